This design comes from an exercise in tuning for small area on the open sky130 flow, not from production work.
RTL that was checked went through simulation tests only; none was proved equivalent to the original.
Runs are listed by start time; runs that overlapped did not see each other's results, and the first one shown may already differ from the original design.
Some runs may be left out. An edit can pass the tests and still lose a function that they never use.
No functional check of the RTL was part of run 22.
Power figures rest on the tool's default switching activity, not on a simulated workload.

===== flow/run.sh =====
#!/bin/bash
# synth_recipe.tcl (not shown) runs the flow's synth.tcl, then flattens the netlist and writes it again
# the make line also repeats each setting of config.mk as NAME=value (left out here)
make -C /OpenROAD-flow-scripts/flow DESIGN_CONFIG=/design/flow/config.mk WORK_HOME=/design/flow/orfs CLKGATE_MAP_FILE= SYNTH_SCRIPT=/design/flow/synth_recipe.tcl finish

===== flow/constraint.sdc =====
create_clock -name core_clock -period 5.0 [get_ports {ap_clk}]
set_input_delay 1.0000 -clock core_clock [delete_from_list [all_inputs] [get_ports {ap_clk}]]
set_output_delay 1.0000 -clock core_clock [all_outputs]
set_load 0.01 [all_outputs]

===== flow/design.v =====
`timescale 1ns/1ps
module ctrl_s_axi
#(parameter
    C_S_AXI_ADDR_WIDTH = 6,
    C_S_AXI_DATA_WIDTH = 32
)(
    input  wire                          ACLK,
    input  wire                          ARESET,
    input  wire                          ACLK_EN,
    input  wire [C_S_AXI_ADDR_WIDTH-1:0] AWADDR,
    input  wire                          AWVALID,
    output wire                          AWREADY,
    input  wire [C_S_AXI_DATA_WIDTH-1:0] WDATA,
    input  wire [C_S_AXI_DATA_WIDTH/8-1:0] WSTRB,
    input  wire                          WVALID,
    output wire                          WREADY,
    output wire [1:0]                    BRESP,
    output wire                          BVALID,
    input  wire                          BREADY,
    input  wire [C_S_AXI_ADDR_WIDTH-1:0] ARADDR,
    input  wire                          ARVALID,
    output wire                          ARREADY,
    output wire [C_S_AXI_DATA_WIDTH-1:0] RDATA,
    output wire [1:0]                    RRESP,
    output wire                          RVALID,
    input  wire                          RREADY,
    output wire [0:0]                    en,
    output wire [2:0]                    sel,
    output wire [16:0]                   size
);
localparam
    ADDR_EN_DATA_0   = 6'h10,
    ADDR_EN_CTRL     = 6'h14,
    ADDR_SEL_DATA_0  = 6'h18,
    ADDR_SEL_CTRL    = 6'h1c,
    ADDR_SIZE_DATA_0 = 6'h20,
    ADDR_SIZE_CTRL   = 6'h24,
    WRIDLE           = 2'd0,
    WRDATA           = 2'd1,
    WRRESP           = 2'd2,
    WRRESET          = 2'd3,
    RDIDLE           = 2'd0,
    RDDATA           = 2'd1,
    RDRESET          = 2'd2,
    ADDR_BITS                = 6;
    reg  [1:0]                    wstate;
    reg  [1:0]                    wnext;
    reg  [ADDR_BITS-1:0]          waddr;
    wire [C_S_AXI_DATA_WIDTH-1:0] wmask;
    wire                          aw_hs;
    wire                          w_hs;
    reg  [1:0]                    rstate;
    reg  [1:0]                    rnext;
    reg  [C_S_AXI_DATA_WIDTH-1:0] rdata;
    wire                          ar_hs;
    wire [ADDR_BITS-1:0]          raddr;
    reg  [0:0]                    int_en;
    reg  [2:0]                    int_sel;
    reg  [16:0]                   int_size;
assign AWREADY = (wstate == WRIDLE);
assign WREADY  = (wstate == WRDATA);
assign BRESP   = 2'b00;   
assign BVALID  = (wstate == WRRESP);
assign wmask   = { {8{WSTRB[3]}}, {8{WSTRB[2]}}, {8{WSTRB[1]}}, {8{WSTRB[0]}} };
assign aw_hs   = AWVALID & AWREADY;
assign w_hs    = WVALID & WREADY;
always @(posedge ACLK) begin
    if (ARESET)
        wstate <= WRRESET;
    else if (ACLK_EN)
        wstate <= wnext;
end
always @(*) begin
    case (wstate)
        WRIDLE:
            if (AWVALID)
                wnext = WRDATA;
            else
                wnext = WRIDLE;
        WRDATA:
            if (WVALID)
                wnext = WRRESP;
            else
                wnext = WRDATA;
        WRRESP:
            if (BREADY)
                wnext = WRIDLE;
            else
                wnext = WRRESP;
        default:
            wnext = WRIDLE;
    endcase
end
always @(posedge ACLK) begin
    if (ACLK_EN) begin
        if (aw_hs)
            waddr <= AWADDR[ADDR_BITS-1:0];
    end
end
assign ARREADY = (rstate == RDIDLE);
assign RDATA   = rdata;
assign RRESP   = 2'b00;   
assign RVALID  = (rstate == RDDATA);
assign ar_hs   = ARVALID & ARREADY;
assign raddr   = ARADDR[ADDR_BITS-1:0];
always @(posedge ACLK) begin
    if (ARESET)
        rstate <= RDRESET;
    else if (ACLK_EN)
        rstate <= rnext;
end
always @(*) begin
    case (rstate)
        RDIDLE:
            if (ARVALID)
                rnext = RDDATA;
            else
                rnext = RDIDLE;
        RDDATA:
            if (RREADY & RVALID)
                rnext = RDIDLE;
            else
                rnext = RDDATA;
        default:
            rnext = RDIDLE;
    endcase
end
always @(posedge ACLK) begin
    if (ACLK_EN) begin
        if (ar_hs) begin
            rdata <= 'b0;
            case (raddr)
                ADDR_EN_DATA_0: begin
                    rdata <= int_en[0:0];
                end
                ADDR_SEL_DATA_0: begin
                    rdata <= int_sel[2:0];
                end
                ADDR_SIZE_DATA_0: begin
                    rdata <= int_size[16:0];
                end
            endcase
        end
    end
end
assign en   = int_en;
assign sel  = int_sel;
assign size = int_size;
always @(posedge ACLK) begin
    if (ARESET)
        int_en[0:0] <= 0;
    else if (ACLK_EN) begin
        if (w_hs && waddr == ADDR_EN_DATA_0)
            int_en[0:0] <= (WDATA[31:0] & wmask) | (int_en[0:0] & ~wmask);
    end
end
always @(posedge ACLK) begin
    if (ARESET)
        int_sel[2:0] <= 0;
    else if (ACLK_EN) begin
        if (w_hs && waddr == ADDR_SEL_DATA_0)
            int_sel[2:0] <= (WDATA[31:0] & wmask) | (int_sel[2:0] & ~wmask);
    end
end
always @(posedge ACLK) begin
    if (ARESET)
        int_size[16:0] <= 0;
    else if (ACLK_EN) begin
        if (w_hs && waddr == ADDR_SIZE_DATA_0)
            int_size[16:0] <= (WDATA[31:0] & wmask) | (int_size[16:0] & ~wmask);
    end
end
endmodule
`timescale 1 ns / 1 ps
module probe_core (clk,rst_n,en,sel,size,data_num,s0_axis_tdata,s0_axis_tvalid,s0_axis_tlast,s0_axis_tkeep,s0_axis_tstrb,s0_axis_tready,s1_axis_tdata,s1_axis_tvalid,s1_axis_tlast,s1_axis_tkeep,s1_axis_tstrb,s1_axis_tready,s2_axis_tdata,s2_axis_tvalid,s2_axis_tlast,s2_axis_tkeep,s2_axis_tstrb,s2_axis_tready,s3_axis_tdata,s3_axis_tvalid,s3_axis_tlast,s3_axis_tkeep,s3_axis_tstrb,s3_axis_tready,s4_axis_tdata,s4_axis_tvalid,s4_axis_tlast,s4_axis_tkeep,s4_axis_tstrb,s4_axis_tready,s5_axis_tdata,s5_axis_tvalid,s5_axis_tlast,s5_axis_tkeep,s5_axis_tstrb,s5_axis_tready,s6_axis_tdata,s6_axis_tvalid,s6_axis_tlast,s6_axis_tkeep,s6_axis_tstrb,s6_axis_tready,s7_axis_tdata,s7_axis_tvalid,s7_axis_tlast,s7_axis_tkeep,s7_axis_tstrb,s7_axis_tready,probe_axis_tdata,probe_axis_tvalid,probe_axis_tlast,probe_axis_tkeep,probe_axis_tstrb,probe_axis_tready,m0_axis_tdata,m0_axis_tvalid,m0_axis_tlast,m0_axis_tkeep,m0_axis_tstrb,m0_axis_tready,m1_axis_tdata,m1_axis_tvalid,m1_axis_tlast,m1_axis_tkeep,m1_axis_tstrb,m1_axis_tready,m2_axis_tdata,m2_axis_tvalid,m2_axis_tlast,m2_axis_tkeep,m2_axis_tstrb,m2_axis_tready,m3_axis_tdata,m3_axis_tvalid,m3_axis_tlast,m3_axis_tkeep,m3_axis_tstrb,m3_axis_tready,m4_axis_tdata,m4_axis_tvalid,m4_axis_tlast,m4_axis_tkeep,m4_axis_tstrb,m4_axis_tready,m5_axis_tdata,m5_axis_tvalid,m5_axis_tlast,m5_axis_tkeep,m5_axis_tstrb,m5_axis_tready,m6_axis_tdata,m6_axis_tvalid,m6_axis_tlast,m6_axis_tkeep,m6_axis_tstrb,m6_axis_tready,m7_axis_tdata,m7_axis_tvalid,m7_axis_tlast,m7_axis_tkeep,m7_axis_tstrb,m7_axis_tready);
parameter width=32;
parameter num=8;
parameter timeout=1000;
input clk;    
input rst_n;  
input en;                    
input [2:0] sel;             
input [16:0] size;           
output reg [16:0] data_num;  
input [width-1:0] s0_axis_tdata;    
input s0_axis_tvalid;
input s0_axis_tlast;
input [width/8-1:0] s0_axis_tkeep;
input [width/8-1:0] s0_axis_tstrb;
output reg s0_axis_tready;
input [width-1:0] s1_axis_tdata;    
input s1_axis_tvalid;
input s1_axis_tlast;
input [width/8-1:0] s1_axis_tkeep;
input [width/8-1:0] s1_axis_tstrb;
output reg s1_axis_tready;
input [width-1:0] s2_axis_tdata;    
input s2_axis_tvalid;
input s2_axis_tlast;
input [width/8-1:0] s2_axis_tkeep;
input [width/8-1:0] s2_axis_tstrb;
output reg s2_axis_tready;
input [width-1:0] s3_axis_tdata;    
input s3_axis_tvalid;
input s3_axis_tlast;
input [width/8-1:0] s3_axis_tkeep;
input [width/8-1:0] s3_axis_tstrb;
output reg s3_axis_tready;
input [width-1:0] s4_axis_tdata;    
input s4_axis_tvalid;
input s4_axis_tlast;
input [width/8-1:0] s4_axis_tkeep;
input [width/8-1:0] s4_axis_tstrb;
output reg s4_axis_tready;
input [width-1:0] s5_axis_tdata;    
input s5_axis_tvalid;
input s5_axis_tlast;
input [width/8-1:0] s5_axis_tkeep;
input [width/8-1:0] s5_axis_tstrb;
output reg s5_axis_tready;
input [width-1:0] s6_axis_tdata;    
input s6_axis_tvalid;
input s6_axis_tlast;
input [width/8-1:0] s6_axis_tkeep;
input [width/8-1:0] s6_axis_tstrb;
output reg s6_axis_tready;
input [width-1:0] s7_axis_tdata;    
input s7_axis_tvalid;
input s7_axis_tlast;
input [width/8-1:0] s7_axis_tkeep;
input [width/8-1:0] s7_axis_tstrb;
output reg s7_axis_tready;
output reg [width-1:0] probe_axis_tdata;   
output reg probe_axis_tvalid;
output reg probe_axis_tlast;
output reg [width/8-1:0] probe_axis_tkeep;
output reg [width/8-1:0] probe_axis_tstrb;
input probe_axis_tready;
output reg [width-1:0] m0_axis_tdata;      
output reg m0_axis_tvalid;
output reg m0_axis_tlast;
output reg [width/8-1:0] m0_axis_tkeep;
output reg [width/8-1:0] m0_axis_tstrb;
input m0_axis_tready;
output reg [width-1:0] m1_axis_tdata;      
output reg m1_axis_tvalid;
output reg m1_axis_tlast;
output reg [width/8-1:0] m1_axis_tkeep;
output reg [width/8-1:0] m1_axis_tstrb;
input m1_axis_tready;
output reg [width-1:0] m2_axis_tdata;      
output reg m2_axis_tvalid;
output reg m2_axis_tlast;
output reg [width/8-1:0] m2_axis_tkeep;
output reg [width/8-1:0] m2_axis_tstrb;
input m2_axis_tready;
output reg [width-1:0] m3_axis_tdata;      
output reg m3_axis_tvalid;
output reg m3_axis_tlast;
output reg [width/8-1:0] m3_axis_tkeep;
output reg [width/8-1:0] m3_axis_tstrb;
input m3_axis_tready;
output reg [width-1:0] m4_axis_tdata;      
output reg m4_axis_tvalid;
output reg m4_axis_tlast;
output reg [width/8-1:0] m4_axis_tkeep;
output reg [width/8-1:0] m4_axis_tstrb;
input m4_axis_tready;
output reg [width-1:0] m5_axis_tdata;      
output reg m5_axis_tvalid;
output reg m5_axis_tlast;
output reg [width/8-1:0] m5_axis_tkeep;
output reg [width/8-1:0] m5_axis_tstrb;
input m5_axis_tready;
output reg [width-1:0] m6_axis_tdata;      
output reg m6_axis_tvalid;
output reg m6_axis_tlast;
output reg [width/8-1:0] m6_axis_tkeep;
output reg [width/8-1:0] m6_axis_tstrb;
input m6_axis_tready;
output reg [width-1:0] m7_axis_tdata;      
output reg m7_axis_tvalid;
output reg m7_axis_tlast;
output reg [width/8-1:0] m7_axis_tkeep;
output reg [width/8-1:0] m7_axis_tstrb;
input m7_axis_tready;
always@(posedge clk or negedge rst_n)
begin
  if(!rst_n)
    begin
      s0_axis_tready<=0;
      m0_axis_tdata<=0;
      m0_axis_tvalid<=0;
      m0_axis_tlast<=0;
      m0_axis_tkeep<=0;
      m0_axis_tstrb<=0;
      s1_axis_tready<=0;
      m1_axis_tdata<=0;
      m1_axis_tvalid<=0;
      m1_axis_tlast<=0;
      m1_axis_tkeep<=0;
      m1_axis_tstrb<=0;
      s2_axis_tready<=0;
      m2_axis_tdata<=0;
      m2_axis_tvalid<=0;
      m2_axis_tlast<=0;
      m2_axis_tkeep<=0;
      m2_axis_tstrb<=0;
      s3_axis_tready<=0;
      m3_axis_tdata<=0;
      m3_axis_tvalid<=0;
      m3_axis_tlast<=0;
      m3_axis_tkeep<=0;
      m3_axis_tstrb<=0;
      s4_axis_tready<=0;
      m4_axis_tdata<=0;
      m4_axis_tvalid<=0;
      m4_axis_tlast<=0;
      m4_axis_tkeep<=0;
      m4_axis_tstrb<=0;
      s5_axis_tready<=0;
      m5_axis_tdata<=0;
      m5_axis_tvalid<=0;
      m5_axis_tlast<=0;
      m5_axis_tkeep<=0;
      m5_axis_tstrb<=0;
      s6_axis_tready<=0;
      m6_axis_tdata<=0;
      m6_axis_tvalid<=0;
      m6_axis_tlast<=0;
      m6_axis_tkeep<=0;
      m6_axis_tstrb<=0;
      s7_axis_tready<=0;
      m7_axis_tdata<=0;
      m7_axis_tvalid<=0;
      m7_axis_tlast<=0;
      m7_axis_tkeep<=0;
      m7_axis_tstrb<=0;
    end
  else
    begin
      s0_axis_tready<=m0_axis_tready;
      m0_axis_tdata<=s0_axis_tdata;
      m0_axis_tvalid<=s0_axis_tvalid;
      m0_axis_tlast<=s0_axis_tlast;
      m0_axis_tkeep<=s0_axis_tkeep;
      m0_axis_tstrb<=s0_axis_tstrb;
      s1_axis_tready<=m1_axis_tready;
      m1_axis_tdata<=s1_axis_tdata;
      m1_axis_tvalid<=s1_axis_tvalid;
      m1_axis_tlast<=s1_axis_tlast;
      m1_axis_tkeep<=s1_axis_tkeep;
      m1_axis_tstrb<=s1_axis_tstrb;
      s2_axis_tready<=m2_axis_tready;
      m2_axis_tdata<=s2_axis_tdata;
      m2_axis_tvalid<=s2_axis_tvalid;
      m2_axis_tlast<=s2_axis_tlast;
      m2_axis_tkeep<=s2_axis_tkeep;
      m2_axis_tstrb<=s2_axis_tstrb;
      s3_axis_tready<=m3_axis_tready;
      m3_axis_tdata<=s3_axis_tdata;
      m3_axis_tvalid<=s3_axis_tvalid;
      m3_axis_tlast<=s3_axis_tlast;
      m3_axis_tkeep<=s3_axis_tkeep;
      m3_axis_tstrb<=s3_axis_tstrb;
      s4_axis_tready<=m4_axis_tready;
      m4_axis_tdata<=s4_axis_tdata;
      m4_axis_tvalid<=s4_axis_tvalid;
      m4_axis_tlast<=s4_axis_tlast;
      m4_axis_tkeep<=s4_axis_tkeep;
      m4_axis_tstrb<=s4_axis_tstrb;
      s5_axis_tready<=m5_axis_tready;
      m5_axis_tdata<=s5_axis_tdata;
      m5_axis_tvalid<=s5_axis_tvalid;
      m5_axis_tlast<=s5_axis_tlast;
      m5_axis_tkeep<=s5_axis_tkeep;
      m5_axis_tstrb<=s5_axis_tstrb;
      s6_axis_tready<=m6_axis_tready;
      m6_axis_tdata<=s6_axis_tdata;
      m6_axis_tvalid<=s6_axis_tvalid;
      m6_axis_tlast<=s6_axis_tlast;
      m6_axis_tkeep<=s6_axis_tkeep;
      m6_axis_tstrb<=s6_axis_tstrb;
      s7_axis_tready<=m7_axis_tready;
      m7_axis_tdata<=s7_axis_tdata;
      m7_axis_tvalid<=s7_axis_tvalid;
      m7_axis_tlast<=s7_axis_tlast;
      m7_axis_tkeep<=s7_axis_tkeep;
      m7_axis_tstrb<=s7_axis_tstrb;
    end
end
reg en_reg;
always@(posedge clk or negedge rst_n)
begin
  if(!rst_n)
    en_reg<=0;
  else
    en_reg<=en;
end
reg [width-1:0] target_tdata;
reg target_tvalid;
reg target_tlast;
reg [width/8-1:0] target_tkeep;
reg [width/8-1:0] target_tstrb;
reg target_tready;
always@(*)
begin
  if(!rst_n)
    begin
      target_tdata=0;
      target_tvalid=0;
      target_tlast=0;
      target_tkeep=0;
      target_tstrb=0;
      target_tready=0;
    end
  else
    begin
      case(sel)
        3'd0 : begin
                 target_tdata=s0_axis_tdata;
                 target_tvalid=s0_axis_tvalid;
                 target_tlast=s0_axis_tlast;
                 target_tkeep=s0_axis_tkeep;
                 target_tstrb=s0_axis_tstrb;
                 target_tready=s0_axis_tready;
               end
        3'd1 : begin
                 target_tdata=s1_axis_tdata;
                 target_tvalid=s1_axis_tvalid;
                 target_tlast=s1_axis_tlast;
                 target_tkeep=s1_axis_tkeep;
                 target_tstrb=s1_axis_tstrb;
                 target_tready=s1_axis_tready;
               end
        3'd2 : begin
                 target_tdata=s2_axis_tdata;
                 target_tvalid=s2_axis_tvalid;
                 target_tlast=s2_axis_tlast;
                 target_tkeep=s2_axis_tkeep;
                 target_tstrb=s2_axis_tstrb;
                 target_tready=s2_axis_tready;
               end
        3'd3 : begin
                 target_tdata=s3_axis_tdata;
                 target_tvalid=s3_axis_tvalid;
                 target_tlast=s3_axis_tlast;
                 target_tkeep=s3_axis_tkeep;
                 target_tstrb=s3_axis_tstrb;
                 target_tready=s3_axis_tready;
               end
        3'd4 : begin
                 target_tdata=s4_axis_tdata;
                 target_tvalid=s4_axis_tvalid;
                 target_tlast=s4_axis_tlast;
                 target_tkeep=s4_axis_tkeep;
                 target_tstrb=s4_axis_tstrb;
                 target_tready=s4_axis_tready;
               end
        3'd5 : begin
                 target_tdata=s5_axis_tdata;
                 target_tvalid=s5_axis_tvalid;
                 target_tlast=s5_axis_tlast;
                 target_tkeep=s5_axis_tkeep;
                 target_tstrb=s5_axis_tstrb;
                 target_tready=s5_axis_tready;
               end
        3'd6 : begin
                 target_tdata=s6_axis_tdata;
                 target_tvalid=s6_axis_tvalid;
                 target_tlast=s6_axis_tlast;
                 target_tkeep=s6_axis_tkeep;
                 target_tstrb=s6_axis_tstrb;
                 target_tready=s6_axis_tready;
               end
        3'd7 : begin
                 target_tdata=s7_axis_tdata;
                 target_tvalid=s7_axis_tvalid;
                 target_tlast=s7_axis_tlast;
                 target_tkeep=s7_axis_tkeep;
                 target_tstrb=s7_axis_tstrb;
                 target_tready=s7_axis_tready;
               end
      endcase
    end
end
reg [15:0] wait_time;
reg [16:0] data_cnt;
reg [2:0] state;
localparam STATE_init=3'b001;      
localparam STATE_transfer=3'b010;  
localparam STATE_done=3'b100;      
always@(posedge clk or negedge rst_n)
begin
  if(!rst_n)
    begin
      state<=STATE_init;
      wait_time<=0;
      data_num<=0;
      data_cnt<=0;
      probe_axis_tdata<=0;
      probe_axis_tvalid<=0;
      probe_axis_tlast<=0;
      probe_axis_tkeep<=0;
      probe_axis_tstrb<=0;
    end
  else
    begin
      case(state)
        STATE_init : begin
                       if(!en_reg&&en)
                         begin
                           state<=STATE_transfer;
                           wait_time<=0;
                           data_num<=0;
                           data_cnt<=0;
                           probe_axis_tdata<=0;
                           probe_axis_tvalid<=0;
                           probe_axis_tlast<=0;
                           probe_axis_tkeep<=0;
                           probe_axis_tstrb<=0;
                         end
                       else
                         begin
                           state<=STATE_init;
                           wait_time<=0;
                           data_num<=data_num;
                           data_cnt<=0;
                           probe_axis_tdata<=0;
                           probe_axis_tvalid<=0;
                           probe_axis_tlast<=0;
                           probe_axis_tkeep<=0;
                           probe_axis_tstrb<=0;
                         end
                     end
        STATE_transfer : begin
                           if(probe_axis_tready&&target_tready)
                             begin
                               if(probe_axis_tvalid)  
                                 data_num<=data_num+1;
                               else
                                 data_num<=data_num;
                               if(target_tvalid)  
                                 begin
                                   wait_time<=0;
                                   data_cnt<=data_cnt+1;
                                   probe_axis_tdata<=target_tdata;
                                   probe_axis_tvalid<=target_tvalid;
                                   probe_axis_tkeep<=target_tkeep;
                                   probe_axis_tstrb<=target_tstrb;
                                   if(data_cnt==size-1)  
                                     begin
                                       state<=STATE_done;
                                       probe_axis_tlast<=1;
                                     end
                                   else
                                     begin
                                       state<=state;
                                       probe_axis_tlast<=0;
                                     end
                                 end
                               else  
                                 begin
                                   if(wait_time==timeout)
                                     begin
                                       state<=STATE_done;
                                       wait_time<=wait_time;
                                       data_cnt<=data_cnt;
                                       probe_axis_tdata<=0;
                                       probe_axis_tvalid<=1;
                                       probe_axis_tlast<=1;
                                       probe_axis_tkeep<=(1<<(width/8))-1;
                                       probe_axis_tstrb<=(1<<(width/8))-1;
                                     end
                                   else
                                     begin
                                       state<=state;
                                       wait_time<=wait_time+1;
                                       data_cnt<=data_cnt;
                                       probe_axis_tdata<=0;
                                       probe_axis_tvalid<=0;
                                       probe_axis_tlast<=0;
                                       probe_axis_tkeep<=0;
                                       probe_axis_tstrb<=0;
                                     end
                                 end
                             end
                           else
                             begin
                               state<=state;
                               wait_time<=wait_time;
                               data_num<=data_num;
                               data_cnt<=data_cnt;
                               probe_axis_tdata<=probe_axis_tdata;
                               probe_axis_tvalid<=probe_axis_tvalid;
                               probe_axis_tlast<=probe_axis_tlast;
                               probe_axis_tkeep<=probe_axis_tkeep;
                               probe_axis_tstrb<=probe_axis_tstrb;
                             end
                         end
        STATE_done : begin
                       if(probe_axis_tready)
                         begin
                           state<=STATE_init;
                           wait_time<=0;
                           data_cnt<=0;
                           probe_axis_tdata<=0;
                           probe_axis_tvalid<=0;
                           probe_axis_tlast<=0;
                           probe_axis_tkeep<=0;
                           probe_axis_tstrb<=0;
                           if(wait_time==0)  
                             data_num<=data_num+1;
                           else  
                             data_num<=data_num;
                         end
                       else
                         begin
                           state<=state;
                           wait_time<=wait_time;
                           data_num<=data_num;
                           data_cnt<=data_cnt;
                           probe_axis_tdata<=probe_axis_tdata;
                           probe_axis_tvalid<=probe_axis_tvalid;
                           probe_axis_tlast<=probe_axis_tlast;
                           probe_axis_tkeep<=probe_axis_tkeep;
                           probe_axis_tstrb<=probe_axis_tstrb;
                         end
                     end
        default : begin
                    state<=STATE_init;
                    wait_time<=0;
                    data_num<=0;
                    data_cnt<=0;
                    probe_axis_tdata<=0;
                    probe_axis_tvalid<=0;
                    probe_axis_tlast<=0;
                    probe_axis_tkeep<=0;
                    probe_axis_tstrb<=0;
                  end
      endcase
    end
end
endmodule
`timescale 1 ns / 1 ps
module dma_probe (ap_clk,ap_rst_n,s_axi_control_AWVALID,s_axi_control_AWREADY,s_axi_control_AWADDR,s_axi_control_WVALID,s_axi_control_WREADY,s_axi_control_WDATA,s_axi_control_WSTRB,s_axi_control_ARVALID,s_axi_control_ARREADY,s_axi_control_ARADDR,s_axi_control_RVALID,s_axi_control_RREADY,s_axi_control_RDATA,s_axi_control_RRESP,s_axi_control_BVALID,s_axi_control_BREADY,s_axi_control_BRESP,data_num,s0_axis_tdata,s0_axis_tvalid,s0_axis_tlast,s0_axis_tkeep,s0_axis_tready,s1_axis_tdata,s1_axis_tvalid,s1_axis_tlast,s1_axis_tkeep,s1_axis_tready,s2_axis_tdata,s2_axis_tvalid,s2_axis_tlast,s2_axis_tkeep,s2_axis_tready,s3_axis_tdata,s3_axis_tvalid,s3_axis_tlast,s3_axis_tkeep,s3_axis_tready,s4_axis_tdata,s4_axis_tvalid,s4_axis_tlast,s4_axis_tkeep,s4_axis_tready,s5_axis_tdata,s5_axis_tvalid,s5_axis_tlast,s5_axis_tkeep,s5_axis_tready,s6_axis_tdata,s6_axis_tvalid,s6_axis_tlast,s6_axis_tkeep,s6_axis_tready,s7_axis_tdata,s7_axis_tvalid,s7_axis_tlast,s7_axis_tkeep,s7_axis_tready,probe_axis_tdata,probe_axis_tvalid,probe_axis_tlast,probe_axis_tkeep,probe_axis_tready,m0_axis_tdata,m0_axis_tvalid,m0_axis_tlast,m0_axis_tkeep,m0_axis_tready,m1_axis_tdata,m1_axis_tvalid,m1_axis_tlast,m1_axis_tkeep,m1_axis_tready,m2_axis_tdata,m2_axis_tvalid,m2_axis_tlast,m2_axis_tkeep,m2_axis_tready,m3_axis_tdata,m3_axis_tvalid,m3_axis_tlast,m3_axis_tkeep,m3_axis_tready,m4_axis_tdata,m4_axis_tvalid,m4_axis_tlast,m4_axis_tkeep,m4_axis_tready,m5_axis_tdata,m5_axis_tvalid,m5_axis_tlast,m5_axis_tkeep,m5_axis_tready,m6_axis_tdata,m6_axis_tvalid,m6_axis_tlast,m6_axis_tkeep,m6_axis_tready,m7_axis_tdata,m7_axis_tvalid,m7_axis_tlast,m7_axis_tkeep,m7_axis_tready);
parameter width=32;
parameter num=8;
parameter timeout=1000;
localparam C_S_AXI_CONTROL_ADDR_WIDTH=6;
localparam C_S_AXI_CONTROL_DATA_WIDTH=32;
localparam C_S_AXI_CONTROL_WSTRB_WIDTH=(32/8);
input ap_clk;
input ap_rst_n;
input s_axi_control_AWVALID;
output s_axi_control_AWREADY;
input [C_S_AXI_CONTROL_ADDR_WIDTH-1:0] s_axi_control_AWADDR;
input s_axi_control_WVALID;
output s_axi_control_WREADY;
input [C_S_AXI_CONTROL_DATA_WIDTH-1:0] s_axi_control_WDATA;
input [C_S_AXI_CONTROL_WSTRB_WIDTH-1:0] s_axi_control_WSTRB;
input s_axi_control_ARVALID;
output s_axi_control_ARREADY;
input [C_S_AXI_CONTROL_ADDR_WIDTH-1:0] s_axi_control_ARADDR;
output s_axi_control_RVALID;
input s_axi_control_RREADY;
output [C_S_AXI_CONTROL_DATA_WIDTH-1:0] s_axi_control_RDATA;
output [1:0] s_axi_control_RRESP;
output s_axi_control_BVALID;
input s_axi_control_BREADY;
output [1:0] s_axi_control_BRESP;
output [16:0] data_num;             
input [width-1:0] s0_axis_tdata;    
input s0_axis_tvalid;
input s0_axis_tlast;
input [width/8-1:0] s0_axis_tkeep;
output s0_axis_tready;
input [width-1:0] s1_axis_tdata;    
input s1_axis_tvalid;
input s1_axis_tlast;
input [width/8-1:0] s1_axis_tkeep;
output s1_axis_tready;
input [width-1:0] s2_axis_tdata;    
input s2_axis_tvalid;
input s2_axis_tlast;
input [width/8-1:0] s2_axis_tkeep;
output s2_axis_tready;
input [width-1:0] s3_axis_tdata;    
input s3_axis_tvalid;
input s3_axis_tlast;
input [width/8-1:0] s3_axis_tkeep;
output s3_axis_tready;
input [width-1:0] s4_axis_tdata;    
input s4_axis_tvalid;
input s4_axis_tlast;
input [width/8-1:0] s4_axis_tkeep;
output s4_axis_tready;
input [width-1:0] s5_axis_tdata;    
input s5_axis_tvalid;
input s5_axis_tlast;
input [width/8-1:0] s5_axis_tkeep;
output s5_axis_tready;
input [width-1:0] s6_axis_tdata;    
input s6_axis_tvalid;
input s6_axis_tlast;
input [width/8-1:0] s6_axis_tkeep;
output s6_axis_tready;
input [width-1:0] s7_axis_tdata;    
input s7_axis_tvalid;
input s7_axis_tlast;
input [width/8-1:0] s7_axis_tkeep;
output s7_axis_tready;
output [width-1:0] probe_axis_tdata;   
output probe_axis_tvalid;
output probe_axis_tlast;
output [width/8-1:0] probe_axis_tkeep;
input probe_axis_tready;
output [width-1:0] m0_axis_tdata;      
output m0_axis_tvalid;
output m0_axis_tlast;
output [width/8-1:0] m0_axis_tkeep;
input m0_axis_tready;
output [width-1:0] m1_axis_tdata;      
output m1_axis_tvalid;
output m1_axis_tlast;
output [width/8-1:0] m1_axis_tkeep;
input m1_axis_tready;
output [width-1:0] m2_axis_tdata;      
output m2_axis_tvalid;
output m2_axis_tlast;
output [width/8-1:0] m2_axis_tkeep;
input m2_axis_tready;
output [width-1:0] m3_axis_tdata;      
output m3_axis_tvalid;
output m3_axis_tlast;
output [width/8-1:0] m3_axis_tkeep;
input m3_axis_tready;
output [width-1:0] m4_axis_tdata;      
output m4_axis_tvalid;
output m4_axis_tlast;
output [width/8-1:0] m4_axis_tkeep;
input m4_axis_tready;
output [width-1:0] m5_axis_tdata;      
output m5_axis_tvalid;
output m5_axis_tlast;
output [width/8-1:0] m5_axis_tkeep;
input m5_axis_tready;
output [width-1:0] m6_axis_tdata;      
output m6_axis_tvalid;
output m6_axis_tlast;
output [width/8-1:0] m6_axis_tkeep;
input m6_axis_tready;
output [width-1:0] m7_axis_tdata;      
output m7_axis_tvalid;
output m7_axis_tlast;
output [width/8-1:0] m7_axis_tkeep;
input m7_axis_tready;
wire en;
wire [2:0] sel;
wire [16:0] size;
ctrl_s_axi #(
    .C_S_AXI_ADDR_WIDTH(C_S_AXI_CONTROL_ADDR_WIDTH),
    .C_S_AXI_DATA_WIDTH(C_S_AXI_CONTROL_DATA_WIDTH))
U_ctrl_s_axi(
    .AWVALID(s_axi_control_AWVALID),
    .AWREADY(s_axi_control_AWREADY),
    .AWADDR(s_axi_control_AWADDR),
    .WVALID(s_axi_control_WVALID),
    .WREADY(s_axi_control_WREADY),
    .WDATA(s_axi_control_WDATA),
    .WSTRB(s_axi_control_WSTRB),
    .ARVALID(s_axi_control_ARVALID),
    .ARREADY(s_axi_control_ARREADY),
    .ARADDR(s_axi_control_ARADDR),
    .RVALID(s_axi_control_RVALID),
    .RREADY(s_axi_control_RREADY),
    .RDATA(s_axi_control_RDATA),
    .RRESP(s_axi_control_RRESP),
    .BVALID(s_axi_control_BVALID),
    .BREADY(s_axi_control_BREADY),
    .BRESP(s_axi_control_BRESP),
    .ACLK(ap_clk),
    .ARESET(!ap_rst_n),
    .ACLK_EN(1'b1),
    .en(en),
    .sel(sel),
    .size(size)
);
probe_core #(
    .width(width),
    .num(num),
    .timeout(timeout))
U_core(
    .clk(ap_clk),
    .rst_n(ap_rst_n),
    .en(en),
    .sel(sel),
    .size(size),
    .data_num(data_num),
    .s0_axis_tdata(s0_axis_tdata),
    .s0_axis_tvalid(s0_axis_tvalid),
    .s0_axis_tlast(s0_axis_tlast),
    .s0_axis_tkeep(s0_axis_tkeep),
    .s0_axis_tstrb(0),
    .s0_axis_tready(s0_axis_tready),
    .s1_axis_tdata(s1_axis_tdata),
    .s1_axis_tvalid(s1_axis_tvalid),
    .s1_axis_tlast(s1_axis_tlast),
    .s1_axis_tkeep(s1_axis_tkeep),
    .s1_axis_tstrb(0),
    .s1_axis_tready(s1_axis_tready),
    .s2_axis_tdata(s2_axis_tdata),
    .s2_axis_tvalid(s2_axis_tvalid),
    .s2_axis_tlast(s2_axis_tlast),
    .s2_axis_tkeep(s2_axis_tkeep),
    .s2_axis_tstrb(0),
    .s2_axis_tready(s2_axis_tready),
    .s3_axis_tdata(s3_axis_tdata),
    .s3_axis_tvalid(s3_axis_tvalid),
    .s3_axis_tlast(s3_axis_tlast),
    .s3_axis_tkeep(s3_axis_tkeep),
    .s3_axis_tstrb(0),
    .s3_axis_tready(s3_axis_tready),
    .s4_axis_tdata(s4_axis_tdata),
    .s4_axis_tvalid(s4_axis_tvalid),
    .s4_axis_tlast(s4_axis_tlast),
    .s4_axis_tkeep(s4_axis_tkeep),
    .s4_axis_tstrb(0),
    .s4_axis_tready(s4_axis_tready),
    .s5_axis_tdata(s5_axis_tdata),
    .s5_axis_tvalid(s5_axis_tvalid),
    .s5_axis_tlast(s5_axis_tlast),
    .s5_axis_tkeep(s5_axis_tkeep),
    .s5_axis_tstrb(0),
    .s5_axis_tready(s5_axis_tready),
    .s6_axis_tdata(s6_axis_tdata),
    .s6_axis_tvalid(s6_axis_tvalid),
    .s6_axis_tlast(s6_axis_tlast),
    .s6_axis_tkeep(s6_axis_tkeep),
    .s6_axis_tstrb(0),
    .s6_axis_tready(s6_axis_tready),
    .s7_axis_tdata(s7_axis_tdata),
    .s7_axis_tvalid(s7_axis_tvalid),
    .s7_axis_tlast(s7_axis_tlast),
    .s7_axis_tkeep(s7_axis_tkeep),
    .s7_axis_tstrb(0),
    .s7_axis_tready(s7_axis_tready),
    .probe_axis_tdata(probe_axis_tdata),
    .probe_axis_tvalid(probe_axis_tvalid),
    .probe_axis_tlast(probe_axis_tlast),
    .probe_axis_tkeep(probe_axis_tkeep),
    .probe_axis_tstrb(),
    .probe_axis_tready(probe_axis_tready),
    .m0_axis_tdata(m0_axis_tdata),
    .m0_axis_tvalid(m0_axis_tvalid),
    .m0_axis_tlast(m0_axis_tlast),
    .m0_axis_tkeep(m0_axis_tkeep),
    .m0_axis_tstrb(),
    .m0_axis_tready(m0_axis_tready),
    .m1_axis_tdata(m1_axis_tdata),
    .m1_axis_tvalid(m1_axis_tvalid),
    .m1_axis_tlast(m1_axis_tlast),
    .m1_axis_tkeep(m1_axis_tkeep),
    .m1_axis_tstrb(),
    .m1_axis_tready(m1_axis_tready),
    .m2_axis_tdata(m2_axis_tdata),
    .m2_axis_tvalid(m2_axis_tvalid),
    .m2_axis_tlast(m2_axis_tlast),
    .m2_axis_tkeep(m2_axis_tkeep),
    .m2_axis_tstrb(),
    .m2_axis_tready(m2_axis_tready),
    .m3_axis_tdata(m3_axis_tdata),
    .m3_axis_tvalid(m3_axis_tvalid),
    .m3_axis_tlast(m3_axis_tlast),
    .m3_axis_tkeep(m3_axis_tkeep),
    .m3_axis_tstrb(),
    .m3_axis_tready(m3_axis_tready),
    .m4_axis_tdata(m4_axis_tdata),
    .m4_axis_tvalid(m4_axis_tvalid),
    .m4_axis_tlast(m4_axis_tlast),
    .m4_axis_tkeep(m4_axis_tkeep),
    .m4_axis_tstrb(),
    .m4_axis_tready(m4_axis_tready),
    .m5_axis_tdata(m5_axis_tdata),
    .m5_axis_tvalid(m5_axis_tvalid),
    .m5_axis_tlast(m5_axis_tlast),
    .m5_axis_tkeep(m5_axis_tkeep),
    .m5_axis_tstrb(),
    .m5_axis_tready(m5_axis_tready),
    .m6_axis_tdata(m6_axis_tdata),
    .m6_axis_tvalid(m6_axis_tvalid),
    .m6_axis_tlast(m6_axis_tlast),
    .m6_axis_tkeep(m6_axis_tkeep),
    .m6_axis_tstrb(),
    .m6_axis_tready(m6_axis_tready),
    .m7_axis_tdata(m7_axis_tdata),
    .m7_axis_tvalid(m7_axis_tvalid),
    .m7_axis_tlast(m7_axis_tlast),
    .m7_axis_tkeep(m7_axis_tkeep),
    .m7_axis_tstrb(),
    .m7_axis_tready(m7_axis_tready)
);
endmodule

===== flow/config.mk =====
export PLATFORM = sky130hd
export DESIGN_NAME = dma_probe
export DESIGN_NICKNAME = dma_probe
export VERILOG_FILES = /design/flow/design.v
export SDC_FILE = /design/flow/constraint.sdc
export NUM_CORES = 4
export LEC_CHECK = 0
export CAP_MARGIN = 20
export CORE_AREA = 5 5 245 245
export DIE_AREA = 0 0 250 250
export SLEW_MARGIN = 20

==> flow_summary.ini, run 1 <==
[outcome]
run_status = timing/DRC/antenna clean

[global_routing]
antenna_found_initial = 40
grt_remaining_overflow = 0
grt_pass1_wl_um = 114000
grt_max_degree = 157
first_global_vias = 14800
grt_use_total_pct = 25.4

[cts]
htree_levels = 2
clock_latency_ns = 0.59
clock_sinks = 452
clkTransAtPathRegs_ns = 0.06
cts_tree = done
root_buffer = clkbuf_16
post_cts_buffers = 0
clk_path_buf_depth = 3
cts_inserted_buffers = 51
cts_hold_buf = 0
ctsResizeCount = 0

[placement]
dp_hpwl_um = 65700
port-buffer-count = 740
post-place-ws_ns = 0.723
routabilityCongestion = 0.996

[layout]
final_net_count = 2478
final_util_pct = 47.3
drive_above_1_share_pct = 7.93
syn_to_final_growth_pct = 58.4

[route]
drtAntennaViolNets = 0
wl_per_cell_um = 28.2
finalWirelength_um = 82600
drt_iter0_markers = 837
via_count = 14600
drc = 0
viasPerCell = 4.99
dr.pass1.iters = 5

[floorplanning]
initial_core_util_pct = 29.9
fp-row-count = 88
pin_count = 776
core_area_um2 = 57400
dieHeight_um = 250
chipWidth_um = 250
die_area_um2 = 62500

[sta]
skew_ns = 0.0176
timing.final.ws_setup_ns = 1.24
tightest_slew_ns = 1.02
final_max_slew_viol_count = 0
layout_worst_path_cycle_share_pct = 75.3
slew_headroom_pct = 32.2
rsz0062_at_grt = no
finalSetupTns_ns = 0
hold_violations = 0
finalSetupViolCount = 0
timing.hold.ws_ns = 0.339
max_clock_freq_ghz = 0.266
period_minus_slack_ns = 3.76

[pwr]
p_leak_nw = 10.9
pwr-share-clk_pct = 44.6
comb_power_share_pct = 10.6
p_sw_share_pct = 23.4
p_per_area_nw_per_um2 = 318
pwr-share-seq_pct = 44.8
total_power_mw = 8.64
p_int_mw = 6.61
ir_worst_vdd_mv = 0.295
switchingPower_mw = 2.02

[logic_synthesis]
synth_top_cell_by_area = dfrtp_1
synth_area_per_cell_um2 = 12.6
synth.area.top_cells = dfrtp_1 (59%), edfxtp_1 (4.0%), dfxtp_1 (2.9%)
synth_warnings = 10
synth.distinct_cells = 84
ys_seq_elements = 452
netlist_instances = 1361
ys_seq_area_share_pct = 66.0
synth-async-reset-ratio_pct = 89.4
synth-edff-count = 23
yosysTopAreaCellShare_pct = 58.9
syn_area_um2 = 17100
yosys_most_used_dff = dfrtp_1

[critical_path]
ff2ff_path_depth = 7
worstReg2RegEnd = U_core.data_cnt[16]$_DFFE_PN0P_
critPathKind = flop to flop
crit_required_ns = 5.51
r2r_setup_slack_ns = 1.24
critical_path.endpoint_type = flop
cp.arrival_ns = 4.27
cp_max_fo = 30
start_kind = flop

[job]
cap_violations = 0

[min_path]
hp-class = primary input to asynchronous set/reset pin
## cells in the mapped netlist, types with 5 or more instances
master and number:
mux2i_1 34, o41ai_1 21, xnor2_1 10, o31ai_1 14, a211oi_1 9, dfxtp_1 25, mux2_2 15, clkbuf_1 46
nor3_1 15, dfrtp_1 403, buf_2 15, a31oi_1 7, nand2_1 119, and3_1 11, or4_1 12, nand4_1 11
or3_1 25, o21ai_0 39, a21oi_1 93, a221oi_1 19, nand2b_1 6, xor2_1 11, a22o_1 6, nor3b_1 6
o21a_1 19, o21ai_1 28, nor4_1 5, nor2_1 66, buf_4 20, buf_1 6, mux4_2 20, inv_1 23
o22ai_1 17, a22oi_1 8, and2_1 18, edfxtp_1 23, nor2b_1 13, nand3_1 51, ha_1 5
## cells by family after synthesis
logic type / Yosys count / share of synthesized area, %
other: 1 / 0.0219
DFF: 452 / 66.0
adders and majority gates: 5 / 0.365
AOI/OAI and AO/OA: 322 / 12.5
muxes: 69 / 5.60
and+or+nand+nor: 379 / 11.3
xor gates and xnor gates: 21 / 1.07
buffers and inverters: 112 / 3.10
## cell type report
cell class / instances / area [um^2]
tap: 765 / 957
timing repair buffer: 762 / 7630
inverter: 23 / 86.3
multi-input combinational: 815 / 5380
sequential: 452 / 11300
antenna: 23 / 57.6
clock inverter: 25 / 277
clock buffer: 67 / 1440
fill: 5199 / 30200
## worst max path at each step
stage,from,to,slack (ns),cells past startpoint
2_1_floorplan,s4_axis_tvalid,U_core.data_cnt[13]$_DFFE_PN0P_,2.43,7
3_3_place_gp,s5_axis_tvalid,U_core.data_cnt[16]$_DFFE_PN0P_,0.80,7
4_1_cts,flop,U_core.data_cnt[16]$_DFFE_PN0P_,1.15,7
6_report,flop,U_core.data_cnt[16]$_DFFE_PN0P_,1.24,7
3_5_place_dp,s5_axis_tvalid,U_core.data_cnt[16]$_DFFE_PN0P_,0.72,7
5_1_grt,flop,U_core.data_cnt[16]$_DFFE_PN0P_,0.97,7
## placed cells by master, fill, tap and decap left out, types with 14 or more instances in the layout
cell type,count
a21oi_1,93
a221oi_1,19
and2_1,18
buf_4,17
clkbuf_16,52
clkdlybuf4s50_1,739
conb_1,19
dfrtp_1,403
dfxtp_1,22
diode_2,23
edfxtp_1,23
inv_1,20
mux2_2,15
mux2i_1,34
mux4_2,20
nand2_1,119
nand3_1,51
nor2_1,65
nor3_1,15
o21a_1,19
o21ai_0,39
o21ai_1,28
o22ai_1,17
o31ai_1,14
o41ai_1,21
or3_1,24
## critical path, cell delays in order (launching register included)
cell	delay, ns
dfxtp_4	0.67
or3_2	0.21
buf_4	0.42
o21ai_0	0.21
a31oi_2	0.79
o221ai_1	0.64
or4_1	0.58
a21oi_1	0.15
## power by group through the flow
stage | sequential, mW | combinational [mW] | clock (mW)
detailed placement | 3.94 | 0.921 | 0
finish | 3.87 | 0.914 | 3.86
global route | 3.88 | 0.962 | 4.11
floorplan | 4.00 | 0.0816 | 0
global placement | 3.93 | 0.916 | 0
CTS | 3.87 | 0.924 | 3.94
## per-layer routing
layer / part of all wire (%) / track usage, % / up-vias
met5: 0.092 / 0 / -
met4: 4.6 / 11.8 / 12
met3: 9.0 / 8.61 / 150
met2: 48 / 41.2 / 741
met1: 38 / 30.6 / 7310
li1: - / - / 6431
## per-stage QoR
stage | instances | instance area (um^2)
after floorplan | 1379 | 17200
after global routing | 2929 | 27100
final | 2932 | 27100
after global placement | 2817 | 25400
after CTS | 2909 | 27100
after detailed placement | 2817 | 25400
==> run 2: changes to the inputs <==
==> flow/design.v (replaced) <==
`timescale 1ns/1ps
module ctrl_s_axi (
    input  wire        ACLK,
    input  wire        ARESET,
    input  wire [5:0]  AWADDR,
    input  wire        AWVALID,
    output wire        AWREADY,
    input  wire [31:0] WDATA,
    input  wire [3:0]  WSTRB,
    input  wire        WVALID,
    output wire        WREADY,
    output wire [1:0]  BRESP,
    output wire        BVALID,
    input  wire        BREADY,
    input  wire [5:0]  ARADDR,
    input  wire        ARVALID,
    output wire        ARREADY,
    output wire [31:0] RDATA,
    output wire [1:0]  RRESP,
    output wire        RVALID,
    input  wire        RREADY,
    output wire        en,
    output wire [2:0]  sel,
    output wire [16:0] size
);
reg aw_rdy, w_rdy, b_vld;
reg [1:0] wsel;
assign AWREADY = aw_rdy;
assign WREADY  = w_rdy;
assign BVALID  = b_vld;
assign BRESP   = 2'b00;
always @(posedge ACLK) begin
    if (ARESET) begin
        aw_rdy <= 1'b0;
        w_rdy  <= 1'b0;
        b_vld  <= 1'b0;
    end else begin
        aw_rdy <= (aw_rdy & ~AWVALID) | (b_vld & BREADY) | (~aw_rdy & ~w_rdy & ~b_vld);
        w_rdy  <= (aw_rdy & AWVALID) | (w_rdy & ~WVALID);
        b_vld  <= (w_rdy & WVALID) | (b_vld & ~BREADY);
    end
end
wire aw_en   = (AWADDR == 6'h10);
wire aw_sel  = (AWADDR == 6'h18);
wire aw_size = (AWADDR == 6'h20);
always @(posedge ACLK) begin
    if (aw_rdy)
        wsel <= {aw_sel | aw_size, aw_en | aw_sel};
end
wire w_hs = w_rdy & WVALID;
reg        int_en;
reg [2:0]  int_sel;
reg [16:0] int_size;
assign en   = int_en;
assign sel  = int_sel;
assign size = int_size;
always @(posedge ACLK) begin
    if (ARESET)
        int_en <= 1'b0;
    else if (w_hs && wsel == 2'b01 && WSTRB[0])
        int_en <= WDATA[0];
end
always @(posedge ACLK) begin
    if (ARESET)
        int_sel <= 3'd0;
    else if (w_hs && wsel == 2'b11 && WSTRB[0])
        int_sel <= WDATA[2:0];
end
always @(posedge ACLK) begin
    if (ARESET)
        int_size <= 17'd0;
    else if (w_hs && wsel == 2'b10) begin
        if (WSTRB[0]) int_size[7:0]  <= WDATA[7:0];
        if (WSTRB[1]) int_size[15:8] <= WDATA[15:8];
        if (WSTRB[2]) int_size[16]   <= WDATA[16];
    end
end
reg ar_rdy, r_vld;
reg [16:0] rdata;
assign ARREADY = ar_rdy;
assign RVALID  = r_vld;
assign RRESP   = 2'b00;
assign RDATA   = {15'd0, rdata};
always @(posedge ACLK) begin
    if (ARESET) begin
        ar_rdy <= 1'b0;
        r_vld  <= 1'b0;
    end else begin
        ar_rdy <= (ar_rdy & ~ARVALID) | (r_vld & RREADY) | (~ar_rdy & ~r_vld);
        r_vld  <= (ar_rdy & ARVALID) | (r_vld & ~RREADY);
    end
end
wire ar_en   = (ARADDR == 6'h10);
wire ar_sel  = (ARADDR == 6'h18);
wire ar_size = (ARADDR == 6'h20);
always @(posedge ACLK) begin
    if (ar_rdy)
        rdata <= ({17{ar_en}}   & {16'd0, int_en})
               | ({17{ar_sel}}  & {14'd0, int_sel})
               | ({17{ar_size}} & int_size);
end
endmodule
`timescale 1 ns / 1 ps
module probe_core (
    input  wire         clk,
    input  wire         rst_n,
    input  wire         en,
    input  wire [2:0]   sel,
    input  wire [16:0]  size,
    output reg  [16:0]  data_num,
    input  wire [255:0] s_tdata,
    input  wire [7:0]   s_tvalid,
    input  wire [31:0]  s_tkeep,
    input  wire [7:0]   s_tready,       
    output reg  [31:0]  probe_axis_tdata,
    output reg          probe_axis_tvalid,
    output reg          probe_axis_tlast,
    output reg  [3:0]   probe_axis_tkeep,
    input  wire         probe_axis_tready
);
wire [7:0] sel_oh = 8'd1 << sel;
wire [7:0] vsel   = sel_oh & s_tvalid;    
wire t_ready = |(sel_oh & s_tready);
wire t_valid = |vsel;
reg [31:0] t_data;
reg [3:0]  t_nkeep;    
integer i;
always @(*) begin
    t_data  = 32'd0;
    t_nkeep = 4'd0;
    for (i = 0; i < 8; i = i + 1) begin
        t_data  = t_data  | ({32{vsel[i]}} & s_tdata[32*i +: 32]);
        t_nkeep = t_nkeep | ({4{vsel[i]}}  & ~s_tkeep[4*i +: 4]);
    end
end
reg en_q;
reg xfer, done;           
reg [9:0]  wait_time;     
reg [16:0] data_cnt;      
wire start = ~xfer & ~done & en & ~en_q;
wire step  = xfer & probe_axis_tready & t_ready;
wire tmo   = &{wait_time[9:5], wait_time[3]};
wire [17:0] cnt_inc = {1'b0, data_cnt} + 18'd1;
wire hit   = (cnt_inc == {1'b0, size});
wire fin   = step & (t_valid ? hit : tmo);
wire last_real = ~wait_time[3];
always @(posedge clk or negedge rst_n) begin
    if (!rst_n)
        en_q <= 1'b0;
    else
        en_q <= en;
end
always @(posedge clk or negedge rst_n) begin
    if (!rst_n) begin
        xfer <= 1'b0;
        done <= 1'b0;
        probe_axis_tvalid <= 1'b0;
        data_num <= 17'd0;
    end else begin
        if (start) begin
            xfer <= 1'b1;
            data_num <= 17'd0;
        end else if (step) begin
            if (fin) begin
                xfer <= 1'b0;
                done <= 1'b1;
            end
            probe_axis_tvalid <= t_valid | tmo;
            if (probe_axis_tvalid)
                data_num <= data_num + 17'd1;
        end else if (done & probe_axis_tready) begin
            done <= 1'b0;
            probe_axis_tvalid <= 1'b0;
            if (last_real)
                data_num <= data_num + 17'd1;
        end
    end
end
always @(posedge clk) begin
    if (start) begin
        wait_time <= 10'd0;
        data_cnt  <= 17'd0;
    end else if (step) begin
        if (t_valid) begin
            wait_time <= 10'd0;
            data_cnt  <= cnt_inc[16:0];
        end else begin
            wait_time <= wait_time + 10'd1;
        end
    end
end
always @(posedge clk) begin
    if (step) begin
        probe_axis_tdata <= t_data;
        probe_axis_tkeep <= ~t_nkeep;
        probe_axis_tlast <= ~t_valid | hit;
    end
end
endmodule
`timescale 1 ns / 1 ps
module dma_probe (ap_clk,ap_rst_n,s_axi_control_AWVALID,s_axi_control_AWREADY,s_axi_control_AWADDR,s_axi_control_WVALID,s_axi_control_WREADY,s_axi_control_WDATA,s_axi_control_WSTRB,s_axi_control_ARVALID,s_axi_control_ARREADY,s_axi_control_ARADDR,s_axi_control_RVALID,s_axi_control_RREADY,s_axi_control_RDATA,s_axi_control_RRESP,s_axi_control_BVALID,s_axi_control_BREADY,s_axi_control_BRESP,data_num,s0_axis_tdata,s0_axis_tvalid,s0_axis_tlast,s0_axis_tkeep,s0_axis_tready,s1_axis_tdata,s1_axis_tvalid,s1_axis_tlast,s1_axis_tkeep,s1_axis_tready,s2_axis_tdata,s2_axis_tvalid,s2_axis_tlast,s2_axis_tkeep,s2_axis_tready,s3_axis_tdata,s3_axis_tvalid,s3_axis_tlast,s3_axis_tkeep,s3_axis_tready,s4_axis_tdata,s4_axis_tvalid,s4_axis_tlast,s4_axis_tkeep,s4_axis_tready,s5_axis_tdata,s5_axis_tvalid,s5_axis_tlast,s5_axis_tkeep,s5_axis_tready,s6_axis_tdata,s6_axis_tvalid,s6_axis_tlast,s6_axis_tkeep,s6_axis_tready,s7_axis_tdata,s7_axis_tvalid,s7_axis_tlast,s7_axis_tkeep,s7_axis_tready,probe_axis_tdata,probe_axis_tvalid,probe_axis_tlast,probe_axis_tkeep,probe_axis_tready,m0_axis_tdata,m0_axis_tvalid,m0_axis_tlast,m0_axis_tkeep,m0_axis_tready,m1_axis_tdata,m1_axis_tvalid,m1_axis_tlast,m1_axis_tkeep,m1_axis_tready,m2_axis_tdata,m2_axis_tvalid,m2_axis_tlast,m2_axis_tkeep,m2_axis_tready,m3_axis_tdata,m3_axis_tvalid,m3_axis_tlast,m3_axis_tkeep,m3_axis_tready,m4_axis_tdata,m4_axis_tvalid,m4_axis_tlast,m4_axis_tkeep,m4_axis_tready,m5_axis_tdata,m5_axis_tvalid,m5_axis_tlast,m5_axis_tkeep,m5_axis_tready,m6_axis_tdata,m6_axis_tvalid,m6_axis_tlast,m6_axis_tkeep,m6_axis_tready,m7_axis_tdata,m7_axis_tvalid,m7_axis_tlast,m7_axis_tkeep,m7_axis_tready);
parameter width=32;
parameter num=8;
parameter timeout=1000;
localparam C_S_AXI_CONTROL_ADDR_WIDTH=6;
localparam C_S_AXI_CONTROL_DATA_WIDTH=32;
localparam C_S_AXI_CONTROL_WSTRB_WIDTH=(32/8);
input ap_clk;
input ap_rst_n;
input s_axi_control_AWVALID;
output s_axi_control_AWREADY;
input [C_S_AXI_CONTROL_ADDR_WIDTH-1:0] s_axi_control_AWADDR;
input s_axi_control_WVALID;
output s_axi_control_WREADY;
input [C_S_AXI_CONTROL_DATA_WIDTH-1:0] s_axi_control_WDATA;
input [C_S_AXI_CONTROL_WSTRB_WIDTH-1:0] s_axi_control_WSTRB;
input s_axi_control_ARVALID;
output s_axi_control_ARREADY;
input [C_S_AXI_CONTROL_ADDR_WIDTH-1:0] s_axi_control_ARADDR;
output s_axi_control_RVALID;
input s_axi_control_RREADY;
output [C_S_AXI_CONTROL_DATA_WIDTH-1:0] s_axi_control_RDATA;
output [1:0] s_axi_control_RRESP;
output s_axi_control_BVALID;
input s_axi_control_BREADY;
output [1:0] s_axi_control_BRESP;
output [16:0] data_num;             
input [width-1:0] s0_axis_tdata;    
input s0_axis_tvalid;
input s0_axis_tlast;
input [width/8-1:0] s0_axis_tkeep;
output s0_axis_tready;
input [width-1:0] s1_axis_tdata;    
input s1_axis_tvalid;
input s1_axis_tlast;
input [width/8-1:0] s1_axis_tkeep;
output s1_axis_tready;
input [width-1:0] s2_axis_tdata;    
input s2_axis_tvalid;
input s2_axis_tlast;
input [width/8-1:0] s2_axis_tkeep;
output s2_axis_tready;
input [width-1:0] s3_axis_tdata;    
input s3_axis_tvalid;
input s3_axis_tlast;
input [width/8-1:0] s3_axis_tkeep;
output s3_axis_tready;
input [width-1:0] s4_axis_tdata;    
input s4_axis_tvalid;
input s4_axis_tlast;
input [width/8-1:0] s4_axis_tkeep;
output s4_axis_tready;
input [width-1:0] s5_axis_tdata;    
input s5_axis_tvalid;
input s5_axis_tlast;
input [width/8-1:0] s5_axis_tkeep;
output s5_axis_tready;
input [width-1:0] s6_axis_tdata;    
input s6_axis_tvalid;
input s6_axis_tlast;
input [width/8-1:0] s6_axis_tkeep;
output s6_axis_tready;
input [width-1:0] s7_axis_tdata;    
input s7_axis_tvalid;
input s7_axis_tlast;
input [width/8-1:0] s7_axis_tkeep;
output s7_axis_tready;
output [width-1:0] probe_axis_tdata;   
output probe_axis_tvalid;
output probe_axis_tlast;
output [width/8-1:0] probe_axis_tkeep;
input probe_axis_tready;
output [width-1:0] m0_axis_tdata;      
output m0_axis_tvalid;
output m0_axis_tlast;
output [width/8-1:0] m0_axis_tkeep;
input m0_axis_tready;
output [width-1:0] m1_axis_tdata;      
output m1_axis_tvalid;
output m1_axis_tlast;
output [width/8-1:0] m1_axis_tkeep;
input m1_axis_tready;
output [width-1:0] m2_axis_tdata;      
output m2_axis_tvalid;
output m2_axis_tlast;
output [width/8-1:0] m2_axis_tkeep;
input m2_axis_tready;
output [width-1:0] m3_axis_tdata;      
output m3_axis_tvalid;
output m3_axis_tlast;
output [width/8-1:0] m3_axis_tkeep;
input m3_axis_tready;
output [width-1:0] m4_axis_tdata;      
output m4_axis_tvalid;
output m4_axis_tlast;
output [width/8-1:0] m4_axis_tkeep;
input m4_axis_tready;
output [width-1:0] m5_axis_tdata;      
output m5_axis_tvalid;
output m5_axis_tlast;
output [width/8-1:0] m5_axis_tkeep;
input m5_axis_tready;
output [width-1:0] m6_axis_tdata;      
output m6_axis_tvalid;
output m6_axis_tlast;
output [width/8-1:0] m6_axis_tkeep;
input m6_axis_tready;
output [width-1:0] m7_axis_tdata;      
output m7_axis_tvalid;
output m7_axis_tlast;
output [width/8-1:0] m7_axis_tkeep;
input m7_axis_tready;
wire [8*width-1:0] s_tdata  = {s7_axis_tdata,s6_axis_tdata,s5_axis_tdata,s4_axis_tdata,s3_axis_tdata,s2_axis_tdata,s1_axis_tdata,s0_axis_tdata};
wire [num-1:0]     s_tvalid = {s7_axis_tvalid,s6_axis_tvalid,s5_axis_tvalid,s4_axis_tvalid,s3_axis_tvalid,s2_axis_tvalid,s1_axis_tvalid,s0_axis_tvalid};
wire [num-1:0]     s_tlast  = {s7_axis_tlast,s6_axis_tlast,s5_axis_tlast,s4_axis_tlast,s3_axis_tlast,s2_axis_tlast,s1_axis_tlast,s0_axis_tlast};
wire [8*width/8-1:0] s_tkeep = {s7_axis_tkeep,s6_axis_tkeep,s5_axis_tkeep,s4_axis_tkeep,s3_axis_tkeep,s2_axis_tkeep,s1_axis_tkeep,s0_axis_tkeep};
wire [num-1:0]     m_tready = {m7_axis_tready,m6_axis_tready,m5_axis_tready,m4_axis_tready,m3_axis_tready,m2_axis_tready,m1_axis_tready,m0_axis_tready};
reg [num-1:0]      s_tready_r;
reg [num-1:0]      m_tvalid_r;
reg [8*width-1:0]  m_tdata_r;
reg [num-1:0]      m_tlast_r;
reg [8*width/8-1:0] m_tkeep_r;
always @(posedge ap_clk or negedge ap_rst_n)
  if (!ap_rst_n) begin
    s_tready_r <= 0;
    m_tvalid_r <= 0;
  end else begin
    s_tready_r <= m_tready;
    m_tvalid_r <= s_tvalid;
  end
always @(posedge ap_clk) begin
  m_tdata_r <= s_tdata;
  m_tlast_r <= s_tlast;
  m_tkeep_r <= s_tkeep;
end
assign {s7_axis_tready,s6_axis_tready,s5_axis_tready,s4_axis_tready,s3_axis_tready,s2_axis_tready,s1_axis_tready,s0_axis_tready} = s_tready_r;
assign {m7_axis_tvalid,m6_axis_tvalid,m5_axis_tvalid,m4_axis_tvalid,m3_axis_tvalid,m2_axis_tvalid,m1_axis_tvalid,m0_axis_tvalid} = m_tvalid_r;
assign {m7_axis_tdata,m6_axis_tdata,m5_axis_tdata,m4_axis_tdata,m3_axis_tdata,m2_axis_tdata,m1_axis_tdata,m0_axis_tdata} = m_tdata_r;
assign {m7_axis_tlast,m6_axis_tlast,m5_axis_tlast,m4_axis_tlast,m3_axis_tlast,m2_axis_tlast,m1_axis_tlast,m0_axis_tlast} = m_tlast_r;
assign {m7_axis_tkeep,m6_axis_tkeep,m5_axis_tkeep,m4_axis_tkeep,m3_axis_tkeep,m2_axis_tkeep,m1_axis_tkeep,m0_axis_tkeep} = m_tkeep_r;
wire en;
wire [2:0] sel;
wire [16:0] size;
ctrl_s_axi U_ctrl_s_axi (
  .ACLK(ap_clk),
  .ARESET(!ap_rst_n),
  .AWADDR(s_axi_control_AWADDR),
  .AWVALID(s_axi_control_AWVALID),
  .AWREADY(s_axi_control_AWREADY),
  .WDATA(s_axi_control_WDATA),
  .WSTRB(s_axi_control_WSTRB),
  .WVALID(s_axi_control_WVALID),
  .WREADY(s_axi_control_WREADY),
  .BRESP(s_axi_control_BRESP),
  .BVALID(s_axi_control_BVALID),
  .BREADY(s_axi_control_BREADY),
  .ARADDR(s_axi_control_ARADDR),
  .ARVALID(s_axi_control_ARVALID),
  .ARREADY(s_axi_control_ARREADY),
  .RDATA(s_axi_control_RDATA),
  .RRESP(s_axi_control_RRESP),
  .RVALID(s_axi_control_RVALID),
  .RREADY(s_axi_control_RREADY),
  .en(en),
  .sel(sel),
  .size(size)
);
probe_core U_core (
  .clk(ap_clk),
  .rst_n(ap_rst_n),
  .en(en),
  .sel(sel),
  .size(size),
  .data_num(data_num),
  .s_tdata(s_tdata),
  .s_tvalid(s_tvalid),
  .s_tkeep(s_tkeep),
  .s_tready(s_tready_r),
  .probe_axis_tdata(probe_axis_tdata),
  .probe_axis_tvalid(probe_axis_tvalid),
  .probe_axis_tlast(probe_axis_tlast),
  .probe_axis_tkeep(probe_axis_tkeep),
  .probe_axis_tready(probe_axis_tready)
);
endmodule
==> flow_summary.ini, run 2 <==
[cts]
clk_path_buf_depth = 3
cts_hold_buf = 0
cts_inserted_buffers = 49
ctsResizeCount = 0
clkTransAtPathRegs_ns = 0.06
clock_latency_ns = 0.59
clock_sinks = 442
post_cts_buffers = 0
root_buffer = clkbuf_16
cts_tree = done
htree_levels = 2

[layout]
drive_above_1_share_pct = 6.19
syn_to_final_growth_pct = 72.2
top_register = m_tdata_r
layout_commonest_cell = clkdlybuf4s50_1
final_net_count = 2236
top_regs = m_tdata_r: 256 flops, U_core.probe_axis_tdata: 32 flops, m_tkeep_r: 32 flops
mostFrequentLayoutCells = clkdlybuf4s50_1 (739), dfxtp_1 (349), a22oi_1 (128)
largest_reg_flops = 256
nFillCells = 5409

[critical_path]
cp_max_fo = 22
cpPeakStageDelay_ns = 0.97
cp_cell_sequence = mux4_2 -> a21oi_4 -> buf_4 -> o21ai_1 -> buf_4 -> nand2b_1 -> nor2_1
crit_required_ns = 5.45
cp.arrival_ns = 3.62
critical_path.endpoint_type = flop
slowest_stage = dfxtp_1
crit_top_cell = buf_4
worst_r2r_startpoint = U_ctrl_s_axi.int_sel[0]$_SDFFE_PN0P_
critPathKind = flop to flop
start_kind = flop
crit_path_start = U_ctrl_s_axi.int_sel[0]$_SDFFE_PN0P_

[floorplanning]
dieHeight_um = 250
pin_count = 776
die_area_um2 = 62500
chipWidth_um = 250
core_area_um2 = 57400
initial_core_util_pct = 24.1
fp-row-count = 88

[sta]
period_minus_slack_ns = 3.17
max_clock_freq_ghz = 0.316
slew_headroom_pct = 31.5
finalSetupTns_ns = 0
final_max_slew_viol_count = 0
hold_violations = 0
tightest_slew_ns = 1.03
layout_worst_path_cycle_share_pct = 63.4
finalSetupViolCount = 0
skew_ns = 0.0191
rsz0062_at_grt = no

[logic_synthesis]
synth_warnings = 3
syn_area_um2 = 13800
ys_seq_area_share_pct = 69.4
synth_most_common_cell = dfxtp_1
netlist_top_cells_count = dfxtp_1 (349), a22oi_1 (128), nor2_1 (59), edfxtp_1 (56), nand2_1 (54)
synth-edff-count = 56
synth.distinct_cells = 61
synth.area.top_cells = dfxtp_1 (51%), edfxtp_1 (12%), a22oi_1 (6.9%)
synth_top_cell_by_area = dfxtp_1
synth-async-reset-ratio_pct = 8.37
netlist_instances = 1114
ys_seq_elements = 442
yosys_most_used_dff = dfxtp_1
synth_area_per_cell_um2 = 12.4
yosysTopAreaCellShare_pct = 50.5

[placement]
port-buffer-count = 740
dp_hpwl_um = 60300
routabilityCongestion = 0.963

[pwr]
ir_worst_vdd_mv = 0.255
p_per_area_nw_per_um2 = 359
p_leak_nw = 8.87
total_power_mw = 8.55

[global_routing]
grt_pass1_wl_um = 100000
grt_remaining_overflow = 0
antenna_found_initial = 53
grt_max_degree = 39
grt_use_total_pct = 22.4
first_global_vias = 12600

[route]
dr.pass1.iters = 6
drtAntennaViolNets = 0
viasPerCell = 4.67
finalWirelength_um = 74400
wl_per_cell_um = 27.5
drt_iter0_markers = 877
via_count = 12600
drc = 0

[min_path]
hp-class = flop to flop
min_from = U_ctrl_s_axi.int_en$_SDFFE_PN0P_

[job]
cap_violations = 0

[outcome]
run_status = timing/DRC/antenna clean
-- run 2: area by class of cell --
type	instances	area (um^2)	area share, %
flip-flops and latches	442	9590	40.3
repair buffers	759	7540	31.7
multi-input cells	606	3970	16.7
clock buffers	74	1450	6.09
well taps	765	957	4.02
clock inverters	18	203	0.851
diodes	29	72.6	0.305
inverters	7	26.3	0.110
-- run 2: kinds of logic after synthesis --
kind of cell | Yosys count | share of synthesized area, %
compound gates | 219 | 11.2
xor+xnor | 50 | 3.17
fa+ha+maj | 3 | 0.271
buf+inv | 84 | 2.93
flops | 442 | 69.4
mux | 10 | 0.823
other cells | 1 | 0.0271
simple gates | 305 | 12.2
-- run 2: path summary, 6_finish.rpt --
kind                                               endpoint  slack (ns)  cells past startpoint
max reg2reg                U_core.wait_time[6]$_SDFFE_PP0P_        1.83                      7
min reg2reg                           U_core.en_q$_DFF_PN0_        0.42                      0
max in group asynchronous           m_tvalid_r[2]$_DFF_PN0_        3.65                      2
min in group asynchronous           s_tready_r[6]$_DFF_PN0_        0.52                      1
min                                   U_core.en_q$_DFF_PN0_        0.42                      0
max                        U_core.wait_time[6]$_SDFFE_PP0P_        1.83                      7
-- run 2: stage by stage --
step           setup WS (ns)  util (%)  instance area (um^2)  hold WS [ns]  instances
5_1_grt                 1.61      41.4                 23700         0.453       2673
6_report                1.83      41.5                 23800         0.421       2700
3_3_place_gp            1.47      38.5                 22100         0.420       2579
2_1_floorplan           2.34         -                 13900         0.350       1132
4_1_cts                 1.78      41.4                 23700         0.431       2671
3_5_place_dp            1.46      38.5                 22100         0.416       2579
-- run 2: per-layer routing --
metal / vias up / global-route usage, % / part of all wire (%)
li1: 5552 / - / -
met1: 6088 / 26.8 / 39
met2: 782 / 36.2 / 46
met3: 151 / 10.1 / 12
met4: 28 / 7.00 / 3.5
met5: - / 0 / 0.25
-- run 2: critical path: cells and delay by family, from the launching register on --
kind,cells,cell delay (ns)
AO/OA/AOI/OAI,2,0.50
buffers and inverters,2,0.64
flip-flops,1,0.97
multiplexers,1,0.50
AND/OR/NAND/NOR,2,0.40
-- run 2: power by group --
part           switching, mW  leakage (nW)  internal (mW)
clock                   1.52         0.816           2.17
sequential            0.0885          3.93           3.79
combinational          0.417          4.13          0.571
total                   2.02          8.87           6.53
==> run 3: changes to the inputs <==
==> flow/flow/run.sh (new file) <==
#!/bin/bash
# Standard ORFS layout (standard.sh, unchanged synthesis), except that the
# port buffers that global placement inserts on every input and output use the
# smallest buffer, sky130_fd_sc_hd__buf_1, instead of the resizer's default choice.
set -euo pipefail
export BUFFER_PORTS_ARGS="-buffer_cell sky130_fd_sc_hd__buf_1"
bash standard.sh synth > synth.log 2>&1
bash standard.sh finish > layout.log 2>&1
==> flow/standard.sh (new file) <==
#!/bin/bash
# synth_recipe.tcl (not shown) runs the flow's synth.tcl, then flattens the netlist and writes it again
# the make line also repeats each setting of config.mk as NAME=value (left out here)
make -C /OpenROAD-flow-scripts/flow DESIGN_CONFIG=/design/flow/config.mk WORK_HOME=/design/flow/orfs CLKGATE_MAP_FILE= SYNTH_SCRIPT=/design/flow/synth_recipe.tcl "${@:-finish}"
removed: flow/run.sh
==> flow_summary.ini, run 3 <==
[outcome]
run_status = timing/DRC/antenna clean

[floorplanning]
pin_count = 776
chipWidth_um = 250
initial_core_util_pct = 24.1
dieHeight_um = 250
fp-row-count = 88
core_area_um2 = 57400
die_area_um2 = 62500

[pwr]
p_int_mw = 6.30
ir_worst_vdd_mv = 0.254
p_leak_nw = 6.92
p_sw_share_pct = 24.3
switchingPower_mw = 2.02
p_per_area_nw_per_um2 = 432
pwr-share-seq_pct = 46.6
comb_power_share_pct = 7.3
pwr-share-clk_pct = 46.1

[placement]
port-buffer-count = 740
dp_hpwl_um = 58900
routabilityCongestion = 1.02

[sta]
finalSetupTns_ns = 0
skew_ns = 0.0146
hold_violations = 0
final_max_slew_viol_count = 0
finalSetupViolCount = 0
layout_worst_path_cycle_share_pct = 68.3
period_minus_slack_ns = 3.42
max_clock_freq_ghz = 0.293
slew_headroom_pct = 30.1
tightest_slew_ns = 1.05
timing.hold.ws_ns = 0.409
rsz0062_at_grt = no

[logic_synthesis]
synth.distinct_cells = 61
synth_most_common_cell = dfxtp_1
ys_seq_elements = 442
syn_area_um2 = 13800
ys_seq_area_share_pct = 69.4
synth-async-reset-ratio_pct = 8.37
synth_warnings = 3
yosysTopAreaCellShare_pct = 50.5
synth_top_cell_by_area = dfxtp_1
synth.area.top_cells = dfxtp_1 (51%), edfxtp_1 (12%), a22oi_1 (6.9%)
netlist_top_cells_count = dfxtp_1 (349), a22oi_1 (128), nor2_1 (59), edfxtp_1 (56), nand2_1 (54)
synth-edff-count = 56
yosys_most_used_dff = dfxtp_1
netlist_instances = 1114
synth_area_per_cell_um2 = 12.4

[global_routing]
first_global_vias = 12700
grt_use_total_pct = 21.6
antenna_found_initial = 56
grt_pass1_wl_um = 97500
grt_remaining_overflow = 0
grt_max_degree = 42

[cts]
post_cts_buffers = 0
clock_latency_ns = 0.58
cts_tree = done
clk_path_buf_depth = 3
htree_levels = 2
ctsResizeCount = 0
clkTransAtPathRegs_ns = 0.06
clock_sinks = 442
root_buffer = clkbuf_16
cts_hold_buf = 0
cts_inserted_buffers = 48

[critical_path]
cp_max_fo = 20
crit_required_ns = 5.45
cpPeakStageDelay_ns = 1.01
cp_top_family = simple AND/OR/NAND/NOR gates
cp_cell_sequence = or4bb_1 -> nand4_1 -> nor2_1 -> nor2b_1 -> nand4_1 -> xor2_1 -> nor2_1
cp.arrival_ns = 3.87
critical_path.endpoint_type = flop
critPathKind = flop to flop
start_kind = flop
crit_buf_inv = 0
slowest_stage = dfxtp_1

[layout]
largest_reg_flops = 256
syn_to_final_growth_pct = 39.4
top_register = m_tdata_r
top_regs = m_tdata_r: 256 flops, U_core.probe_axis_tdata: 32 flops, m_tkeep_r: 32 flops
nFillCells = 5869
mostFrequentLayoutCells = buf_1 (739), dfxtp_1 (349), a22oi_1 (128)
layout_commonest_cell = buf_1
drive_above_1_share_pct = 6.46
final_net_count = 2237

[route]
dr.pass1.iters = 5
viasPerCell = 4.75
drc = 0
via_count = 12800
drt_iter0_markers = 1114
finalWirelength_um = 72300
wl_per_cell_um = 26.8
drtAntennaViolNets = 0

[job]
cap_violations = 0

[min_path]
hp-class = flop to flop
[run 3: metal layers]
metal	GRT usage, %	vias up	share of wire [%]
met3	10.7	179	13
li1	-	5545	-
met2	33.6	891	45
met1	26.0	6157	38
met5	0	-	0.37
met4	7.66	40	3.6
[run 3: cell type report]
cell class,instances,area (um^2),area share (%)
sequential,442,9590,49.8
clock buffer,67,1460,7.57
tap,765,957,4.96
clock inverter,22,277,1.43
timing repair buffer,761,2940,15.2
antenna,26,65.1,0.337
inverter,7,26.3,0.136
multi-input combinational,606,3970,20.6
[run 3: cell families after synthesis]
logic type	synth area share, %
other	0.0271
XOR/XNOR	3.17
adder cells (fa/ha/maj)	0.271
AO/OA/AOI/OAI	11.2
flip-flops	69.4
multiplexers	0.823
buffers and inverters	2.93
AND/OR/NAND/NOR	12.2
[run 3: power groups by stage]
stage / Clock [mW] / Combinational (mW) / Sequential [mW]
after global routing: 4.04 / 0.651 / 3.89
after CTS: 3.89 / 0.608 / 3.88
after floorplan: 0 / 0.146 / 4.02
after global placement: 0 / 0.600 / 3.95
after detailed placement: 0 / 0.605 / 3.95
final: 3.84 / 0.609 / 3.88
[run 3: path summary, 6_finish.rpt]
path	start	endpoint	slack [ns]	cells after the start
max reg2reg	U_ctrl_s_axi.int_sel[0]$_SDFFE_PN0P_	U_core.data_cnt[9]$_SDFFE_PP0P_	1.58	7
max in group asynchronous	ap_rst_n	m_tvalid_r[2]$_DFF_PN0_	3.65	2
min in group asynchronous	ap_rst_n	U_core.data_num[16]$_DFFE_PN0P_	0.46	1
min reg2reg	U_ctrl_s_axi.int_en$_SDFFE_PN0P_	U_core.en_q$_DFF_PN0_	0.41	0
max	U_ctrl_s_axi.int_sel[0]$_SDFFE_PN0P_	U_core.data_cnt[9]$_SDFFE_PP0P_	1.58	7
min	U_ctrl_s_axi.int_en$_SDFFE_PN0P_	U_core.en_q$_DFF_PN0_	0.41	0
[run 3: worst reg2reg max path, delay by kind of cell, from the launching register on]
family           cells  cell delay [ns]
flip-flops           1             1.01
AND/OR/NAND/NOR      6             2.11
XOR/XNOR             1             0.18
[run 3: per-stage QoR]
stage	power, mW	area (um^2)	worst slack [ns]	std cells	util [%]
2_1_floorplan	4.16	13900	2.34	1132	-
3_3_place_gp	4.55	17500	1.60	2581	30.5
3_5_place_dp	4.56	17500	1.58	2581	30.5
4_1_cts	8.38	19200	1.72	2670	33.5
5_1_grt	8.59	19200	1.49	2676	33.5
6_report	8.32	19300	1.58	2696	33.6
==> run 4: changes to the inputs <==
--- a/flow/design.v
+++ b/flow/design.v
@@ -137,11 +137,11 @@
 reg xfer, done;           
-reg [9:0]  wait_time;     
-reg [16:0] data_cnt;      
+reg [9:0]  wait_lfsr;
+wire [9:0] wait_next = {wait_lfsr[8:0], ~(wait_lfsr[9] ^ wait_lfsr[6])};
+wire [16:0] last_num = size - 17'd1 - {16'd0, probe_axis_tvalid};
 wire start = ~xfer & ~done & en & ~en_q;
 wire step  = xfer & probe_axis_tready & t_ready;
-wire tmo   = &{wait_time[9:5], wait_time[3]};
-wire [17:0] cnt_inc = {1'b0, data_cnt} + 18'd1;
-wire hit   = (cnt_inc == {1'b0, size});
+wire tmo   = (wait_lfsr == 10'h164);
+wire hit   = (|size) & (data_num == last_num);
 wire fin   = step & (t_valid ? hit : tmo);
-wire last_real = ~wait_time[3];
+wire last_real = ~wait_lfsr[6];
 always @(posedge clk or negedge rst_n) begin
@@ -179,13 +179,6 @@
 always @(posedge clk) begin
-    if (start) begin
-        wait_time <= 10'd0;
-        data_cnt  <= 17'd0;
-    end else if (step) begin
-        if (t_valid) begin
-            wait_time <= 10'd0;
-            data_cnt  <= cnt_inc[16:0];
-        end else begin
-            wait_time <= wait_time + 10'd1;
-        end
-    end
+    if (start | (step & t_valid))
+        wait_lfsr <= 10'd0;
+    else if (step)
+        wait_lfsr <= wait_next;
 end
==> flow_summary.ini, run 4 <==
[route]
dr.pass1.iters = 7
drt_iter0_markers = 915
viasPerCell = 4.71
via_count = 12200
drc = 0
wl_per_cell_um = 29.4
drtAntennaViolNets = 0
finalWirelength_um = 76200

[critical_path]
critPathKind = flop to flop
worstReg2RegEnd = U_core.xfer$_DFFE_PN0P_
critical_path.endpoint_type = flop
cpPeakStageDelay_ns = 0.92
worst_r2r_startpoint = U_ctrl_s_axi.int_sel[0]$_SDFFE_PN0P_
cp_top_family = compound AO/OA/AOI/OAI gates
cp_cell_sequence = nor3b_2 -> a21oi_1 -> a21oi_4 -> buf_4 -> a21boi_0 -> o21ai_1 -> a21o_1
slowest_stage = dfxtp_1
crit_buf_inv = 1
cp_max_fo = 48
ff2ff_path_depth = 7
start_kind = flop
crit_required_ns = 5.46
cp.arrival_ns = 3.57
r2r_setup_slack_ns = 1.88

[cts]
ctsResizeCount = 0
cts_tree = done
post_cts_buffers = 0
cts_hold_buf = 0
clock_sinks = 425
root_buffer = clkbuf_16
clk_path_buf_depth = 3
clkTransAtPathRegs_ns = 0.06
cts_inserted_buffers = 47
clock_latency_ns = 0.58
htree_levels = 2

[placement]
dp_cells = 2479
routabilityCongestion = 0.987
post-place-ws_ns = 1.71
port-buffer-count = 740
dp_hpwl_um = 63200

[layout]
multi_input_area_um2 = 3590
syn_to_final_growth_pct = 40.1
layout_commonest_cell = buf_1
final_util_pct = 32.1
final_cell_count_no_fill = 2589
top_regs = m_tdata_r: 256 flops, U_core.probe_axis_tdata: 32 flops, m_tkeep_r: 32 flops
top_register = m_tdata_r
mostFrequentLayoutCells = buf_1 (739), dfxtp_1 (332), a22oi_1 (82)
largest_reg_flops = 256
nFillCells = 6028
final_net_count = 2134
drive_above_1_share_pct = 6.44
regArea_um2 = 9250

[floorplanning]
chipWidth_um = 250
dieHeight_um = 250
core_area_um2 = 57400
fp-row-count = 88
initial_core_util_pct = 22.9
pin_count = 776
die_area_um2 = 62500

[sta]
rsz0062_at_grt = no
max_clock_freq_ghz = 0.321
tightest_slew_ns = 0.965
final_max_slew_viol_count = 0
timing.final.ws_setup_ns = 1.88
layout_worst_path_cycle_share_pct = 62.3
timing.hold.ws_ns = 0.457
finalSetupViolCount = 0
slew_headroom_pct = 35.5
finalSetupTns_ns = 0
period_minus_slack_ns = 3.12
skew_ns = 0.0263
hold_violations = 0

[min_path]
min_from = U_ctrl_s_axi.int_en$_SDFFE_PN0P_
hp-class = flop to flop
min_to = U_core.en_q$_DFF_PN0_
hold-path-cell-count = 0

[logic_synthesis]
yosysTopAreaCellShare_pct = 50.6
synth_warnings = 3
netlist_top_cells_count = dfxtp_1 (332), a22oi_1 (82), nand3_1 (57), edfxtp_1 (56), clkbuf_1 (50)
synth.area.top_cells = dfxtp_1 (51%), edfxtp_1 (13%), dfrtp_1 (7.1%)
synth_most_common_cell = dfxtp_1
ys_seq_area_share_pct = 70.5
synth-edff-count = 56
netlist_instances = 1017
synth.distinct_cells = 57
ys_seq_elements = 425
synth-async-reset-ratio_pct = 8.71
syn_area_um2 = 13100
synth_area_per_cell_um2 = 12.9
synth_top_cell_by_area = dfxtp_1
yosys_most_used_dff = dfxtp_1

[job]
cap_violations = 0

[global_routing]
grt_remaining_overflow = 0
grt_max_degree = 64
antenna_found_initial = 71
first_global_vias = 12000
grt_use_total_pct = 22.9
grt_pass1_wl_um = 101000

[pwr]
p_leak_nw = 6.61
p_per_area_nw_per_um2 = 428
ir_worst_vdd_mv = 0.230

[outcome]
run_status = timing/DRC/antenna clean
==> run 4: cell families (layout without fill, tap and decap cells) <==
group	count (synthesis)	count (layout)	share of synthesized area (%)
AOI/OAI and AO/OA	222	222	12.8
xor gates and xnor gates	25	25	1.67
adders and majority gates	3	3	0.286
buffers and inverters	87	853	3.11
DFF	425	425	70.5
muxes	24	24	1.87
other	1	42	0.0286
and+or+nand+nor	230	230	9.78
==> run 4: final cells by class <==
class / instances / area share (%)
Antenna cell: 23 / 0.313
Multi-Input combinational cell: 523 / 19.5
Tap cell: 765 / 5.20
Timing Repair Buffer: 756 / 15.8
Clock buffer: 65 / 7.56
Inverter: 10 / 0.204
Clock inverter: 22 / 1.16
Sequential cell: 425 / 50.3
==> run 4: worst register-to-register path, cell delays in order, from the launching register on <==
cell      delay (ns)
dfxtp_1         0.92
nor3b_2         0.30
a21oi_1         0.10
a21oi_4         0.28
buf_4           0.68
a21boi_0        0.37
o21ai_1         0.13
a21o_1          0.21
==> run 4: per-stage QoR <==
step	instance area, um^2	total power [mW]
floorplan	13200	3.98
global placement	16700	4.36
detailed placement	16700	4.37
CTS	18300	7.93
global route	18400	8.12
finish	18400	7.87
==> run 4: power by group <==
| group | total [mW] | leakage, nW | internal [mW] | switching [mW] |
|---|---|---|---|---|
| registers | 3.73 | 3.79 | 3.64 | 0.0856 |
| logic | 0.566 | 2.04 | 0.178 | 0.388 |
| clock network | 3.57 | 0.786 | 2.11 | 1.46 |
==> run 4: per-layer routing <==
metal	up-vias	part of all wire, %	global-route usage, %
met3	163	14	11.0
met5	-	0.36	0
met2	777	45	35.7
li1	5251	-	-
met4	44	3.0	6.47
met1	5969	38	28.4
==> run 4: how the worst max path moves through the flow <==
stage          slack [ns]  depth (start not counted)                                  from                                to
2_1_floorplan        2.43                          4               s_axi_control_ARADDR[1]   U_ctrl_s_axi.rdata[8]$_DFFE_PP_
3_3_place_gp         1.76                          7                        s0_axis_tvalid  U_core.wait_lfsr[1]$_SDFFE_PP0P_
3_5_place_dp         1.71                          7                        s0_axis_tvalid  U_core.wait_lfsr[4]$_SDFFE_PP0P_
4_1_cts              1.77                          7  U_ctrl_s_axi.int_sel[0]$_SDFFE_PN0P_           U_core.xfer$_DFFE_PN0P_
5_1_grt              1.54                         11  U_core.probe_axis_tvalid$_DFFE_PN0P_           U_core.xfer$_DFFE_PN0P_
6_report             1.88                          7  U_ctrl_s_axi.int_sel[0]$_SDFFE_PN0P_           U_core.xfer$_DFFE_PN0P_
==> run 5: changes to the inputs <==
==> flow/flow/run.sh (replaced) <==
#!/bin/bash
set -euo pipefail
export BUFFER_PORTS_ARGS="-buffer_cell sky130_fd_sc_hd__buf_1"
export CTS_ARGS="-sink_clustering_enable -repair_clock_nets -dont_use_dummy_load -sink_clustering_size 20 -sink_clustering_max_diameter 60 -buf_list sky130_fd_sc_hd__clkbuf_8"
bash standard.sh synth > synth.log 2>&1
bash standard.sh finish > layout.log 2>&1
==> flow_summary.ini, run 5 <==
[cts]
clk_path_buf_depth = 3
clock_latency_ns = 0.64
root_buffer = clkbuf_8
clock_sinks = 425
post_cts_buffers = 0
cts_tree = done
clkTransAtPathRegs_ns = 0.10
cts_inserted_buffers = 37
htree_levels = 2
ctsResizeCount = 0
cts_hold_buf = 0

[layout]
final_net_count = 2124
drive_above_1_share_pct = 4.28
syn_to_final_growth_pct = 31.7
final_area_um2 = 17300
largest_reg_flops = 256
layout_commonest_cell = buf_1
top_register = m_tdata_r
mostFrequentLayoutCells = buf_1 (739), dfxtp_1 (332), a22oi_1 (82)
top_regs = m_tdata_r: 256 flops, U_core.probe_axis_tdata: 32 flops, m_tkeep_r: 32 flops

[outcome]
run_status = timing/DRC/antenna clean

[global_routing]
grt_remaining_overflow = 0
antenna_found_initial = 69
grt_pass1_wl_um = 99900
grt_use_total_pct = 22.8
grt_max_degree = 64
first_global_vias = 11800

[sta]
finalSetupViolCount = 0
tightest_slew_ns = 0.922
finalSetupTns_ns = 0
rsz0062_at_grt = no
final_max_slew_viol_count = 0
hold_violations = 0
max_clock_freq_ghz = 0.320
slew_headroom_pct = 38.2
layout_worst_path_cycle_share_pct = 62.4
period_minus_slack_ns = 3.12
timing.final.ws_setup_ns = 1.88
skew_ns = 0.0888

[logic_synthesis]
yosysTopAreaCellShare_pct = 50.6
yosys_most_used_dff = dfxtp_1
synth_warnings = 3
synth_top_cell_by_area = dfxtp_1
synth-edff-count = 56
netlist_top_cells_count = dfxtp_1 (332), a22oi_1 (82), nand3_1 (57), edfxtp_1 (56), clkbuf_1 (50)
syn_area_um2 = 13100
synth-async-reset-ratio_pct = 8.71
synth_area_per_cell_um2 = 12.9
ys_seq_area_share_pct = 70.5
ys_seq_elements = 425
synth.area.top_cells = dfxtp_1 (51%), edfxtp_1 (13%), dfrtp_1 (7.1%)
synth_most_common_cell = dfxtp_1
netlist_instances = 1017
synth.distinct_cells = 57

[floorplanning]
core_area_um2 = 57400
die_area_um2 = 62500
initial_core_util_pct = 22.9
fp-row-count = 88
pin_count = 776
chipWidth_um = 250
dieHeight_um = 250

[route]
drtAntennaViolNets = 0
via_count = 12100
finalWirelength_um = 75600
drc = 0
wl_per_cell_um = 29.8
viasPerCell = 4.76
drt_iter0_markers = 869
dr.pass1.iters = 5

[pwr]
ir_worst_vdd_mv = 0.216
p_per_area_nw_per_um2 = 351
p_leak_nw = 6.09

[critical_path]
cp.arrival_ns = 3.61
critPathKind = flop to flop
cp_max_fo = 48
critical_path.endpoint_type = flop
start_kind = flop
crit_required_ns = 5.49

[placement]
routabilityCongestion = 0.987
post-place-ws_ns = 1.71
dp_hpwl_um = 63200
port-buffer-count = 740
place_area_um2 = 16700

[min_path]
hp-class = flop to flop

[job]
cap_violations = 0
==> run 5: path summary, 6_finish.rpt <==
| check | slack [ns] | depth (start not counted) | from | to |
|---|---|---|---|---|
| max in group asynchronous | 3.92 | 2 | ap_rst_n | m_tvalid_r[0]$_DFF_PN0_ |
| worst max register to register | 1.88 | 7 | U_ctrl_s_axi.int_sel[0]$_SDFFE_PN0P_ | U_core.xfer$_DFFE_PN0P_ |
| worst min-delay path | 0.44 | 0 | U_ctrl_s_axi.int_en$_SDFFE_PN0P_ | U_core.en_q$_DFF_PN0_ |
| worst max-delay path | 1.88 | 7 | U_ctrl_s_axi.int_sel[0]$_SDFFE_PN0P_ | U_core.xfer$_DFFE_PN0P_ |
| worst min register to register | 0.44 | 0 | U_ctrl_s_axi.int_en$_SDFFE_PN0P_ | U_core.en_q$_DFF_PN0_ |
| min in group asynchronous | 0.53 | 2 | ap_rst_n | U_core.data_num[10]$_DFFE_PN0P_ |
==> run 5: cell families (layout without fill, tap and decap cells) <==
| group | count (synthesis) | after routing | share of synthesized area [%] |
|---|---|---|---|
| other cells | 1 | 41 | 0.0286 |
| flops | 425 | 425 | 70.5 |
| fa+ha+maj | 3 | 3 | 0.286 |
| xor+xnor | 25 | 25 | 1.67 |
| buf+inv | 87 | 803 | 3.11 |
| simple gates | 230 | 230 | 9.78 |
| mux | 24 | 24 | 1.87 |
| compound gates | 222 | 222 | 12.8 |
==> run 5: per-layer routing <==
layer / share of wire [%] / routed length [um] / GRT usage, % / vias up
li1: - / - / - / 5172
met3: 13 / 9830 / 10.3 / 160
met2: 45 / 34000 / 35.9 / 786
met5: 0.32 / 241 / 0 / -
met1: 39 / 29400 / 28.5 / 5918
met4: 2.8 / 2150 / 6.03 / 38
==> run 5: power breakdown <==
group / internal, mW / switching, mW / total (mW)
clock network: 0.663 / 1.12 / 1.78
registers: 3.64 / 0.0838 / 3.72
logic: 0.178 / 0.388 / 0.566
total: 4.48 / 1.59 / 6.07
==> run 5: cell type report <==
class / count / area (um^2)
clock buffers: 37 / 509
inverters: 10 / 37.5
diodes: 22 / 55.1
multi-input cells: 523 / 3590
fillers: 6116 / 40100
repair buffers: 756 / 2900
well taps: 765 / 957
flip-flops and latches: 425 / 9250
==> run 5: through the flow <==
step	util, %	total power [mW]	hold WS, ns	std cells
2_1_floorplan	-	3.98	0.358	1035
3_3_place_gp	29.2	4.36	0.459	2479
3_5_place_dp	29.2	4.37	0.459	2479
4_1_cts	30.1	6.12	0.398	2516
5_1_grt	30.1	6.29	0.430	2524
6_report	30.2	6.07	0.443	2538
==> run 5: worst max-delay path, stage by stage, from the launching register on <==
cell and delay, ns:
dfxtp_1 0.93, a22o_1 0.28, a21oi_1 0.12, a21oi_4 0.28, buf_4 0.69, a21boi_0 0.36, o21ai_1 0.13, a21o_1 0.21
==> run 6: changes to the inputs <==
==> flow/flow/run.sh (replaced) <==
#!/bin/bash
set -euo pipefail
export BUFFER_PORTS_ARGS="-buffer_cell sky130_fd_sc_hd__buf_1"
export CTS_ARGS="-sink_clustering_enable -repair_clock_nets -dont_use_dummy_load -sink_clustering_size 28 -sink_clustering_max_diameter 80 -buf_list sky130_fd_sc_hd__clkbuf_16"
bash standard.sh synth > synth.log 2>&1
bash standard.sh finish > layout.log 2>&1
==> flow_summary.ini, run 6 <==
[cts]
clk_path_buf_depth = 3
clock_latency_ns = 0.60
clkTransAtPathRegs_ns = 0.11
root_buffer = clkbuf_16
post_cts_buffers = 0
cts_tree = done
htree_levels = 1
cts_inserted_buffers = 26
clock_sinks = 425
ctsResizeCount = 0
cts_hold_buf = 0

[route]
via_count = 12000
wl_met2_um = 34200
wl_per_cell_um = 30.0
dr.pass1.iters = 5
wl_met1_um = 29200
drtAntennaViolNets = 0
finalWirelength_um = 75800
routed.top_layer = met5
drc = 0
viasPerCell = 4.75
drt_iter0_markers = 804
routed-wl-met3_um = 9980

[job]
cap_violations = 0

[logic_synthesis]
synth_area_per_cell_um2 = 12.9
synth_top_cell_by_area = dfxtp_1
synth_warnings = 3
synth_most_common_cell = dfxtp_1
ys_seq_area_share_pct = 70.5
netlist_top_cells_count = dfxtp_1 (332), a22oi_1 (82), nand3_1 (57), edfxtp_1 (56), clkbuf_1 (50)
syn_area_um2 = 13100
yosys_most_used_dff = dfxtp_1
yosysTopAreaCellShare_pct = 50.6
synth-async-reset-ratio_pct = 8.71
synth.distinct_cells = 57
netlist_instances = 1017
synth-edff-count = 56
synth.area.top_cells = dfxtp_1 (51%), edfxtp_1 (13%), dfrtp_1 (7.1%)
ys_seq_elements = 425

[global_routing]
grt_max_degree = 64
grt_remaining_overflow = 0
grt_pass1_wl_um = 99700
grt_use_total_pct = 22.6
first_global_vias = 11800
antenna_found_initial = 70

[layout]
mostFrequentLayoutCells = buf_1 (739), dfxtp_1 (332), a22oi_1 (82)
final_cell_count_no_fill = 2525
final_util_pct = 30.4
top_register = m_tdata_r
nFillCells = 6094
syn_to_final_growth_pct = 32.8
top_regs = m_tdata_r: 256 flops, U_core.probe_axis_tdata: 32 flops, m_tkeep_r: 32 flops
largest_reg_flops = 256
drive_above_1_share_pct = 3.68
layout_commonest_cell = buf_1
final_net_count = 2113

[sta]
finalSetupViolCount = 0
rsz0062_at_grt = no
finalSetupTns_ns = 0
max_clock_freq_ghz = 0.315
skew_ns = 0.0732
slew_headroom_pct = 37.6
tightest_slew_ns = 0.935
period_minus_slack_ns = 3.17
final_max_slew_viol_count = 0
layout_worst_path_cycle_share_pct = 63.4
hold_violations = 0

[pwr]
p_per_area_nw_per_um2 = 364
ir_worst_vdd_mv = 0.271
p_leak_nw = 6.15

[floorplanning]
initial_core_util_pct = 22.9
chipWidth_um = 250
pin_count = 776
die_area_um2 = 62500
fp-row-count = 88
dieHeight_um = 250
core_area_um2 = 57400

[placement]
port-buffer-count = 740
routabilityCongestion = 0.987
dp_hpwl_um = 63200
dp_cells = 2479

[min_path]
hp-class = primary input to flop

[critical_path]
critical_path.endpoint_type = flop
cp.arrival_ns = 3.62
cp_max_fo = 48
crit_required_ns = 5.45
critPathKind = flop to flop
start_kind = flop

[outcome]
run_status = timing/DRC/antenna clean
==> run 6: cell count changes in the layout (fill, tap and decap cells not counted) <==
cell       before  now
diode_2        22   20
clkbuf_16       0   26
clkbuf_8       37    0
==> run 6: worst paths after layout <==
check,from,to,slack [ns],cells past startpoint
setup reg to reg,U_ctrl_s_axi.int_sel[0]$_SDFFE_PN0P_,U_core.xfer$_DFFE_PN0P_,1.83,7
max in group asynchronous,ap_rst_n,s_tready_r[0]$_DFF_PN0_,3.88,2
hold / removal,m7_axis_tready,s_tready_r[7]$_DFF_PN0_,0.48,1
hold reg to reg,U_ctrl_s_axi.int_en$_SDFFE_PN0P_,U_core.en_q$_DFF_PN0_,0.51,0
min in group asynchronous,ap_rst_n,s_tready_r[7]$_DFF_PN0_,0.53,2
setup / recovery,U_ctrl_s_axi.int_sel[0]$_SDFFE_PN0P_,U_core.xfer$_DFFE_PN0P_,1.83,7
==> run 6: area by class of cell <==
| cell class | count | area, um^2 | area share [%] |
|---|---|---|---|
| antenna | 20 | 50.0 | 0.287 |
| sequential | 425 | 9250 | 53.1 |
| inverter | 10 | 37.5 | 0.215 |
| timing repair buffer | 756 | 2900 | 16.6 |
| clock buffer | 26 | 651 | 3.73 |
| tap | 765 | 957 | 5.49 |
| multi-input combinational | 523 | 3590 | 20.6 |
==> run 6: metrics by stage <==
stage / area (um^2) / setup slack [ns] / hold WS, ns / power (mW)
after floorplan: 13200 / 2.43 / 0.358 / 3.98
final: 17400 / 1.83 / 0.483 / 6.35
after global placement: 16700 / 1.76 / 0.459 / 4.36
after CTS: 17400 / 1.72 / 0.436 / 6.41
after global routing: 17400 / 1.54 / 0.446 / 6.57
after detailed placement: 16700 / 1.71 / 0.459 / 4.37
==> run 6: worst max-delay path, stage by stage (launching register included) <==
cell,delay (ns)
dfxtp_1,0.95
a22o_1,0.28
a21oi_1,0.12
a21oi_4,0.28
buf_4,0.68
a21boi_0,0.35
o21ai_1,0.13
a21o_1,0.21
==> run 6: kinds of logic after synthesis <==
family | Yosys count | synth area share [%]
multiplexers | 24 | 1.87
XOR/XNOR | 25 | 1.67
AND/OR/NAND/NOR | 230 | 9.78
other | 1 | 0.0286
AO/OA/AOI/OAI | 222 | 12.8
flip-flops | 425 | 70.5
adder cells (fa/ha/maj) | 3 | 0.286
buffers and inverters | 87 | 3.11
==> run 6: metal layers <==
layer | up-vias | global-route usage (%)
li1 | 5161 | -
met1 | 5882 | 28.3
met2 | 747 | 35.8
met3 | 155 | 10.3
met4 | 44 | 5.85
met5 | - | 0
==> run 6: where the power goes <==
| part | internal (mW) | switching, mW |
|---|---|---|
| Sequential | 3.64 | 0.0847 |
| Combinational | 0.178 | 0.388 |
| Clock | 0.918 | 1.14 |
| Total | 4.74 | 1.62 |
==> run 7: changes to the inputs <==
==> flow/flow/run.sh (replaced) <==
#!/bin/bash
set -euo pipefail
export BUFFER_PORTS_ARGS="-buffer_cell sky130_fd_sc_hd__buf_1"
export CTS_ARGS="-sink_clustering_enable -repair_clock_nets -dont_use_dummy_load -sink_clustering_size 16 -sink_clustering_max_diameter 50 -buf_list sky130_fd_sc_hd__clkbuf_8"
bash standard.sh synth > synth.log 2>&1
bash standard.sh finish > layout.log 2>&1
==> flow_summary.ini, run 7 <==
[outcome]
run_status = timing/DRC/antenna clean

[placement]
dp_hpwl_um = 63200
port-buffer-count = 740
dp_cells = 2479
routabilityCongestion = 0.987

[floorplanning]
fp-row-count = 88
initial_core_util_pct = 22.9
core_area_um2 = 57400
die_area_um2 = 62500
dieHeight_um = 250
pin_count = 776
chipWidth_um = 250

[cts]
post_cts_buffers = 0
root_buffer = clkbuf_8
ctsResizeCount = 0
clk_path_buf_depth = 3
clock_latency_ns = 0.64
cts_inserted_buffers = 46
htree_levels = 2
clkTransAtPathRegs_ns = 0.07
cts_hold_buf = 0
cts_tree = done
clock_sinks = 425

[critical_path]
start_kind = flop
cpPeakStageDelay_ns = 0.93
critical_path.endpoint_type = flop
critPathKind = flop to flop
crit_path_start = U_ctrl_s_axi.int_sel[0]$_SDFFE_PN0P_
cp_max_fo = 48
cp.arrival_ns = 3.63
worst_r2r_startpoint = U_ctrl_s_axi.int_sel[0]$_SDFFE_PN0P_
slowest_stage = dfxtp_1
crit_required_ns = 5.51
r2r_setup_slack_ns = 1.88
cp_cell_sequence = a22o_1 -> a21oi_1 -> a21oi_4 -> buf_4 -> a21boi_0 -> o21ai_1 -> a21o_1

[logic_synthesis]
ys_seq_elements = 425
synth-async-reset-ratio_pct = 8.71
synth_top_cell_by_area = dfxtp_1
yosysTopAreaCellShare_pct = 50.6
yosys_most_used_dff = dfxtp_1
synth_most_common_cell = dfxtp_1
netlist_top_cells_count = dfxtp_1 (332), a22oi_1 (82), nand3_1 (57), edfxtp_1 (56), clkbuf_1 (50)
synth.distinct_cells = 57
syn_area_um2 = 13100
synth-edff-count = 56
synth.area.top_cells = dfxtp_1 (51%), edfxtp_1 (13%), dfrtp_1 (7.1%)
synth_area_per_cell_um2 = 12.9
synth_warnings = 3
netlist_instances = 1017
ys_seq_area_share_pct = 70.5

[pwr]
p_leak_nw = 6.16
p_per_area_nw_per_um2 = 359
ir_worst_vdd_mv = 0.189

[sta]
final_max_slew_viol_count = 0
period_minus_slack_ns = 3.12
finalSetupTns_ns = 0
max_clock_freq_ghz = 0.320
hold_violations = 0
finalSetupViolCount = 0
rsz0062_at_grt = no
layout_worst_path_cycle_share_pct = 62.5
skew_ns = 0.0836
tightest_slew_ns = 0.923
slew_headroom_pct = 38.2

[global_routing]
grt_util_met3_pct = 10.8
grt_max_degree = 64
grt_use_total_pct = 22.8
grt_use_met1_pct = 28.2
grt.busiest_layer = met2
antenna_found_initial = 69
grt_use_met2_pct = 35.8
grt_remaining_overflow = 0
first_global_vias = 11900
grt_pass1_wl_um = 100000

[route]
finalWirelength_um = 75600
dr.pass1.iters = 5
drtAntennaViolNets = 0
viasPerCell = 4.75
drt_iter0_markers = 803
drc = 0
wl_per_cell_um = 29.7
via_count = 12100

[job]
cap_violations = 0

[layout]
largest_reg_flops = 256
layout_commonest_cell = buf_1
final_cell_count_no_fill = 2546
final_net_count = 2133
mostFrequentLayoutCells = buf_1 (739), dfxtp_1 (332), a22oi_1 (82)
top_register = m_tdata_r
top_regs = m_tdata_r: 256 flops, U_core.probe_axis_tdata: 32 flops, m_tkeep_r: 32 flops
syn_to_final_growth_pct = 32.7
drive_above_1_share_pct = 4.77

[min_path]
min_from = U_ctrl_s_axi.int_en$_SDFFE_PN0P_
hp-class = flop to flop
## run 7: cell types whose count changed in the layout (fill, tap and decap cells not counted)
| cell | change |
|---|---|
| clkbuf_8 | +46 |
| diode_2 | +1 |
| clkbuf_16 | -26 |
## run 7: layout make-up
type | instances | area [um^2]
Clock buffer | 46 | 633
Antenna cell | 21 | 52.6
Tap cell | 765 | 957
Timing Repair Buffer | 756 | 2900
Inverter | 10 | 37.5
Fill cell | 6107 | 39900
Sequential cell | 425 | 9250
Multi-Input combinational cell | 523 | 3590
## run 7: worst max-delay path: cells and delay by family, from the launching register on
family	cells	cell delay, ns
buffers and inverters	1	0.70
DFF	1	0.93
AOI/OAI and AO/OA	6	1.41
## run 7: path summary, 6_finish.rpt
kind,to,cells past startpoint
setup / recovery,U_core.xfer$_DFFE_PN0P_,7
hold / removal,U_core.en_q$_DFF_PN0_,0
setup reg to reg,U_core.xfer$_DFFE_PN0P_,7
hold reg to reg,U_core.en_q$_DFF_PN0_,0
max in group asynchronous,s_tready_r[4]$_DFF_PN0_,2
min in group asynchronous,m_tvalid_r[4]$_DFF_PN0_,2
## run 7: logic make-up (layout without fill, tap and decap cells)
| group | count (synthesis) | count (layout) | share of synthesized area, % |
|---|---|---|---|
| simple gates | 230 | 230 | 9.78 |
| fa+ha+maj | 3 | 3 | 0.286 |
| buf+inv | 87 | 812 | 3.11 |
| flops | 425 | 425 | 70.5 |
| mux | 24 | 24 | 1.87 |
| compound gates | 222 | 222 | 12.8 |
| xor+xnor | 25 | 25 | 1.67 |
| other cells | 1 | 40 | 0.0286 |
## run 7: stage by stage
step           worst slack, ns  cell area, um^2  util, %  hold slack [ns]  total power, mW
6_report                  1.88            17400     30.4            0.419             6.25
5_1_grt                   1.52            17400     30.3            0.410             6.49
4_1_cts                   1.81            17400     30.3            0.394             6.32
3_5_place_dp              1.71            16700     29.2            0.459             4.37
3_3_place_gp              1.76            16700     29.2            0.459             4.36
2_1_floorplan             2.43            13200        -            0.358             3.98
## run 7: layer usage
layer | routed length (um) | share of wire (%)
met5 | 272 | 0.36
met4 | 2360 | 3.1
met3 | 10100 | 13
met2 | 33800 | 45
met1 | 29100 | 38
## run 7: power by group
| part | total, mW | internal [mW] | switching [mW] | leakage [nW] |
|---|---|---|---|---|
| registers | 3.72 | 3.64 | 0.0842 | 3.79 |
| logic | 0.567 | 0.178 | 0.389 | 2.04 |
| clock network | 1.96 | 0.814 | 1.15 | 0.331 |
==> run 8: changes to the inputs <==
--- a/flow/config.mk
+++ b/flow/config.mk
@@ -8,4 +8,4 @@
 export CAP_MARGIN = 20
-export CORE_AREA = 5 5 245 245
-export DIE_AREA = 0 0 250 250
+export CORE_AREA = 5 5 175 175
+export DIE_AREA = 0 0 180 180
 export SLEW_MARGIN = 20
==> flow_summary.ini, run 8 <==
[outcome]
run_status = stopped before the end
haltStage = I/O pin placement (3_2_place_iop)
error_line = [ERROR PPL-0024] Number of IO pins (776) exceeds maximum number of available positions (644). Increase the die perimeter from 720.00um to 1055.36um.

[floorplanning]
initial_core_util_pct = 45.9
dieHeight_um = 180
fp-row-count = 62
chipWidth_um = 180

[logic_synthesis]
synth_warnings = 3
yosys_most_used_dff = dfxtp_1
ys_seq_area_share_pct = 70.5
synth-simple-area-share_pct = 9.78
yosysTopAreaCellShare_pct = 50.6
synth-edff-count = 56
synth_area_per_cell_um2 = 12.9
synth_most_common_cell = dfxtp_1
synthMuxAreaShare_pct = 1.87
syn_area_um2 = 13100
synth_compound_area_share_pct = 12.8
synth.area.top_cells = dfxtp_1 (51%), edfxtp_1 (13%), dfrtp_1 (7.1%)
ys_seq_elements = 425
synth.distinct_cells = 57
synth_top_family_by_area = compound AO/OA/AOI/OAI gates
netlist_top_cells_count = dfxtp_1 (332), a22oi_1 (82), nand3_1 (57), edfxtp_1 (56), clkbuf_1 (50)
synthXorXnorAreaFrac_pct = 1.67
synth_fa_ha_area_share_pct = 0.286
netlist_instances = 1017
synth_top_cell_by_area = dfxtp_1
synth-async-reset-ratio_pct = 8.71
run 8: logic make-up after synthesis:
family | after synthesis
AO/OA/AOI/OAI | 222
multiplexers | 24
AND/OR/NAND/NOR | 230
buffers and inverters | 87
XOR/XNOR | 25
adder cells (fa/ha/maj) | 3
other | 1
flip-flops | 425
==> run 9: changes to the inputs <==
--- a/flow/config.mk
+++ b/flow/config.mk
@@ -8,4 +8,4 @@
 export CAP_MARGIN = 20
-export CORE_AREA = 5 5 175 175
-export DIE_AREA = 0 0 180 180
+export CORE_AREA = 5 5 155 155
+export DIE_AREA = 0 0 160 160
 export SLEW_MARGIN = 20
==> flow_summary.ini, run 9 <==
[logic_synthesis]
ys_seq_elements = 425
syn_area_um2 = 13100
synth_top_cell_by_area = dfxtp_1
synth_area_per_cell_um2 = 12.9
synth_warnings = 3
synth-async-reset-ratio_pct = 8.71
ys_seq_area_share_pct = 70.5
yosysTopAreaCellShare_pct = 50.6
synth_most_common_cell = dfxtp_1
synth-edff-count = 56
synth.distinct_cells = 57
netlist_instances = 1017
yosys_most_used_dff = dfxtp_1
synth.area.top_cells = dfxtp_1 (51%), edfxtp_1 (13%), dfrtp_1 (7.1%)
netlist_top_cells_count = dfxtp_1 (332), a22oi_1 (82), nand3_1 (57), edfxtp_1 (56), clkbuf_1 (50)

[floorplanning]
fp-row-count = 54
chipWidth_um = 160
dieHeight_um = 160
initial_core_util_pct = 59.8

[outcome]
run_status = stopped before the end
haltStage = I/O pin placement (3_2_place_iop)
error_line = [ERROR PPL-0024] Number of IO pins (776) exceeds maximum number of available positions (572). Increase the die perimeter from 640.00um to 1055.36um.
[run 9: logic make-up after synthesis]
kind of cell | Yosys count | share of synthesized area, %
and+or+nand+nor | 230 | 9.78
buffers and inverters | 87 | 3.11
xor gates and xnor gates | 25 | 1.67
AOI/OAI and AO/OA | 222 | 12.8
other | 1 | 0.0286
muxes | 24 | 1.87
DFF | 425 | 70.5
adders and majority gates | 3 | 0.286
==> run 10: changes to the inputs <==
--- a/flow/config.mk
+++ b/flow/config.mk
@@ -8,4 +8,4 @@
 export CAP_MARGIN = 20
-export CORE_AREA = 5 5 155 155
-export DIE_AREA = 0 0 160 160
+export CORE_AREA = 5 5 220 220
+export DIE_AREA = 0 0 225 225
 export SLEW_MARGIN = 20
==> flow_summary.ini, run 10 <==
[critical_path]
critical_path.endpoint_type = flop
cp_cell_sequence = a22o_1 -> a21oi_1 -> a21oi_4 -> buf_4 -> inv_1 -> o21ai_1 -> nor2_1
cpPeakStageDelay_ns = 0.87
crit_required_ns = 5.45
slowest_stage = dfxtp_1
cp.arrival_ns = 3.68
start_kind = flop
cp_max_fo = 51
ff2ff_path_depth = 7
critPathKind = flop to flop

[route]
viasPerCell = 5.04
wl_per_cell_um = 31.0
finalWirelength_um = 74000
dr.pass1.iters = 5
drtAntennaViolNets = 0
drc = 0
drt_iter0_markers = 907
via_count = 12100

[outcome]
run_status = timing/DRC/antenna clean

[sta]
final_max_slew_viol_count = 0
rsz0062_at_grt = no
skew_ns = 0.0596
finalSetupTns_ns = 0
layout_worst_path_cycle_share_pct = 64.7
timing.hold.ws_ns = 0.184
finalSetupViolCount = 0
max_clock_freq_ghz = 0.309
slew_headroom_pct = 29.2
hold_violations = 0
tightest_slew_ns = 1.06
period_minus_slack_ns = 3.23

[floorplanning]
dieHeight_um = 225
fp-row-count = 78
core_area_um2 = 45600
initial_core_util_pct = 28.8
chipWidth_um = 225
die_area_um2 = 50600
pin_count = 776

[placement]
routabilityCongestion = 0.936
port-buffer-count = 740
dp_hpwl_um = 61200

[cts]
clock_latency_ns = 0.64
post_cts_buffers = 0
clk_path_buf_depth = 3
clkTransAtPathRegs_ns = 0.09
cts_tree = done
cts_inserted_buffers = 45
ctsResizeCount = 0
htree_levels = 2
clock_sinks = 425
cts_hold_buf = 0
root_buffer = clkbuf_8

[pwr]
total_power_mw = 6.22
p_leak_nw = 6.14
ir_worst_vdd_mv = 0.185
p_per_area_nw_per_um2 = 361

[global_routing]
grt_use_total_pct = 27.3
grt_max_degree = 61
grt_remaining_overflow = 0
first_global_vias = 11600
grt_pass1_wl_um = 95800
antenna_found_initial = 81

[logic_synthesis]
synth_area_per_cell_um2 = 12.9
synthMuxAreaShare_pct = 1.87
yosysTopAreaCellShare_pct = 50.6
synth_most_common_cell = dfxtp_1
synth.area.top_cells = dfxtp_1 (51%), edfxtp_1 (13%), dfrtp_1 (7.1%)
synth_fa_ha_area_share_pct = 0.286
netlist_instances = 1017
syn_area_um2 = 13100
synth_compound_area_share_pct = 12.8
synth_warnings = 3
synth-async-reset-ratio_pct = 8.71
synth.distinct_cells = 57
ys_seq_area_share_pct = 70.5
synth-simple-area-share_pct = 9.78
netlist_top_cells_count = dfxtp_1 (332), a22oi_1 (82), nand3_1 (57), edfxtp_1 (56), clkbuf_1 (50)
synthXorXnorAreaFrac_pct = 1.67
synth_top_family_by_area = compound AO/OA/AOI/OAI gates
synth-edff-count = 56
synth_top_cell_by_area = dfxtp_1
yosys_most_used_dff = dfxtp_1
ys_seq_elements = 425

[layout]
drive_above_1_share_pct = 4.66
multi_input_area_um2 = 3580
syn_to_final_growth_pct = 31.1
top_register = m_tdata_r
final_net_count = 2131
layout_commonest_cell = buf_1
largest_reg_flops = 256
mostFrequentLayoutCells = buf_1 (739), dfxtp_1 (332), a22oi_1 (82)
top_regs = m_tdata_r: 256 flops, U_core.probe_axis_tdata: 32 flops, m_tkeep_r: 32 flops
nFillCells = 4638
regArea_um2 = 9250
final_util_pct = 37.8

[job]
cap_violations = 0

[min_path]
hp-class = primary input to asynchronous set/reset pin
==> run 10: cell counts after synthesis <==
Identical to the previous run, type by type.
==> run 10: worst max-delay path, delay by kind of cell, from the launching register on <==
family          cells  cell delay (ns)
compound gates      4             1.22
buf+inv             2             0.85
simple gates        1             0.10
flops               1             0.87
==> run 10: power by group <==
part	leakage, nW	internal, mW	switching [mW]
sequential	3.79	3.64	0.0894
clock	0.324	0.797	1.13
combinational	2.02	0.178	0.383
==> run 10: worst paths after layout <==
| check | start | end | slack (ns) |
|---|---|---|---|
| max | U_ctrl_s_axi.int_sel[0]$_SDFFE_PN0P_ | U_core.wait_lfsr[2]$_SDFFE_PP0P_ | 1.77 |
| min | ap_rst_n | s_tready_r[5]$_DFF_PN0_ | 0.18 |
| max reg2reg | U_ctrl_s_axi.int_sel[0]$_SDFFE_PN0P_ | U_core.wait_lfsr[2]$_SDFFE_PP0P_ | 1.77 |
| min reg2reg | U_ctrl_s_axi.int_en$_SDFFE_PN0P_ | U_core.en_q$_DFF_PN0_ | 0.38 |
| max in group asynchronous | ap_rst_n | m_tvalid_r[7]$_DFF_PN0_ | 3.91 |
| min in group core_clock | U_ctrl_s_axi.int_en$_SDFFE_PN0P_ | U_core.en_q$_DFF_PN0_ | 0.38 |
==> run 10: cell families after synthesis <==
kind of cell,count (synthesis)
buffers and inverters,87
AO/OA/AOI/OAI,222
flip-flops,425
multiplexers,24
XOR/XNOR,25
other,1
AND/OR/NAND/NOR,230
adder cells (fa/ha/maj),3
==> run 10: through the flow <==
stage	cells	worst slack [ns]	instance area (um^2)
global route	2375	1.43	17200
finish	2392	1.77	17200
floorplan	1035	2.43	13200
CTS	2358	1.65	17100
global placement	2313	1.77	16500
detailed placement	2313	1.70	16500
==> run 10: layout make-up <==
| class | count | share of cell area [%] |
|---|---|---|
| repair buffers | 755 | 16.8 |
| flip-flops and latches | 425 | 53.7 |
| inverters | 10 | 0.218 |
| well taps | 600 | 4.36 |
| clock buffers | 45 | 3.60 |
| diodes | 34 | 0.494 |
| multi-input cells | 523 | 20.8 |
==> run 10: routing by layer <==
layer	share of wire (%)	global-route usage, %	up-vias
met4	3.8	11.2	56
li1	-	-	5208
met3	15	18.1	167
met2	45	41.6	769
met5	0.50	0	-
met1	35	30.2	5864
==> run 11: changes to the inputs <==
--- a/flow/flow/run.sh
+++ b/flow/flow/run.sh
@@ -1,2 +1,7 @@
 #!/bin/bash
+# The standard layout (standard.sh, standard synthesis unchanged) with two changes:
+#  - global placement buffers every input and output port with the smallest buffer,
+#    sky130_fd_sc_hd__buf_1, rather than the resizer's default pick;
+#  - clock tree synthesis uses clkbuf_8 leaf clusters of at most 16 sinks within 50 um
+#    and no dummy loads. The tree is still balanced for the registers it drives.
 set -euo pipefail
--- a/flow/config.mk
+++ b/flow/config.mk
@@ -8,4 +8,4 @@
 export CAP_MARGIN = 20
-export CORE_AREA = 5 5 220 220
-export DIE_AREA = 0 0 225 225
+export CORE_AREA = 5 5 245 245
+export DIE_AREA = 0 0 250 250
 export SLEW_MARGIN = 20
==> flow_summary.ini, run 11 <==
[route]
finalWirelength_um = 75600
drt_iter0_markers = 803
via_count = 12100
drtAntennaViolNets = 0
viasPerCell = 4.75
dr.pass1.iters = 5
wl_per_cell_um = 29.7
drc = 0

[logic_synthesis]
synth_most_common_cell = dfxtp_1
yosysTopAreaCellShare_pct = 50.6
synth.distinct_cells = 57
synth.area.top_cells = dfxtp_1 (51%), edfxtp_1 (13%), dfrtp_1 (7.1%)
netlist_top_cells_count = dfxtp_1 (332), a22oi_1 (82), nand3_1 (57), edfxtp_1 (56), clkbuf_1 (50)
yosys_most_used_dff = dfxtp_1
synth_warnings = 3
synth_area_per_cell_um2 = 12.9
ys_seq_area_share_pct = 70.5
netlist_instances = 1017
synth-async-reset-ratio_pct = 8.71
synth_top_cell_by_area = dfxtp_1
synth-edff-count = 56
ys_seq_elements = 425
syn_area_um2 = 13100

[sta]
timing.hold.ws_ns = 0.419
period_minus_slack_ns = 3.12
rsz0062_at_grt = no
final_max_slew_viol_count = 0
skew_ns = 0.0836
layout_worst_path_cycle_share_pct = 62.5
tightest_slew_ns = 0.923
slew_headroom_pct = 38.2
finalSetupViolCount = 0
finalSetupTns_ns = 0
hold_violations = 0
timing.final.ws_setup_ns = 1.88
max_clock_freq_ghz = 0.320

[pwr]
total_power_mw = 6.25
p_leak_nw = 6.16
p_per_area_nw_per_um2 = 359
ir_worst_vdd_mv = 0.189

[cts]
ctsResizeCount = 0
cts_hold_buf = 0
post_cts_buffers = 0
cts_tree = done
clkTransAtPathRegs_ns = 0.07
htree_levels = 2
cts_inserted_buffers = 46
clk_path_buf_depth = 3
clock_sinks = 425
clock_latency_ns = 0.64
root_buffer = clkbuf_8

[critical_path]
start_kind = flop
cp.arrival_ns = 3.63
critical_path.endpoint_type = flop
cp_cell_sequence = a22o_1 -> a21oi_1 -> a21oi_4 -> buf_4 -> a21boi_0 -> o21ai_1 -> a21o_1
slowest_stage = dfxtp_1
cp_max_fo = 48
critPathKind = flop to flop
crit_required_ns = 5.51
cpPeakStageDelay_ns = 0.93

[layout]
syn_to_final_growth_pct = 32.7
final_area_um2 = 17400
mostFrequentLayoutCells = buf_1 (739), dfxtp_1 (332), a22oi_1 (82)
nFillCells = 6107
multi_input_area_um2 = 3590
top_regs = m_tdata_r: 256 flops, U_core.probe_axis_tdata: 32 flops, m_tkeep_r: 32 flops
top_register = m_tdata_r
final_cell_count_no_fill = 2546
regArea_um2 = 9250
final_util_pct = 30.4
largest_reg_flops = 256
layout_commonest_cell = buf_1
final_net_count = 2133
drive_above_1_share_pct = 4.77

[outcome]
run_status = timing/DRC/antenna clean

[placement]
place_area_um2 = 16700
dp_hpwl_um = 63200
port-buffer-count = 740
post-place-ws_ns = 1.71
routabilityCongestion = 0.987
dp_cells = 2479

[job]
cap_violations = 0

[global_routing]
grt_use_total_pct = 22.8
antenna_found_initial = 69
grt_max_degree = 64
first_global_vias = 11900
grt_remaining_overflow = 0
grt_pass1_wl_um = 100000

[floorplanning]
core_area_um2 = 57400
pin_count = 776
initial_core_util_pct = 22.9
dieHeight_um = 250
chipWidth_um = 250
die_area_um2 = 62500
fp-row-count = 88

[min_path]
hp-class = flop to flop
run 11: changes by cell type in the layout (fill, tap and decap cells not counted):
| cell | change |
|---|---|
| clkbuf_8 | +1 |
| buf_4 | +1 |
| diode_2 | -13 |
| nor4b_2 | -1 |
| nor4b_4 | +1 |
run 11: worst paths after layout:
path / depth (start not counted) / slack [ns] / start / to
worst min-delay path: 0 / 0.42 / U_ctrl_s_axi.int_en$_SDFFE_PN0P_ / U_core.en_q$_DFF_PN0_
max in group asynchronous: 2 / 3.92 / ap_rst_n / s_tready_r[4]$_DFF_PN0_
worst max register to register: 7 / 1.88 / U_ctrl_s_axi.int_sel[0]$_SDFFE_PN0P_ / U_core.xfer$_DFFE_PN0P_
worst min register to register: 0 / 0.42 / U_ctrl_s_axi.int_en$_SDFFE_PN0P_ / U_core.en_q$_DFF_PN0_
min in group asynchronous: 2 / 0.53 / ap_rst_n / m_tvalid_r[4]$_DFF_PN0_
worst max-delay path: 7 / 1.88 / U_ctrl_s_axi.int_sel[0]$_SDFFE_PN0P_ / U_core.xfer$_DFFE_PN0P_
run 11: area by class of cell:
cell class / instances / share of cell area [%]
antenna: 21 / 0.302
clock buffer: 46 / 3.63
inverter: 10 / 0.215
multi-input combinational: 523 / 20.6
sequential: 425 / 53.1
tap: 765 / 5.49
timing repair buffer: 756 / 16.6
run 11: cell families after synthesis:
kind of cell | after synthesis | share of synthesized area, %
compound gates | 222 | 12.8
xor+xnor | 25 | 1.67
fa+ha+maj | 3 | 0.286
buf+inv | 87 | 3.11
flops | 425 | 70.5
mux | 24 | 1.87
other cells | 1 | 0.0286
simple gates | 230 | 9.78
run 11: worst max-delay path, delay by kind of cell (launching register included):
kind            cells  cell delay (ns)
buf+inv             1             0.70
compound gates      6             1.41
flops               1             0.93
run 11: layer usage:
metal	part of all wire [%]	global-route usage (%)
met1	38	28.2
met2	45	35.8
met3	13	10.8
met4	3.1	6.22
met5	0.36	0
run 11: power breakdown:
part           leakage [nW]  switching [mW]  internal [mW]
sequential             3.79          0.0842           3.64
combinational          2.04           0.389          0.178
clock                 0.331            1.15          0.814
==> run 12: changes to the inputs <==
--- a/flow/config.mk
+++ b/flow/config.mk
@@ -7,5 +7,5 @@
 export LEC_CHECK = 0
-export CAP_MARGIN = 20
+export CAP_MARGIN = 0
 export CORE_AREA = 5 5 245 245
 export DIE_AREA = 0 0 250 250
-export SLEW_MARGIN = 20
+export SLEW_MARGIN = 0
==> flow_summary.ini, run 12 <==
[outcome]
run_status = timing/DRC/antenna clean

[layout]
drive_above_1_share_pct = 4.77
final_util_pct = 30.4
top_register = m_tdata_r
syn_to_final_growth_pct = 32.7
layout_commonest_cell = buf_1
final_cell_count_no_fill = 2546
mostFrequentLayoutCells = buf_1 (739), dfxtp_1 (332), a22oi_1 (82)
largest_reg_flops = 256
top_regs = m_tdata_r: 256 flops, U_core.probe_axis_tdata: 32 flops, m_tkeep_r: 32 flops
final_net_count = 2133

[critical_path]
start_kind = flop
cp.arrival_ns = 3.63
cp_max_fo = 48
crit_required_ns = 5.51
critPathKind = flop to flop
critical_path.endpoint_type = flop

[pwr]
ir_worst_vdd_mv = 0.189
pwr-share-seq_pct = 59.5
p_per_area_nw_per_um2 = 359
switchingPower_mw = 1.62
p_int_mw = 4.63
comb_power_share_pct = 9.1
total_power_mw = 6.25
p_leak_nw = 6.16
p_sw_share_pct = 25.9
pwr-share-clk_pct = 31.4

[placement]
dp_cells = 2479
routabilityCongestion = 0.987
port-buffer-count = 740
dp_hpwl_um = 63200

[logic_synthesis]
ys_seq_elements = 425
yosys_most_used_dff = dfxtp_1
synth.area.top_cells = dfxtp_1 (51%), edfxtp_1 (13%), dfrtp_1 (7.1%)
ys_seq_area_share_pct = 70.5
synth-edff-count = 56
synth_top_cell_by_area = dfxtp_1
synth_most_common_cell = dfxtp_1
synth.distinct_cells = 57
synth_area_per_cell_um2 = 12.9
synth-async-reset-ratio_pct = 8.71
netlist_top_cells_count = dfxtp_1 (332), a22oi_1 (82), nand3_1 (57), edfxtp_1 (56), clkbuf_1 (50)
yosysTopAreaCellShare_pct = 50.6
synth_warnings = 3
netlist_instances = 1017
syn_area_um2 = 13100

[global_routing]
first_global_vias = 11900
grt_use_total_pct = 22.8
grt_remaining_overflow = 0
grt_max_degree = 64
antenna_found_initial = 69
grt_pass1_wl_um = 100000

[cts]
clk_path_buf_depth = 3
htree_levels = 2
clock_latency_ns = 0.64
post_cts_buffers = 0
ctsResizeCount = 0
cts_inserted_buffers = 46
clock_sinks = 425
root_buffer = clkbuf_8
cts_tree = done
clkTransAtPathRegs_ns = 0.07
cts_hold_buf = 0

[route]
finalWirelength_um = 75600
drtAntennaViolNets = 0
drc = 0
wl_per_cell_um = 29.7
via_count = 12100
viasPerCell = 4.75
dr.pass1.iters = 5
drt_iter0_markers = 803

[floorplanning]
chipWidth_um = 250
core_area_um2 = 57400
die_area_um2 = 62500
initial_core_util_pct = 22.9
fp-row-count = 88
dieHeight_um = 250
pin_count = 776

[sta]
period_minus_slack_ns = 3.12
max_clock_freq_ghz = 0.320
finalSetupViolCount = 0
finalSetupTns_ns = 0
tightest_slew_ns = 0.923
layout_worst_path_cycle_share_pct = 62.5
slew_headroom_pct = 38.2
rsz0062_at_grt = no
skew_ns = 0.0836
hold_violations = 0
final_max_slew_viol_count = 0

[job]
cap_violations = 0

[min_path]
hp-class = flop to flop
==> run 12: metrics by stage <==
stage	setup WS (ns)	cell area, um^2	hold WS (ns)
after floorplan	2.43	13200	0.358
after global placement	1.76	16700	0.459
after detailed placement	1.71	16700	0.459
after CTS	1.81	17400	0.394
after global routing	1.52	17400	0.410
final	1.88	17400	0.419
==> run 12: worst max-delay path, stage by stage (launching register included) <==
cell and delay, ns:
dfxtp_1 0.93, a22o_1 0.28, a21oi_1 0.12, a21oi_4 0.28
buf_4 0.70, a21boi_0 0.38, o21ai_1 0.14, a21o_1 0.21
==> run 12: worst paths after layout <==
path	start	cells after the start	slack (ns)	to
min	U_ctrl_s_axi.int_en$_SDFFE_PN0P_	0	0.42	U_core.en_q$_DFF_PN0_
max in group asynchronous	ap_rst_n	2	3.92	s_tready_r[4]$_DFF_PN0_
max	U_ctrl_s_axi.int_sel[0]$_SDFFE_PN0P_	7	1.88	U_core.xfer$_DFFE_PN0P_
max reg2reg	U_ctrl_s_axi.int_sel[0]$_SDFFE_PN0P_	7	1.88	U_core.xfer$_DFFE_PN0P_
min in group asynchronous	ap_rst_n	2	0.53	m_tvalid_r[4]$_DFF_PN0_
min reg2reg	U_ctrl_s_axi.int_en$_SDFFE_PN0P_	0	0.42	U_core.en_q$_DFF_PN0_
==> run 12: logic make-up after synthesis <==
| logic type | after synthesis | share of synthesized area [%] |
|---|---|---|
| flip-flops | 425 | 70.5 |
| AND/OR/NAND/NOR | 230 | 9.78 |
| AO/OA/AOI/OAI | 222 | 12.8 |
| buffers and inverters | 87 | 3.11 |
| XOR/XNOR | 25 | 1.67 |
| multiplexers | 24 | 1.87 |
| adder cells (fa/ha/maj) | 3 | 0.286 |
| other | 1 | 0.0286 |
==> run 12: layout make-up <==
| type | count | area, um^2 |
|---|---|---|
| Tap cell | 765 | 957 |
| Timing Repair Buffer | 756 | 2900 |
| Antenna cell | 21 | 52.6 |
| Fill cell | 6107 | 39900 |
| Inverter | 10 | 37.5 |
| Clock buffer | 46 | 633 |
| Multi-Input combinational cell | 523 | 3590 |
| Sequential cell | 425 | 9250 |
==> run 12: power by group through the flow <==
stage / combinational (mW) / sequential (mW) / clock (mW)
floorplan: 0.111 / 3.86 / 0
global placement: 0.560 / 3.80 / 0
detailed placement: 0.570 / 3.80 / 0
CTS: 0.572 / 3.72 / 2.02
global route: 0.607 / 3.74 / 2.15
finish: 0.567 / 3.72 / 1.96
==> run 12: per-layer routing <==
metal	track usage (%)	part of all wire, %	vias up
met1	28.2	38	5895
met2	35.8	45	798
met3	10.8	13	166
met5	0	0.36	-
met4	6.22	3.1	42
li1	-	-	5195
==> run 13: changes to the inputs <==
--- a/flow/flow/run.sh
+++ b/flow/flow/run.sh
@@ -8,3 +8,3 @@
 export BUFFER_PORTS_ARGS="-buffer_cell sky130_fd_sc_hd__buf_1"
-export CTS_ARGS="-sink_clustering_enable -repair_clock_nets -dont_use_dummy_load -sink_clustering_size 16 -sink_clustering_max_diameter 50 -buf_list sky130_fd_sc_hd__clkbuf_8"
+export CTS_ARGS="-sink_clustering_enable -repair_clock_nets -dont_use_dummy_load -sink_clustering_size 10 -sink_clustering_max_diameter 40 -buf_list {sky130_fd_sc_hd__clkbuf_4 sky130_fd_sc_hd__clkbuf_8}"
 bash standard.sh synth > synth.log 2>&1
--- a/flow/config.mk
+++ b/flow/config.mk
@@ -7,5 +7,5 @@
 export LEC_CHECK = 0
-export CAP_MARGIN = 0
+export CAP_MARGIN = 20
 export CORE_AREA = 5 5 245 245
 export DIE_AREA = 0 0 250 250
-export SLEW_MARGIN = 0
+export SLEW_MARGIN = 20
==> flow_summary.ini, run 13 <==
[outcome]
run_status = timing/DRC/antenna clean

[layout]
largest_reg_flops = 256
final_area_um2 = 17700
nFillCells = 6092
final_net_count = 2157
syn_to_final_growth_pct = 35.2
top_regs = m_tdata_r: 256 flops, U_core.probe_axis_tdata: 32 flops, m_tkeep_r: 32 flops
drive_above_1_share_pct = 6.05
layout_commonest_cell = buf_1
top_register = m_tdata_r
mostFrequentLayoutCells = buf_1 (739), dfxtp_1 (332), a22oi_1 (82)

[sta]
hold_violations = 0
layout_worst_path_cycle_share_pct = 64.0
final_max_slew_viol_count = 0
slew_headroom_pct = 36.8
skew_ns = 0.0758
max_clock_freq_ghz = 0.312
finalSetupTns_ns = 0
rsz0062_at_grt = no
tightest_slew_ns = 0.943
period_minus_slack_ns = 3.20
finalSetupViolCount = 0

[global_routing]
grt_use_total_pct = 23.0
grt_max_degree = 64
grt_remaining_overflow = 0
grt_pass1_wl_um = 101000
antenna_found_initial = 71
first_global_vias = 12100

[floorplanning]
dieHeight_um = 250
pin_count = 776
core_area_um2 = 57400
chipWidth_um = 250
fp-row-count = 88
initial_core_util_pct = 22.9
die_area_um2 = 62500

[logic_synthesis]
syn_area_um2 = 13100
synth_warnings = 3
synth_top_cell_by_area = dfxtp_1
yosys_most_used_dff = dfxtp_1
ys_seq_elements = 425
synth-async-reset-ratio_pct = 8.71
ys_seq_area_share_pct = 70.5
yosysTopAreaCellShare_pct = 50.6
synth_most_common_cell = dfxtp_1
netlist_top_cells_count = dfxtp_1 (332), a22oi_1 (82), nand3_1 (57), edfxtp_1 (56), clkbuf_1 (50)
netlist_instances = 1017
synth.distinct_cells = 57
synth-edff-count = 56
synth.area.top_cells = dfxtp_1 (51%), edfxtp_1 (13%), dfrtp_1 (7.1%)
synth_area_per_cell_um2 = 12.9

[critical_path]
cp.arrival_ns = 3.68
worstReg2RegEnd = U_core.xfer$_DFFE_PN0P_
crit_path_start = U_core.probe_axis_tvalid$_DFFE_PN0P_
critical_path.endpoint_type = flop
crit_required_ns = 5.48
cp_max_fo = 8
r2r_setup_slack_ns = 1.80
ff2ff_path_depth = 11
critPathKind = flop to flop
endpoint = U_core.xfer$_DFFE_PN0P_
worst_r2r_startpoint = U_core.probe_axis_tvalid$_DFFE_PN0P_
start_kind = flop

[pwr]
p_leak_nw = 6.33
p_per_area_nw_per_um2 = 381
ir_worst_vdd_mv = 0.174

[cts]
clkTransAtPathRegs_ns = 0.07
ctsResizeCount = 0
cts_hold_buf = 0
htree_levels = 3
cts_tree = done
clock_latency_ns = 0.65
root_buffer = clkbuf_8
clock_sinks = 425
cts_inserted_buffers = 70
clk_path_buf_depth = 3
post_cts_buffers = 0

[placement]
place_area_um2 = 16700
routabilityCongestion = 0.987
dp_hpwl_um = 63200
port-buffer-count = 740

[route]
drc = 0
drt_iter0_markers = 845
via_count = 12300
drtAntennaViolNets = 0
viasPerCell = 4.77
dr.pass1.iters = 5
finalWirelength_um = 75900
wl_per_cell_um = 29.5

[min_path]
hold-path-cell-count = 1
hp-class = primary input to flop

[job]
cap_violations = 0
## run 13: cell counts after synthesis
No cell type changed its count.
## run 13: worst min path at each step
stage | end | start | slack, ns
CTS | m_tlast_r[1]$_DFF_P_ | s1_axis_tlast | 0.37
detailed placement | U_core.en_q$_DFF_PN0_ | U_ctrl_s_axi.int_en$_SDFFE_PN0P_ | 0.46
global placement | U_core.en_q$_DFF_PN0_ | U_ctrl_s_axi.int_en$_SDFFE_PN0P_ | 0.46
global route | m_tlast_r[1]$_DFF_P_ | s1_axis_tlast | 0.38
floorplan | U_core.en_q$_DFF_PN0_ | U_ctrl_s_axi.int_en$_SDFFE_PN0P_ | 0.36
finish | m_tlast_r[1]$_DFF_P_ | s1_axis_tlast | 0.45
## run 13: stage by stage
stage	power [mW]	utilization, %	worst slack [ns]	instances	hold slack [ns]
5_1_grt	7.04	30.9	1.50	2557	0.382
3_5_place_dp	4.37	29.2	1.71	2479	0.459
3_3_place_gp	4.36	29.2	1.76	2479	0.459
2_1_floorplan	3.98	-	2.43	1035	0.358
6_report	6.77	30.9	1.80	2569	0.454
4_1_cts	6.85	30.9	1.77	2549	0.368
## run 13: layout make-up
type	instances	area, um^2	area share [%]
diodes	20	50.0	0.282
multi-input cells	523	3590	20.2
repair buffers	756	2900	16.3
flip-flops and latches	425	9250	52.1
clock buffers	70	963	5.43
well taps	765	957	5.39
inverters	10	37.5	0.211
## run 13: report_power, final
part | internal, mW | total (mW) | leakage, nW | switching (mW)
registers | 3.64 | 3.73 | 3.79 | 0.0843
clock network | 1.23 | 2.47 | 0.503 | 1.25
logic | 0.178 | 0.566 | 2.04 | 0.388
total | 5.05 | 6.77 | 6.33 | 1.72
## run 13: cells by family (layout without fill, tap and decap cells)
family / count (synthesis) / in the layout / synth area share, %
fa+ha+maj: 3 / 3 / 0.286
other cells: 1 / 39 / 0.0286
xor+xnor: 25 / 25 / 1.67
mux: 24 / 24 / 1.87
flops: 425 / 425 / 70.5
compound gates: 222 / 222 / 12.8
simple gates: 230 / 230 / 9.78
buf+inv: 87 / 836 / 3.11
## run 13: critical path, stage by stage (launching register included)
cell and delay [ns]:
dfrtp_1 0.41, inv_1 0.07, ha_1 0.24, inv_1 0.07, ha_1 0.21, nor3b_2 0.45
a41oi_1 0.23, nor4_1 0.23, nand4_1 0.11, a2111oi_0 0.70, o21ai_1 0.16, a21o_1 0.21
## run 13: layer usage
metal	routed length, um	share of wire (%)	vias to the layer above	global-route usage (%)
met5	277	0.37	-	0
met2	33800	44	839	36.0
met4	2680	3.5	40	6.66
met1	29100	38	5941	28.2
li1	-	-	5239	-
met3	10100	13	192	11.5
==> run 14: changes to the inputs <==
--- a/flow/flow/run.sh
+++ b/flow/flow/run.sh
@@ -8,3 +8,3 @@
 export BUFFER_PORTS_ARGS="-buffer_cell sky130_fd_sc_hd__buf_1"
-export CTS_ARGS="-sink_clustering_enable -repair_clock_nets -dont_use_dummy_load -sink_clustering_size 10 -sink_clustering_max_diameter 40 -buf_list {sky130_fd_sc_hd__clkbuf_4 sky130_fd_sc_hd__clkbuf_8}"
+export CTS_ARGS="-sink_clustering_enable -repair_clock_nets -dont_use_dummy_load -sink_clustering_size 16 -sink_clustering_max_diameter 50 -buf_list sky130_fd_sc_hd__clkbuf_8"
 bash standard.sh synth > synth.log 2>&1
--- a/flow/config.mk
+++ b/flow/config.mk
@@ -10,2 +10,3 @@
 export DIE_AREA = 0 0 250 250
+export GPL_TIMING_DRIVEN = 0
 export SLEW_MARGIN = 20
==> flow_summary.ini, run 14 <==
[floorplanning]
die_area_um2 = 62500
pin_count = 776
chipWidth_um = 250
dieHeight_um = 250
core_area_um2 = 57400
fp-row-count = 88
initial_core_util_pct = 22.9

[logic_synthesis]
synth-async-reset-ratio_pct = 8.71
netlist_instances = 1017
ys_seq_elements = 425
synth-edff-count = 56
synth_area_per_cell_um2 = 12.9
yosys_most_used_dff = dfxtp_1
synth_warnings = 3
synth_top_cell_by_area = dfxtp_1
synth_most_common_cell = dfxtp_1
netlist_top_cells_count = dfxtp_1 (332), a22oi_1 (82), nand3_1 (57), edfxtp_1 (56), clkbuf_1 (50)
syn_area_um2 = 13100
synth.distinct_cells = 57
ys_seq_area_share_pct = 70.5
yosysTopAreaCellShare_pct = 50.6
synth.area.top_cells = dfxtp_1 (51%), edfxtp_1 (13%), dfrtp_1 (7.1%)

[placement]
routabilityCongestion = 0.998
dp_cells = 2543
port-buffer-count = 738
dp_hpwl_um = 67300

[pwr]
p_per_area_nw_per_um2 = 357
ir_worst_vdd_mv = 0.187
p_leak_nw = 6.32

[critical_path]
start_kind = primary input
ff2ff_path_depth = 7
cp_max_fo = 10
crit_path_start = s3_axis_tvalid
crit_required_ns = 5.44
critical_path.endpoint_type = flop
critPathKind = primary input to flop
worst_r2r_startpoint = U_ctrl_s_axi.int_sel[2]$_SDFFE_PN0P_
cp.arrival_ns = 4.08

[cts]
clock_sinks = 425
cts_hold_buf = 0
clk_path_buf_depth = 3
clock_latency_ns = 0.66
post_cts_buffers = 0
clkTransAtPathRegs_ns = 0.07
ctsResizeCount = 0
root_buffer = clkbuf_8
cts_inserted_buffers = 49
cts_tree = done
htree_levels = 2

[route]
wl_per_cell_um = 30.2
drtAntennaViolNets = 0
via_count = 12400
viasPerCell = 4.75
drc = 0
dr.pass1.iters = 5
finalWirelength_um = 79200
drt_iter0_markers = 950

[global_routing]
antenna_found_initial = 75
grt_remaining_overflow = 0
grt_max_degree = 31
first_global_vias = 12400
grt_pass1_wl_um = 105000
grt_use_total_pct = 24.0

[min_path]
hp-class = primary input to asynchronous set/reset pin

[layout]
final_net_count = 2200
final_cell_count_no_fill = 2620
layout_commonest_cell = buf_1
top_regs = m_tdata_r: 256 flops, U_core.probe_axis_tdata: 32 flops, m_tkeep_r: 32 flops
syn_to_final_growth_pct = 35.3
drive_above_1_share_pct = 5.25
top_register = m_tdata_r
largest_reg_flops = 256
multi_input_area_um2 = 3570
mostFrequentLayoutCells = buf_1 (739), dfxtp_1 (332), a22oi_1 (82)
regArea_um2 = 9250
nFillCells = 6036

[sta]
period_minus_slack_ns = 3.64
layout_worst_path_cycle_share_pct = 72.9
hold_violations = 0
finalSetupTns_ns = 0
slew_headroom_pct = 30.5
tightest_slew_ns = 1.04
finalSetupViolCount = 0
final_max_slew_viol_count = 0
rsz0062_at_grt = no
max_clock_freq_ghz = 0.274
skew_ns = 0.0852

[job]
cap_violations = 0

[outcome]
run_status = timing/DRC/antenna clean
-- run 14: worst paths after layout --
path | end | slack (ns)
min reg2reg | U_core.en_q$_DFF_PN0_ | 0.51
min | m_tvalid_r[4]$_DFF_PN0_ | 0.31
max | U_core.probe_axis_tdata[2]$_DFFE_PP_ | 1.36
max reg2reg | U_core.probe_axis_tdata[2]$_DFFE_PP_ | 1.43
min in group core_clock | m_tdata_r[49]$_DFF_P_ | 0.46
max in group asynchronous | U_core.data_num[2]$_DFFE_PN0P_ | 4.13
-- run 14: cell families (layout without fill, tap and decap cells) --
group	count (synthesis)	after routing	share of synthesized area, %
other	1	47	0.0286
multiplexers	24	24	1.87
buffers and inverters	87	879	3.11
AO/OA/AOI/OAI	222	222	12.8
AND/OR/NAND/NOR	230	230	9.78
XOR/XNOR	25	25	1.67
adder cells (fa/ha/maj)	3	3	0.286
flip-flops	425	425	70.5
-- run 14: power breakdown --
part	internal, mW	switching (mW)
clock network	0.863	1.17
registers	3.64	0.0951
logic	0.189	0.379
-- run 14: worst max-delay path, cell delays in order --
cell	delay (ns)
buf_1	0.36
and4b_1	0.32
clkbuf_1	0.25
clkbuf_1	0.77
clkbuf_1	0.84
a22oi_1	0.32
nand3_1	0.19
-- run 14: through the flow --
stage                     instance area, um^2  power, mW  setup WS (ns)  util (%)  hold WS (ns)
after CTS                               17700       6.40           1.31      30.8         0.246
after global routing                    17700       6.59           1.28      30.9         0.274
after floorplan                         13200       3.98           2.43         -         0.358
after detailed placement                17000       4.38          0.741      29.7         0.471
after global placement                  16900       4.37         -0.128      29.5         0.462
final                                   17800       6.34           1.36      31.0         0.310
-- run 14: area by class of cell --
class                   count  area share (%)
inverters                  10           0.211
flip-flops and latches    425            52.1
repair buffers            743            15.9
diodes                     28           0.394
clock buffers              49            3.80
well taps                 765            5.39
plain buffers              77            2.11
multi-input cells         523            20.1
-- run 14: metal layers --
layer | GRT usage, % | wire [um]
met1 | 28.8 | 30000
met2 | 37.4 | 35600
met3 | 11.7 | 10200
met4 | 9.12 | 3070
met5 | 0 | 350
==> run 15: changes to the inputs <==
--- a/flow/config.mk
+++ b/flow/config.mk
@@ -10,3 +10,3 @@
 export DIE_AREA = 0 0 250 250
-export GPL_TIMING_DRIVEN = 0
+export PLACE_DENSITY = 0.9
 export SLEW_MARGIN = 20
==> flow_summary.ini, run 15 <==
[logic_synthesis]
netlist_top_cells_count = dfxtp_1 (332), a22oi_1 (82), nand3_1 (57), edfxtp_1 (56), clkbuf_1 (50)
synth_fa_ha_area_share_pct = 0.286
ys_seq_elements = 425
synth.area.top_cells = dfxtp_1 (51%), edfxtp_1 (13%), dfrtp_1 (7.1%)
synth_top_family_by_area = compound AO/OA/AOI/OAI gates
synthXorXnorAreaFrac_pct = 1.67
synth-edff-count = 56
yosys_most_used_dff = dfxtp_1
synthMuxAreaShare_pct = 1.87
synth.distinct_cells = 57
synth-simple-area-share_pct = 9.78
synth-async-reset-ratio_pct = 8.71
yosysTopAreaCellShare_pct = 50.6
synth_top_cell_by_area = dfxtp_1
synth_warnings = 3
synth_area_per_cell_um2 = 12.9
synth_compound_area_share_pct = 12.8
syn_area_um2 = 13100
synth_most_common_cell = dfxtp_1
netlist_instances = 1017
ys_seq_area_share_pct = 70.5

[placement]
dp_hpwl_um = 71000
dp_cells = 2481
port-buffer-count = 740
post-place-ws_ns = 1.59
routabilityCongestion = 0.992

[floorplanning]
die_area_um2 = 62500
core_area_um2 = 57400
initial_core_util_pct = 22.9
dieHeight_um = 250
chipWidth_um = 250
fp-row-count = 88
pin_count = 776

[critical_path]
critical_path.endpoint_type = flop
cp_max_fo = 8
worst_r2r_startpoint = U_core.probe_axis_tvalid$_DFFE_PN0P_
crit_required_ns = 5.49
start_kind = flop
cp.arrival_ns = 3.90
critPathKind = flop to flop
crit_path_start = U_core.probe_axis_tvalid$_DFFE_PN0P_

[layout]
largest_reg_flops = 256
final_net_count = 2132
drive_above_1_share_pct = 4.72
syn_to_final_growth_pct = 33.0
regArea_um2 = 9250
top_register = m_tdata_r
layout_commonest_cell = buf_1
final_cell_count_no_fill = 2578
multi_input_area_um2 = 3580
mostFrequentLayoutCells = buf_1 (739), dfxtp_1 (332), a22oi_1 (82)
nFillCells = 6041
final_util_pct = 30.5
top_regs = m_tdata_r: 256 flops, U_core.probe_axis_tdata: 32 flops, m_tkeep_r: 32 flops

[min_path]
hp-class = primary input to flop
min_from = s4_axis_tlast

[cts]
root_buffer = clkbuf_8
cts_tree = done
clkTransAtPathRegs_ns = 0.09
clock_latency_ns = 0.65
htree_levels = 2
ctsResizeCount = 0
clock_sinks = 425
clk_path_buf_depth = 3
cts_inserted_buffers = 43
post_cts_buffers = 0
cts_hold_buf = 0

[sta]
timing.final.ws_setup_ns = 1.60
final_max_slew_viol_count = 0
rsz0062_at_grt = no
hold_violations = 0
tightest_slew_ns = 1.04
period_minus_slack_ns = 3.40
finalSetupTns_ns = 0
layout_worst_path_cycle_share_pct = 68.1
finalSetupViolCount = 0
skew_ns = 0.115
slew_headroom_pct = 29.1
max_clock_freq_ghz = 0.294

[pwr]
p_leak_nw = 6.14
p_per_area_nw_per_um2 = 354
ir_worst_vdd_mv = 0.193
total_power_mw = 6.19

[route]
finalWirelength_um = 82900
drt_iter0_markers = 1101
wl_per_cell_um = 32.1
drc = 0
viasPerCell = 4.79
drtAntennaViolNets = 0
dr.pass1.iters = 5
via_count = 12300

[global_routing]
grt_use_total_pct = 25.0
first_global_vias = 11900
grt_pass1_wl_um = 106000
grt_max_degree = 64
grt_remaining_overflow = 0
antenna_found_initial = 116

[outcome]
run_status = timing/DRC/antenna clean

[job]
cap_violations = 0
## run 15: metrics by stage
step / cell area (um^2) / hold slack (ns)
finish: 17500 / 0.452
global route: 17400 / 0.404
CTS: 17300 / 0.376
detailed placement: 16700 / 0.441
global placement: 16700 / 0.442
floorplan: 13200 / 0.358
## run 15: kinds of logic (layout without fill, tap and decap cells)
| kind of cell | count (synthesis) | in the layout |
|---|---|---|
| AO/OA/AOI/OAI | 222 | 222 |
| XOR/XNOR | 25 | 25 |
| adder cells (fa/ha/maj) | 3 | 3 |
| buffers and inverters | 87 | 811 |
| flip-flops | 425 | 425 |
| multiplexers | 24 | 24 |
| other | 1 | 73 |
| AND/OR/NAND/NOR | 230 | 230 |
## run 15: report_power, final
part	internal [mW]	switching, mW	leakage, nW
combinational	0.176	0.391	2.04
sequential	3.64	0.0921	3.79
clock	0.763	1.12	0.310
total	4.58	1.61	6.14
## run 15: area by class of cell
cell class / instances / area share, %
inverter: 10 / 0.215
tap: 765 / 5.48
clock buffer: 43 / 3.39
antenna: 54 / 0.774
sequential: 425 / 53.0
timing repair buffer: 758 / 16.7
multi-input combinational: 523 / 20.5
## run 15: per-layer routing
metal / part of all wire, % / vias to the layer above / global-route usage (%)
met3: 18 / 211 / 17.7
li1: - / 5242 / -
met4: 5.0 / 62 / 11.7
met5: 0.49 / - / 0
met1: 35 / 5917 / 27.6
met2: 42 / 915 / 36.5
## run 15: path summary, 6_finish.rpt
kind                                      endpoint  slack [ns]  cells after the start
max in group asynchronous  s_tready_r[0]$_DFF_PN0_        3.87                      2
min in group asynchronous  m_tvalid_r[7]$_DFF_PN0_        0.55                      2
max                        U_core.xfer$_DFFE_PN0P_        1.60                     11
min reg2reg                  U_core.en_q$_DFF_PN0_        0.47                      0
max reg2reg                U_core.xfer$_DFFE_PN0P_        1.60                     11
min                           m_tlast_r[4]$_DFF_P_        0.45                      1
## run 15: critical path, cell delays in order (launching register included)
cell and delay (ns):
dfrtp_1 0.41, inv_1 0.08, ha_1 0.24, inv_1 0.07, ha_1 0.22, nor3b_2 0.43
a41oi_1 0.18, nor4_1 0.26, nand4_1 0.12, a2111oi_0 0.92, o21ai_1 0.16, a21o_1 0.21
==> run 16: changes to the inputs <==
--- a/flow/flow/run.sh
+++ b/flow/flow/run.sh
@@ -8,3 +8,3 @@
 export BUFFER_PORTS_ARGS="-buffer_cell sky130_fd_sc_hd__buf_1"
-export CTS_ARGS="-sink_clustering_enable -repair_clock_nets -dont_use_dummy_load -sink_clustering_size 16 -sink_clustering_max_diameter 50 -buf_list sky130_fd_sc_hd__clkbuf_8"
+export CTS_ARGS="-sink_clustering_enable -repair_clock_nets -dont_use_dummy_load -sink_clustering_size 16 -sink_clustering_max_diameter 80 -buf_list sky130_fd_sc_hd__clkbuf_8"
 bash standard.sh synth > synth.log 2>&1
--- a/flow/config.mk
+++ b/flow/config.mk
@@ -10,3 +10,2 @@
 export DIE_AREA = 0 0 250 250
-export PLACE_DENSITY = 0.9
 export SLEW_MARGIN = 20
==> flow_summary.ini, run 16 <==
[global_routing]
antenna_found_initial = 73
grt_use_total_pct = 22.8
grt_pass1_wl_um = 100000
grt_max_degree = 64
first_global_vias = 11800
grt_remaining_overflow = 0

[cts]
root_buffer = clkbuf_8
cts_inserted_buffers = 37
clk_path_buf_depth = 3
clkTransAtPathRegs_ns = 0.10
clock_latency_ns = 0.61
post_cts_buffers = 0
htree_levels = 2
cts_tree = done
cts_hold_buf = 0
clock_sinks = 425
ctsResizeCount = 0

[min_path]
min_from = U_ctrl_s_axi.int_en$_SDFFE_PN0P_
hold-path-cell-count = 0
min_to = U_core.en_q$_DFF_PN0_
hp-class = flop to flop

[critical_path]
critical_path.endpoint_type = flop
worst_r2r_startpoint = U_ctrl_s_axi.int_sel[0]$_SDFFE_PN0P_
cp_max_fo = 48
critPathKind = flop to flop
slowest_stage = dfxtp_1
crit_buf_inv = 1
cp.arrival_ns = 3.61
ff2ff_path_depth = 7
crit_required_ns = 5.48
worstReg2RegEnd = U_core.xfer$_DFFE_PN0P_
cp_cell_sequence = a22o_1 -> a21oi_1 -> a21oi_4 -> buf_4 -> a21boi_0 -> o21ai_1 -> a21o_1
cp_top_family = compound AO/OA/AOI/OAI gates
r2r_setup_slack_ns = 1.86
cpPeakStageDelay_ns = 0.95
start_kind = flop

[route]
drtAntennaViolNets = 0
via_count = 12100
wl_per_cell_um = 29.9
finalWirelength_um = 75800
viasPerCell = 4.76
dr.pass1.iters = 5
drt_iter0_markers = 858
drc = 0

[layout]
final_cell_count_no_fill = 2536
mostFrequentLayoutCells = buf_1 (739), dfxtp_1 (332), a22oi_1 (82)
top_regs = m_tdata_r: 256 flops, U_core.probe_axis_tdata: 32 flops, m_tkeep_r: 32 flops
final_area_um2 = 17300
nFillCells = 6110
layout_commonest_cell = buf_1
largest_reg_flops = 256
drive_above_1_share_pct = 4.28
syn_to_final_growth_pct = 31.7
final_net_count = 2124
top_register = m_tdata_r

[floorplanning]
fp-row-count = 88
dieHeight_um = 250
core_area_um2 = 57400
pin_count = 776
die_area_um2 = 62500
chipWidth_um = 250
initial_core_util_pct = 22.9

[sta]
period_minus_slack_ns = 3.14
rsz0062_at_grt = no
finalSetupViolCount = 0
tightest_slew_ns = 0.955
timing.final.ws_setup_ns = 1.86
slew_headroom_pct = 36.1
hold_violations = 0
max_clock_freq_ghz = 0.319
layout_worst_path_cycle_share_pct = 62.7
finalSetupTns_ns = 0
skew_ns = 0.0698
final_max_slew_viol_count = 0

[logic_synthesis]
synth.area.top_cells = dfxtp_1 (51%), edfxtp_1 (13%), dfrtp_1 (7.1%)
netlist_instances = 1017
synth_most_common_cell = dfxtp_1
ys_seq_area_share_pct = 70.5
synth.distinct_cells = 57
synth_warnings = 3
yosys_most_used_dff = dfxtp_1
synth-async-reset-ratio_pct = 8.71
synth_area_per_cell_um2 = 12.9
ys_seq_elements = 425
synth_top_cell_by_area = dfxtp_1
yosysTopAreaCellShare_pct = 50.6
syn_area_um2 = 13100
synth-edff-count = 56
netlist_top_cells_count = dfxtp_1 (332), a22oi_1 (82), nand3_1 (57), edfxtp_1 (56), clkbuf_1 (50)

[pwr]
total_power_mw = 6.09
p_leak_nw = 6.09
ir_worst_vdd_mv = 0.212
p_per_area_nw_per_um2 = 352

[placement]
port-buffer-count = 740
post-place-ws_ns = 1.71
dp_cells = 2479
routabilityCongestion = 0.987
dp_hpwl_um = 63200
place_area_um2 = 16700

[job]
cap_violations = 0

[outcome]
run_status = timing/DRC/antenna clean
-- run 16: cell types whose count changed in the layout (fill, tap and decap cells not counted) --
cell | before | now
buf_4 | 18 | 16
clkbuf_8 | 43 | 37
diode_2 | 54 | 20
nor4b_2 | 3 | 2
nor4b_4 | 0 | 1
-- run 16: how the worst max path moves through the flow --
stage,cells after the start,slack [ns],from,to
finish,7,1.86,U_ctrl_s_axi.int_sel[0]$_SDFFE_PN0P_,U_core.xfer$_DFFE_PN0P_
floorplan,4,2.43,s_axi_control_ARADDR[1],U_ctrl_s_axi.rdata[8]$_DFFE_PP_
global route,11,1.53,U_core.probe_axis_tvalid$_DFFE_PN0P_,U_core.xfer$_DFFE_PN0P_
detailed placement,7,1.71,s0_axis_tvalid,U_core.wait_lfsr[4]$_SDFFE_PP0P_
global placement,7,1.76,s0_axis_tvalid,U_core.wait_lfsr[1]$_SDFFE_PP0P_
CTS,7,1.78,U_ctrl_s_axi.int_sel[0]$_SDFFE_PN0P_,U_core.xfer$_DFFE_PN0P_
-- run 16: layout make-up --
cell class                 count  area, um^2  area share [%]
antenna                       20        50.0           0.289
clock buffer                  37         509            2.94
inverter                      10        37.5           0.217
multi-input combinational    523        3590            20.7
sequential                   425        9250            53.5
tap                          765         957            5.53
timing repair buffer         756        2900            16.8
-- run 16: stage by stage --
| stage | util (%) | hold WS (ns) |
|---|---|---|
| floorplan | - | 0.358 |
| global placement | 29.2 | 0.459 |
| detailed placement | 29.2 | 0.459 |
| CTS | 30.1 | 0.398 |
| global route | 30.1 | 0.430 |
| finish | 30.1 | 0.450 |
-- run 16: cells by family after synthesis --
group | count (synthesis) | share of synthesized area [%]
AOI/OAI and AO/OA | 222 | 12.8
other | 1 | 0.0286
buffers and inverters | 87 | 3.11
muxes | 24 | 1.87
xor gates and xnor gates | 25 | 1.67
DFF | 425 | 70.5
adders and majority gates | 3 | 0.286
and+or+nand+nor | 230 | 9.78
-- run 16: layer usage --
metal  track usage (%)  part of all wire, %  up-vias
li1                  -                    -     5173
met1              28.3                   39     5908
met2              35.5                   44      771
met3              10.9                   13      176
met4              6.81                  3.6       42
met5                 0                 0.37        -
-- run 16: power by group --
group / switching [mW] / leakage, nW / internal (mW) / total [mW]
Combinational: 0.389 / 2.04 / 0.178 / 0.567
Sequential: 0.0842 / 3.79 / 3.64 / 3.72
Clock: 1.13 / 0.266 / 0.665 / 1.80
==> run 17: changes to the inputs <==
--- a/flow/flow/run.sh
+++ b/flow/flow/run.sh
@@ -8,3 +8,3 @@
 export BUFFER_PORTS_ARGS="-buffer_cell sky130_fd_sc_hd__buf_1"
-export CTS_ARGS="-sink_clustering_enable -repair_clock_nets -dont_use_dummy_load -sink_clustering_size 16 -sink_clustering_max_diameter 80 -buf_list sky130_fd_sc_hd__clkbuf_8"
+export CTS_ARGS="-sink_clustering_enable -repair_clock_nets -dont_use_dummy_load -sink_clustering_size 22 -sink_clustering_max_diameter 100 -buf_list sky130_fd_sc_hd__clkbuf_16"
 bash standard.sh synth > synth.log 2>&1
==> flow_summary.ini, run 17 <==
[outcome]
run_status = timing/DRC/antenna clean

[logic_synthesis]
ys_seq_area_share_pct = 70.5
syn_area_um2 = 13100
yosys_most_used_dff = dfxtp_1
synth_warnings = 3
synth_area_per_cell_um2 = 12.9
synth.area.top_cells = dfxtp_1 (51%), edfxtp_1 (13%), dfrtp_1 (7.1%)
netlist_instances = 1017
synth-async-reset-ratio_pct = 8.71
synth.distinct_cells = 57
yosysTopAreaCellShare_pct = 50.6
synth_top_cell_by_area = dfxtp_1
synth_most_common_cell = dfxtp_1
synth-edff-count = 56
ys_seq_elements = 425
netlist_top_cells_count = dfxtp_1 (332), a22oi_1 (82), nand3_1 (57), edfxtp_1 (56), clkbuf_1 (50)

[global_routing]
grt_pass1_wl_um = 99600
grt_max_degree = 64
first_global_vias = 11700
grt_remaining_overflow = 0
antenna_found_initial = 69
grt_use_total_pct = 22.6

[cts]
cts_tree = done
cts_hold_buf = 0
root_buffer = clkbuf_16
clk_path_buf_depth = 3
post_cts_buffers = 0
clock_sinks = 425
clock_latency_ns = 0.57
htree_levels = 1
cts_inserted_buffers = 24
ctsResizeCount = 0
clkTransAtPathRegs_ns = 0.09

[route]
routed-wl-met3_um = 9600
wl_met2_um = 33500
finalWirelength_um = 75500
drt_iter0_markers = 793
wl_met1_um = 29500
routed.top_layer = met5
dr.pass1.iters = 5
drtAntennaViolNets = 0
viasPerCell = 4.75
wl_per_cell_um = 29.9
via_count = 12000
drc = 0

[floorplanning]
core_area_um2 = 57400
fp-row-count = 88
chipWidth_um = 250
die_area_um2 = 62500
dieHeight_um = 250
initial_core_util_pct = 22.9
pin_count = 776

[critical_path]
worstReg2RegEnd = U_core.xfer$_DFFE_PN0P_
cp_cell_sequence = inv_1 -> ha_1 -> inv_1 -> ha_1 -> nor3b_2 -> a41oi_1 -> nor4_1 -> nand4_1 -> a2111oi_0 -> o21ai_1 -> a21o_1
cp_max_fo = 8
start_kind = flop
critical_path.endpoint_type = flop
cp_top_family = compound AO/OA/AOI/OAI gates
critPathKind = flop to flop
crit_buf_inv = 2
slowest_stage = a2111oi_0
cpPeakStageDelay_ns = 0.62
cp.arrival_ns = 3.59
ff2ff_path_depth = 11
crit_required_ns = 5.47
r2r_setup_slack_ns = 1.88
worst_r2r_startpoint = U_core.probe_axis_tvalid$_DFFE_PN0P_

[sta]
tightest_slew_ns = 0.920
finalSetupViolCount = 0
layout_worst_path_cycle_share_pct = 62.4
final_max_slew_viol_count = 0
skew_ns = 0.0441
period_minus_slack_ns = 3.12
max_clock_freq_ghz = 0.321
timing.final.ws_setup_ns = 1.88
hold_violations = 0
rsz0062_at_grt = no
finalSetupTns_ns = 0
slew_headroom_pct = 38.5
timing.hold.ws_ns = 0.410

[placement]
dp_hpwl_um = 63200
port-buffer-count = 740
place_area_um2 = 16700
routabilityCongestion = 0.987
post-place-ws_ns = 1.71

[pwr]
p_per_area_nw_per_um2 = 360
p_leak_nw = 6.12
ir_worst_vdd_mv = 0.245
total_power_mw = 6.26

[min_path]
hold-path-cell-count = 0
min_to = U_core.en_q$_DFF_PN0_
hp-class = flop to flop
min_from = U_ctrl_s_axi.int_en$_SDFFE_PN0P_

[layout]
final_net_count = 2111
largest_reg_flops = 256
top_regs = m_tdata_r: 256 flops, U_core.probe_axis_tdata: 32 flops, m_tkeep_r: 32 flops
syn_to_final_growth_pct = 32.3
mostFrequentLayoutCells = buf_1 (739), dfxtp_1 (332), a22oi_1 (82)
final_area_um2 = 17400
layout_commonest_cell = buf_1
top_register = m_tdata_r
drive_above_1_share_pct = 3.57

[job]
cap_violations = 0
[run 17: worst max path at each step]
stage	from	to	slack (ns)	cells after the start
2_1_floorplan	s_axi_control_ARADDR[1]	U_ctrl_s_axi.rdata[8]$_DFFE_PP_	2.43	4
3_3_place_gp	s0_axis_tvalid	U_core.wait_lfsr[1]$_SDFFE_PP0P_	1.76	7
3_5_place_dp	s0_axis_tvalid	U_core.wait_lfsr[4]$_SDFFE_PP0P_	1.71	7
4_1_cts	U_ctrl_s_axi.int_sel[0]$_SDFFE_PN0P_	U_core.xfer$_DFFE_PN0P_	1.83	7
5_1_grt	U_core.probe_axis_tvalid$_DFFE_PN0P_	U_core.xfer$_DFFE_PN0P_	1.53	11
6_report	U_core.probe_axis_tvalid$_DFFE_PN0P_	U_core.xfer$_DFFE_PN0P_	1.88	11
[run 17: cells by family (layout without fill, tap and decap cells)]
group | count (synthesis) | count (layout) | synth area share, %
multiplexers | 24 | 24 | 1.87
flip-flops | 425 | 425 | 70.5
XOR/XNOR | 25 | 25 | 1.67
adder cells (fa/ha/maj) | 3 | 3 | 0.286
other | 1 | 36 | 0.0286
buffers and inverters | 87 | 790 | 3.11
AND/OR/NAND/NOR | 230 | 230 | 9.78
AO/OA/AOI/OAI | 222 | 222 | 12.8
[run 17: area by class of cell]
class                           instances  area, um^2
Sequential cell                       425        9250
Fill cell                            6104       40000
Multi-Input combinational cell        523        3590
Antenna cell                           17        42.5
Clock buffer                           24         601
Tap cell                              765         957
Timing Repair Buffer                  756        2900
Inverter                               10        37.5
[run 17: worst register-to-register path: cells and delay by family (launching register included)]
family,cells,cell delay [ns]
flip-flops,1,0.43
adder cells (fa/ha/maj),2,0.45
buffers and inverters,2,0.14
AND/OR/NAND/NOR,3,0.79
AO/OA/AOI/OAI,4,1.20
[run 17: metal layers]
metal	up-vias	GRT usage [%]
li1	5146	-
met4	44	6.49
met2	743	35.4
met5	-	0
met1	5880	28.2
met3	158	10.2
[run 17: where the power goes]
part	internal [mW]	switching (mW)	total, mW
sequential	3.64	0.0848	3.72
clock	0.854	1.12	1.97
combinational	0.178	0.388	0.567
[run 17: metrics by stage]
step	instances	util (%)
CTS	2503	30.2
global placement	2479	29.2
floorplan	1035	-
finish	2520	30.3
detailed placement	2479	29.2
global route	2513	30.3
==> run 18: changes to the inputs <==
--- a/flow/flow/run.sh
+++ b/flow/flow/run.sh
@@ -8,3 +8,3 @@
 export BUFFER_PORTS_ARGS="-buffer_cell sky130_fd_sc_hd__buf_1"
-export CTS_ARGS="-sink_clustering_enable -repair_clock_nets -dont_use_dummy_load -sink_clustering_size 22 -sink_clustering_max_diameter 100 -buf_list sky130_fd_sc_hd__clkbuf_16"
+export CTS_ARGS="-sink_clustering_enable -repair_clock_nets -dont_use_dummy_load -sink_clustering_size 16 -sink_clustering_max_diameter 80 -buf_list sky130_fd_sc_hd__clkbuf_8"
 bash standard.sh synth > synth.log 2>&1
--- a/flow/config.mk
+++ b/flow/config.mk
@@ -10,2 +10,3 @@
 export DIE_AREA = 0 0 250 250
+export PLACE_DENSITY = 0.9
 export SLEW_MARGIN = 20
==> flow_summary.ini, run 18 <==
[sta]
final_max_slew_viol_count = 0
period_minus_slack_ns = 3.34
hold_violations = 0
finalSetupTns_ns = 0
slew_headroom_pct = 29.5
skew_ns = 0.0792
max_clock_freq_ghz = 0.300
layout_worst_path_cycle_share_pct = 66.7
timing.final.ws_setup_ns = 1.66
timing.hold.ws_ns = 0.456
rsz0062_at_grt = no
tightest_slew_ns = 1.03
finalSetupViolCount = 0

[route]
drt_iter0_markers = 1169
viasPerCell = 4.78
wl_per_cell_um = 32.3
via_count = 12300
dr.pass1.iters = 5
drtAntennaViolNets = 0
finalWirelength_um = 82900
drc = 0

[cts]
clkTransAtPathRegs_ns = 0.11
root_buffer = clkbuf_8
post_cts_buffers = 0
htree_levels = 2
ctsResizeCount = 0
clock_sinks = 425
cts_tree = done
clk_path_buf_depth = 3
clock_latency_ns = 0.62
cts_inserted_buffers = 36
cts_hold_buf = 0

[floorplanning]
initial_core_util_pct = 22.9
chipWidth_um = 250
pin_count = 776
die_area_um2 = 62500
dieHeight_um = 250
fp-row-count = 88
core_area_um2 = 57400

[min_path]
hold-path-cell-count = 1
min_from = s4_axis_tlast
hp-class = primary input to flop
min_to = m_tlast_r[4]$_DFF_P_

[global_routing]
grt_use_met1_pct = 27.7
antenna_found_initial = 119
grt_use_total_pct = 25.0
first_global_vias = 11800
grt_max_degree = 64
grt_pass1_wl_um = 106000
grt_remaining_overflow = 0
grt_use_met2_pct = 37.0
grt_util_met3_pct = 18.0
grt.busiest_layer = met2

[placement]
dp_cells = 2481
dp_hpwl_um = 71000
port-buffer-count = 740
routabilityCongestion = 0.992
post-place-ws_ns = 1.59

[layout]
mostFrequentLayoutCells = buf_1 (739), dfxtp_1 (332), a22oi_1 (82)
syn_to_final_growth_pct = 32.2
top_register = m_tdata_r
final_cell_count_no_fill = 2568
final_net_count = 2125
largest_reg_flops = 256
layout_commonest_cell = buf_1
top_regs = m_tdata_r: 256 flops, U_core.probe_axis_tdata: 32 flops, m_tkeep_r: 32 flops
nFillCells = 6058
drive_above_1_share_pct = 4.34

[logic_synthesis]
netlist_instances = 1017
synth_area_per_cell_um2 = 12.9
synth_warnings = 3
synth.area.top_cells = dfxtp_1 (51%), edfxtp_1 (13%), dfrtp_1 (7.1%)
synth_most_common_cell = dfxtp_1
netlist_top_cells_count = dfxtp_1 (332), a22oi_1 (82), nand3_1 (57), edfxtp_1 (56), clkbuf_1 (50)
synth.distinct_cells = 57
ys_seq_area_share_pct = 70.5
synth_top_cell_by_area = dfxtp_1
yosys_most_used_dff = dfxtp_1
ys_seq_elements = 425
synth-async-reset-ratio_pct = 8.71
yosysTopAreaCellShare_pct = 50.6
syn_area_um2 = 13100
synth-edff-count = 56

[critical_path]
cp_max_fo = 8
r2r_setup_slack_ns = 1.66
ff2ff_path_depth = 11
crit_path_start = U_core.probe_axis_tvalid$_DFFE_PN0P_
cp_cell_sequence = inv_1 -> ha_1 -> inv_1 -> ha_1 -> nor3b_2 -> a41oi_1 -> nor4_1 -> nand4_1 -> a2111oi_0 -> o21ai_1 -> a21o_1
critPathKind = flop to flop
cpPeakStageDelay_ns = 0.91
start_kind = flop
crit_required_ns = 5.49
critical_path.endpoint_type = flop
worst_r2r_startpoint = U_core.probe_axis_tvalid$_DFFE_PN0P_
worstReg2RegEnd = U_core.xfer$_DFFE_PN0P_
slowest_stage = a2111oi_0
cp.arrival_ns = 3.83

[outcome]
run_status = timing/DRC/antenna clean

[pwr]
p_leak_nw = 6.09
ir_worst_vdd_mv = 0.199
p_per_area_nw_per_um2 = 349

[job]
cap_violations = 0
[run 18: changes by cell type in the layout (fill, tap and decap cells not counted)]
cell       change
diode_2       +34
buf_4          +2
nor4b_4        -1
nor4b_2        +1
clkbuf_8      +36
clkbuf_16     -24
[run 18: final cells by class]
class	count	area [um^2]	area share, %
timing repair buffer	758	2910	16.8
inverter	10	37.5	0.216
multi-input combinational	523	3580	20.6
sequential	425	9250	53.3
antenna	51	128	0.735
clock buffer	36	495	2.85
tap	765	957	5.51
[run 18: how the worst max path moves through the flow]
stage	to	slack, ns	cells after the start
finish	U_core.xfer$_DFFE_PN0P_	1.66	11
global route	U_core.xfer$_DFFE_PN0P_	1.38	11
CTS	U_core.data_num[1]$_DFFE_PN0P_	1.59	8
detailed placement	U_core.data_num[1]$_DFFE_PN0P_	1.59	8
global placement	U_core.data_num[1]$_DFFE_PN0P_	1.66	8
floorplan	U_ctrl_s_axi.rdata[8]$_DFFE_PP_	2.43	4
[run 18: metal layers]
layer	vias up	wire, um
met1	5916	28900
li1	5220	-
met5	-	446
met4	68	3650
met2	855	35500
met3	215	14400
[run 18: worst max-delay path, delay by kind of cell, from the launching register on]
kind / cells / cell delay, ns
DFF: 1 / 0.40
adders and majority gates: 2 / 0.46
AOI/OAI and AO/OA: 4 / 1.46
and+or+nand+nor: 3 / 0.81
buffers and inverters: 2 / 0.15
[run 18: per-stage QoR]
stage | area [um^2] | util, % | power (mW)
after detailed placement | 16700 | 29.2 | 4.37
after global routing | 17300 | 30.1 | 6.27
after global placement | 16700 | 29.2 | 4.36
after floorplan | 13200 | - | 3.98
final | 17400 | 30.3 | 6.06
after CTS | 17200 | 30.0 | 6.11
[run 18: cells by family (layout without fill, tap and decap cells)]
family	after synthesis	in the layout	share of synthesized area [%]
compound gates	222	222	12.8
xor+xnor	25	25	1.67
other cells	1	70	0.0286
simple gates	230	230	9.78
flops	425	425	70.5
buf+inv	87	804	3.11
fa+ha+maj	3	3	0.286
mux	24	24	1.87
[run 18: report_power, final]
| group | internal [mW] | leakage (nW) | switching [mW] | total, mW |
|---|---|---|---|---|
| registers | 3.64 | 3.79 | 0.0921 | 3.73 |
| clock network | 0.646 | 0.259 | 1.11 | 1.76 |
| logic | 0.176 | 2.04 | 0.392 | 0.568 |
==> run 19: changes to the inputs <==
--- a/flow/design.v
+++ b/flow/design.v
@@ -179,3 +179,3 @@
 always @(posedge clk) begin
-    if (start | (step & t_valid))
+    if ((~xfer & ~done) | (step & t_valid))
         wait_lfsr <= 10'd0;
--- a/flow/flow/run.sh
+++ b/flow/flow/run.sh
@@ -4,3 +4,3 @@
 #    sky130_fd_sc_hd__buf_1, rather than the resizer's default pick;
-#  - clock tree synthesis uses clkbuf_8 leaf clusters of at most 16 sinks within 50 um
+#  - clock tree synthesis uses clkbuf_8 leaf clusters of at most 16 sinks within 80 um
 #    and no dummy loads. The tree is still balanced for the registers it drives.
==> flow_summary.ini, run 19 <==
[layout]
drive_above_1_share_pct = 4.18
final_util_pct = 30.1
final_net_count = 2118
top_register = m_tdata_r
final_area_um2 = 17300
mostFrequentLayoutCells = buf_1 (739), dfxtp_1 (332), a22oi_1 (108)
layout_commonest_cell = buf_1
final_cell_count_no_fill = 2544
top_regs = m_tdata_r: 256 flops, U_core.probe_axis_tdata: 32 flops, m_tkeep_r: 32 flops
largest_reg_flops = 256
syn_to_final_growth_pct = 32.0

[pwr]
ir_worst_vdd_mv = 0.221
total_power_mw = 6.02
p_per_area_nw_per_um2 = 348
p_leak_nw = 6.05

[cts]
cts_hold_buf = 0
cts_tree = done
clkTransAtPathRegs_ns = 0.10
post_cts_buffers = 0
clock_sinks = 425
clk_path_buf_depth = 3
cts_inserted_buffers = 36
htree_levels = 2
root_buffer = clkbuf_8
clock_latency_ns = 0.61
ctsResizeCount = 0

[route]
dr.pass1.iters = 6
finalWirelength_um = 76200
viasPerCell = 4.82
via_count = 12300
drt_iter0_markers = 1205
drc = 0
wl_per_cell_um = 29.9
drtAntennaViolNets = 0

[floorplanning]
fp-row-count = 88
dieHeight_um = 250
initial_core_util_pct = 22.8
die_area_um2 = 62500
pin_count = 776
core_area_um2 = 57400
chipWidth_um = 250

[critical_path]
ff2ff_path_depth = 7
worst_r2r_startpoint = U_ctrl_s_axi.int_sel[1]$_SDFFE_PN0P_
worstReg2RegEnd = U_core.wait_lfsr[8]$_SDFFE_PP0P_
cp.arrival_ns = 3.91
critPathKind = flop to flop
start_kind = flop
r2r_setup_slack_ns = 1.57
critical_path.endpoint_type = flop
cp_max_fo = 48
crit_required_ns = 5.48

[logic_synthesis]
synth.distinct_cells = 66
synthMuxAreaShare_pct = 1.93
yosysTopAreaCellShare_pct = 50.8
synth_top_cell_by_area = dfxtp_1
synth_area_per_cell_um2 = 13.0
yosys_most_used_dff = dfxtp_1
synth_warnings = 3
syn_area_um2 = 13100
ys_seq_elements = 425
synth_fa_ha_area_share_pct = 0.287
ys_seq_area_share_pct = 70.7
synthXorXnorAreaFrac_pct = 2.52
synth.area.top_cells = dfxtp_1 (51%), edfxtp_1 (13%), dfrtp_1 (7.1%)
synth-edff-count = 56
synth-async-reset-ratio_pct = 8.71
synth_top_family_by_area = compound AO/OA/AOI/OAI gates
synth-simple-area-share_pct = 10.2
synth_compound_area_share_pct = 11.5
netlist_instances = 1007
netlist_top_cells_count = dfxtp_1 (332), a22oi_1 (108), edfxtp_1 (56), clkbuf_1 (46), nand3_1 (44)
synth_most_common_cell = dfxtp_1

[placement]
place_area_um2 = 16700
port-buffer-count = 740
dp_hpwl_um = 64300
dp_cells = 2474
routabilityCongestion = 0.962
post-place-ws_ns = 1.53

[sta]
layout_worst_path_cycle_share_pct = 68.7
finalSetupViolCount = 0
rsz0062_at_grt = no
tightest_slew_ns = 1.06
timing.final.ws_setup_ns = 1.57
final_max_slew_viol_count = 0
hold_violations = 0
finalSetupTns_ns = 0
max_clock_freq_ghz = 0.291
slew_headroom_pct = 29.7
timing.hold.ws_ns = 0.416
period_minus_slack_ns = 3.43
skew_ns = 0.0715

[min_path]
min_to = U_core.en_q$_DFF_PN0_
hp-class = flop to flop
hold-path-cell-count = 0
min_from = U_ctrl_s_axi.int_en$_SDFFE_PN0P_

[global_routing]
first_global_vias = 11800
antenna_found_initial = 67
grt_remaining_overflow = 0
grt_max_degree = 49
grt_pass1_wl_um = 99600
grt_use_total_pct = 22.9

[job]
cap_violations = 0

[outcome]
run_status = timing/DRC/antenna clean
run 19: changes by cell type after synthesis, sizes merged, moves of 7 or more:
cell and delta:
a21oi -9, nand3 -13, nor2 +11, or4 -10, o31ai -13, nand4 +13, a221oi -14, nand2 +7
a22o -14, a22oi +26, xor2 +9
run 19: cell families (layout without fill, tap and decap cells):
family,after synthesis,count (layout)
flip-flops,425,425
AND/OR/NAND/NOR,244,244
AO/OA/AOI/OAI,200,200
buffers and inverters,76,796
XOR/XNOR,36,36
multiplexers,22,22
adder cells (fa/ha/maj),3,3
other,1,53
run 19: worst max-delay path by stage:
stage | from | end | slack (ns)
CTS | U_ctrl_s_axi.int_sel[1]$_SDFFE_PN0P_ | U_core.wait_lfsr[8]$_SDFFE_PP0P_ | 1.55
global route | U_ctrl_s_axi.int_sel[1]$_SDFFE_PN0P_ | U_core.wait_lfsr[6]$_SDFFE_PP0P_ | 1.31
global placement | U_ctrl_s_axi.int_sel[1]$_SDFFE_PN0P_ | U_core.wait_lfsr[7]$_SDFFE_PP0P_ | 1.61
finish | U_ctrl_s_axi.int_sel[1]$_SDFFE_PN0P_ | U_core.wait_lfsr[8]$_SDFFE_PP0P_ | 1.57
floorplan | s_axi_control_ARADDR[1] | U_ctrl_s_axi.rdata[9]$_DFFE_PP_ | 2.43
detailed placement | U_ctrl_s_axi.int_sel[1]$_SDFFE_PN0P_ | U_core.wait_lfsr[8]$_SDFFE_PP0P_ | 1.53
run 19: final cells by class:
| type | instances | area (um^2) |
|---|---|---|
| well taps | 765 | 957 |
| clock buffers | 36 | 495 |
| multi-input cells | 524 | 3580 |
| flip-flops and latches | 425 | 9250 |
| repair buffers | 753 | 2890 |
| fillers | 5978 | 40100 |
| diodes | 34 | 85.1 |
| inverters | 7 | 26.3 |
run 19: per-layer routing:
metal  part of all wire (%)  up-vias  track usage, %
li1                       -     5127               -
met1                     35     5881            25.9
met2                     43      984            34.6
met3                     16      247            13.5
met4                    5.9       28            11.1
met5                   0.26        -               0
run 19: power by group:
group,internal (mW),total [mW],leakage [nW],switching (mW)
clock,0.647,1.74,0.259,1.09
sequential,3.63,3.71,3.79,0.0860
combinational,0.175,0.561,2.00,0.386
total,4.45,6.02,6.05,1.57
run 19: worst max-delay path, stage by stage (launching register included):
cell,delay (ns)
dfxtp_1,0.93
mux2i_1,0.17
mux4_2,0.54
a21oi_4,0.24
buf_4,0.75
inv_1,0.21
o22ai_2,0.40
nor2_1,0.10
==> run 20: changes to the inputs <==
--- a/flow/flow/run.sh
+++ b/flow/flow/run.sh
@@ -8,3 +8,3 @@
 export BUFFER_PORTS_ARGS="-buffer_cell sky130_fd_sc_hd__buf_1"
-export CTS_ARGS="-sink_clustering_enable -repair_clock_nets -dont_use_dummy_load -sink_clustering_size 16 -sink_clustering_max_diameter 80 -buf_list sky130_fd_sc_hd__clkbuf_8"
+export CTS_ARGS="-sink_clustering_enable -repair_clock_nets -dont_use_dummy_load -sink_clustering_size 18 -sink_clustering_max_diameter 80 -buf_list sky130_fd_sc_hd__clkbuf_8"
 bash standard.sh synth > synth.log 2>&1
==> flow_summary.ini, run 20 <==
[floorplanning]
pin_count = 776
initial_core_util_pct = 22.8
die_area_um2 = 62500
dieHeight_um = 250
core_area_um2 = 57400
chipWidth_um = 250
fp-row-count = 88

[logic_synthesis]
ys_seq_area_share_pct = 70.7
netlist_top_cells_count = dfxtp_1 (332), a22oi_1 (108), edfxtp_1 (56), clkbuf_1 (46), nand3_1 (44)
syn_area_um2 = 13100
synth_warnings = 3
synth.distinct_cells = 66
ys_seq_elements = 425
synth_area_per_cell_um2 = 13.0
synth-async-reset-ratio_pct = 8.71
synth.area.top_cells = dfxtp_1 (51%), edfxtp_1 (13%), dfrtp_1 (7.1%)
yosys_most_used_dff = dfxtp_1
netlist_instances = 1007
yosysTopAreaCellShare_pct = 50.8
synth_top_cell_by_area = dfxtp_1
synth-edff-count = 56
synth_most_common_cell = dfxtp_1

[global_routing]
grt_max_degree = 49
grt_pass1_wl_um = 99900
grt_remaining_overflow = 0
grt_use_total_pct = 22.8
antenna_found_initial = 62
first_global_vias = 11800

[cts]
clock_sinks = 425
post_cts_buffers = 0
ctsResizeCount = 0
clock_latency_ns = 0.69
root_buffer = clkbuf_8
clk_path_buf_depth = 3
cts_tree = done
cts_inserted_buffers = 31
htree_levels = 1
clkTransAtPathRegs_ns = 0.11
cts_hold_buf = 0

[route]
viasPerCell = 4.79
via_count = 12200
drt_iter0_markers = 1157
drc = 0
wl_per_cell_um = 30.1
finalWirelength_um = 76300
dr.pass1.iters = 10
drtAntennaViolNets = 0

[layout]
nFillCells = 5996
layout_commonest_cell = buf_1
drive_above_1_share_pct = 3.91
largest_reg_flops = 256
top_register = m_tdata_r
syn_to_final_growth_pct = 31.5
top_regs = m_tdata_r: 256 flops, U_core.probe_axis_tdata: 32 flops, m_tkeep_r: 32 flops
final_net_count = 2113
mostFrequentLayoutCells = buf_1 (739), dfxtp_1 (332), a22oi_1 (108)
final_area_um2 = 17200
final_cell_count_no_fill = 2539

[sta]
rsz0062_at_grt = no
skew_ns = 0.0849
max_clock_freq_ghz = 0.291
timing.hold.ws_ns = 0.398
finalSetupTns_ns = 0
period_minus_slack_ns = 3.44
hold_violations = 0
finalSetupViolCount = 0
layout_worst_path_cycle_share_pct = 68.8
slew_headroom_pct = 30.2
tightest_slew_ns = 1.05
final_max_slew_viol_count = 0

[critical_path]
cp_max_fo = 48
critPathKind = flop to flop
crit_required_ns = 5.53
critical_path.endpoint_type = flop
cp.arrival_ns = 3.97
worst_r2r_startpoint = U_ctrl_s_axi.int_sel[1]$_SDFFE_PN0P_
start_kind = flop
crit_path_start = U_ctrl_s_axi.int_sel[1]$_SDFFE_PN0P_

[pwr]
p_per_area_nw_per_um2 = 343
p_leak_nw = 6.02
ir_worst_vdd_mv = 0.195

[outcome]
run_status = timing/DRC/antenna clean

[placement]
port-buffer-count = 740
dp_hpwl_um = 64300
place_area_um2 = 16700
dp_cells = 2474
routabilityCongestion = 0.962

[job]
cap_violations = 0

[min_path]
min_from = s5_axis_tlast
hp-class = primary input to flop
[run 20: worst paths after layout]
check	slack, ns	end	depth (start not counted)
hold / removal	0.40	m_tlast_r[5]$_DFF_P_	1
hold reg to reg	0.43	U_core.en_q$_DFF_PN0_	0
setup reg to reg	1.56	U_core.wait_lfsr[8]$_SDFFE_PP0P_	7
max in group asynchronous	3.68	s_tready_r[7]$_DFF_PN0_	2
setup / recovery	1.56	U_core.wait_lfsr[8]$_SDFFE_PP0P_	7
min in group asynchronous	0.48	U_core.data_num[8]$_DFFE_PN0P_	1
[run 20: final cells by class]
class	instances	area [um^2]	share of cell area, %
Inverter	7	26.3	0.153
Sequential cell	425	9250	53.8
Timing Repair Buffer	753	2890	16.8
Clock buffer	31	427	2.48
Multi-Input combinational cell	524	3580	20.8
Antenna cell	34	85.1	0.494
Tap cell	765	957	5.56
[run 20: worst max-delay path, cell delays in order (launching register included)]
cell	delay (ns)
dfxtp_1	0.92
mux2i_1	0.17
mux4_2	0.54
a21oi_4	0.24
buf_4	0.73
inv_1	0.21
o22ai_2	0.40
nor2_1	0.10
[run 20: logic make-up (layout without fill, tap and decap cells)]
family,Yosys count,after routing,synth area share [%]
compound gates,200,200,11.5
xor+xnor,36,36,2.52
fa+ha+maj,3,3,0.287
buf+inv,76,791,2.80
flops,425,425,70.7
mux,22,22,1.93
other cells,1,53,0.0286
simple gates,244,244,10.2
[run 20: power breakdown]
group	switching [mW]	internal (mW)
combinational	0.384	0.175
clock	1.08	0.550
sequential	0.0869	3.63
[run 20: through the flow]
step	setup WS, ns	total power [mW]	utilization, %
5_1_grt	1.30	6.11	29.9
3_5_place_dp	1.53	4.34	29.1
4_1_cts	1.52	5.94	29.9
6_report	1.56	5.91	30.0
3_3_place_gp	1.61	4.33	29.1
2_1_floorplan	2.43	3.96	-
[run 20: routing by layer]
metal	track usage, %	routed length [um]
met4	10.5	4500
met1	26.1	27400
met3	12.9	11300
met2	34.8	32900
met5	0	162
==> run 21: changes to the inputs <==
--- a/flow/flow/run.sh
+++ b/flow/flow/run.sh
@@ -8,3 +8,3 @@
 export BUFFER_PORTS_ARGS="-buffer_cell sky130_fd_sc_hd__buf_1"
-export CTS_ARGS="-sink_clustering_enable -repair_clock_nets -dont_use_dummy_load -sink_clustering_size 18 -sink_clustering_max_diameter 80 -buf_list sky130_fd_sc_hd__clkbuf_8"
+export CTS_ARGS="-sink_clustering_enable -repair_clock_nets -dont_use_dummy_load -sink_clustering_size 24 -sink_clustering_max_diameter 90 -buf_list sky130_fd_sc_hd__clkbuf_16"
 bash standard.sh synth > synth.log 2>&1
==> flow_summary.ini, run 21 <==
[sta]
hold_violations = 0
slew_headroom_pct = 29.8
rsz0062_at_grt = no
finalSetupTns_ns = 0
timing.hold.ws_ns = 0.444
final_max_slew_viol_count = 0
max_clock_freq_ghz = 0.285
period_minus_slack_ns = 3.51
skew_ns = 0.0576
tightest_slew_ns = 1.05
finalSetupViolCount = 0
layout_worst_path_cycle_share_pct = 70.2

[route]
viasPerCell = 4.80
via_count = 12200
drtAntennaViolNets = 0
drc = 0
drt_iter0_markers = 1176
finalWirelength_um = 76500
wl_per_cell_um = 30.1
dr.pass1.iters = 7

[pwr]
p_int_mw = 4.72
p_sw_share_pct = 25.3
pwr-share-seq_pct = 58.8
p_per_area_nw_per_um2 = 362
ir_worst_vdd_mv = 0.316
pwr-share-clk_pct = 32.3
switchingPower_mw = 1.60
comb_power_share_pct = 8.9
p_leak_nw = 6.11

[cts]
clk_path_buf_depth = 3
cts_inserted_buffers = 26
clkTransAtPathRegs_ns = 0.10
cts_hold_buf = 0
clock_latency_ns = 0.60
ctsResizeCount = 0
htree_levels = 1
cts_tree = done
root_buffer = clkbuf_16
post_cts_buffers = 0
clock_sinks = 425

[layout]
mostFrequentLayoutCells = buf_1 (739), dfxtp_1 (332), a22oi_1 (108)
syn_to_final_growth_pct = 33.3
final_net_count = 2108
top_register = m_tdata_r
layout_commonest_cell = buf_1
nFillCells = 5970
top_regs = m_tdata_r: 256 flops, U_core.probe_axis_tdata: 32 flops, m_tkeep_r: 32 flops
largest_reg_flops = 256
final_util_pct = 30.4
drive_above_1_share_pct = 3.63

[min_path]
min_from = U_ctrl_s_axi.int_en$_SDFFE_PN0P_
hp-class = flop to flop

[global_routing]
first_global_vias = 11800
grt_remaining_overflow = 0
grt_pass1_wl_um = 100000
grt_use_total_pct = 22.9
grt_max_degree = 49
antenna_found_initial = 66

[floorplanning]
dieHeight_um = 250
chipWidth_um = 250
initial_core_util_pct = 22.8
fp-row-count = 88
core_area_um2 = 57400
die_area_um2 = 62500
pin_count = 776

[logic_synthesis]
yosys_most_used_dff = dfxtp_1
netlist_instances = 1007
synth.area.top_cells = dfxtp_1 (51%), edfxtp_1 (13%), dfrtp_1 (7.1%)
synth_top_cell_by_area = dfxtp_1
synth-edff-count = 56
synth_warnings = 3
synth-async-reset-ratio_pct = 8.71
synth.distinct_cells = 66
synth_area_per_cell_um2 = 13.0
synth_most_common_cell = dfxtp_1
syn_area_um2 = 13100
yosysTopAreaCellShare_pct = 50.8
ys_seq_elements = 425
ys_seq_area_share_pct = 70.7
netlist_top_cells_count = dfxtp_1 (332), a22oi_1 (108), edfxtp_1 (56), clkbuf_1 (46), nand3_1 (44)

[job]
cap_violations = 0

[outcome]
run_status = timing/DRC/antenna clean

[placement]
routabilityCongestion = 0.962
port-buffer-count = 740
dp_hpwl_um = 64300

[critical_path]
critical_path.endpoint_type = flop
critPathKind = flop to flop
crit_path_start = U_ctrl_s_axi.int_sel[1]$_SDFFE_PN0P_
worst_r2r_startpoint = U_ctrl_s_axi.int_sel[1]$_SDFFE_PN0P_
start_kind = flop
cp.arrival_ns = 3.93
crit_required_ns = 5.42
cp_max_fo = 48
==> run 21: cell counts after synthesis <==
Identical to the previous run, type by type.
==> run 21: path summary, 6_finish.rpt <==
check                                                   endpoint  slack, ns  cells after the start
worst max-delay path            U_core.wait_lfsr[8]$_SDFFE_PP0P_       1.49                      7
worst max register to register  U_core.wait_lfsr[8]$_SDFFE_PP0P_       1.49                      7
worst min register to register             U_core.en_q$_DFF_PN0_       0.44                      0
min in group asynchronous        U_core.data_num[10]$_DFFE_PN0P_       0.55                      1
worst min-delay path                       U_core.en_q$_DFF_PN0_       0.44                      0
max in group asynchronous                s_tready_r[7]$_DFF_PN0_       3.63                      2
==> run 21: metrics by stage <==
stage | cell area (um^2) | std cells | setup slack [ns] | power (mW)
after global routing | 17400 | 2516 | 1.24 | 6.52
after global placement | 16700 | 2474 | 1.61 | 4.33
after detailed placement | 16700 | 2474 | 1.53 | 4.34
after floorplan | 13200 | 1025 | 2.43 | 3.96
final | 17500 | 2538 | 1.49 | 6.32
after CTS | 17400 | 2500 | 1.47 | 6.36
==> run 21: worst max-delay path: stages (launching register included) <==
cell     delay, ns
dfxtp_1       0.92
mux2i_1       0.17
mux4_2        0.54
a21oi_4       0.25
buf_4         0.75
inv_1         0.20
o22ai_2       0.41
nor2_1        0.10
==> run 21: layout make-up <==
| class | instances | area (um^2) | area share [%] |
|---|---|---|---|
| flip-flops and latches | 425 | 9250 | 53.0 |
| multi-input cells | 524 | 3580 | 20.5 |
| repair buffers | 753 | 2890 | 16.6 |
| well taps | 765 | 957 | 5.49 |
| clock buffers | 26 | 651 | 3.73 |
| diodes | 38 | 95.1 | 0.545 |
| inverters | 7 | 26.3 | 0.151 |
==> run 21: routing by layer <==
metal	vias up	part of all wire, %	GRT usage [%]
li1	5123	-	-
met1	5870	36	26.3
met2	966	43	34.2
met3	208	15	12.7
met4	26	5.7	11.9
met5	-	0.23	0
==> run 21: kinds of logic (layout without fill, tap and decap cells) <==
| logic type | after synthesis | count (layout) | synth area share [%] |
|---|---|---|---|
| flops | 425 | 425 | 70.7 |
| simple gates | 244 | 244 | 10.2 |
| compound gates | 200 | 200 | 11.5 |
| buf+inv | 76 | 786 | 2.80 |
| xor+xnor | 36 | 36 | 2.52 |
| mux | 22 | 22 | 1.93 |
| fa+ha+maj | 3 | 3 | 0.287 |
| other cells | 1 | 57 | 0.0286 |
==> run 21: power groups by stage <==
stage	Combinational, mW	Sequential (mW)	Clock, mW
floorplan	0.109	3.85	0
global placement	0.545	3.78	0
detailed placement	0.554	3.79	0
CTS	0.557	3.71	2.09
global route	0.593	3.73	2.19
finish	0.561	3.72	2.04
==> run 22: changes to the inputs <==
--- a/flow/design.v
+++ b/flow/design.v
@@ -136,3 +136,4 @@
 reg en_q;
-reg xfer, done;           
+reg xfer;
+wire done = ~xfer & probe_axis_tvalid;
 reg [9:0]  wait_lfsr;
@@ -155,3 +156,2 @@
         xfer <= 1'b0;
-        done <= 1'b0;
         probe_axis_tvalid <= 1'b0;
@@ -163,6 +163,4 @@
         end else if (step) begin
-            if (fin) begin
+            if (fin)
                 xfer <= 1'b0;
-                done <= 1'b1;
-            end
             probe_axis_tvalid <= t_valid | tmo;
@@ -171,3 +169,2 @@
         end else if (done & probe_axis_tready) begin
-            done <= 1'b0;
             probe_axis_tvalid <= 1'b0;
--- a/flow/flow/run.sh
+++ b/flow/flow/run.sh
@@ -8,3 +8,3 @@
 export BUFFER_PORTS_ARGS="-buffer_cell sky130_fd_sc_hd__buf_1"
-export CTS_ARGS="-sink_clustering_enable -repair_clock_nets -dont_use_dummy_load -sink_clustering_size 24 -sink_clustering_max_diameter 90 -buf_list sky130_fd_sc_hd__clkbuf_16"
+export CTS_ARGS="-sink_clustering_enable -repair_clock_nets -dont_use_dummy_load -sink_clustering_size 16 -sink_clustering_max_diameter 80 -buf_list sky130_fd_sc_hd__clkbuf_8"
 bash standard.sh synth > synth.log 2>&1
==> flow_summary.ini, run 22 <==
[logic_synthesis]
synth_area_per_cell_um2 = 12.8
netlist_instances = 1026
yosys_most_used_dff = dfxtp_1
yosysTopAreaCellShare_pct = 50.6
netlist_top_cells_count = dfxtp_1 (332), a22oi_1 (123), nand2_1 (59), edfxtp_1 (56), clkbuf_1 (48)
synth.distinct_cells = 70
synth-edff-count = 56
ys_seq_elements = 424
synth-async-reset-ratio_pct = 8.49
syn_area_um2 = 13100
ys_seq_area_share_pct = 70.3
synth.area.top_cells = dfxtp_1 (51%), edfxtp_1 (13%), a22oi_1 (7.0%)
synth_warnings = 3
synth_most_common_cell = dfxtp_1
synth_top_cell_by_area = dfxtp_1

[sta]
rsz0062_at_grt = no
period_minus_slack_ns = 3.38
slew_headroom_pct = 37.0
hold_violations = 0
finalSetupTns_ns = 0
max_clock_freq_ghz = 0.296
layout_worst_path_cycle_share_pct = 67.6
finalSetupViolCount = 0
final_max_slew_viol_count = 0
skew_ns = 0.0632
tightest_slew_ns = 0.946

[floorplanning]
initial_core_util_pct = 22.9
fp-row-count = 88
core_area_um2 = 57400
dieHeight_um = 250
pin_count = 776
chipWidth_um = 250
die_area_um2 = 62500

[route]
wl_met1_um = 26500
routed.top_layer = met5
routed-wl-met3_um = 12900
dr.pass1.iters = 7
drc = 0
drt_iter0_markers = 1612
viasPerCell = 4.81
via_count = 12300
wl_per_cell_um = 27.9
wl_met2_um = 29000
finalWirelength_um = 71400
drtAntennaViolNets = 0

[cts]
cts_inserted_buffers = 34
clock_latency_ns = 0.58
htree_levels = 2
ctsResizeCount = 0
clk_path_buf_depth = 3
cts_hold_buf = 0
root_buffer = clkbuf_8
cts_tree = done
post_cts_buffers = 0
clock_sinks = 424
clkTransAtPathRegs_ns = 0.10

[placement]
routabilityCongestion = 0.989
port-buffer-count = 740
dp_hpwl_um = 59000

[layout]
largest_reg_flops = 256
regArea_um2 = 9230
final_net_count = 2135
drive_above_1_share_pct = 4.37
layout_commonest_cell = buf_1
mostFrequentLayoutCells = buf_1 (739), dfxtp_1 (332), a22oi_1 (123)
top_register = m_tdata_r
syn_to_final_growth_pct = 31.9
nFillCells = 5908
top_regs = m_tdata_r: 256 flops, U_core.probe_axis_tdata: 32 flops, m_tkeep_r: 32 flops
multi_input_area_um2 = 3630

[critical_path]
r2r_setup_slack_ns = 1.62
critical_path.endpoint_type = flop
cpPeakStageDelay_ns = 0.60
crit_top_cell = buf_4
ff2ff_path_depth = 6
worstReg2RegEnd = U_core.probe_axis_tdata[29]$_DFFE_PP_
cp_max_fo = 23
cp_cell_sequence = buf_4 -> mux2i_1 -> a22o_1 -> or3_1 -> inv_2 -> buf_4
cp_top_family = buffers and inverters
worst_r2r_startpoint = U_ctrl_s_axi.int_sel[1]$_SDFFE_PN0P_
cp.arrival_ns = 3.55
crit_required_ns = 5.17
critPathKind = flop to flop
start_kind = flop
crit_buf_inv = 3
slowest_stage = or3_1

[pwr]
total_power_mw = 6.07
p_leak_nw = 6.07
ir_worst_vdd_mv = 0.275
p_per_area_nw_per_um2 = 351

[global_routing]
grt_use_total_pct = 21.4
grt_pass1_wl_um = 94200
antenna_found_initial = 72
grt_remaining_overflow = 0
first_global_vias = 11900
grt_max_degree = 36

[job]
cap_violations = 0

[min_path]
min_to = U_core.en_q$_DFF_PN0_
min_from = U_ctrl_s_axi.int_en$_SDFFE_PN0P_
hold-path-cell-count = 0
hp-class = flop to flop

[outcome]
run_status = timing/DRC/antenna clean
[run 22: changes by cell type in the layout (fill, tap and decap cells not counted), moves of 15 or more]
cell / previous run / this run
a21oi_1: 8 / 25
nand2_1: 42 / 59
clkbuf_16: 26 / 0
clkbuf_8: 0 / 34
a22oi_1: 108 / 123
nor2_1: 40 / 17
[run 22: kinds of logic after synthesis]
logic type | synth area share [%]
buffers and inverters | 3.08
AO/OA/AOI/OAI | 13.2
AND/OR/NAND/NOR | 10.6
flip-flops | 70.3
other | 0.0286
adder cells (fa/ha/maj) | 0.286
multiplexers | 1.09
XOR/XNOR | 1.47
[run 22: worst register-to-register path, delay by kind of cell (launching register included)]
kind	cells	cell delay, ns
buffers and inverters	3	1.39
AND/OR/NAND/NOR	1	0.61
flip-flops	1	0.49
AO/OA/AOI/OAI	1	0.32
multiplexers	1	0.12
[run 22: through the flow]
| stage | worst slack [ns] | area (um^2) | utilization (%) | hold WS (ns) | cells |
|---|---|---|---|---|---|
| final | 1.62 | 17300 | 30.2 | 0.418 | 2558 |
| after floorplan | 1.84 | 13200 | - | 0.358 | 1044 |
| after CTS | 1.64 | 17200 | 30.0 | 0.416 | 2527 |
| after detailed placement | 1.74 | 16800 | 29.2 | 0.403 | 2493 |
| after global placement | 1.75 | 16800 | 29.2 | 0.395 | 2493 |
| after global routing | 1.52 | 17200 | 30.1 | 0.428 | 2532 |
[run 22: layout make-up]
cell class | count | share of cell area [%]
Antenna cell | 31 | 0.448
Clock buffer | 34 | 2.70
Inverter | 12 | 0.260
Multi-Input combinational cell | 535 | 20.9
Sequential cell | 424 | 53.3
Tap cell | 765 | 5.53
Timing Repair Buffer | 757 | 16.8
[run 22: per-layer routing]
| metal | GRT usage [%] | vias up |
|---|---|---|
| li1 | - | 5214 |
| met1 | 25.9 | 5765 |
| met2 | 30.3 | 1057 |
| met3 | 14.7 | 207 |
| met4 | 7.38 | 50 |
| met5 | 0 | - |
[run 22: how the worst max path moves through the flow]
stage,from,end,slack [ns],cells after the start
after floorplan,probe_axis_tready,U_core.probe_axis_tdata[0]$_DFFE_PP_,1.84,5
after global placement,s0_axis_tvalid,U_core.probe_axis_tdata[27]$_DFFE_PP_,1.75,6
after detailed placement,U_ctrl_s_axi.int_sel[1]$_SDFFE_PN0P_,U_core.probe_axis_tdata[29]$_DFFE_PP_,1.74,6
after CTS,U_ctrl_s_axi.int_sel[1]$_SDFFE_PN0P_,U_core.probe_axis_tdata[29]$_DFFE_PP_,1.64,6
after global routing,U_ctrl_s_axi.int_sel[2]$_SDFFE_PN0P_,U_core.probe_axis_tdata[29]$_DFFE_PP_,1.52,5
final,U_ctrl_s_axi.int_sel[1]$_SDFFE_PN0P_,U_core.probe_axis_tdata[29]$_DFFE_PP_,1.62,6
[run 22: power by group]
group	leakage, nW	internal [mW]	switching, mW
Combinational	2.05	0.211	0.431
Sequential	3.77	3.64	0.102
Clock	0.245	0.613	1.07
==> run 23: changes to the inputs <==
--- a/flow/design.v
+++ b/flow/design.v
@@ -136,4 +136,3 @@
 reg en_q;
-reg xfer;
-wire done = ~xfer & probe_axis_tvalid;
+reg xfer, done;           
 reg [9:0]  wait_lfsr;
@@ -156,2 +155,3 @@
         xfer <= 1'b0;
+        done <= 1'b0;
         probe_axis_tvalid <= 1'b0;
@@ -163,4 +163,6 @@
         end else if (step) begin
-            if (fin)
+            if (fin) begin
                 xfer <= 1'b0;
+                done <= 1'b1;
+            end
             probe_axis_tvalid <= t_valid | tmo;
@@ -169,2 +171,3 @@
         end else if (done & probe_axis_tready) begin
+            done <= 1'b0;
             probe_axis_tvalid <= 1'b0;
@@ -216,3 +219,3 @@
 output [1:0] s_axi_control_BRESP;
-output [16:0] data_num;             
+output [16:0] data_num;
 input [width-1:0] s0_axis_tdata;    
@@ -257,3 +260,3 @@
 output s7_axis_tready;
-output [width-1:0] probe_axis_tdata;   
+output [width-1:0] probe_axis_tdata;    
 output probe_axis_tvalid;
@@ -262,3 +265,3 @@
 input probe_axis_tready;
-output [width-1:0] m0_axis_tdata;      
+output [width-1:0] m0_axis_tdata;    
 output m0_axis_tvalid;
@@ -267,3 +270,3 @@
 input m0_axis_tready;
-output [width-1:0] m1_axis_tdata;      
+output [width-1:0] m1_axis_tdata;    
 output m1_axis_tvalid;
@@ -272,3 +275,3 @@
 input m1_axis_tready;
-output [width-1:0] m2_axis_tdata;      
+output [width-1:0] m2_axis_tdata;    
 output m2_axis_tvalid;
@@ -277,3 +280,3 @@
 input m2_axis_tready;
-output [width-1:0] m3_axis_tdata;      
+output [width-1:0] m3_axis_tdata;    
 output m3_axis_tvalid;
@@ -282,3 +285,3 @@
 input m3_axis_tready;
-output [width-1:0] m4_axis_tdata;      
+output [width-1:0] m4_axis_tdata;    
 output m4_axis_tvalid;
@@ -287,3 +290,3 @@
 input m4_axis_tready;
-output [width-1:0] m5_axis_tdata;      
+output [width-1:0] m5_axis_tdata;    
 output m5_axis_tvalid;
@@ -292,3 +295,3 @@
 input m5_axis_tready;
-output [width-1:0] m6_axis_tdata;      
+output [width-1:0] m6_axis_tdata;    
 output m6_axis_tvalid;
@@ -297,3 +300,3 @@
 input m6_axis_tready;
-output [width-1:0] m7_axis_tdata;      
+output [width-1:0] m7_axis_tdata;    
 output m7_axis_tvalid;
@@ -302,11 +305,11 @@
 input m7_axis_tready;
-wire [8*width-1:0] s_tdata  = {s7_axis_tdata,s6_axis_tdata,s5_axis_tdata,s4_axis_tdata,s3_axis_tdata,s2_axis_tdata,s1_axis_tdata,s0_axis_tdata};
-wire [num-1:0]     s_tvalid = {s7_axis_tvalid,s6_axis_tvalid,s5_axis_tvalid,s4_axis_tvalid,s3_axis_tvalid,s2_axis_tvalid,s1_axis_tvalid,s0_axis_tvalid};
-wire [num-1:0]     s_tlast  = {s7_axis_tlast,s6_axis_tlast,s5_axis_tlast,s4_axis_tlast,s3_axis_tlast,s2_axis_tlast,s1_axis_tlast,s0_axis_tlast};
-wire [8*width/8-1:0] s_tkeep = {s7_axis_tkeep,s6_axis_tkeep,s5_axis_tkeep,s4_axis_tkeep,s3_axis_tkeep,s2_axis_tkeep,s1_axis_tkeep,s0_axis_tkeep};
-wire [num-1:0]     m_tready = {m7_axis_tready,m6_axis_tready,m5_axis_tready,m4_axis_tready,m3_axis_tready,m2_axis_tready,m1_axis_tready,m0_axis_tready};
-reg [num-1:0]      s_tready_r;
-reg [num-1:0]      m_tvalid_r;
-reg [8*width-1:0]  m_tdata_r;
-reg [num-1:0]      m_tlast_r;
+wire [8*width-1:0]   s_tdata  = {s7_axis_tdata,s6_axis_tdata,s5_axis_tdata,s4_axis_tdata,s3_axis_tdata,s2_axis_tdata,s1_axis_tdata,s0_axis_tdata};
+wire [num-1:0]       s_tvalid = {s7_axis_tvalid,s6_axis_tvalid,s5_axis_tvalid,s4_axis_tvalid,s3_axis_tvalid,s2_axis_tvalid,s1_axis_tvalid,s0_axis_tvalid};
+wire [num-1:0]       s_tlast  = {s7_axis_tlast,s6_axis_tlast,s5_axis_tlast,s4_axis_tlast,s3_axis_tlast,s2_axis_tlast,s1_axis_tlast,s0_axis_tlast};
+wire [8*width/8-1:0] s_tkeep  = {s7_axis_tkeep,s6_axis_tkeep,s5_axis_tkeep,s4_axis_tkeep,s3_axis_tkeep,s2_axis_tkeep,s1_axis_tkeep,s0_axis_tkeep};
+wire [num-1:0]       m_tready = {m7_axis_tready,m6_axis_tready,m5_axis_tready,m4_axis_tready,m3_axis_tready,m2_axis_tready,m1_axis_tready,m0_axis_tready};
+reg [num-1:0]       s_tready_r;
+reg [num-1:0]       m_tvalid_r;
+reg [8*width-1:0]   m_tdata_r;
+reg [num-1:0]       m_tlast_r;
 reg [8*width/8-1:0] m_tkeep_r;
==> flow_summary.ini, run 23 <==
[outcome]
run_status = timing/DRC/antenna clean

[route]
drc = 0
drtAntennaViolNets = 0
drt_iter0_markers = 1205
finalWirelength_um = 76200
viasPerCell = 4.82
wl_per_cell_um = 29.9
dr.pass1.iters = 6
via_count = 12300

[global_routing]
grt_use_total_pct = 22.9
first_global_vias = 11800
grt_max_degree = 49
antenna_found_initial = 67
grt_pass1_wl_um = 99600
grt_remaining_overflow = 0

[cts]
cts_tree = done
cts_inserted_buffers = 36
cts_hold_buf = 0
clock_latency_ns = 0.61
clkTransAtPathRegs_ns = 0.10
root_buffer = clkbuf_8
post_cts_buffers = 0
htree_levels = 2
clk_path_buf_depth = 3
clock_sinks = 425
ctsResizeCount = 0

[layout]
nFillCells = 5978
top_register = m_tdata_r
drive_above_1_share_pct = 4.18
syn_to_final_growth_pct = 32.0
mostFrequentLayoutCells = buf_1 (739), dfxtp_1 (332), a22oi_1 (108)
final_util_pct = 30.1
final_net_count = 2118
final_area_um2 = 17300
layout_commonest_cell = buf_1
final_cell_count_no_fill = 2544
top_regs = m_tdata_r: 256 flops, U_core.probe_axis_tdata: 32 flops, m_tkeep_r: 32 flops
largest_reg_flops = 256

[placement]
port-buffer-count = 740
dp_cells = 2474
dp_hpwl_um = 64300
place_area_um2 = 16700
post-place-ws_ns = 1.53
routabilityCongestion = 0.962

[logic_synthesis]
synth-async-reset-ratio_pct = 8.71
synth-simple-area-share_pct = 10.2
synth_warnings = 3
synth_top_family_by_area = compound AO/OA/AOI/OAI gates
synth_most_common_cell = dfxtp_1
synth-edff-count = 56
synth_fa_ha_area_share_pct = 0.287
netlist_top_cells_count = dfxtp_1 (332), a22oi_1 (108), edfxtp_1 (56), clkbuf_1 (46), nand3_1 (44)
ys_seq_elements = 425
synth_compound_area_share_pct = 11.5
synth_top_cell_by_area = dfxtp_1
synth_area_per_cell_um2 = 13.0
yosys_most_used_dff = dfxtp_1
synthXorXnorAreaFrac_pct = 2.52
ys_seq_area_share_pct = 70.7
yosysTopAreaCellShare_pct = 50.8
syn_area_um2 = 13100
synth.distinct_cells = 66
netlist_instances = 1007
synthMuxAreaShare_pct = 1.93
synth.area.top_cells = dfxtp_1 (51%), edfxtp_1 (13%), dfrtp_1 (7.1%)

[pwr]
p_per_area_nw_per_um2 = 348
ir_worst_vdd_mv = 0.221
total_power_mw = 6.02
p_leak_nw = 6.05

[critical_path]
cp_max_fo = 48
slowest_stage = dfxtp_1
start_kind = flop
cpPeakStageDelay_ns = 0.93
critical_path.endpoint_type = flop
crit_required_ns = 5.48
crit_buf_inv = 2
cp_top_family = buffers and inverters
cp.arrival_ns = 3.91
cp_cell_sequence = mux2i_1 -> mux4_2 -> a21oi_4 -> buf_4 -> inv_1 -> o22ai_2 -> nor2_1
critPathKind = flop to flop

[sta]
hold_violations = 0
layout_worst_path_cycle_share_pct = 68.7
slew_headroom_pct = 29.7
timing.hold.ws_ns = 0.416
rsz0062_at_grt = no
max_clock_freq_ghz = 0.291
skew_ns = 0.0715
period_minus_slack_ns = 3.43
finalSetupViolCount = 0
finalSetupTns_ns = 0
final_max_slew_viol_count = 0
tightest_slew_ns = 1.06
timing.final.ws_setup_ns = 1.57

[floorplanning]
core_area_um2 = 57400
chipWidth_um = 250
fp-row-count = 88
pin_count = 776
initial_core_util_pct = 22.8
dieHeight_um = 250
die_area_um2 = 62500

[job]
cap_violations = 0

[min_path]
hp-class = flop to flop
[run 23: changes by cell type after synthesis, sizes merged, moves of 5 or more]
| cell | previous run | this run |
|---|---|---|
| nor2 | 17 | 41 |
| a21oi | 26 | 9 |
| nand2 | 59 | 42 |
| a22oi | 123 | 108 |
| nand3 | 33 | 44 |
| or3 | 13 | 2 |
| xnor2 | 12 | 20 |
| a221oi | 4 | 11 |
| and2 | 19 | 14 |
| inv | 12 | 7 |
| mux2i | 12 | 17 |
| o211ai | 7 | 2 |
| o21ai | 10 | 5 |
| xor2 | 10 | 15 |
[run 23: final timing paths]
kind | start | end | slack [ns] | cells past startpoint
worst max-delay path | U_ctrl_s_axi.int_sel[1]$_SDFFE_PN0P_ | U_core.wait_lfsr[8]$_SDFFE_PP0P_ | 1.57 | 7
worst min-delay path | U_ctrl_s_axi.int_en$_SDFFE_PN0P_ | U_core.en_q$_DFF_PN0_ | 0.42 | 0
worst max register to register | U_ctrl_s_axi.int_sel[1]$_SDFFE_PN0P_ | U_core.wait_lfsr[8]$_SDFFE_PP0P_ | 1.57 | 7
worst min register to register | U_ctrl_s_axi.int_en$_SDFFE_PN0P_ | U_core.en_q$_DFF_PN0_ | 0.42 | 0
max in group asynchronous | ap_rst_n | s_tready_r[7]$_DFF_PN0_ | 3.65 | 2
min in group asynchronous | ap_rst_n | U_core.data_num[0]$_DFFE_PN0P_ | 0.53 | 1
[run 23: cell type report]
class                      instances  area [um^2]  area share, %
sequential                       425         9250           53.5
multi-input combinational        524         3580           20.7
timing repair buffer             753         2890           16.7
tap                              765          957           5.54
clock buffer                      36          495           2.87
antenna                           34         85.1          0.492
inverter                           7         26.3          0.152
[run 23: cells by family (layout without fill, tap and decap cells)]
family                   Yosys count  in the layout
AO/OA/AOI/OAI                    200            200
XOR/XNOR                          36             36
adder cells (fa/ha/maj)            3              3
buffers and inverters             76            796
flip-flops                       425            425
multiplexers                      22             22
other                              1             53
AND/OR/NAND/NOR                  244            244
[run 23: where the power goes]
group | leakage (nW) | internal [mW] | switching, mW
Combinational | 2.00 | 0.175 | 0.386
Sequential | 3.79 | 3.63 | 0.0860
Clock | 0.259 | 0.647 | 1.09
Total | 6.05 | 4.45 | 1.57
[run 23: layer usage]
layer | global-route usage, % | share of wire (%) | up-vias
li1 | - | - | 5127
met1 | 25.9 | 35 | 5881
met2 | 34.6 | 43 | 984
met3 | 13.5 | 16 | 247
met4 | 11.1 | 5.9 | 28
met5 | 0 | 0.26 | -
==> run 24: changes to the inputs <==
--- a/flow/flow/run.sh
+++ b/flow/flow/run.sh
@@ -8,3 +8,3 @@
 export BUFFER_PORTS_ARGS="-buffer_cell sky130_fd_sc_hd__buf_1"
-export CTS_ARGS="-sink_clustering_enable -repair_clock_nets -dont_use_dummy_load -sink_clustering_size 16 -sink_clustering_max_diameter 80 -buf_list sky130_fd_sc_hd__clkbuf_8"
+export CTS_ARGS="-sink_clustering_enable -repair_clock_nets -dont_use_dummy_load -sink_clustering_size 17 -sink_clustering_max_diameter 80 -buf_list sky130_fd_sc_hd__clkbuf_8"
 bash standard.sh synth > synth.log 2>&1
==> flow_summary.ini, run 24 <==
[layout]
top_register = m_tdata_r
top_regs = m_tdata_r: 256 flops, U_core.probe_axis_tdata: 32 flops, m_tkeep_r: 32 flops
final_cell_count_no_fill = 2541
mostFrequentLayoutCells = buf_1 (739), dfxtp_1 (332), a22oi_1 (108)
final_net_count = 2117
nFillCells = 5973
drive_above_1_share_pct = 4.13
layout_commonest_cell = buf_1
largest_reg_flops = 256
syn_to_final_growth_pct = 31.9

[logic_synthesis]
netlist_top_cells_count = dfxtp_1 (332), a22oi_1 (108), edfxtp_1 (56), clkbuf_1 (46), nand3_1 (44)
synth.area.top_cells = dfxtp_1 (51%), edfxtp_1 (13%), dfrtp_1 (7.1%)
synth_area_per_cell_um2 = 13.0
yosysTopAreaCellShare_pct = 50.8
yosys_most_used_dff = dfxtp_1
synth_most_common_cell = dfxtp_1
synth-async-reset-ratio_pct = 8.71
synth_warnings = 3
synth_top_cell_by_area = dfxtp_1
synth-edff-count = 56
ys_seq_area_share_pct = 70.7
netlist_instances = 1007
syn_area_um2 = 13100
synth.distinct_cells = 66
ys_seq_elements = 425

[sta]
rsz0062_at_grt = no
layout_worst_path_cycle_share_pct = 68.3
final_max_slew_viol_count = 0
skew_ns = 0.0839
timing.hold.ws_ns = 0.423
max_clock_freq_ghz = 0.293
tightest_slew_ns = 1.09
slew_headroom_pct = 27.4
finalSetupTns_ns = 0
hold_violations = 0
period_minus_slack_ns = 3.41
finalSetupViolCount = 0

[critical_path]
critPathKind = flop to flop
r2r_setup_slack_ns = 1.59
ff2ff_path_depth = 8
critical_path.endpoint_type = flop
cp_max_fo = 48
cp.arrival_ns = 3.90
worstReg2RegEnd = U_core.xfer$_DFFE_PN0P_
crit_required_ns = 5.49
worst_r2r_startpoint = U_ctrl_s_axi.int_sel[1]$_SDFFE_PN0P_
start_kind = flop

[min_path]
min_to = U_core.en_q$_DFF_PN0_
min_from = U_ctrl_s_axi.int_en$_SDFFE_PN0P_
hold-path-cell-count = 0
hp-class = flop to flop

[route]
drtAntennaViolNets = 0
dr.pass1.iters = 8
drc = 0
drt_iter0_markers = 1121
viasPerCell = 4.80
wl_per_cell_um = 30.0
finalWirelength_um = 76100
via_count = 12200

[global_routing]
grt_use_met2_pct = 34.5
grt_pass1_wl_um = 99500
grt_remaining_overflow = 0
grt.busiest_layer = met2
grt_util_met3_pct = 12.8
grt_use_total_pct = 22.9
first_global_vias = 11800
grt_use_met1_pct = 26.3
grt_max_degree = 49
antenna_found_initial = 65

[cts]
root_buffer = clkbuf_8
post_cts_buffers = 0
clk_path_buf_depth = 3
cts_inserted_buffers = 35
clock_latency_ns = 0.62
clkTransAtPathRegs_ns = 0.10
clock_sinks = 425
ctsResizeCount = 0
htree_levels = 2
cts_hold_buf = 0
cts_tree = done

[placement]
dp_hpwl_um = 64300
routabilityCongestion = 0.962
port-buffer-count = 740
dp_cells = 2474

[pwr]
p_per_area_nw_per_um2 = 347
ir_worst_vdd_mv = 0.224
p_leak_nw = 6.05

[floorplanning]
fp-row-count = 88
dieHeight_um = 250
chipWidth_um = 250
pin_count = 776
initial_core_util_pct = 22.8
core_area_um2 = 57400
die_area_um2 = 62500

[outcome]
run_status = timing/DRC/antenna clean

[job]
cap_violations = 0
==> run 24: cell counts after synthesis <==
Identical to the previous run, type by type.
==> run 24: per-stage QoR <==
| step | setup WS, ns | power, mW | area (um^2) | utilization, % |
|---|---|---|---|---|
| CTS | 1.54 | 6.04 | 17200 | 30.0 |
| floorplan | 2.43 | 3.96 | 13200 | - |
| finish | 1.59 | 6.00 | 17300 | 30.1 |
| detailed placement | 1.53 | 4.34 | 16700 | 29.1 |
| global placement | 1.61 | 4.33 | 16700 | 29.1 |
| global route | 1.30 | 6.21 | 17200 | 30.0 |
==> run 24: critical path, cell delays in order (launching register included) <==
cell and delay, ns:
dfxtp_1 0.90, mux2i_1 0.17, mux4_2 0.54, a21oi_4 0.24
buf_4 0.74, inv_1 0.21, a21oi_1 0.21, o21ai_1 0.11
a21o_1 0.19
==> run 24: cell families (layout without fill, tap and decap cells) <==
family / count (synthesis) / after routing / synth area share, %
flip-flops: 425 / 425 / 70.7
multiplexers: 22 / 22 / 1.93
buffers and inverters: 76 / 795 / 2.80
adder cells (fa/ha/maj): 3 / 3 / 0.287
AO/OA/AOI/OAI: 200 / 200 / 11.5
AND/OR/NAND/NOR: 244 / 244 / 10.2
other: 1 / 51 / 0.0286
XOR/XNOR: 36 / 36 / 2.52
==> run 24: layout make-up <==
class	count	area (um^2)	share of cell area, %
repair buffers	753	2890	16.7
well taps	765	957	5.54
multi-input cells	524	3580	20.7
diodes	32	80.1	0.464
clock buffers	35	482	2.79
flip-flops and latches	425	9250	53.6
inverters	7	26.3	0.152
==> run 24: power breakdown <==
part | switching [mW] | internal (mW) | total (mW)
registers | 0.0864 | 3.63 | 3.72
logic | 0.384 | 0.175 | 0.559
clock network | 1.10 | 0.630 | 1.72
total | 1.57 | 4.43 | 6.00
==> run 24: per-layer routing <==
metal | up-vias | wire, um | share of wire, %
met5 | - | 207 | 0.27
met4 | 30 | 4510 | 5.9
met3 | 246 | 11900 | 16
met2 | 956 | 32700 | 43
met1 | 5846 | 26900 | 35
li1 | 5117 | - | -
==> run 24: worst max path at each step <==
stage                                                   to                            startpoint  slack [ns]  cells after the start
after floorplan            U_ctrl_s_axi.rdata[9]$_DFFE_PP_               s_axi_control_ARADDR[1]        2.43                      4
after global placement    U_core.wait_lfsr[7]$_SDFFE_PP0P_  U_ctrl_s_axi.int_sel[1]$_SDFFE_PN0P_        1.61                      7
after detailed placement  U_core.wait_lfsr[8]$_SDFFE_PP0P_  U_ctrl_s_axi.int_sel[1]$_SDFFE_PN0P_        1.53                      7
after CTS                 U_core.wait_lfsr[8]$_SDFFE_PP0P_  U_ctrl_s_axi.int_sel[1]$_SDFFE_PN0P_        1.54                      7
after global routing      U_core.wait_lfsr[6]$_SDFFE_PP0P_  U_ctrl_s_axi.int_sel[1]$_SDFFE_PN0P_        1.30                      7
final                              U_core.xfer$_DFFE_PN0P_  U_ctrl_s_axi.int_sel[1]$_SDFFE_PN0P_        1.59                      8
==> run 25: changes to the inputs <==
--- a/flow/flow/run.sh
+++ b/flow/flow/run.sh
@@ -8,3 +8,3 @@
 export BUFFER_PORTS_ARGS="-buffer_cell sky130_fd_sc_hd__buf_1"
-export CTS_ARGS="-sink_clustering_enable -repair_clock_nets -dont_use_dummy_load -sink_clustering_size 17 -sink_clustering_max_diameter 80 -buf_list sky130_fd_sc_hd__clkbuf_8"
+export CTS_ARGS="-sink_clustering_enable -repair_clock_nets -dont_use_dummy_load -sink_clustering_size 16 -sink_clustering_max_diameter 80 -buf_list sky130_fd_sc_hd__clkbuf_8"
 bash standard.sh synth > synth.log 2>&1
--- a/flow/config.mk
+++ b/flow/config.mk
@@ -10,3 +10,3 @@
 export DIE_AREA = 0 0 250 250
-export PLACE_DENSITY = 0.9
+export PLACE_DENSITY = 0.95
 export SLEW_MARGIN = 20
==> flow_summary.ini, run 25 <==
[outcome]
run_status = timing/DRC/antenna clean

[floorplanning]
fp-row-count = 88
core_area_um2 = 57400
dieHeight_um = 250
chipWidth_um = 250
pin_count = 776
initial_core_util_pct = 22.8
die_area_um2 = 62500

[sta]
max_clock_freq_ghz = 0.310
final_max_slew_viol_count = 0
timing.hold.ws_ns = 0.422
rsz0062_at_grt = no
tightest_slew_ns = 1.06
period_minus_slack_ns = 3.23
skew_ns = 0.108
timing.final.ws_setup_ns = 1.77
slew_headroom_pct = 29.1
hold_violations = 0
finalSetupTns_ns = 0
finalSetupViolCount = 0
layout_worst_path_cycle_share_pct = 64.6

[global_routing]
grt_pass1_wl_um = 97700
antenna_found_initial = 70
grt_use_total_pct = 22.4
first_global_vias = 11900
grt_remaining_overflow = 0
grt_max_degree = 38

[pwr]
total_power_mw = 6.02
p_per_area_nw_per_um2 = 349
ir_worst_vdd_mv = 0.231
p_leak_nw = 6.06

[logic_synthesis]
synth_top_cell_by_area = dfxtp_1
yosys_most_used_dff = dfxtp_1
synth.area.top_cells = dfxtp_1 (51%), edfxtp_1 (13%), dfrtp_1 (7.1%)
yosysTopAreaCellShare_pct = 50.8
synth.distinct_cells = 66
synth_most_common_cell = dfxtp_1
synth_area_per_cell_um2 = 13.0
netlist_instances = 1007
synth-async-reset-ratio_pct = 8.71
synth-edff-count = 56
syn_area_um2 = 13100
synth_warnings = 3
ys_seq_elements = 425
netlist_top_cells_count = dfxtp_1 (332), a22oi_1 (108), edfxtp_1 (56), clkbuf_1 (46), nand3_1 (44)
ys_seq_area_share_pct = 70.7

[critical_path]
slowest_stage = dfxtp_1
cpPeakStageDelay_ns = 0.87
critPathKind = flop to flop
worstReg2RegEnd = U_core.data_num[14]$_DFFE_PN0P_
crit_required_ns = 5.43
cp.arrival_ns = 3.66
ff2ff_path_depth = 8
start_kind = flop
crit_buf_inv = 1
critical_path.endpoint_type = flop
crit_top_cell = mux2i_1
r2r_setup_slack_ns = 1.77
cp_top_family = multiplexers
cp_cell_sequence = mux2i_1 -> mux4_2 -> a21oi_4 -> buf_4 -> mux2i_1 -> nor3_1 -> xnor2_1 -> nor2_1
worst_r2r_startpoint = U_ctrl_s_axi.int_sel[1]$_SDFFE_PN0P_
cp_max_fo = 26

[cts]
root_buffer = clkbuf_8
cts_hold_buf = 0
clock_latency_ns = 0.65
clk_path_buf_depth = 3
htree_levels = 2
ctsResizeCount = 0
clkTransAtPathRegs_ns = 0.11
post_cts_buffers = 0
clock_sinks = 425
cts_inserted_buffers = 36
cts_tree = done

[layout]
drive_above_1_share_pct = 4.24
final_area_um2 = 17300
final_cell_count_no_fill = 2538
nFillCells = 5968
multi_input_area_um2 = 3580
final_util_pct = 30.1
mostFrequentLayoutCells = buf_1 (739), dfxtp_1 (332), a22oi_1 (108)
regArea_um2 = 9250
layout_commonest_cell = buf_1
syn_to_final_growth_pct = 31.9
largest_reg_flops = 256
top_regs = m_tdata_r: 256 flops, U_core.probe_axis_tdata: 32 flops, m_tkeep_r: 32 flops
top_register = m_tdata_r
final_net_count = 2119

[route]
drc = 0
wl_per_cell_um = 29.5
drt_iter0_markers = 1058
wl_met2_um = 33000
dr.pass1.iters = 6
routed.top_layer = met5
finalWirelength_um = 74900
via_count = 12300
wl_met1_um = 26500
routed-wl-met3_um = 11100
viasPerCell = 4.84
drtAntennaViolNets = 0

[placement]
dp_hpwl_um = 63300
dp_cells = 2475
place_area_um2 = 16700
post-place-ws_ns = 1.76
routabilityCongestion = 0.996
port-buffer-count = 740

[min_path]
min_to = U_core.en_q$_DFF_PN0_
hold-path-cell-count = 0
min_from = U_ctrl_s_axi.int_en$_SDFFE_PN0P_
hp-class = flop to flop

[job]
cap_violations = 0
-- run 25: cell types whose count changed in the layout (fill, tap and decap cells not counted), sizes merged --
cell / before / now
clkbuf: 35 / 37
diode: 32 / 27
-- run 25: routing by layer --
metal | global-route usage (%) | vias up
met4 | 10.7 | 32
li1 | - | 5121
met1 | 24.8 | 5876
met3 | 13.0 | 243
met5 | 0 | -
met2 | 34.6 | 1001
-- run 25: cell families (layout without fill, tap and decap cells) --
family	count (synthesis)	after routing	synth area share, %
muxes	22	22	1.93
and+or+nand+nor	244	244	10.2
DFF	425	425	70.7
AOI/OAI and AO/OA	200	200	11.5
other	1	46	0.0286
adders and majority gates	3	3	0.287
xor gates and xnor gates	36	36	2.52
buffers and inverters	76	797	2.80
-- run 25: power by group --
part | total (mW) | switching, mW | internal [mW]
registers | 3.70 | 0.0729 | 3.63
clock network | 1.75 | 1.10 | 0.646
logic | 0.567 | 0.391 | 0.176
total | 6.02 | 1.57 | 4.45
-- run 25: final cells by class --
class                           count  area share [%]
Inverter                            7           0.152
Multi-Input combinational cell    524            20.8
Sequential cell                   425            53.6
Clock buffer                       36            2.87
Antenna cell                       27           0.391
Timing Repair Buffer              754            16.7
Tap cell                          765            5.54
-- run 25: worst reg2reg max path: stages (launching register included) --
cell and delay [ns]:
dfxtp_1 0.87, mux2i_1 0.20, mux4_2 0.53, a21oi_4 0.14, buf_4 0.41, mux2i_1 0.59
nor3_1 0.15, xnor2_1 0.17, nor2_1 0.05
-- run 25: worst max path at each step --
stage               slack (ns)                            startpoint                              end  cells past startpoint
floorplan                 2.43               s_axi_control_ARADDR[1]  U_ctrl_s_axi.rdata[9]$_DFFE_PP_                      4
global placement          1.90  U_ctrl_s_axi.int_sel[1]$_SDFFE_PN0P_  U_core.data_num[13]$_DFFE_PN0P_                      8
detailed placement        1.76  U_ctrl_s_axi.int_sel[1]$_SDFFE_PN0P_   U_core.data_num[5]$_DFFE_PN0P_                      8
CTS                       1.74  U_ctrl_s_axi.int_sel[1]$_SDFFE_PN0P_   U_core.data_num[5]$_DFFE_PN0P_                      8
global route              1.50  U_ctrl_s_axi.int_sel[1]$_SDFFE_PN0P_  U_core.data_num[13]$_DFFE_PN0P_                      8
finish                    1.77  U_ctrl_s_axi.int_sel[1]$_SDFFE_PN0P_  U_core.data_num[14]$_DFFE_PN0P_                      8
==> run 26: changes to the inputs <==
--- a/flow/flow/run.sh
+++ b/flow/flow/run.sh
@@ -8,3 +8,3 @@
 export BUFFER_PORTS_ARGS="-buffer_cell sky130_fd_sc_hd__buf_1"
-export CTS_ARGS="-sink_clustering_enable -repair_clock_nets -dont_use_dummy_load -sink_clustering_size 16 -sink_clustering_max_diameter 80 -buf_list sky130_fd_sc_hd__clkbuf_8"
+export CTS_ARGS="-sink_clustering_enable -repair_clock_nets -dont_use_dummy_load -sink_clustering_size 16 -sink_clustering_max_diameter 90 -buf_list sky130_fd_sc_hd__clkbuf_8"
 bash standard.sh synth > synth.log 2>&1
--- a/flow/config.mk
+++ b/flow/config.mk
@@ -10,3 +10,3 @@
 export DIE_AREA = 0 0 250 250
-export PLACE_DENSITY = 0.95
+export PLACE_DENSITY = 0.9
 export SLEW_MARGIN = 20
==> flow_summary.ini, run 26 <==
[logic_synthesis]
netlist_top_cells_count = dfxtp_1 (332), a22oi_1 (108), edfxtp_1 (56), clkbuf_1 (46), nand3_1 (44)
netlist_instances = 1007
synth_top_cell_by_area = dfxtp_1
syn_area_um2 = 13100
synth-async-reset-ratio_pct = 8.71
synth_area_per_cell_um2 = 13.0
synth_most_common_cell = dfxtp_1
synth_warnings = 3
yosys_most_used_dff = dfxtp_1
ys_seq_area_share_pct = 70.7
synth-edff-count = 56
synth.distinct_cells = 66
yosysTopAreaCellShare_pct = 50.8
synth.area.top_cells = dfxtp_1 (51%), edfxtp_1 (13%), dfrtp_1 (7.1%)
ys_seq_elements = 425

[floorplanning]
initial_core_util_pct = 22.8
pin_count = 776
dieHeight_um = 250
die_area_um2 = 62500
core_area_um2 = 57400
fp-row-count = 88
chipWidth_um = 250

[sta]
layout_worst_path_cycle_share_pct = 69.0
hold_violations = 0
tightest_slew_ns = 1.07
max_clock_freq_ghz = 0.290
finalSetupViolCount = 0
skew_ns = 0.0743
final_max_slew_viol_count = 0
finalSetupTns_ns = 0
rsz0062_at_grt = no
timing.final.ws_setup_ns = 1.55
slew_headroom_pct = 28.6
timing.hold.ws_ns = 0.439
period_minus_slack_ns = 3.45

[critical_path]
ff2ff_path_depth = 7
critical_path.endpoint_type = flop
crit_required_ns = 5.47
cp.arrival_ns = 3.92
start_kind = flop
critPathKind = flop to flop
cp_max_fo = 48

[route]
wl_per_cell_um = 29.9
wl_met1_um = 26400
routed-wl-met3_um = 12400
drtAntennaViolNets = 0
dr.pass1.iters = 5
wl_met2_um = 32500
drc = 0
viasPerCell = 4.78
via_count = 12100
routed.top_layer = met5
finalWirelength_um = 76100
drt_iter0_markers = 1154

[pwr]
p_leak_nw = 6.04
p_per_area_nw_per_um2 = 347
ir_worst_vdd_mv = 0.207

[cts]
cts_tree = done
post_cts_buffers = 0
cts_inserted_buffers = 34
root_buffer = clkbuf_8
cts_hold_buf = 0
ctsResizeCount = 0
clkTransAtPathRegs_ns = 0.11
htree_levels = 2
clock_latency_ns = 0.61
clock_sinks = 425
clk_path_buf_depth = 3

[layout]
final_util_pct = 30.1
largest_reg_flops = 256
syn_to_final_growth_pct = 31.8
mostFrequentLayoutCells = buf_1 (739), dfxtp_1 (332), a22oi_1 (108)
multi_input_area_um2 = 3580
nFillCells = 5987
final_net_count = 2116
layout_commonest_cell = buf_1
drive_above_1_share_pct = 4.07
top_register = m_tdata_r
regArea_um2 = 9250
final_cell_count_no_fill = 2543
top_regs = m_tdata_r: 256 flops, U_core.probe_axis_tdata: 32 flops, m_tkeep_r: 32 flops

[global_routing]
grt_max_degree = 49
antenna_found_initial = 67
grt_use_total_pct = 22.9
first_global_vias = 11800
grt_pass1_wl_um = 99400
grt_remaining_overflow = 0

[placement]
routabilityCongestion = 0.962
post-place-ws_ns = 1.53
port-buffer-count = 740
dp_cells = 2474
dp_hpwl_um = 64300

[min_path]
hold-path-cell-count = 0
hp-class = flop to flop

[outcome]
run_status = timing/DRC/antenna clean

[job]
cap_violations = 0
run 26: cell families (layout without fill, tap and decap cells):
family / Yosys count / after routing / synth area share [%]
AO/OA/AOI/OAI: 200 / 200 / 11.5
XOR/XNOR: 36 / 36 / 2.52
adder cells (fa/ha/maj): 3 / 3 / 0.287
buffers and inverters: 76 / 794 / 2.80
flip-flops: 425 / 425 / 70.7
multiplexers: 22 / 22 / 1.93
other: 1 / 54 / 0.0286
AND/OR/NAND/NOR: 244 / 244 / 10.2
run 26: critical path: stages, from the launching register on:
cell and delay, ns:
dfxtp_1 0.92, mux2i_1 0.18, mux4_2 0.54, a21oi_4 0.24
buf_4 0.75, inv_1 0.21, o22ai_2 0.40, nor2_1 0.10
run 26: per-layer routing:
layer | global-route usage [%] | vias up
li1 | - | 5125
met1 | 25.7 | 5732
met2 | 34.3 | 1012
met3 | 13.8 | 249
met4 | 11.5 | 30
met5 | 0 | -
run 26: final cells by class:
cell class | count | share of cell area, %
antenna | 35 | 0.507
sequential | 425 | 53.6
multi-input combinational | 524 | 20.7
clock buffer | 34 | 2.71
timing repair buffer | 753 | 16.7
tap | 765 | 5.55
inverter | 7 | 0.152
run 26: worst paths after layout:
path	start	to	slack [ns]
min in group asynchronous	ap_rst_n	U_core.data_num[8]$_DFFE_PN0P_	0.54
max in group asynchronous	ap_rst_n	s_tready_r[7]$_DFF_PN0_	3.60
hold reg to reg	U_ctrl_s_axi.int_en$_SDFFE_PN0P_	U_core.en_q$_DFF_PN0_	0.44
setup reg to reg	U_ctrl_s_axi.int_sel[1]$_SDFFE_PN0P_	U_core.wait_lfsr[8]$_SDFFE_PP0P_	1.55
hold / removal	U_ctrl_s_axi.int_en$_SDFFE_PN0P_	U_core.en_q$_DFF_PN0_	0.44
setup / recovery	U_ctrl_s_axi.int_sel[1]$_SDFFE_PN0P_	U_core.wait_lfsr[8]$_SDFFE_PP0P_	1.55
run 26: metrics by stage:
stage	area (um^2)	power (mW)
5_1_grt	17200	6.19
6_report	17300	5.99
3_5_place_dp	16700	4.34
2_1_floorplan	13200	3.96
3_3_place_gp	16700	4.33
4_1_cts	17200	6.02
run 26: where the power goes:
part,total (mW),switching (mW),leakage (nW),internal (mW)
Clock,1.71,1.10,0.245,0.614
Combinational,0.560,0.385,2.00,0.175
Sequential,3.71,0.0860,3.79,3.63
Total,5.99,1.57,6.04,4.42

==> what the ideal ports hide <==
The flow's constraints put no driver on any port. The routed layouts listed below were extracted and timed again, unchanged, in two steps. Step 1 (the two cells are an assumption about what drives the block):
set clk [get_ports {ap_clk}]
set_driving_cell -lib_cell sky130_fd_sc_hd__clkbuf_16 $clk
set_driving_cell -lib_cell sky130_fd_sc_hd__buf_2 [delete_from_list [all_inputs] $clk]
Step 2 also shifts input and output timing later by t, the mid clock arrival at the registers, as if the neighbouring blocks saw the same clock. a / b / c = no drivers / after step 1 / after step 2; a / b = the first two.
run | t (ns) | slack for setup (ns) | worst hold slack (ns) | clock arrival spread, ns | worst slew at a driven data input, ns
run 1 | 0.639 | 1.235 / 1.235 / 0.770 | 0.339 / 0.338 / 0.413 | 0.019 / 0.019 | 0.22
run 2 | 0.629 | 1.832 / 1.798 / 1.403 | 0.421 / 0.421 / 0.421 | 0.022 / 0.021 | 0.20
run 3 | 0.619 | 1.584 / 1.584 / 1.398 | 0.409 / 0.409 / 0.409 | 0.017 / 0.016 | 0.25
run 4 | 0.623 | 1.882 / 1.882 / 1.750 | 0.457 / 0.457 / 0.457 | 0.026 / 0.026 | 0.25
run 5 | 0.634 | 1.879 / 1.879 / 1.831 | 0.443 / 0.434 / 0.443 | 0.111 / 0.112 | 0.24
run 6 | 0.624 | 1.828 / 1.828 / 1.812 | 0.483 / 0.450 / 0.506 | 0.074 / 0.074 | 0.27
run 7 | 0.645 | 1.875 / 1.875 / 1.816 | 0.419 / 0.419 / 0.419 | 0.084 / 0.084 | 0.23
run 10 | 0.650 | 1.767 / 1.767 / 1.767 | 0.184 / 0.161 / 0.376 | 0.078 / 0.078 | 0.23
run 11 | 0.645 | 1.875 / 1.875 / 1.816 | 0.419 / 0.419 / 0.419 | 0.084 / 0.084 | 0.23
run 12 | 0.645 | 1.875 / 1.875 / 1.816 | 0.419 / 0.419 / 0.419 | 0.084 / 0.084 | 0.23
run 13 | 0.655 | 1.799 / 1.799 / 1.764 | 0.454 / 0.453 / 0.469 | 0.087 / 0.088 | 0.23
run 14 | 0.665 | 1.356 / 1.385 / 0.720 | 0.310 / 0.281 / 0.510 | 0.086 / 0.086 | 0.23
run 15 | 0.640 | 1.595 / 1.595 / 1.595 | 0.452 / 0.445 / 0.475 | 0.116 / 0.116 | 0.24
run 16 | 0.631 | 1.863 / 1.863 / 1.792 | 0.450 / 0.450 / 0.450 | 0.071 / 0.071 | 0.24
run 17 | 0.607 | 1.881 / 1.881 / 1.821 | 0.410 / 0.410 / 0.410 | 0.046 / 0.046 | 0.24
run 18 | 0.630 | 1.664 / 1.664 / 1.664 | 0.456 / 0.457 / 0.499 | 0.094 / 0.094 | 0.24
run 19 | 0.629 | 1.565 / 1.565 / 1.565 | 0.416 / 0.416 / 0.416 | 0.076 / 0.075 | 0.25
run 20 | 0.699 | 1.560 / 1.560 / 1.560 | 0.398 / 0.369 / 0.428 | 0.102 / 0.102 | 0.25
run 21 | 0.623 | 1.490 / 1.490 / 1.490 | 0.444 / 0.444 / 0.444 | 0.068 / 0.069 | 0.25
run 22 | 0.609 | 1.622 / 1.622 / 1.622 | 0.418 / 0.418 / 0.418 | 0.079 / 0.079 | 0.25
run 23 | 0.629 | 1.565 / 1.565 / 1.565 | 0.416 / 0.416 / 0.416 | 0.076 / 0.075 | 0.25
run 24 | 0.635 | 1.587 / 1.587 / 1.587 | 0.423 / 0.423 / 0.423 | 0.094 / 0.094 | 0.23
run 25 | 0.637 | 1.772 / 1.772 / 1.772 | 0.422 / 0.422 / 0.422 | 0.119 / 0.119 | 0.23
run 26 | 0.629 | 1.551 / 1.551 / 1.551 | 0.439 / 0.439 / 0.439 | 0.083 / 0.082 | 0.25
After both steps setup and hold are still met in every run listed. For run 14, which loses most, drivers alone change the setup slack by +0.029 ns; drivers and shift together by -0.636 ns.
